From an optimization exercise on the open Yosys and OpenROAD flow, aimed at small area; shortcuts taken in it are not production practice.
Only simulation tests tie the RTL to the original design; equivalence was not proved.
Order is by start time. A run may have started before the one above it ended, and the first run may already hold edits.
The series may have gaps, and a smaller design here may also do less where the tests do not look.
The clock input has no modelled driver; a real chip could not lean on it and would need a root buffer or a full tree.

`run.sh`:
```
#!/bin/bash
# synth_recipe.tcl (not shown) runs the flow's synth.tcl, then flattens the netlist and writes it again
# the make line also repeats each setting of config.mk as NAME=value (left out here)
make -C /OpenROAD-flow-scripts/flow DESIGN_CONFIG=/design/flow/config.mk WORK_HOME=/design/flow/orfs CLKGATE_MAP_FILE= SYNTH_SCRIPT=/design/flow/synth_recipe.tcl finish
```
`config.mk`:
```
export PLATFORM = sky130hd
export DESIGN_NAME = top_tx
export DESIGN_NICKNAME = top_tx
export VERILOG_FILES = /design/flow/design.v
export SDC_FILE = /design/flow/constraint.sdc
export NUM_CORES = 4
export LEC_CHECK = 0
export CAP_MARGIN = 20
export CORE_MARGIN = 2
export CORE_UTILIZATION = 40
export SLEW_MARGIN = 20
```
`constraint.sdc`:
```
create_clock -name core_clock -period 10.0 [get_ports {clock}]
set_input_delay 2.0000 -clock core_clock [delete_from_list [all_inputs] [get_ports {clock}]]
set_output_delay 2.0000 -clock core_clock [all_outputs]
set_load 0.01 [all_outputs]
```
`design.v`:
```
module PRBS #(parameter NB = 9, 
		      parameter SEED = 9'h1AA,
		      parameter HIGH = 9,
		      parameter LOW = 5)(
	output o_data,
	input i_reset, i_valid, clock, i_enable);
reg [NB-1:0] shift_reg;
always @(posedge clock) begin
	if (i_reset) begin
		shift_reg <= SEED;
	end
	else if (i_enable && i_valid) begin
		shift_reg <= {shift_reg[NB-2-:NB-1],shift_reg[LOW-1]^shift_reg[HIGH-9]};  
	end
	else 
		shift_reg <= shift_reg;
end
assign o_data = shift_reg[NB-1];
endmodule
module fir_filter #(parameter NB_COEFF = 10, NBF_COEFF = 8, OVER_SAMP = 8, N_BAUDS = 7, NB_COUNT = 3, NB_OUTPUT = 13)(
	input clk, i_enable, i_valid, i_prbs, i_rst,
	output [NB_OUTPUT-1:0]o_data
);
wire signed [NB_COEFF-1:0] coeffs [(OVER_SAMP*N_BAUDS)-1:0];  
wire signed [NB_OUTPUT-1:0] sample_add_w [OVER_SAMP - 1:0];
reg [N_BAUDS-1:0] shift_reg;
reg [ NB_COUNT-1:0]counter;
reg signed [NB_OUTPUT-1:0] sample_add;
assign coeffs[0] = 10'd0;
assign coeffs[1] = 10'd0;
assign coeffs[2] = 10'd1;
assign coeffs[3] = 10'd3;
assign coeffs[4] = 10'd4;
assign coeffs[5] = 10'd6;
assign coeffs[6] = 10'd6;
assign coeffs[7] = 10'd4;
assign coeffs[8] = 10'd0;
assign coeffs[9] = 10'd1018;
assign coeffs[10] = 10'd1009;
assign coeffs[11] = 10'd1001;
assign coeffs[12] = 10'd993;
assign coeffs[13] = 10'd990;
assign coeffs[14] = 10'd993;
assign coeffs[15] = 10'd1004;
assign coeffs[16] = 10'd0;
assign coeffs[17] = 10'd30;
assign coeffs[18] = 10'd67;
assign coeffs[19] = 10'd110;
assign coeffs[20] = 10'd154;
assign coeffs[21] = 10'd194;
assign coeffs[22] = 10'd227;
assign coeffs[23] = 10'd249;
assign coeffs[24] = 10'd256;
assign coeffs[25] = 10'd249;
assign coeffs[26] = 10'd227;
assign coeffs[27] = 10'd194;
assign coeffs[28] = 10'd154;
assign coeffs[29] = 10'd110;
assign coeffs[30] = 10'd67;
assign coeffs[31] = 10'd30;
assign coeffs[32] = 10'd0;
assign coeffs[33] = 10'd1004;
assign coeffs[34] = 10'd993;
assign coeffs[35] = 10'd990;
assign coeffs[36] = 10'd993;
assign coeffs[37] = 10'd1001;
assign coeffs[38] = 10'd1009;
assign coeffs[39] = 10'd1018;
assign coeffs[40] = 10'd0;
assign coeffs[41] = 10'd4;
assign coeffs[42] = 10'd6;
assign coeffs[43] = 10'd6;
assign coeffs[44] = 10'd4;
assign coeffs[45] = 10'd3;
assign coeffs[46] = 10'd1;
assign coeffs[47] = 10'd0;
assign coeffs[48] = 10'd0;
assign coeffs[49] = 10'd0;
assign coeffs[50] = 10'd1;
assign coeffs[51] = 10'd1;
assign coeffs[52] = 10'd1;
assign coeffs[53] = 10'd1;
assign coeffs[54] = 10'd1;
assign coeffs[55] = 10'd1;
assign o_data = sample_add;
always @(posedge clk) begin
	if (i_rst) begin
		shift_reg <= {N_BAUDS{1'b0}};
	end
	else if (i_enable && i_valid) begin
		shift_reg <= {shift_reg[N_BAUDS-2-:N_BAUDS-1],i_prbs};
	end else begin
		shift_reg <= shift_reg;
	end
end
 always @(posedge clk) begin
    if (i_rst) begin
      counter <= {NB_COUNT{1'b0}}; 
      sample_add <= {NB_OUTPUT{1'b0}};
    end 
    else begin
     	if (i_enable) begin
    		counter <= counter + 1'b1;
    		sample_add <= sample_add_w[counter];
    	end 
    	else begin
    		counter <= counter;
    		sample_add <= sample_add;
    	end
    end
 end        
 generate
 	genvar ptr;
 	for(ptr = 0; ptr < OVER_SAMP; ptr = ptr + 1) begin :adds  
 		assign sample_add_w[ptr] = $signed((shift_reg[0])? -coeffs[ptr + (OVER_SAMP*0)]:coeffs[ptr + (OVER_SAMP*0)]) +    
 								   $signed((shift_reg[1])? -coeffs[ptr + (OVER_SAMP*1)]:coeffs[ptr + (OVER_SAMP*1)]) + 
 								   $signed((shift_reg[2])? -coeffs[ptr + (OVER_SAMP*2)]:coeffs[ptr + (OVER_SAMP*2)]) + 
 								   $signed((shift_reg[3])? -coeffs[ptr + (OVER_SAMP*3)]:coeffs[ptr + (OVER_SAMP*3)]) + 
 								   $signed((shift_reg[4])? -coeffs[ptr + (OVER_SAMP*4)]:coeffs[ptr + (OVER_SAMP*4)]) + 
 								   $signed((shift_reg[5])? -coeffs[ptr + (OVER_SAMP*5)]:coeffs[ptr + (OVER_SAMP*5)]) + 
 								   $signed((shift_reg[6])? -coeffs[ptr + (OVER_SAMP*6)]:coeffs[ptr + (OVER_SAMP*6)]) ; 		
 	end
 endgenerate
endmodule
module top_tx #(parameter NB_COUNT = 3)( 
			input i_reset,
			input [3:0] i_enable,
			input clock,
			output [3:0] o_leds,
			output [12:0] fir_out
			);
reg [NB_COUNT-1:0] count;
wire valid;
wire data_prbs;
assign o_leds = i_enable;
always@(posedge clock) begin
		if (i_reset) 
			count <= {NB_COUNT{1'b0}};
		else 
			if (i_enable[0])
				count <= count + 1;
			else 
				count <= count;
end
assign valid = (count == {NB_COUNT{1'b1}})?1'b1:1'b0;
	PRBS
		u_prbs
		   (.o_data(data_prbs),
			.i_reset(i_reset),
			.i_valid(valid),
			.clock(clock),
			.i_enable(i_enable[1]));
	fir_filter
		u_fir( .clk(clock),
			   .i_rst(i_reset),
			   .i_valid(valid),
			   .i_enable(i_enable[2]),
			   .i_prbs(data_prbs),
			   .o_data(fir_out)
		);
endmodule
```
==> flow_summary_export.csv, run 1 <==
group,metric,value,unit
outcome,status,"complete, no violations",
floorplan,pin_count,23,
critical_path,ff2ff_setup_slack,1.94,ns
sta,skew,0.00834,ns
critical_path,endpoint_kind,"flip-flop",
placed_design,dpl.hpwl,25100,um
synth,netlist_area,11700,um^2
sta,setup_ws,1.94,ns
cts,clock_path_buffers,2,
detailed_routing,num_vias,9131,
synth,ys_seq_area_share,5.99,%
layout,area_growth,7.10,%
floorplan,initial_core_util,40.7,%
cts,hold_buffers,0,
critical_path,rr_worst_depth,26,
cts,cts_setup_buffers,0,
critical_path,slowest_delay,0.90,ns
synth,synthArstFlopShare,0,%
layout,diodes,0,
critical_path,cp.depth,26,
layout,final_common_cell,"inv_1",
floorplan,dieHeight,175,um
detailed_routing,vias_per_cell,5.30,
placed_design,place.gp.congestion,0.916,
critical_path,cp_top_family,"adder cells",
cts,cts_resized,0,
critical_path,cpMostUsedCell,"inv_1",
grt,grt_first_pass_wirelength,50100,um
synth,synth_cell_types,64,
layout,multi_input_area,9870,um^2
detailed_routing,first_pass_iters,5,
layout,fin_nets,1702,
layout,largest_reg_flops,13,
critical_path,critPathMaxFanout,15,
synth,synth-edff-count,0,
cts,clk_pin_slew,0.06,ns
cts,cts_tree,"yes",
critical_path,required,10.15,ns
layout,final_cell_mix,"268 x inv_1, 185 x fa_1, 174 x ha_1",
synth,synth_top_area_share,31.6,%
floorplan,die_w,175,um
critical_path,worstPathArrival,8.20,ns
floorplan,coreArea,28800,um^2
synth,ys_seq_elements,35,
grt,grt_util_all_layers,20.8,%
critical_path,slowest_stage,"fa_1",
layout,seqCellArea,706,um^2
synth,ys.warnings.count,3,
grt,grt_max_degree,36,
synth,syn_inst,1325,
critical_path,critPathBufInv,5,
grt,grt_pass1_vias,9179,
sta,fin_crit_sh,80.6,%
hold_path,worstHoldPathType,"flip-flop to flip-flop",
detailed_routing,drtAntennaViolNets,0,
layout,drive_gt1_share,2.99,%
grt,antenna_found_initial,0,
synth,synth_area_leaders,"fa_1 32%, ha_1 19%, inv_1 8.7%, dfxtp_1 6.0%, xnor2_1 4.9%",
hold_path,hold_depth,2,
floorplan,fp-row-count,62,
cts,cts.sinks,35,
floorplan,dieArea,30600,um^2
cts,clock-root-buffer,"clkbuf_16",
sta,maxSlewViolCount,0,
cts,h-tree-depth,2,
detailed_routing,wl_per_cell,17.8,um
detailed_routing,drc_errors,0,
critical_path,startpoint_type,"flip-flop",
sta,finalSetupTns,0,ns
synth,dominantRegCellSynth,"dfxtp_1",
critical_path,setup.worst_path.class,"flip-flop to flip-flop",
layout,nFillCells,2857,
run,cap_viol_max_count,0,
sta,fmax,0.124,GHz
sta,relSlewSlack,42.5,%
detailed_routing,route.final.wire_length,30700,um
placed_design,post-place-ws,2.03,ns
grt,grt_overflow,0,
synth,syn_area_per_cell,8.83,um^2
detailed_routing,drtIter0Drc,655,
cts,clk_latency,0.29,ns
sta,period_minus_slack,8.06,ns
synth,yosysTopAreaCell,"fa_1",
cts,cts_buffers,5,
placed_design,portBuffers,20,
sta,rsz0062_at_grt,"false",
sta,worst_slew_pin_slew,0.862,ns
sta,setup_viol,0,
sta,hold_viol_final,0,
synth,syn-num-nets,1690,
## stage by stage
step	area, um^2	hold WS [ns]	std cells	utilization (%)
4_1_cts	12500	0.457	1722	43.6
3_5_place_dp	12400	0.449	1714	43.0
2_1_floorplan	11700	0.427	1325	-
3_3_place_gp	12400	0.435	1714	43.0
6_report	12500	0.455	1722	43.6
5_1_grt	12500	0.472	1722	43.6
## per-layer routing
| layer | share of wire [%] | global-route usage, % | up-vias |
|---|---|---|---|
| met1 | 47 | 29.5 | 4508 |
| met4 | 1.6 | 3.85 | 0 |
| met5 | 0 | 0 | - |
| met2 | 47 | 34.9 | 207 |
| met3 | 4.6 | 1.70 | 31 |
| li1 | - | - | 4385 |
## cell type report
type	instances	area share (%)
Timing Repair Buffer	33	2.38
Sequential cell	35	5.63
Clock buffer	5	0.998
Inverter	270	8.08
Multi-Input combinational cell	992	78.7
Tap cell	384	3.83
Clock inverter	3	0.349
## final timing paths
| path | from | to |
|---|---|---|
| worst max-delay path | u_fir.shift_reg[0]$_SDFFE_PP0P_ | u_fir.sample_add[12]$_SDFFE_PP0P_ |
| worst min-delay path | u_prbs.shift_reg[6]$_SDFFE_PP0P_ | u_prbs.shift_reg[6]$_SDFFE_PP0P_ |
| worst max register to register | u_fir.shift_reg[0]$_SDFFE_PP0P_ | u_fir.sample_add[12]$_SDFFE_PP0P_ |
| worst min register to register | u_prbs.shift_reg[6]$_SDFFE_PP0P_ | u_prbs.shift_reg[6]$_SDFFE_PP0P_ |
## logic make-up after synthesis
group	Yosys count	synth area share (%)
adder cells (fa/ha/maj)	360	50.3
buffers and inverters	298	9.69
AO/OA/AOI/OAI	271	15.3
AND/OR/NAND/NOR	248	10.1
XOR/XNOR	105	7.86
flip-flops	35	5.99
multiplexers	8	0.684
## tightest hold or removal path, stage by stage (launching register included)
cell,delay (ns)
dfxtp_1,0.30
nand2_1,0.05
a21oi_1,0.05
## cells in the mapped netlist, types with 22 or more instances
cell type / number
nand3_1: 30
ha_1: 174
dfxtp_1: 35
xor2_1: 39
fa_1: 185
clkbuf_1: 22
nor2_1: 58
o21ai_0: 39
xnor2_1: 66
nand2_1: 77
a21oi_1: 83
inv_1: 270
Power of run 1 is not shown: the default activity estimate is doubtful for this run.
==> run 2, diff against run 1 <==
==> design.v (replaced) <==
module PRBS #(parameter NB = 9, parameter SEED = 9'h1AA)(
	output o_data,
	input i_reset, i_valid, clock, i_enable);
reg [NB-1:0] shift_reg;
always @(posedge clock) begin
	if (i_reset)
		shift_reg <= SEED;
	else if (i_enable && i_valid)
		shift_reg <= {shift_reg[NB-2:0], shift_reg[4] ^ shift_reg[0]};
end
assign o_data = shift_reg[NB-1];
endmodule
module fir_filter (
	input clk, i_enable, i_valid, i_prbs, i_rst,
	output [12:0] o_data
);
reg [6:0] so;
reg pend, b, z;
reg [2:0] k;
reg [8:0] x0;
always @(*) begin
	case ({so[3], so[2], k})
		5'd0: x0 = 9'd119;
		5'd1: x0 = 9'd118;
		5'd2: x0 = 9'd118;
		5'd3: x0 = 9'd118;
		5'd4: x0 = 9'd118;
		5'd5: x0 = 9'd117;
		5'd6: x0 = 9'd118;
		5'd7: x0 = 9'd118;
		5'd8: x0 = 9'd382;
		5'd9: x0 = 9'd118;
		5'd10: x0 = 9'd88;
		5'd11: x0 = 9'd51;
		5'd12: x0 = 9'd8;
		5'd13: x0 = 9'd475;
		5'd14: x0 = 9'd436;
		5'd15: x0 = 9'd403;
		5'd16: x0 = 9'd89;
		5'd17: x0 = 9'd374;
		5'd18: x0 = 9'd381;
		5'd19: x0 = 9'd403;
		5'd20: x0 = 9'd436;
		5'd21: x0 = 9'd475;
		5'd22: x0 = 9'd8;
		5'd23: x0 = 9'd51;
		5'd24: x0 = 9'd352;
		5'd25: x0 = 9'd374;
		5'd26: x0 = 9'd351;
		5'd27: x0 = 9'd336;
		5'd28: x0 = 9'd326;
		5'd29: x0 = 9'd321;
		5'd30: x0 = 9'd326;
		5'd31: x0 = 9'd336;
	endcase
end
reg [5:0] x1;
always @(*) begin
	case ({so[4], so[1], k})
		5'd0: x1 = 6'd0;
		5'd1: x1 = 6'd0;
		5'd2: x1 = 6'd0;
		5'd3: x1 = 6'd0;
		5'd4: x1 = 6'd0;
		5'd5: x1 = 6'd0;
		5'd6: x1 = 6'd0;
		5'd7: x1 = 6'd0;
		5'd8: x1 = 6'd20;
		5'd9: x1 = 6'd0;
		5'd10: x1 = 6'd6;
		5'd11: x1 = 6'd15;
		5'd12: x1 = 6'd23;
		5'd13: x1 = 6'd31;
		5'd14: x1 = 6'd34;
		5'd15: x1 = 6'd31;
		5'd16: x1 = 6'd6;
		5'd17: x1 = 6'd0;
		5'd18: x1 = 6'd20;
		5'd19: x1 = 6'd31;
		5'd20: x1 = 6'd34;
		5'd21: x1 = 6'd31;
		5'd22: x1 = 6'd23;
		5'd23: x1 = 6'd15;
		5'd24: x1 = 6'd26;
		5'd25: x1 = 6'd0;
		5'd26: x1 = 6'd26;
		5'd27: x1 = 6'd46;
		5'd28: x1 = 6'd57;
		5'd29: x1 = 6'd62;
		5'd30: x1 = 6'd57;
		5'd31: x1 = 6'd46;
	endcase
end
reg [3:0] x2;
always @(*) begin
	case ({so[6], so[5], so[0], k})
		6'd0: x2 = 4'd10;
		6'd1: x2 = 4'd10;
		6'd2: x2 = 4'd10;
		6'd3: x2 = 4'd10;
		6'd4: x2 = 4'd10;
		6'd5: x2 = 4'd10;
		6'd6: x2 = 4'd10;
		6'd7: x2 = 4'd10;
		6'd8: x2 = 4'd6;
		6'd9: x2 = 4'd10;
		6'd10: x2 = 4'd10;
		6'd11: x2 = 4'd9;
		6'd12: x2 = 4'd7;
		6'd13: x2 = 4'd6;
		6'd14: x2 = 4'd4;
		6'd15: x2 = 4'd4;
		6'd16: x2 = 4'd10;
		6'd17: x2 = 4'd10;
		6'd18: x2 = 4'd6;
		6'd19: x2 = 4'd4;
		6'd20: x2 = 4'd4;
		6'd21: x2 = 4'd6;
		6'd22: x2 = 4'd7;
		6'd23: x2 = 4'd9;
		6'd24: x2 = 4'd6;
		6'd25: x2 = 4'd10;
		6'd26: x2 = 4'd6;
		6'd27: x2 = 4'd3;
		6'd28: x2 = 4'd1;
		6'd29: x2 = 4'd2;
		6'd30: x2 = 4'd1;
		6'd31: x2 = 4'd3;
		6'd32: x2 = 4'd9;
		6'd33: x2 = 4'd10;
		6'd34: x2 = 4'd10;
		6'd35: x2 = 4'd9;
		6'd36: x2 = 4'd9;
		6'd37: x2 = 4'd9;
		6'd38: x2 = 4'd9;
		6'd39: x2 = 4'd9;
		6'd40: x2 = 4'd5;
		6'd41: x2 = 4'd10;
		6'd42: x2 = 4'd10;
		6'd43: x2 = 4'd8;
		6'd44: x2 = 4'd6;
		6'd45: x2 = 4'd5;
		6'd46: x2 = 4'd3;
		6'd47: x2 = 4'd3;
		6'd48: x2 = 4'd9;
		6'd49: x2 = 4'd10;
		6'd50: x2 = 4'd6;
		6'd51: x2 = 4'd3;
		6'd52: x2 = 4'd3;
		6'd53: x2 = 4'd5;
		6'd54: x2 = 4'd6;
		6'd55: x2 = 4'd8;
		6'd56: x2 = 4'd5;
		6'd57: x2 = 4'd10;
		6'd58: x2 = 4'd6;
		6'd59: x2 = 4'd2;
		6'd60: x2 = 4'd0;
		6'd61: x2 = 4'd1;
		6'd62: x2 = 4'd0;
		6'd63: x2 = 4'd2;
	endcase
end
reg p0;
always @(*) begin
	case (k)
		3'd0: p0 = 1'b0;
		3'd1: p0 = 1'b0;
		3'd2: p0 = 1'b1;
		3'd3: p0 = 1'b0;
		3'd4: p0 = 1'b1;
		3'd5: p0 = 1'b1;
		3'd6: p0 = 1'b1;
		3'd7: p0 = 1'b0;
	endcase
end
wire [8:0] fh = x0 + x1 + x2;
wire [9:0] f = {fh, p0};
always @(posedge clk) begin
	if (i_rst)
		so <= 7'd0;
	else if (i_enable && pend)
		so <= {so[5:0], b};
end
always @(posedge clk) begin
	if (i_rst) begin
		pend <= 1'b0;
		z <= 1'b1;
		k <= 3'd0;
	end else if (i_enable) begin
		pend <= i_valid;
		z <= 1'b0;
		k <= k + 1'b1;
	end
end
always @(posedge clk)
	if (i_enable)
		b <= i_prbs;
wire [9:0] fz = z ? 10'd0 : f;
assign o_data = {{3{fz[9]}}, fz};
endmodule
module top_tx #(parameter NB_COUNT = 3)(
			input i_reset,
			input [3:0] i_enable,
			input clock,
			output [3:0] o_leds,
			output [12:0] fir_out
			);
reg [NB_COUNT-1:0] count;
wire valid;
wire data_prbs;
assign o_leds = i_enable;
always @(posedge clock) begin
	if (i_reset)
		count <= {NB_COUNT{1'b0}};
	else if (i_enable[0])
		count <= count + 1'b1;
end
assign valid = &count;
PRBS u_prbs (.o_data(data_prbs), .i_reset(i_reset), .i_valid(valid), .clock(clock), .i_enable(i_enable[1]));
fir_filter u_fir (.clk(clock), .i_rst(i_reset), .i_valid(valid), .i_enable(i_enable[2]), .i_prbs(data_prbs), .o_data(fir_out));
endmodule
--- a/config.mk
+++ b/config.mk
@@ -5,6 +5,7 @@
 export SDC_FILE = /design/flow/constraint.sdc
 export NUM_CORES = 4
 export LEC_CHECK = 0
+export ABC_AREA = 1
 export CAP_MARGIN = 20
 export CORE_MARGIN = 2
 export CORE_UTILIZATION = 40
==> run 2 against run 1 <==
Effect of this change:
- still clean on timing, DRC and antenna
- non-clock buffer count shrank 13
- clock skew is 0.0042 ns lower
- final area is 81% lower
- sequential share of layout area up 16 points
- maximum frequency rose by 28%
- flip-flop and latch count is 9 lower
- critical path type is now flip-flop to primary output
- largest cell class unchanged
==> flow_summary_export.csv, run 2 <==
group,metric,value,unit
synth,synth_cell_types,37,
sta,rsz0062_at_grt,"false",
cts,hold_buffers,0,
sta,fmax,0.159,GHz
floorplan,fp-row-count,26,
critical_path,path_cells,"clkinv_1 -> ha_1 -> inv_1 -> nor2_1 -> inv_1 -> o21ai_0 -> o21ai_0 -> fa_1 -> ha_1 -> fa_1 -> nand4_1 -> o211ai_1 -> nand2_1 -> nand2_1 -> nor2_1 -> clkdlybuf4s50_1",
placed_design,place.gp.congestion,0.969,
cts,cts_setup_buffers,0,
layout,final_common_cell,"nand2_1",
critical_path,critPathBufInv,4,
synth,ys.warnings.count,3,
hold_path,worstHoldPathType,"flip-flop to flip-flop",
cts,clk_latency,0.26,ns
synth,syn_area_per_cell,6.64,um^2
floorplan,die_w,78.1,um
placed_design,portBuffers,20,
critical_path,setup.worst_path.class,"flip-flop to primary output",
cts,cts.sinks,26,
sta,worst_slew_pin_slew,0.591,ns
detailed_routing,first_pass_iters,6,
critical_path,critPathMaxFanout,10,
grt,antenna_found_initial,0,
detailed_routing,drc_errors,0,
cts,clock-root-buffer,"clkbuf_8",
cts,cts_tree,"yes",
synth,yosysTopAreaCell,"dfxtp_1",
layout,fin_nets,368,
critical_path,slowest_stage,"clkdlybuf4s50_1",
synth,synth_common_cells,"62 x nand2_1, 40 x inv_1, 40 x nor2_1, 34 x o21ai_0",
detailed_routing,drtAntennaViolNets,0,
synth,yosysMostFrequentCell,"nand2_1",
layout,nFillCells,564,
detailed_routing,drtIter0Drc,343,
critical_path,ff2ff_setup_slack,8.25,ns
sta,period_minus_slack,6.29,ns
cts,h-tree-depth,1,
sta,hold_viol_final,0,
synth,synth-edff-count,1,
floorplan,coreArea,5200,um^2
cts,clk_pin_slew,0.08,ns
detailed_routing,num_vias,2256,
layout,diodes,0,
run,cap_viol_max_count,0,
detailed_routing,wl_per_cell,14.3,um
critical_path,worstPathArrival,4.29,ns
outcome,status,"complete, no violations",
floorplan,dieArea,6100,um^2
grt,grt_max_degree,23,
critical_path,slowest_delay,0.54,ns
floorplan,pin_count,23,
synth,ys_seq_area_share,24.1,%
critical_path,worst_r2r_endpoint,"u_fir.p0$_DFF_P_",
synth,netlist_area,2200,um^2
sta,setup_viol,0,
layout,area_growth,9.91,%
hold_path,hold_depth,2,
grt,grt_pass1_vias,2115,
critical_path,rr_worst_depth,6,
cts,cts_resized,0,
sta,finalSetupTns,0,ns
critical_path,reg2reg_from,"u_fir.k[2]$_SDFFE_PP0P_",
synth,synth_area_leaders,"dfxtp_1 23%, nand2_1 11%, ha_1 10%, o21ai_0 7.7%, inv_1 6.8%",
floorplan,dieHeight,78.1,um
synth,dominantRegCellSynth,"dfxtp_1",
critical_path,cp_top_family,"adder cells",
synth,synthArstFlopShare,0,%
hold_path,hold-path-endpoint,"u_prbs.shift_reg[7]$_SDFFE_PP1P_",
synth,ys_seq_elements,26,
layout,drive_gt1_share,3.55,%
cts,cts_buffers,3,
synth,syn-num-nets,360,
critical_path,required,8.00,ns
sta,skew,0.00414,ns
placed_design,dpl.hpwl,4620,um
critical_path,startpoint_type,"flip-flop",
synth,syn_inst,331,
detailed_routing,route.final.wire_length,5850,um
grt,grt_util_all_layers,20.2,%
detailed_routing,vias_per_cell,5.53,
hold_path,worstHoldStart,"u_prbs.shift_reg[6]$_SDFFE_PP0P_",
sta,relSlewSlack,60.5,%
cts,clock_path_buffers,2,
grt,grt_overflow,0,
grt,grt_first_pass_wirelength,9960,um
layout,largest_reg_flops,9,
sta,fin_crit_sh,62.9,%
sta,maxSlewViolCount,0,
layout,final_cell_mix,"62 x nand2_1, 40 x inv_1, 40 x nor2_1",
critical_path,endpoint_kind,"primary output",
floorplan,initial_core_util,42.2,%
synth,synth_top_area_share,22.8,%
## run 2: tightest hold or removal path: cells and delay by family (launching register included)
kind / cells / cell delay (ns)
flops: 1 / 0.34
simple gates: 2 / 0.10
## run 2: worst max path at each step
stage                                  from          end  slack (ns)  cells past startpoint
CTS                 u_fir.k[0]$_SDFFE_PP0P_   fir_out[8]        3.72                     16
floorplan           u_fir.k[0]$_SDFFE_PP0P_  fir_out[10]        4.82                     19
finish              u_fir.k[0]$_SDFFE_PP0P_   fir_out[8]        3.71                     16
detailed placement  u_fir.k[0]$_SDFFE_PP0P_   fir_out[8]        4.02                     16
global route        u_fir.k[0]$_SDFFE_PP0P_   fir_out[8]        3.25                     16
global placement    u_fir.k[0]$_SDFFE_PP0P_   fir_out[8]        4.06                     16
## run 2: kinds of logic (layout without fill, tap and decap cells)
family / Yosys count / in the layout / share of synthesized area [%]
compound gates: 80 / 80 / 21.0
xor+xnor: 1 / 1 / 0.399
flops: 26 / 26 / 24.1
simple gates: 140 / 140 / 26.9
fa+ha+maj: 23 / 23 / 14.8
buf+inv: 61 / 68 / 12.8
## run 2: metal layers
metal | share of wire (%) | wire length, um | GRT usage, %
met1 | 43 | 2510 | 25.9
met2 | 48 | 2790 | 35.8
met3 | 6.1 | 354 | 1.15
met4 | 3.3 | 195 | 7.37
met5 | 0 | 0 | 0
## run 2: area by class of cell
type | instances | area (um^2) | area share [%]
tap | 70 | 87.6 | 3.63
clock buffer | 4 | 45.0 | 1.87
sequential | 26 | 531 | 22.0
multi-input combinational | 244 | 1390 | 57.4
inverter | 44 | 165 | 6.84
timing repair buffer | 20 | 200 | 8.29
## run 2: through the flow
| stage | hold WS (ns) | worst slack, ns | cells | util, % | area (um^2) |
|---|---|---|---|---|---|
| 2_1_floorplan | 0.409 | 4.82 | 331 | - | 2200 |
| 3_3_place_gp | 0.448 | 4.06 | 404 | 45.5 | 2370 |
| 3_5_place_dp | 0.437 | 4.02 | 404 | 45.5 | 2370 |
| 4_1_cts | 0.470 | 3.72 | 408 | 46.4 | 2410 |
| 5_1_grt | 0.470 | 3.25 | 408 | 46.4 | 2410 |
| 6_report | 0.466 | 3.71 | 408 | 46.4 | 2410 |
Power of run 2 is not shown: the default activity estimate is doubtful for this run.
==> run 3, diff against run 2 <==
==> design.v (replaced) <==
module PRBS #(parameter NB = 9, parameter SEED = 9'h1AA)(
	output o_data,
	input i_reset, i_valid, clock, i_enable);
reg [NB-1:0] shift_reg;
always @(posedge clock) begin
	if (i_reset)
		shift_reg <= SEED;
	else if (i_enable && i_valid)
		shift_reg <= {shift_reg[NB-2:0], shift_reg[4] ^ shift_reg[0]};
end
assign o_data = shift_reg[NB-1];
endmodule
module fir_filter (
	input clk, i_enable, i_valid, i_prbs, i_rst,
	output [12:0] o_data
);
reg [6:0] so;
reg pend, b, z;
reg [2:0] k;
reg [2:0] k_next;
wire [9:0] f;
fir_F u_f (.s(so), .k(k), .z(z), .f(f));
always @(*) begin
	case (k)
		3'd0: k_next = 3'd1;
		3'd1: k_next = 3'd3;
		3'd3: k_next = 3'd7;
		3'd7: k_next = 3'd5;
		3'd5: k_next = 3'd2;
		3'd2: k_next = 3'd6;
		3'd6: k_next = 3'd4;
		3'd4: k_next = 3'd0;
	endcase
end
always @(posedge clk) begin
	if (i_rst)
		so <= 7'd0;
	else if (i_enable && pend)
		so <= {so[5:0], b};
end
always @(posedge clk) begin
	if (i_rst) begin
		pend <= 1'b0;
		z <= 1'b1;
		k <= 3'd0;
	end else if (i_enable) begin
		pend <= i_valid;
		z <= 1'b0;
		k <= k_next;
	end
end
always @(posedge clk)
	if (i_enable)
		b <= i_prbs;
assign o_data = {{3{f[9]}}, f};
endmodule
module fir_F (input [6:0] s, input [2:0] k, input z, output [9:0] f);
wire n22, n23, n24, n25, n26, n27, n29, n30, n31, n32;
wire n33, n34, n35, n36, n37, n38, n39, n40, n41, n42;
wire n43, n44, n45, n46, n47, n48, n49, n50, n51, n52;
wire n53, n54, n55, n56, n57, n58, n59, n60, n61, n62;
wire n63, n64, n65, n66, n67, n68, n69, n70, n71, n72;
wire n73, n74, n76, n77, n78, n79, n80, n81, n82, n83;
wire n84, n85, n86, n87, n88, n89, n90, n91, n92, n93;
wire n94, n95, n96, n97, n98, n99, n100, n101, n102, n103;
wire n104, n105, n106, n107, n108, n109, n110, n111, n112, n114;
wire n115, n116, n117, n118, n119, n120, n121, n122, n123, n124;
wire n125, n126, n127, n128, n129, n130, n131, n132, n133, n134;
wire n135, n136, n137, n138, n139, n140, n141, n143, n144, n145;
wire n146, n147, n148, n149, n150, n151, n152, n153, n154, n155;
wire n156, n157, n158, n159, n160, n161, n162, n163, n164, n165;
wire n166, n167, n168, n170, n171, n172, n173, n174, n175, n176;
wire n177, n178, n179, n180, n181, n183, n184, n185, n186, n187;
wire n188, n189, n190, n191, n192, n193, n194, n195, n197, n198;
wire n199, n200, n201, n202, n204, n205, n206, n207, n208;
assign n22 = k[0] & k[1];
assign n23 = ~k[0] & ~k[1];
assign n24 = ~n22 & ~n23;
assign n25 = k[2] & n24;
assign n26 = k[1] & ~k[2];
assign n27 = ~n25 & ~n26;
assign f[0] = ~z & ~n27;
assign n29 = ~s[1] & ~s[4];
assign n30 = s[1] & s[4];
assign n31 = ~n29 & ~n30;
assign n32 = ~k[1] & ~k[2];
assign n33 = s[2] & ~s[3];
assign n34 = ~s[2] & s[3];
assign n35 = ~n33 & ~n34;
assign n36 = ~n32 & ~n35;
assign n37 = k[0] & ~k[2];
assign n38 = ~n25 & ~n37;
assign n39 = n36 & n38;
assign n40 = ~k[0] & ~k[2];
assign n41 = ~n39 & ~n40;
assign n42 = n31 & n41;
assign n43 = ~n26 & ~n39;
assign n44 = ~n31 & ~n43;
assign n45 = ~s[2] & n32;
assign n46 = n38 & ~n45;
assign n47 = ~n44 & n46;
assign n48 = ~n42 & n47;
assign n49 = k[0] & k[2];
assign n50 = ~k[1] & n49;
assign n51 = ~n40 & ~n50;
assign n52 = ~s[4] & n23;
assign n53 = n51 & ~n52;
assign n54 = s[1] & ~n53;
assign n55 = s[1] & n49;
assign n56 = s[4] & k[1];
assign n57 = ~n55 & n56;
assign n58 = ~n54 & ~n57;
assign n59 = n25 & n58;
assign n60 = ~n48 & ~n59;
assign n61 = ~s[0] & k[0];
assign n62 = ~s[5] & ~k[0];
assign n63 = k[2] & ~n62;
assign n64 = ~n61 & n63;
assign n65 = ~s[6] & ~n64;
assign n66 = ~n37 & n65;
assign n67 = s[6] & n64;
assign n68 = s[3] & n37;
assign n69 = k[1] & n68;
assign n70 = ~n67 & ~n69;
assign n71 = ~n66 & n70;
assign n72 = ~n60 & ~n71;
assign n73 = n60 & n71;
assign n74 = ~z & ~n73;
assign f[1] = ~n72 & n74;
assign n76 = ~s[1] & ~n43;
assign n77 = ~s[4] & ~n41;
assign n78 = ~k[1] & n37;
assign n79 = ~n29 & ~n78;
assign n80 = n25 & n30;
assign n81 = n79 & ~n80;
assign n82 = ~n77 & n81;
assign n83 = ~n76 & n82;
assign n84 = s[0] & ~n22;
assign n85 = s[5] & ~n23;
assign n86 = ~n84 & ~n85;
assign n87 = n84 & n85;
assign n88 = k[2] & ~n87;
assign n89 = ~n86 & n88;
assign n90 = n83 & n89;
assign n91 = ~n83 & ~n89;
assign n92 = ~n90 & ~n91;
assign n93 = s[2] & ~n32;
assign n94 = ~s[3] & ~n93;
assign n95 = ~n26 & ~n34;
assign n96 = ~k[0] & ~n95;
assign n97 = s[2] & ~k[0];
assign n98 = ~s[3] & ~n97;
assign n99 = ~n96 & ~n98;
assign n100 = ~n38 & n99;
assign n101 = ~n94 & ~n100;
assign n102 = ~n36 & ~n96;
assign n103 = ~n101 & n102;
assign n104 = ~n39 & ~n103;
assign n105 = n92 & ~n104;
assign n106 = ~n92 & n104;
assign n107 = ~n105 & ~n106;
assign n108 = n60 & ~n67;
assign n109 = ~n65 & ~n108;
assign n110 = ~n107 & ~n109;
assign n111 = n107 & n109;
assign n112 = ~n110 & ~n111;
assign f[2] = ~z & ~n112;
assign n114 = s[0] & ~s[5];
assign n115 = ~n51 & n114;
assign n116 = ~s[0] & ~k[0];
assign n117 = n85 & n116;
assign n118 = ~k[2] & ~n24;
assign n119 = ~n86 & n118;
assign n120 = ~n117 & ~n119;
assign n121 = ~n115 & n120;
assign n122 = n101 & n121;
assign n123 = ~n101 & ~n121;
assign n124 = ~n122 & ~n123;
assign n125 = n79 & ~n118;
assign n126 = ~n25 & n125;
assign n127 = n31 & ~n59;
assign n128 = ~n78 & n127;
assign n129 = ~n126 & ~n128;
assign n130 = ~n124 & ~n129;
assign n131 = n124 & n129;
assign n132 = ~n130 & ~n131;
assign n133 = ~n43 & n47;
assign n134 = ~n90 & ~n133;
assign n135 = n132 & n134;
assign n136 = ~n132 & ~n134;
assign n137 = ~n135 & ~n136;
assign n138 = ~n106 & ~n111;
assign n139 = ~n137 & ~n138;
assign n140 = n137 & n138;
assign n141 = ~z & ~n140;
assign f[3] = ~n139 & n141;
assign n143 = ~n122 & ~n131;
assign n144 = n35 & ~n68;
assign n145 = k[1] & k[2];
assign n146 = s[3] & n145;
assign n147 = ~k[0] & n146;
assign n148 = ~n35 & ~n98;
assign n149 = ~n51 & ~n94;
assign n150 = ~n148 & n149;
assign n151 = ~n147 & ~n150;
assign n152 = k[2] & n151;
assign n153 = ~n144 & ~n152;
assign n154 = ~n30 & ~n126;
assign n155 = ~n86 & n154;
assign n156 = n86 & ~n154;
assign n157 = ~n155 & ~n156;
assign n158 = ~n153 & n157;
assign n159 = n153 & ~n157;
assign n160 = ~n78 & ~n159;
assign n161 = ~n158 & n160;
assign n162 = n143 & ~n161;
assign n163 = ~n143 & n161;
assign n164 = ~n162 & ~n163;
assign n165 = ~n136 & ~n140;
assign n166 = n164 & ~n165;
assign n167 = ~n164 & n165;
assign n168 = ~z & ~n167;
assign f[4] = ~n166 & n168;
assign n170 = n58 & ~n151;
assign n171 = ~n58 & n151;
assign n172 = ~n170 & ~n171;
assign n173 = ~n155 & ~n158;
assign n174 = ~n162 & ~n173;
assign n175 = ~n166 & n174;
assign n176 = n172 & ~n175;
assign n177 = ~n172 & n175;
assign n178 = n153 & ~n154;
assign n179 = n166 & n178;
assign n180 = ~z & ~n179;
assign n181 = ~n177 & n180;
assign f[5] = ~n176 & n181;
assign n183 = n171 & ~n179;
assign n184 = ~n176 & ~n183;
assign n185 = n125 & ~n127;
assign n186 = n93 & ~n145;
assign n187 = n34 & n40;
assign n188 = ~n146 & ~n187;
assign n189 = ~n186 & n188;
assign n190 = n185 & n189;
assign n191 = ~n185 & ~n189;
assign n192 = ~n190 & ~n191;
assign n193 = ~n184 & n192;
assign n194 = n184 & ~n192;
assign n195 = ~z & ~n194;
assign f[6] = ~n193 & n195;
assign n197 = k[2] & ~n35;
assign n198 = ~n179 & ~n190;
assign n199 = ~n193 & n198;
assign n200 = ~n197 & ~n199;
assign n201 = n197 & n199;
assign n202 = ~z & ~n201;
assign f[7] = ~n200 & n202;
assign n204 = ~n35 & ~n199;
assign n205 = n26 & ~n204;
assign n206 = n96 & ~n205;
assign n207 = ~z & ~n206;
assign n208 = ~n148 & ~n200;
assign f[8] = n207 & ~n208;
assign f[9] = ~n98 & n207;
endmodule
module top_tx #(parameter NB_COUNT = 3)(
			input i_reset,
			input [3:0] i_enable,
			input clock,
			output [3:0] o_leds,
			output [12:0] fir_out
			);
reg [NB_COUNT-1:0] count;
wire valid;
wire data_prbs;
assign o_leds = i_enable;
always @(posedge clock) begin
	if (i_reset)
		count <= {NB_COUNT{1'b0}};
	else if (i_enable[0])
		count <= count + 1'b1;
end
assign valid = &count;
PRBS u_prbs (.o_data(data_prbs), .i_reset(i_reset), .i_valid(valid), .clock(clock), .i_enable(i_enable[1]));
fir_filter u_fir (.clk(clock), .i_rst(i_reset), .i_valid(valid), .i_enable(i_enable[2]), .i_prbs(data_prbs), .o_data(fir_out));
endmodule
==> run 3 against run 2 <==
Effect of this change:
- synthesized cell count down 21%
- clock skew barely moved
- sequential share of layout area up 3.6 points
- synthesized area decreased by 20%
- still clean on timing, DRC and antenna
==> flow_summary_export.csv, run 3 <==
group,metric,value,unit
outcome,status,"complete, no violations",
detailed_routing,dr_wl_met3,80,um
run,cap_viol_max_count,0,
critical_path,endpoint_kind,"primary output",
layout,largest_reg_flops,9,
sta,skew,0.00371,ns
synth,syn-num-nets,281,
detailed_routing,wl_met2,1720,um
sta,rsz0062_at_grt,"false",
layout,drive_gt1_share,8.09,%
cts,clock-root-buffer,"clkbuf_8",
detailed_routing,num_vias,1610,
synth,syn_inst,260,
detailed_routing,wl_per_cell,11.6,um
cts,cts_setup_buffers,0,
sta,fmax,0.146,GHz
cts,cts_tree,"yes",
layout,fin_nets,294,
synth,synth-simple-area-share,26.8,%
grt,grt_pass1_vias,1429,
cts,h-tree-depth,1,
critical_path,critPathMaxFanout,9,
synth,syn_area_per_cell,6.80,um^2
hold_path,hold_depth,0,
synth,ys_seq_elements,25,
critical_path,startpoint_type,"flip-flop",
hold_path,worstHoldPathType,"flip-flop to flip-flop",
layout,area_growth,12.9,%
floorplan,fp-row-count,24,
grt,grt_util_all_layers,16.3,%
critical_path,worstPathArrival,4.87,ns
critical_path,ff2ff_setup_slack,8.45,ns
synth,synth_common_cells,"47 x nand2_1, 36 x inv_1, 33 x nor2_1, 24 x dfxtp_1, 24 x o21ai_0",
critical_path,rr_worst_depth,7,
detailed_routing,m1WireLength,1860,um
floorplan,pin_count,23,
synth,netlist_area,1770,um^2
grt,antenna_found_initial,0,
synth,synth_top_family_by_area,"simple AND/OR/NAND/NOR gates",
synth,synth_fa_ha_area_share,11.5,%
grt,grt_first_pass_wirelength,6610,um
synth,ys.warnings.count,3,
synth,dominantRegCellSynth,"dfxtp_1",
floorplan,dieHeight,70.5,um
synth,synth_cell_types,36,
synth,synth-xor-area-share,0.495,%
layout,final_common_cell,"nand2_1",
cts,cts.sinks,25,
critical_path,startpoint,"u_fir.k[0]$_SDFFE_PP0P_",
grt,grt_max_degree,22,
layout,diodes,0,
synth,synth_top_area_share,27.2,%
synth,synthMuxAreaShare,0,%
synth,yosysTopAreaCell,"dfxtp_1",
sta,period_minus_slack,6.87,ns
cts,hold_buffers,0,
detailed_routing,drtAntennaViolNets,0,
sta,fin_crit_sh,68.7,%
critical_path,reg2reg_from,"count[0]$_SDFFE_PP0P_",
synth,synth_area_leaders,"dfxtp_1 27%, nand2_1 10%, ha_1 9.2%, inv_1 7.6%, nor2_1 7.0%",
floorplan,coreArea,4290,um^2
synth,synthArstFlopShare,0,%
detailed_routing,drc_errors,0,
hold_path,worstHoldStart,"u_prbs.shift_reg[8]$_SDFFE_PP1P_",
floorplan,initial_core_util,41.2,%
grt,grt_overflow,0,
sta,maxSlewViolCount,0,
synth,synth-edff-count,1,
sta,setup_viol,0,
sta,finalSetupTns,0,ns
critical_path,cpMostUsedCell,"nand2_1",
placed_design,portBuffers,20,
layout,final_cell_mix,"47 x nand2_1, 36 x inv_1, 33 x nor2_1",
sta,hold_viol_final,0,
detailed_routing,drtIter0Drc,60,
floorplan,dieArea,4970,um^2
cts,clk_pin_slew,0.08,ns
placed_design,place.gp.congestion,0.929,
synth,yosysMostFrequentCell,"nand2_1",
critical_path,slowest_stage,"clkdlybuf4s50_1",
placed_design,dpl.hpwl,2990,um
critical_path,setup.worst_path.class,"flip-flop to primary output",
cts,clock_path_buffers,2,
detailed_routing,top_layer,"met4",
cts,clk_latency,0.26,ns
critical_path,slowest_delay,0.58,ns
hold_path,hold-path-endpoint,"u_fir.b$_DFFE_PP_",
synth,synth_compound_area_share,18.8,%
detailed_routing,route.final.wire_length,3750,um
sta,relSlewSlack,62.0,%
synth,ys_seq_area_share,28.9,%
layout,nFillCells,459,
detailed_routing,vias_per_cell,4.97,
sta,worst_slew_pin_slew,0.564,ns
detailed_routing,first_pass_iters,4,
critical_path,worst_r2r_endpoint,"u_prbs.shift_reg[0]$_SDFFE_PP0P_",
critical_path,required,8.00,ns
floorplan,die_w,70.5,um
cts,cts_buffers,3,
cts,cts_resized,0,
run 3: cell type report:
type	count	area (um^2)	area share (%)
flip-flops and latches	25	510	25.6
inverters	40	158	7.90
multi-input cells	183	1020	51.0
repair buffers	20	200	10.0
well taps	52	65.1	3.26
clock buffers	4	45.0	2.26
run 3: cells by family after synthesis:
| family | count (synthesis) |
|---|---|
| buf+inv | 52 |
| flops | 25 |
| simple gates | 108 |
| xor+xnor | 1 |
| compound gates | 59 |
| fa+ha+maj | 15 |
run 3: critical path, delay by kind of cell (launching register included):
| kind | cells | cell delay, ns |
|---|---|---|
| buffers and inverters | 5 | 0.88 |
| DFF | 1 | 0.55 |
| AOI/OAI and AO/OA | 3 | 0.45 |
| and+or+nand+nor | 18 | 2.03 |
| adders and majority gates | 2 | 0.70 |
run 3: worst max path at each step:
stage | to | slack [ns] | cells after the start
floorplan | fir_out[10] | 4.26 | 29
global route | fir_out[12] | 2.50 | 28
global placement | fir_out[9] | 3.48 | 28
detailed placement | fir_out[12] | 3.44 | 28
finish | fir_out[12] | 3.13 | 28
CTS | fir_out[12] | 3.12 | 28
run 3: layer usage:
layer  track usage (%)  up-vias
met2              26.1       28
met4              7.26        0
met1              21.8      721
met5                 0        -
li1                  -      854
met3              1.88        7
run 3: per-stage QoR:
step	cell area, um^2	instances	hold WS, ns	setup WS, ns	utilization [%]
after floorplan	1770	260	0.409	4.26	-
after global placement	1950	320	0.414	3.48	45.4
after detailed placement	1950	320	0.420	3.44	45.4
after CTS	2000	324	0.445	3.12	46.5
after global routing	2000	324	0.471	2.50	46.5
final	2000	324	0.446	3.13	46.5
Power of run 3 is not shown: the default activity estimate is doubtful for this run.
==> run 4, diff against run 3 <==
==> flow/run.sh (new file) <==
#!/bin/bash
bash standard.sh > standard.log 2>&1
==> standard.sh (new file) <==
#!/bin/bash
# synth_recipe.tcl (not shown) runs the flow's synth.tcl, then flattens the netlist and writes it again
# the make line also repeats each setting of config.mk as NAME=value (left out here)
make -C /OpenROAD-flow-scripts/flow DESIGN_CONFIG=/design/flow/config.mk WORK_HOME=/design/flow/orfs CLKGATE_MAP_FILE= SYNTH_SCRIPT=/design/flow/synth_recipe.tcl "${@:-finish}"
removed: run.sh
==> run 4 against run 3 <==
Effect of this change:
- core utilization stayed put
- cell count unchanged
- clock skew did not move
- global-route usage stayed put
- non-clock buffer count stayed put
- synthesized area unchanged
- flip-flop and latch count is the same
- hold slack is the same
- final area unchanged
- sequential share of layout area stayed put
- worst setup slack did not move
- largest cell class unchanged
==> flow_summary_export.csv, run 4 <==
group,metric,value,unit
critical_path,required,8.00,ns
synth,syn_inst,260,
sta,setup_viol,0,
synth,ys_seq_elements,25,
run,cap_viol_max_count,0,
synth,synth-xor-area-share,0.495,%
sta,period_minus_slack,6.87,ns
grt,grt_util_all_layers,16.3,%
sta,maxSlewViolCount,0,
cts,clock_path_buffers,2,
layout,diodes,0,
synth,synth-simple-area-share,26.8,%
critical_path,cpMostUsedCell,"nand2_1",
critical_path,critPathMaxFanout,9,
sta,skew,0.00371,ns
layout,multi_input_area,1020,um^2
layout,nFillCells,459,
cts,cts.sinks,25,
synth,synthMuxAreaShare,0,%
placed_design,place.gp.congestion,0.929,
floorplan,fp-row-count,24,
grt,grt_overflow,0,
placed_design,post-place-ws,3.44,ns
detailed_routing,wl_per_cell,11.6,um
synth,yosysMostFrequentCell,"nand2_1",
detailed_routing,first_pass_iters,4,
detailed_routing,route.final.wire_length,3750,um
cts,cts_setup_buffers,0,
cts,clk_latency,0.26,ns
grt,grt_first_pass_wirelength,6610,um
outcome,status,"complete, no violations",
synth,synth_top_family_by_area,"simple AND/OR/NAND/NOR gates",
synth,synth_fa_ha_area_share,11.5,%
floorplan,dieHeight,70.5,um
layout,final_common_cell,"nand2_1",
layout,final_cell_mix,"47 x nand2_1, 36 x inv_1, 33 x nor2_1",
synth,synth_common_cells,"47 x nand2_1, 36 x inv_1, 33 x nor2_1, 24 x dfxtp_1, 24 x o21ai_0",
cts,h-tree-depth,1,
floorplan,die_w,70.5,um
synth,ys_seq_area_share,28.9,%
critical_path,slowest_delay,0.58,ns
critical_path,worst_r2r_endpoint,"u_prbs.shift_reg[0]$_SDFFE_PP0P_",
synth,synth_top_area_share,27.2,%
synth,dominantRegCellSynth,"dfxtp_1",
placed_design,dpl.hpwl,2990,um
critical_path,startpoint_type,"flip-flop",
hold_path,hold-path-endpoint,"u_fir.b$_DFFE_PP_",
critical_path,ff2ff_setup_slack,8.45,ns
critical_path,endpoint_kind,"primary output",
cts,cts_tree,"yes",
detailed_routing,num_vias,1610,
layout,seqCellArea,510,um^2
critical_path,reg2reg_from,"count[0]$_SDFFE_PP0P_",
cts,clock-root-buffer,"clkbuf_8",
detailed_routing,drtIter0Drc,60,
layout,design_area,2000,um^2
layout,largest_reg_flops,9,
floorplan,coreArea,4290,um^2
hold_path,worstHoldPathType,"flip-flop to flip-flop",
placed_design,portBuffers,20,
critical_path,slowest_stage,"clkdlybuf4s50_1",
hold_path,worstHoldStart,"u_prbs.shift_reg[8]$_SDFFE_PP1P_",
grt,grt_pass1_vias,1429,
cts,cts_resized,0,
synth,syn_area_per_cell,6.80,um^2
sta,relSlewSlack,62.0,%
synth,synth-edff-count,1,
critical_path,rr_worst_depth,7,
layout,area_growth,12.9,%
detailed_routing,drtAntennaViolNets,0,
sta,finalSetupTns,0,ns
synth,synth_compound_area_share,18.8,%
synth,syn-num-nets,281,
floorplan,initial_core_util,41.2,%
sta,setup_ws,3.13,ns
cts,hold_buffers,0,
cts,cts_buffers,3,
grt,antenna_found_initial,0,
floorplan,pin_count,23,
synth,netlist_area,1770,um^2
synth,ys.warnings.count,3,
sta,fmax,0.146,GHz
synth,yosysTopAreaCell,"dfxtp_1",
floorplan,dieArea,4970,um^2
cts,clk_pin_slew,0.08,ns
sta,hold_viol_final,0,
sta,rsz0062_at_grt,"false",
synth,synth_cell_types,36,
sta,fin_crit_sh,68.7,%
critical_path,worstPathArrival,4.87,ns
detailed_routing,vias_per_cell,4.97,
layout,drive_gt1_share,8.09,%
synth,synth_area_leaders,"dfxtp_1 27%, nand2_1 10%, ha_1 9.2%, inv_1 7.6%, nor2_1 7.0%",
placed_design,placed_cell_area,1950,um^2
layout,fin_nets,294,
sta,worst_slew_pin_slew,0.564,ns
grt,grt_max_degree,22,
hold_path,hold_depth,0,
detailed_routing,drc_errors,0,
critical_path,setup.worst_path.class,"flip-flop to primary output",
synth,synthArstFlopShare,0,%
run 4: cells by family after synthesis:
logic type      Yosys count
buf+inv                  52
fa+ha+maj                15
xor+xnor                  1
flops                    25
simple gates            108
compound gates           59
run 4: layout make-up:
class                      count  area share, %
clock buffer                   4           2.26
tap                           52           3.26
inverter                      40           7.90
multi-input combinational    183           51.0
timing repair buffer          20           10.0
sequential                    25           25.6
run 4: through the flow:
stage	util, %	hold WS, ns	std cells
finish	46.5	0.446	324
global route	46.5	0.471	324
CTS	46.5	0.445	324
detailed placement	45.4	0.420	320
global placement	45.4	0.414	320
floorplan	-	0.409	260
run 4: critical path: cells and delay by family, from the launching register on:
kind | cells | cell delay, ns
flip-flops | 1 | 0.55
buffers and inverters | 5 | 0.88
adder cells (fa/ha/maj) | 2 | 0.70
AO/OA/AOI/OAI | 3 | 0.45
AND/OR/NAND/NOR | 18 | 2.03
run 4: worst max path at each step:
stage / from / endpoint / slack [ns] / cells past startpoint
5_1_grt: u_fir.k[0]$_SDFFE_PP0P_ / fir_out[12] / 2.50 / 28
2_1_floorplan: u_fir.k[0]$_SDFFE_PP0P_ / fir_out[10] / 4.26 / 29
3_3_place_gp: u_fir.k[0]$_SDFFE_PP0P_ / fir_out[9] / 3.48 / 28
4_1_cts: u_fir.k[0]$_SDFFE_PP0P_ / fir_out[12] / 3.12 / 28
6_report: u_fir.k[0]$_SDFFE_PP0P_ / fir_out[12] / 3.13 / 28
3_5_place_dp: u_fir.k[0]$_SDFFE_PP0P_ / fir_out[12] / 3.44 / 28
run 4: metal layers:
layer / share of wire [%] / wire length (um) / track usage (%)
met1: 50 / 1860 / 21.8
met2: 46 / 1720 / 26.1
met3: 2.1 / 80 / 1.88
met4: 2.1 / 79 / 7.26
met5: 0 / 0 / 0
Power of run 4 is not shown: the default activity estimate is doubtful for this run.
==> run 5, diff against run 4 <==
==> run.sh (new file) <==
#!/bin/bash
# synth_recipe.tcl (not shown) runs the flow's synth.tcl, then flattens the netlist and writes it again
# the make line also repeats each setting of config.mk as NAME=value (left out here)
make -C /OpenROAD-flow-scripts/flow DESIGN_CONFIG=/design/flow/config.mk WORK_HOME=/design/flow/orfs CLKGATE_MAP_FILE= SYNTH_SCRIPT=/design/flow/synth_recipe.tcl finish
--- a/config.mk
+++ b/config.mk
@@ -9,4 +9,7 @@
 export CAP_MARGIN = 20
 export CORE_MARGIN = 2
 export CORE_UTILIZATION = 40
+export CTS_BUF_LIST = sky130_fd_sc_hd__clkbuf_4
+export CTS_CLUSTER_DIAMETER = 200
+export CTS_CLUSTER_SIZE = 40
 export SLEW_MARGIN = 20
removed: flow/run.sh
removed: standard.sh
==> run 5 against run 4 <==
Effect of this change:
- first-iteration DRC count increased by 23%
- maximum frequency decreased by 0.80%
- critical endpoint unchanged
- highest routed layer unchanged
- worst setup slack got worse by 0.055 ns
- via count decreased by 0.19%
- still clean on timing, DRC and antenna
- final area decreased by 0.75%
==> flow_summary_export.csv, run 5 <==
group,metric,value,unit
cts,hold_buffers,0,
grt,grt_pass1_vias,1443,
critical_path,ff2ff_setup_slack,8.44,ns
synth,synth_fa_ha_area_share,11.5,%
detailed_routing,wl_met2,1760,um
cts,clk_pin_slew,0.12,ns
grt,antenna_found_initial,0,
sta,whs,0.456,ns
floorplan,die_w,70.5,um
synth,synth_cell_types,36,
synth,netlist_area,1770,um^2
cts,cts_resized,0,
cts,clk_latency,0.30,ns
detailed_routing,top_layer,"met4",
grt,grt_max_degree,22,
synth,ys.warnings.count,3,
sta,maxSlewViolCount,0,
floorplan,coreArea,4290,um^2
critical_path,slowest_delay,0.58,ns
synth,synthMuxAreaShare,0,%
critical_path,endpoint_kind,"primary output",
synth,syn_inst,260,
run,cap_viol_max_count,0,
layout,final_common_cell,"nand2_1",
synth,synthArstFlopShare,0,%
detailed_routing,route.final.wire_length,3730,um
sta,hold_viol_final,0,
sta,relSlewSlack,61.8,%
critical_path,required,8.00,ns
critical_path,critPathBufInv,5,
grt,grt_overflow,0,
synth,ys_seq_area_share,28.9,%
floorplan,pin_count,23,
sta,finalSetupTns,0,ns
critical_path,rr_worst_depth,7,
detailed_routing,first_pass_iters,4,
sta,rsz0062_at_grt,"false",
layout,area_growth,12.0,%
detailed_routing,num_vias,1607,
hold_path,hold-path-endpoint,"u_fir.b$_DFFE_PP_",
detailed_routing,drc_errors,0,
synth,synth_top_family_by_area,"simple AND/OR/NAND/NOR gates",
placed_design,place.gp.congestion,0.929,
grt,grt_first_pass_wirelength,6570,um
critical_path,critPathMaxFanout,9,
synth,synth-edff-count,1,
cts,cts_tree,"yes",
sta,period_minus_slack,6.92,ns
layout,largest_reg_flops,9,
layout,drive_gt1_share,8.46,%
outcome,status,"complete, no violations",
critical_path,reg2reg_from,"count[0]$_SDFFE_PP0P_",
critical_path,slowest_stage,"clkdlybuf4s50_1",
synth,dominantRegCellSynth,"dfxtp_1",
floorplan,dieArea,4970,um^2
synth,yosysTopAreaCell,"dfxtp_1",
detailed_routing,vias_per_cell,4.96,
hold_path,hold_depth,0,
synth,synth_top_area_share,27.2,%
detailed_routing,dr_wl_met3,96,um
critical_path,cpMostUsedCell,"nand2_1",
floorplan,fp-row-count,24,
cts,h-tree-depth,1,
sta,fin_crit_sh,69.2,%
sta,fmax,0.144,GHz
synth,synth_common_cells,"47 x nand2_1, 36 x inv_1, 33 x nor2_1, 24 x dfxtp_1, 24 x o21ai_0",
detailed_routing,wl_per_cell,11.5,um
cts,clock_path_buffers,2,
critical_path,worst_r2r_endpoint,"u_prbs.shift_reg[0]$_SDFFE_PP0P_",
sta,skew,0.00244,ns
hold_path,worstHoldPathType,"flip-flop to flip-flop",
critical_path,cp_top_family,"simple AND/OR/NAND/NOR gates",
critical_path,setup.worst_path.class,"flip-flop to primary output",
critical_path,worstPathArrival,4.92,ns
detailed_routing,m1WireLength,1830,um
synth,syn-num-nets,281,
critical_path,startpoint_type,"flip-flop",
floorplan,initial_core_util,41.2,%
sta,worst_slew_pin_slew,0.566,ns
floorplan,dieHeight,70.5,um
placed_design,dpl.hpwl,2990,um
detailed_routing,drtIter0Drc,74,
placed_design,portBuffers,20,
synth,yosysMostFrequentCell,"nand2_1",
critical_path,startpoint,"u_fir.k[0]$_SDFFE_PP0P_",
layout,fin_nets,294,
cts,cts_buffers,3,
synth,ys_seq_elements,25,
synth,syn_area_per_cell,6.80,um^2
cts,cts_setup_buffers,0,
synth,synth-xor-area-share,0.495,%
synth,synth_area_leaders,"dfxtp_1 27%, nand2_1 10%, ha_1 9.2%, inv_1 7.6%, nor2_1 7.0%",
cts,cts.sinks,25,
sta,setup_viol,0,
hold_path,worstHoldStart,"u_prbs.shift_reg[8]$_SDFFE_PP1P_",
synth,synth_compound_area_share,18.8,%
synth,synth-simple-area-share,26.8,%
grt,grt_util_all_layers,15.9,%
layout,final_cell_mix,"47 x nand2_1, 36 x inv_1, 33 x nor2_1",
detailed_routing,drtAntennaViolNets,0,
cts,clock-root-buffer,"clkbuf_4",
layout,diodes,0,
run 5: cell counts after synthesis:
No cell type changed its count.
run 5: area by class of cell:
class | count | area [um^2]
flip-flops and latches | 25 | 510
well taps | 52 | 65.1
fillers | 458 | 2310
clock buffers | 4 | 30.0
multi-input cells | 183 | 1020
repair buffers | 20 | 200
inverters | 40 | 158
run 5: metrics by stage:
stage	setup slack, ns	std cells	instance area, um^2	utilization, %
5_1_grt	2.44	324	1980	46.1
3_5_place_dp	3.44	320	1950	45.4
6_report	3.08	324	1980	46.1
3_3_place_gp	3.48	320	1950	45.4
4_1_cts	3.06	324	1980	46.1
2_1_floorplan	4.26	260	1770	-
run 5: worst reg2reg max path: stages (launching register included):
cell	delay (ns)
dfxtp_1	0.35
ha_1	0.20
ha_1	0.19
nand2_1	0.23
inv_1	0.19
nand2_1	0.13
o21ai_0	0.08
a21oi_1	0.14
run 5: worst max-delay path by stage:
stage | end | slack (ns) | cells past startpoint
after global placement | fir_out[9] | 3.48 | 28
final | fir_out[12] | 3.08 | 28
after global routing | fir_out[12] | 2.44 | 28
after CTS | fir_out[12] | 3.06 | 28
after floorplan | fir_out[10] | 4.26 | 29
after detailed placement | fir_out[12] | 3.44 | 28
run 5: cells by family after synthesis:
| family | after synthesis |
|---|---|
| AND/OR/NAND/NOR | 108 |
| AO/OA/AOI/OAI | 59 |
| buffers and inverters | 52 |
| flip-flops | 25 |
| adder cells (fa/ha/maj) | 15 |
| XOR/XNOR | 1 |
run 5: metal layers:
| metal | vias to the layer above | GRT usage (%) |
|---|---|---|
| met3 | 4 | 1.01 |
| met2 | 28 | 26.3 |
| met4 | 0 | 5.98 |
| met1 | 717 | 21.7 |
| li1 | 858 | - |
| met5 | - | 0 |
Power of run 5 is not shown: the default activity estimate is doubtful for this run.
==> run 6, diff against run 5 <==
==> flow/run.sh (new file) <==
#!/bin/bash
# Standard layout, except that the port buffers are the smallest buffer cell.
export BUFFER_PORTS_ARGS="-buffer_cell sky130_fd_sc_hd__buf_1"
bash standard.sh > standard.log 2>&1
==> standard.sh (new file) <==
#!/bin/bash
# synth_recipe.tcl (not shown) runs the flow's synth.tcl, then flattens the netlist and writes it again
# the make line also repeats each setting of config.mk as NAME=value (left out here)
make -C /OpenROAD-flow-scripts/flow DESIGN_CONFIG=/design/flow/config.mk WORK_HOME=/design/flow/orfs CLKGATE_MAP_FILE= SYNTH_SCRIPT=/design/flow/synth_recipe.tcl "${@:-finish}"
--- a/config.mk
+++ b/config.mk
@@ -9,7 +9,4 @@
 export CAP_MARGIN = 20
 export CORE_MARGIN = 2
 export CORE_UTILIZATION = 40
-export CTS_BUF_LIST = sky130_fd_sc_hd__clkbuf_4
-export CTS_CLUSTER_DIAMETER = 200
-export CTS_CLUSTER_SIZE = 40
 export SLEW_MARGIN = 20
removed: run.sh
==> run 6 against run 5 <==
Effect of this change:
- final area shrank 5.6%
- count of clock-buffer cells in the layout is the same
- synthesized cell count is the same
- global-route usage grew 0.23 points
- critical endpoint is now fir_out[9]
- largest cell class unchanged
==> flow_summary_export.csv, run 6 <==
group,metric,value,unit
critical_path,slowest_delay,0.54,ns
critical_path,startpoint,"u_fir.k[0]$_SDFFE_PP0P_",
floorplan,dieArea,4970,um^2
synth,synthArstFlopShare,0,%
cts,cts_resized,0,
synth,ys.warnings.count,3,
hold_path,hold_depth,0,
cts,hold_buffers,0,
detailed_routing,num_vias,1601,
critical_path,slowest_stage,"dfxtp_1",
sta,period_minus_slack,6.43,ns
layout,largest_reg_flops,9,
detailed_routing,vias_per_cell,4.94,
sta,maxSlewViolCount,0,
critical_path,cp_top_family,"simple AND/OR/NAND/NOR gates",
cts,clock_path_buffers,2,
placed_design,dpl.hpwl,2950,um
critical_path,rr_worst_depth,7,
critical_path,startpoint_type,"flip-flop",
cts,cts.sinks,25,
floorplan,pin_count,23,
sta,relSlewSlack,60.5,%
floorplan,coreArea,4290,um^2
detailed_routing,first_pass_iters,5,
synth,syn_area_per_cell,6.80,um^2
run,cap_viol_max_count,0,
synth,yosysTopAreaCell,"dfxtp_1",
synth,yosysMostFrequentCell,"nand2_1",
placed_design,place.gp.congestion,0.895,
critical_path,critPathBufInv,5,
cts,clock-root-buffer,"clkbuf_8",
synth,syn_inst,260,
cts,clk_pin_slew,0.08,ns
floorplan,dieHeight,70.5,um
sta,fmax,0.156,GHz
floorplan,initial_core_util,41.2,%
synth,syn-num-nets,281,
floorplan,die_w,70.5,um
synth,ys_seq_elements,25,
critical_path,worstPathArrival,4.43,ns
layout,fin_nets,294,
critical_path,worst_r2r_endpoint,"u_prbs.shift_reg[0]$_SDFFE_PP0P_",
outcome,status,"complete, no violations",
grt,grt_util_all_layers,16.2,%
synth,synth_common_cells,"47 x nand2_1, 36 x inv_1, 33 x nor2_1, 24 x dfxtp_1, 24 x o21ai_0",
critical_path,endpoint_kind,"primary output",
layout,nFillCells,460,
hold_path,hold-path-endpoint,"u_fir.b$_DFFE_PP_",
layout,final_common_cell,"nand2_1",
critical_path,setup.worst_path.class,"flip-flop to primary output",
hold_path,worstHoldPathType,"flip-flop to flip-flop",
synth,dominantRegCellSynth,"dfxtp_1",
synth,synth_top_area_share,27.2,%
critical_path,ff2ff_setup_slack,8.47,ns
synth,netlist_area,1770,um^2
sta,setup_viol,0,
critical_path,required,8.00,ns
synth,synth-edff-count,1,
cts,cts_buffers,3,
cts,clk_latency,0.26,ns
synth,synth_area_leaders,"dfxtp_1 27%, nand2_1 10%, ha_1 9.2%, inv_1 7.6%, nor2_1 7.0%",
critical_path,critPathMaxFanout,9,
critical_path,reg2reg_from,"count[0]$_SDFFE_PP0P_",
floorplan,fp-row-count,24,
placed_design,portBuffers,20,
hold_path,worstHoldStart,"u_prbs.shift_reg[8]$_SDFFE_PP1P_",
sta,hold_viol_final,0,
sta,fin_crit_sh,64.3,%
layout,area_growth,5.80,%
layout,final_cell_mix,"47 x nand2_1, 36 x inv_1, 33 x nor2_1",
detailed_routing,drc_errors,0,
grt,grt_first_pass_wirelength,6640,um
layout,drive_gt1_share,8.09,%
detailed_routing,drtIter0Drc,76,
cts,cts_setup_buffers,0,
critical_path,cpMostUsedCell,"nand2_1",
grt,grt_max_degree,22,
sta,skew,0.00332,ns
cts,h-tree-depth,1,
detailed_routing,wl_per_cell,11.3,um
grt,grt_pass1_vias,1479,
synth,ys_seq_area_share,28.9,%
detailed_routing,route.final.wire_length,3670,um
grt,grt_overflow,0,
cts,cts_tree,"yes",
detailed_routing,drtAntennaViolNets,0,
sta,rsz0062_at_grt,"false",
grt,antenna_found_initial,0,
sta,worst_slew_pin_slew,0.585,ns
sta,finalSetupTns,0,ns
synth,synth_cell_types,36,
layout,diodes,0,
==> run 6: cell count changes in the layout (fill, tap and decap cells not counted), sizes merged <==
cell           previous run  this run
buf                       0        20
clkdlybuf4s50            20         0
==> run 6: metrics by stage <==
stage / setup WS [ns] / hold slack [ns] / std cells / cell area (um^2) / utilization (%)
global placement: 3.94 / 0.414 / 320 / 1830 / 42.5
finish: 3.57 / 0.435 / 324 / 1870 / 43.6
detailed placement: 3.87 / 0.418 / 320 / 1830 / 42.5
global route: 2.98 / 0.454 / 324 / 1870 / 43.6
CTS: 3.54 / 0.439 / 324 / 1870 / 43.6
floorplan: 4.26 / 0.409 / 260 / 1770 / -
==> run 6: area by class of cell <==
type / count / area, um^2 / area share [%]
flip-flops and latches: 25 / 510 / 27.3
repair buffers: 20 / 75.1 / 4.01
inverters: 40 / 158 / 8.43
well taps: 52 / 65.1 / 3.48
multi-input cells: 183 / 1020 / 54.4
clock buffers: 4 / 45.0 / 2.41
==> run 6: metal layers <==
| layer | routed length [um] | vias up | GRT usage [%] |
|---|---|---|---|
| li1 | - | 862 | - |
| met1 | 1770 | 694 | 22.0 |
| met2 | 1720 | 39 | 26.6 |
| met3 | 116 | 6 | 1.30 |
| met4 | 63 | 0 | 5.77 |
| met5 | 0 | - | 0 |
==> run 6: cell families after synthesis <==
| logic type | Yosys count | share of synthesized area [%] |
|---|---|---|
| AO/OA/AOI/OAI | 59 | 18.8 |
| XOR/XNOR | 1 | 0.495 |
| AND/OR/NAND/NOR | 108 | 26.8 |
| buffers and inverters | 52 | 13.6 |
| flip-flops | 25 | 28.9 |
| adder cells (fa/ha/maj) | 15 | 11.5 |
==> run 6: worst max-delay path by stage <==
stage	cells after the start	slack [ns]	endpoint
after global routing	28	2.98	fir_out[11]
final	28	3.57	fir_out[9]
after detailed placement	28	3.87	fir_out[9]
after global placement	28	3.94	fir_out[10]
after floorplan	29	4.26	fir_out[10]
after CTS	28	3.54	fir_out[9]
Power of run 6 is not shown: the default activity estimate is doubtful for this run.
==> run 7, diff against run 6 <==
==> flow/run.sh (replaced) <==
#!/bin/bash
# Own layout flow: the standard layout (standard.sh), with three changes:
#  - Yosys's ABC step maps the combinational logic with an area-oriented script
#    (flow/abc_area_map.script: amap instead of delay-oriented map plus buffering/upsizing),
#  - no full/half-adder cell extraction before ABC (ADDER_MAP_FILE empty),
#  - port buffers are the smallest buffer cell (buf_1).
# Registers, their names and cell types are those of the standard synthesis.
set -euo pipefail
W=$(pwd)
{
  echo "proc abc {args} { set i [lsearch \$args -script]; if {\$i >= 0} { lset args [expr {\$i+1}] $W/flow/abc_area_map.script }; yosys abc {*}\$args }"
  cat synth_recipe.tcl
} > flow_synth.tcl
sed -e "s#SYNTH_SCRIPT=[^ ]*#SYNTH_SCRIPT=$W/flow_synth.tcl ADDER_MAP_FILE=#" standard.sh > flow_standard.sh
grep -q "flow_synth.tcl ADDER_MAP_FILE=" flow_standard.sh
export BUFFER_PORTS_ARGS="-buffer_cell sky130_fd_sc_hd__buf_1"
bash flow_standard.sh > flow_standard.log 2>&1
==> flow/abc_area_map.script (new file) <==
strash
dch
amap
strash
dch
amap
==> run 7 against run 6 <==
Effect of this change:
- worst setup slack worse by 0.70 ns
- critical path depth down 1
- largest cell class unchanged
- hold slack better by 0.015 ns
- sequential share of layout area up 3.8 points
- count of clock-buffer cells in the layout unchanged
- flip-flop and latch count unchanged
- maximum frequency down 9.8%
- die area down 14%
- highest routed layer unchanged
- critical path type unchanged
- synthesized area down 14%
- clock skew about the same
==> flow_summary_export.csv, run 7 <==
group,metric,value,unit
synth,synth_common_cells,"56 x nor2_1, 24 x dfxtp_1, 23 x clkinv_1, 16 x nand2_1, 16 x o21ai_0",
floorplan,dieHeight,65.5,um
critical_path,endpoint_kind,"primary output",
placed_design,portBuffers,20,
run,cap_viol_max_count,0,
sta,setup_viol,0,
detailed_routing,drc_errors,0,
layout,final_common_cell,"nor2_1",
layout,largest_reg_flops,9,
layout,area_growth,8.42,%
layout,multi_input_area,866,um^2
layout,diodes,0,
synth,dominantRegCellSynth,"dfxtp_1",
detailed_routing,wl_per_cell,12.4,um
layout,fin_nets,240,
cts,clock-root-buffer,"clkbuf_8",
cts,clock_path_buffers,2,
layout,drive_gt1_share,1.29,%
floorplan,initial_core_util,41.4,%
sta,maxSlewViolCount,0,
floorplan,pin_count,23,
synth,ys.warnings.count,3,
cts,cts_resized,0,
layout,seqCellArea,510,um^2
sta,fmax,0.140,GHz
floorplan,fp-row-count,22,
layout,nFillCells,399,
critical_path,worst_r2r_endpoint,"u_prbs.shift_reg[7]$_SDFFE_PP1P_",
synth,synth_top_area_share,31.7,%
hold_path,hold_depth,0,
sta,period_minus_slack,7.12,ns
grt,grt_pass1_vias,1307,
cts,h-tree-depth,1,
synth,synthArstFlopShare,0,%
detailed_routing,drtIter0Drc,111,
critical_path,startpoint_type,"flip-flop",
sta,finalSetupTns,0,ns
grt,grt_util_all_layers,17.3,%
cts,clk_latency,0.27,ns
detailed_routing,drtAntennaViolNets,0,
critical_path,required,8.00,ns
sta,rsz0062_at_grt,"false",
critical_path,rr_worst_depth,4,
cts,cts_buffers,3,
detailed_routing,route.final.wire_length,3480,um
grt,grt_first_pass_wirelength,5840,um
floorplan,coreArea,3660,um^2
floorplan,dieArea,4300,um^2
cts,cts_tree,"yes",
sta,worst_slew_pin_slew,1.01,ns
hold_path,worstHoldPathType,"flip-flop to flip-flop",
hold_path,hold-path-endpoint,"u_fir.b$_DFFE_PP_",
placed_design,place.gp.congestion,0.870,
synth,ys_seq_elements,25,
synth,synth_cell_types,34,
sta,relSlewSlack,33.0,%
layout,final_cell_mix,"56 x nor2_1, 24 x dfxtp_1, 23 x clkinv_1",
grt,grt_overflow,0,
cts,cts_setup_buffers,0,
detailed_routing,vias_per_cell,5.49,
synth,yosysMostFrequentCell,"nor2_1",
cts,hold_buffers,0,
sta,skew,0.00350,ns
sta,fin_crit_sh,71.2,%
critical_path,setup.worst_path.class,"flip-flop to primary output",
synth,netlist_area,1520,um^2
sta,hold_viol_final,0,
outcome,status,"complete, no violations",
detailed_routing,num_vias,1543,
synth,yosysTopAreaCell,"dfxtp_1",
placed_design,dpl.hpwl,2650,um
critical_path,slowest_delay,0.47,ns
hold_path,worstHoldStart,"u_prbs.shift_reg[8]$_SDFFE_PP1P_",
grt,antenna_found_initial,0,
synth,ys_seq_area_share,33.7,%
critical_path,critPathMaxFanout,7,
detailed_routing,first_pass_iters,4,
critical_path,worstPathArrival,5.12,ns
grt,grt_max_degree,25,
synth,syn_inst,216,
synth,synth-edff-count,1,
cts,cts.sinks,25,
critical_path,reg2reg_from,"count[2]$_SDFFE_PP0P_",
cts,clk_pin_slew,0.08,ns
synth,syn-num-nets,222,
critical_path,ff2ff_setup_slack,8.47,ns
critical_path,slowest_stage,"dfxtp_1",
synth,synth_area_leaders,"dfxtp_1 32%, nor2_1 14%, clkinv_1 5.7%, o21ai_0 5.3%, a221oi_1 4.0%",
floorplan,die_w,65.5,um
synth,syn_area_per_cell,7.01,um^2
critical_path,cpMostUsedCell,"nor2_1",
run 7: cell count changes after synthesis, moves of 8 or more:
cell | previous run | this run
a211oi_1 | 0 | 8
ha_1 | 13 | 0
inv_1 | 36 | 0
nand2_2 | 9 | 0
o21ai_0 | 24 | 16
nand2_1 | 47 | 16
nor2_1 | 33 | 56
clkinv_1 | 0 | 23
run 7: cell families (layout without fill, tap and decap cells):
| logic type | count (synthesis) | in the layout | synth area share (%) |
|---|---|---|---|
| buf+inv | 30 | 47 | 9.17 |
| simple gates | 88 | 88 | 23.9 |
| flops | 25 | 25 | 33.7 |
| compound gates | 73 | 73 | 33.2 |
run 7: per-stage QoR:
stage / area (um^2) / worst slack (ns) / hold WS (ns) / utilization, % / instances
after floorplan: 1520 / 3.86 / 0.409 / - / 216
after global placement: 1600 / 3.35 / 0.426 / 43.6 / 277
after detailed placement: 1600 / 3.29 / 0.418 / 43.6 / 277
after CTS: 1640 / 2.97 / 0.452 / 44.9 / 281
after global routing: 1640 / 2.24 / 0.465 / 44.9 / 281
final: 1640 / 2.88 / 0.450 / 44.9 / 281
run 7: area by class of cell:
class                           instances  share of cell area, %
Clock buffer                            4                   2.74
Sequential cell                        25                   31.1
Inverter                               23                   5.26
Timing Repair Buffer                   20                   4.57
Tap cell                               48                   3.66
Multi-Input combinational cell        161                   52.7
run 7: worst max-delay path by stage:
stage,cells past startpoint,to,from
finish,27,fir_out[12],u_fir.k[0]$_SDFFE_PP0P_
global route,27,fir_out[9],u_fir.k[0]$_SDFFE_PP0P_
CTS,27,fir_out[12],u_fir.k[0]$_SDFFE_PP0P_
detailed placement,27,fir_out[12],u_fir.k[0]$_SDFFE_PP0P_
global placement,27,fir_out[10],u_fir.k[0]$_SDFFE_PP0P_
floorplan,27,fir_out[10],u_fir.k[0]$_SDFFE_PP0P_
run 7: routing by layer:
| metal | GRT usage (%) | share of wire, % |
|---|---|---|
| met5 | 0 | 0 |
| met4 | 4.95 | 1.1 |
| met3 | 3.77 | 6.8 |
| met2 | 25.9 | 41 |
| met1 | 24.8 | 51 |
run 7: worst max-delay path: cells and delay by family, from the launching register on:
kind                   cells  cell delay [ns]
flip-flops                 1             0.47
AND/OR/NAND/NOR           16             2.61
buffers and inverters      4             0.68
AO/OA/AOI/OAI              7             1.11
Power of run 7 is not shown: the default activity estimate is doubtful for this run.
==> run 8, diff against run 7 <==
==> design.v (replaced) <==
module PRBS #(parameter NB = 9, parameter SEED = 9'h1AA)(
	output o_data,
	input i_reset, i_valid, clock, i_enable);
reg [NB-1:0] shift_reg;
always @(posedge clock) begin
	if (i_reset)
		shift_reg <= SEED;
	else if (i_enable && i_valid)
		shift_reg <= {shift_reg[NB-2:0], shift_reg[4] ^ shift_reg[0]};
end
assign o_data = shift_reg[NB-1];
endmodule
module fir_filter (
	input clk, i_enable, i_valid, i_prbs, i_rst,
	output [12:0] o_data
);
reg [6:0] so;
reg u, v;
reg [2:0] k;
wire [6:0] so_d;
wire u_d, v_d;
wire [2:0] k_d;
wire [9:0] f;
fir_logic u_logic (.so(so), .u(u), .v(v), .k(k), .en(i_enable), .valid(i_valid), .prbs(i_prbs), .rst(i_rst),
	.so_d(so_d), .u_d(u_d), .v_d(v_d), .k_d(k_d), .fo(f));
always @(posedge clk) begin
	so <= so_d;
	u <= u_d;
	v <= v_d;
	k <= k_d;
end
assign o_data = {{3{f[9]}}, f};
endmodule
module fir_logic(input [6:0] so, input u, input v, input [2:0] k, input en, input valid, input prbs, input rst,
  output [6:0] so_d, output u_d, output v_d, output [2:0] k_d, output [9:0] fo);
wire n39, n40, n41, n42, n43, n45, n46, n48, n49, n51;
wire n52, n54, n55, n57, n58, n60, n61, n63, n64, n66;
wire n67, n68, n70, n71, n72, n73, n74, n76, n77, n78;
wire n79, n81, n83, n84, n85, n86, n87, n88, n90, n91;
wire n92, n93, n94, n95, n96, n97, n98, n99, n100, n101;
wire n102, n103, n104, n105, n106, n107, n108, n109, n110, n111;
wire n112, n113, n114, n115, n116, n117, n118, n119, n120, n121;
wire n122, n123, n124, n125, n126, n127, n128, n129, n130, n131;
wire n132, n133, n134, n135, n137, n138, n139, n140, n141, n142;
wire n143, n144, n145, n146, n147, n148, n149, n150, n151, n152;
wire n153, n154, n155, n156, n157, n158, n159, n160, n161, n162;
wire n163, n164, n165, n166, n167, n168, n169, n170, n171, n173;
wire n174, n175, n176, n177, n178, n179, n180, n181, n182, n183;
wire n184, n185, n186, n187, n188, n189, n190, n191, n192, n193;
wire n194, n195, n197, n198, n199, n200, n201, n202, n203, n204;
wire n205, n206, n207, n208, n209, n210, n211, n212, n213, n214;
wire n215, n216, n217, n218, n219, n220, n222, n223, n224, n225;
wire n226, n227, n228, n229, n230, n231, n232, n233, n234, n235;
wire n236, n237, n238, n239, n241, n242, n243, n244, n245, n246;
wire n247, n248, n249, n250, n251, n252, n254, n255, n256, n257;
wire n258, n259, n261, n262, n263, n264, n265, n266, n267, n268;
wire n269, n271;
assign n39 = en & ~rst;
assign n40 = u & n39;
assign n41 = ~rst & ~n40;
assign n42 = so[0] & n41;
assign n43 = v & n40;
assign so_d[0] = n42 | n43;
assign n45 = so[0] & n40;
assign n46 = so[1] & n41;
assign so_d[1] = n45 | n46;
assign n48 = so[1] & n40;
assign n49 = so[2] & n41;
assign so_d[2] = n48 | n49;
assign n51 = so[2] & n40;
assign n52 = so[3] & n41;
assign so_d[3] = n51 | n52;
assign n54 = so[3] & n40;
assign n55 = so[4] & n41;
assign so_d[4] = n54 | n55;
assign n57 = so[4] & n40;
assign n58 = so[5] & n41;
assign so_d[5] = n57 | n58;
assign n60 = so[5] & n40;
assign n61 = so[6] & n41;
assign so_d[6] = n60 | n61;
assign n63 = valid & n39;
assign n64 = u & n41;
assign u_d = n63 | n64;
assign n66 = prbs & n63;
assign n67 = v & ~en;
assign n68 = ~rst & ~n67;
assign v_d = n66 | ~n68;
assign n70 = ~k[1] & ~k[2];
assign n71 = n39 & n70;
assign n72 = ~k[1] & en;
assign n73 = ~rst & ~n72;
assign n74 = k[0] & n73;
assign k_d[0] = n71 | n74;
assign n76 = k[2] & en;
assign n77 = k[1] & ~n76;
assign n78 = k[0] & n72;
assign n79 = ~n77 & ~n78;
assign k_d[1] = ~rst & ~n79;
assign n81 = ~k[2] & ~en;
assign k_d[2] = n73 & ~n81;
assign n83 = k[0] & k[1];
assign n84 = ~k[0] & ~k[1];
assign n85 = ~n83 & ~n84;
assign n86 = k[2] & ~n85;
assign n87 = ~u & v;
assign n88 = ~n70 & ~n87;
assign fo[0] = ~n86 & n88;
assign n90 = ~so[1] & ~so[4];
assign n91 = so[1] & so[4];
assign n92 = ~n90 & ~n91;
assign n93 = k[1] & ~k[2];
assign n94 = ~k[0] & n93;
assign n95 = ~n86 & ~n94;
assign n96 = so[2] & so[3];
assign n97 = ~so[2] & ~so[3];
assign n98 = ~n96 & ~n97;
assign n99 = ~n70 & n98;
assign n100 = ~n94 & ~n99;
assign n101 = ~n95 & ~n100;
assign n102 = n92 & n101;
assign n103 = so[1] & ~n95;
assign n104 = so[4] & k[1];
assign n105 = k[1] & k[2];
assign n106 = k[0] & ~k[2];
assign n107 = so[1] & ~n106;
assign n108 = ~n105 & n107;
assign n109 = ~n104 & ~n108;
assign n110 = n85 & n109;
assign n111 = n92 & ~n110;
assign n112 = ~n103 & ~n111;
assign n113 = k[2] & ~n90;
assign n114 = n112 & n113;
assign n115 = k[2] & ~n92;
assign n116 = ~n114 & n115;
assign n117 = so[2] & ~k[0];
assign n118 = ~k[2] & n117;
assign n119 = ~n110 & ~n118;
assign n120 = ~n116 & n119;
assign n121 = ~n101 & ~n120;
assign n122 = ~n102 & ~n121;
assign n123 = so[6] & ~n106;
assign n124 = ~so[0] & k[0];
assign n125 = ~so[5] & ~k[0];
assign n126 = k[2] & ~n125;
assign n127 = ~n124 & n126;
assign n128 = ~n123 & ~n127;
assign n129 = so[6] & n127;
assign n130 = ~n128 & ~n129;
assign n131 = n122 & n130;
assign n132 = ~n122 & ~n130;
assign n133 = ~so[3] & n106;
assign n134 = ~n87 & ~n133;
assign n135 = ~n132 & n134;
assign fo[1] = ~n131 & n135;
assign n137 = n102 & n128;
assign n138 = ~n102 & ~n128;
assign n139 = ~n137 & ~n138;
assign n140 = ~n131 & ~n139;
assign n141 = n105 & n117;
assign n142 = k[0] & ~k[1];
assign n143 = so[3] & ~n106;
assign n144 = ~n142 & n143;
assign n145 = so[2] & n99;
assign n146 = ~n144 & ~n145;
assign n147 = ~n141 & ~n146;
assign n148 = n100 & ~n147;
assign n149 = ~n95 & n99;
assign n150 = ~n148 & ~n149;
assign n151 = so[1] & ~n70;
assign n152 = so[4] & ~n106;
assign n153 = ~n151 & ~n152;
assign n154 = n151 & n152;
assign n155 = n95 & n154;
assign n156 = ~n153 & ~n155;
assign n157 = so[5] & ~n84;
assign n158 = so[0] & ~n83;
assign n159 = ~n157 & ~n158;
assign n160 = n157 & n158;
assign n161 = k[2] & ~n160;
assign n162 = ~n159 & n161;
assign n163 = n156 & n162;
assign n164 = ~n156 & ~n162;
assign n165 = ~n163 & ~n164;
assign n166 = n150 & ~n165;
assign n167 = ~n150 & n165;
assign n168 = ~n166 & ~n167;
assign n169 = ~n140 & n168;
assign n170 = n140 & ~n168;
assign n171 = ~n87 & ~n170;
assign fo[2] = ~n169 & n171;
assign n173 = ~n137 & ~n169;
assign n174 = k[2] & ~n142;
assign n175 = so[0] & ~n106;
assign n176 = ~n157 & n175;
assign n177 = ~n174 & n176;
assign n178 = k[0] & k[2];
assign n179 = so[5] & k[1];
assign n180 = ~n178 & n179;
assign n181 = ~n158 & n180;
assign n182 = ~n177 & ~n181;
assign n183 = n147 & n182;
assign n184 = ~n147 & ~n182;
assign n185 = ~n183 & ~n184;
assign n186 = n112 & ~n185;
assign n187 = ~n112 & n185;
assign n188 = ~n186 & ~n187;
assign n189 = ~n163 & ~n167;
assign n190 = n188 & ~n189;
assign n191 = ~n188 & n189;
assign n192 = ~n190 & ~n191;
assign n193 = ~n173 & n192;
assign n194 = n173 & ~n192;
assign n195 = ~n87 & ~n194;
assign fo[3] = ~n193 & n195;
assign n197 = so[3] & ~n178;
assign n198 = ~n86 & n197;
assign n199 = ~so[2] & n198;
assign n200 = so[2] & ~n143;
assign n201 = ~n174 & n200;
assign n202 = ~n199 & ~n201;
assign n203 = n159 & ~n202;
assign n204 = ~n159 & n202;
assign n205 = ~n203 & ~n204;
assign n206 = ~n90 & ~n95;
assign n207 = ~n91 & ~n206;
assign n208 = ~n205 & n207;
assign n209 = n205 & ~n207;
assign n210 = ~n208 & ~n209;
assign n211 = ~n184 & ~n187;
assign n212 = n210 & ~n211;
assign n213 = ~k[1] & n106;
assign n214 = ~n210 & ~n213;
assign n215 = n211 & n214;
assign n216 = ~n212 & ~n215;
assign n217 = ~n190 & ~n193;
assign n218 = ~n216 & n217;
assign n219 = n216 & ~n217;
assign n220 = ~n87 & ~n219;
assign fo[4] = ~n218 & n220;
assign n222 = ~n212 & ~n219;
assign n223 = ~n203 & ~n209;
assign n224 = n222 & n223;
assign n225 = ~n109 & ~n116;
assign n226 = ~k[2] & ~n117;
assign n227 = n198 & ~n226;
assign n228 = so[2] & ~n70;
assign n229 = ~n105 & n228;
assign n230 = n178 & n229;
assign n231 = ~n227 & ~n230;
assign n232 = n225 & n231;
assign n233 = ~n225 & ~n231;
assign n234 = ~n232 & ~n233;
assign n235 = ~n224 & n234;
assign n236 = n224 & ~n234;
assign n237 = ~n222 & ~n223;
assign n238 = ~n87 & ~n237;
assign n239 = ~n236 & n238;
assign fo[5] = ~n235 & n239;
assign n241 = n232 & ~n237;
assign n242 = ~n235 & ~n241;
assign n243 = ~n105 & n202;
assign n244 = n143 & ~n243;
assign n245 = ~n229 & ~n244;
assign n246 = ~n114 & ~n154;
assign n247 = n245 & ~n246;
assign n248 = ~n245 & n246;
assign n249 = ~n247 & ~n248;
assign n250 = ~n242 & n249;
assign n251 = n242 & ~n249;
assign n252 = ~n87 & ~n251;
assign fo[6] = ~n250 & n252;
assign n254 = k[2] & n98;
assign n255 = ~n237 & ~n247;
assign n256 = ~n250 & n255;
assign n257 = ~n254 & ~n256;
assign n258 = n254 & n256;
assign n259 = ~n87 & ~n258;
assign fo[7] = ~n257 & n259;
assign n261 = ~so[3] & ~n117;
assign n262 = n93 & fo[7];
assign n263 = so[2] & ~n93;
assign n264 = ~k[0] & ~n263;
assign n265 = ~n262 & n264;
assign n266 = ~n261 & ~n265;
assign n267 = n99 & ~n266;
assign n268 = ~n99 & n256;
assign n269 = ~n87 & ~n268;
assign fo[8] = ~n267 & n269;
assign n271 = ~n96 & ~n266;
assign fo[9] = ~n87 & ~n271;
endmodule
module top_tx #(parameter NB_COUNT = 3)(
			input i_reset,
			input [3:0] i_enable,
			input clock,
			output [3:0] o_leds,
			output [12:0] fir_out
			);
reg [NB_COUNT-1:0] count;
wire valid;
wire data_prbs;
assign o_leds = i_enable;
always @(posedge clock) begin
	if (i_reset)
		count <= {NB_COUNT{1'b0}};
	else if (i_enable[0])
		count <= count + 1'b1;
end
assign valid = &count;
PRBS u_prbs (.o_data(data_prbs), .i_reset(i_reset), .i_valid(valid), .clock(clock), .i_enable(i_enable[1]));
fir_filter u_fir (.clk(clock), .i_rst(i_reset), .i_valid(valid), .i_enable(i_enable[2]), .i_prbs(data_prbs), .o_data(fir_out));
endmodule
==> run 8 against run 7 <==
Effect of this change:
- non-clock buffer count unchanged
- flip-flop and latch count is 1 lower
- register-to-register slack improved by 0.11 ns
- clock skew decreased by 0.0020 ns
- worst setup slack lost 0.61 ns
- hold slack better by 0.023 ns
- synthesized cell count decreased by 0.93%
- final area is 1.1% lower
- critical path type unchanged
==> flow_summary_export.csv, run 8 <==
group,metric,value,unit
cts,cts_setup_buffers,0,
synth,synth_top_area_share,32.7,%
synth,yosysTopAreaCell,"dfxtp_1",
cts,cts.sinks,24,
critical_path,slowest_delay,0.49,ns
grt,grt_overflow,0,
grt,grt_first_pass_wirelength,5620,um
critical_path,endpoint_kind,"primary output",
floorplan,coreArea,3610,um^2
critical_path,reg2reg_from,"count[0]$_SDFFE_PP0P_",
synth,syn_area_per_cell,6.88,um^2
hold_path,worstHoldPathType,"flip-flop to flip-flop",
cts,clk_pin_slew,0.08,ns
grt,grt_util_all_layers,17.1,%
cts,h-tree-depth,1,
cts,cts_buffers,3,
critical_path,cpMostUsedCell,"nor2_1",
detailed_routing,route.final.wire_length,3420,um
sta,period_minus_slack,7.73,ns
cts,clock_path_buffers,2,
detailed_routing,wl_per_cell,12.3,um
synth,synth-edff-count,0,
detailed_routing,drtIter0Drc,113,
critical_path,critPathMaxFanout,9,
grt,grt_pass1_vias,1296,
synth,synthArstFlopShare,0,%
synth,ys_seq_elements,24,
sta,fin_crit_sh,77.3,%
synth,syn_inst,214,
cts,cts_resized,0,
cts,cts_tree,"yes",
layout,final_cell_mix,"46 x nor2_1, 24 x dfxtp_1, 22 x clkinv_1",
layout,drive_gt1_share,1.73,%
placed_design,dpl.hpwl,2630,um
sta,finalSetupTns,0,ns
layout,fin_nets,238,
hold_path,worstHoldStart,"u_prbs.shift_reg[8]$_SDFFE_PP1P_",
placed_design,place.gp.congestion,0.889,
floorplan,pin_count,23,
placed_design,place_inst,275,
cts,hold_buffers,0,
layout,final_common_cell,"nor2_1",
critical_path,rr_worst_depth,3,
outcome,status,"complete, no violations",
grt,antenna_found_initial,0,
floorplan,die_w,64.7,um
synth,synth_area_leaders,"dfxtp_1 33%, nor2_1 12%, o22ai_1 6.4%, nor3_1 5.8%, clkinv_1 5.6%",
sta,worst_slew_pin_slew,0.761,ns
synth,ys.warnings.count,3,
synth,ys_seq_area_share,32.7,%
cts,clk_latency,0.26,ns
floorplan,dieArea,4180,um^2
sta,relSlewSlack,49.1,%
floorplan,fp-row-count,22,
sta,fmax,0.129,GHz
run,cap_viol_max_count,0,
layout,design_area,1630,um^2
synth,yosysMostFrequentCell,"nor2_1",
synth,dominantRegCellSynth,"dfxtp_1",
floorplan,dieHeight,64.7,um
placed_design,portBuffers,20,
critical_path,worstPathArrival,5.73,ns
placed_design,placed_cell_area,1550,um^2
detailed_routing,first_pass_iters,4,
layout,area_growth,10.5,%
layout,largest_reg_flops,9,
sta,hold_viol_final,0,
sta,rsz0062_at_grt,"false",
detailed_routing,num_vias,1522,
detailed_routing,drtAntennaViolNets,0,
synth,syn-num-nets,220,
detailed_routing,drc_errors,0,
hold_path,hold_depth,2,
layout,nFillCells,384,
synth,netlist_area,1470,um^2
synth,synth_common_cells,"46 x nor2_1, 24 x dfxtp_1, 22 x clkinv_1, 17 x nor3_1",
critical_path,setup.worst_path.class,"flip-flop to primary output",
critical_path,slowest_stage,"dfxtp_1",
cts,clock-root-buffer,"clkbuf_8",
layout,layout.cells.non_filler,279,
layout,diodes,0,
critical_path,required,8.00,ns
sta,setup_viol,0,
critical_path,startpoint,"u_fir.k[1]$_DFF_P_",
floorplan,initial_core_util,40.8,%
layout,utilization,45.1,%
critical_path,startpoint_type,"flip-flop",
detailed_routing,vias_per_cell,5.46,
grt,grt_max_degree,15,
sta,maxSlewViolCount,0,
sta,skew,0.00145,ns
synth,synth_cell_types,31,
## run 8: final cells by class
cell class | instances | area (um^2) | area share, %
clock inverters | 1 | 30.0 | 1.85
repair buffers | 20 | 75.1 | 4.62
multi-input cells | 161 | 856 | 52.7
well taps | 48 | 60.1 | 3.70
flip-flops and latches | 24 | 480 | 29.6
inverters | 22 | 82.6 | 5.08
clock buffers | 3 | 41.3 | 2.54
## run 8: worst paths after layout
kind,endpoint,slack [ns]
hold / removal,u_prbs.shift_reg[8]$_SDFFE_PP1P_,0.47
setup reg to reg,u_prbs.shift_reg[7]$_SDFFE_PP1P_,8.58
setup / recovery,fir_out[8],2.27
hold reg to reg,u_prbs.shift_reg[8]$_SDFFE_PP1P_,0.47
## run 8: worst max-delay path: cells and delay by family (launching register included)
family                 cells  cell delay [ns]
AND/OR/NAND/NOR           14             2.16
buffers and inverters      4             0.79
flip-flops                 1             0.49
AO/OA/AOI/OAI             10             2.02
## run 8: kinds of logic (layout without fill, tap and decap cells)
logic type | count (synthesis) | count (layout) | share of synthesized area (%)
buf+inv | 29 | 46 | 9.18
compound gates | 70 | 70 | 30.8
flops | 24 | 24 | 32.7
simple gates | 91 | 91 | 27.4
## run 8: per-layer routing
| metal | track usage (%) | wire length, um | vias to the layer above |
|---|---|---|---|
| li1 | - | - | 810 |
| met1 | 20.9 | 1630 | 676 |
| met2 | 29.8 | 1610 | 32 |
| met3 | 3.65 | 139 | 4 |
| met4 | 5.85 | 31 | 0 |
| met5 | 0 | 0 | - |
## run 8: through the flow
stage / worst slack [ns] / hold WS, ns
after floorplan: 3.21 / 0.432
after global placement: 2.64 / 0.453
after detailed placement: 2.65 / 0.459
after CTS: 2.31 / 0.480
after global routing: 1.76 / 0.495
final: 2.27 / 0.474
Power of run 8 is not shown: the default activity estimate is doubtful for this run.
==> run 9, diff against run 8 <==
==> flow/run.sh (replaced) <==
#!/bin/bash
# Own layout flow: the standard layout (standard.sh), with these changes:
#  - Yosys's ABC step maps the combinational logic with an area-oriented script
#    (flow/abc_area_map.script: amap instead of delay-oriented map plus buffering/upsizing),
#  - no full/half-adder cell extraction before ABC (ADDER_MAP_FILE empty),
#  - port buffers are the smallest buffer cell (buf_1),
#  - clock tree: no dummy load cells, and after CTS (flow/post_cts.tcl) one clock buffer
#    from the clock port drives all registers.
# Registers, their names and cell types are those of the standard synthesis.
set -euo pipefail
W=$(pwd)
{
  echo "proc abc {args} { set i [lsearch \$args -script]; if {\$i >= 0} { lset args [expr {\$i+1}] $W/flow/abc_area_map.script }; yosys abc {*}\$args }"
  cat synth_recipe.tcl
} > flow_synth.tcl
sed -e "s#SYNTH_SCRIPT=[^ ]*#SYNTH_SCRIPT=$W/flow_synth.tcl ADDER_MAP_FILE=#" standard.sh > flow_standard.sh
grep -q "flow_synth.tcl ADDER_MAP_FILE=" flow_standard.sh
export BUFFER_PORTS_ARGS="-buffer_cell sky130_fd_sc_hd__buf_1"
export CTS_ARGS="$(cat flow/cts_args.txt)"
export POST_CTS_TCL=$W/flow/post_cts.tcl
export CLOCK_ROOT_CELL=sky130_fd_sc_hd__clkbuf_16
bash flow_standard.sh > flow_standard.log 2>&1
==> flow/cts_args.txt (new file) <==
-sink_clustering_enable -repair_clock_nets -dont_use_dummy_load
==> flow/post_cts.tcl (new file) <==
# After clock tree synthesis: the design is small, so the clock root buffer drives every
# register directly. The tree's other buffers are removed and their loads moved to the
# root buffer's net; the root buffer is the cell named in CLOCK_ROOT_CELL (set in run.sh), placed at the centre of the registers. Clock port -> one buffer -> registers.
set block [ord::get_db_block]
set clk_port_net [$block findNet clock]
set root ""
foreach it [$clk_port_net getITerms] {
  set inst [$it getInst]
  if {[string match "*clkbuf*" [[$inst getMaster] getName]]} { set root $inst }
}
if {$root eq ""} { error "post_cts: no clock root buffer found" }
set rootnet [[$root findITerm X] getNet]
set removed 1
while {$removed} {
  set removed 0
  foreach it [$rootnet getITerms] {
    set inst [$it getInst]
    if {$inst == $root} { continue }
    if {![string match "*clkbuf*" [[$inst getMaster] getName]]} { continue }
    set outnet [[$inst findITerm X] getNet]
    foreach sit [$outnet getITerms] {
      if {[$sit getInst] != $inst} { $sit disconnect; $sit connect $rootnet }
    }
    puts "post_cts: removing [$inst getName]"
    odb::dbInst_destroy $inst
    odb::dbNet_destroy $outnet
    set removed 1
    break
  }
}
replace_cell [$root getName] $::env(CLOCK_ROOT_CELL)
# place the root buffer at the centre of its loads (detailed_placement legalizes it)
set sx 0; set sy 0; set n 0
foreach it [$rootnet getITerms] {
  set inst [$it getInst]
  if {$inst == $root} { continue }
  set loc [$inst getLocation]
  incr sx [lindex $loc 0]; incr sy [lindex $loc 1]; incr n
}
if {$n > 0} {
  $root setPlacementStatus PLACED
  $root setLocation [expr {$sx / $n}] [expr {$sy / $n}]
}
puts "post_cts: root [$root getName] drives [llength [$rootnet getITerms]] pins"
estimate_parasitics -placement
detailed_placement
check_placement -verbose
report_clock_min_period
==> run 9 against run 8 <==
Effect of this change:
- global-route usage is 0.95 points higher
- cell count decreased by 1.1%
- wire length is 0.76% lower
- clock skew is 0.00051 ns lower
- sequential share of layout area is 0.87 points higher
- hold slack gained 0.0070 ns
- synthesized area unchanged
- flip-flop and latch count stayed put
- final area fell by 2.8%
- critical endpoint unchanged
==> flow_summary_export.csv, run 9 <==
group,metric,value,unit
layout,final_cell_mix,"46 x nor2_1, 24 x dfxtp_1, 22 x clkinv_1",
placed_design,portBuffers,20,
synth,syn-num-nets,220,
layout,utilization,43.8,%
synth,synth_area_leaders,"dfxtp_1 33%, nor2_1 12%, o22ai_1 6.4%, nor3_1 5.8%, clkinv_1 5.6%",
critical_path,slowest_stage,"dfxtp_1",
critical_path,cp_top_family,"simple AND/OR/NAND/NOR gates",
sta,maxSlewViolCount,0,
detailed_routing,route.final.wire_length,3390,um
critical_path,worstPathArrival,5.60,ns
sta,period_minus_slack,7.60,ns
layout,drive_gt1_share,0.439,%
floorplan,dieHeight,64.7,um
sta,hold_viol_final,0,
grt,grt_pass1_vias,1275,
critical_path,endpoint_kind,"primary output",
layout,design_area,1580,um^2
placed_design,dpl.hpwl,2630,um
synth,dominantRegCellSynth,"dfxtp_1",
detailed_routing,drtAntennaViolNets,0,
cts,cts.sinks,24,
detailed_routing,wl_per_cell,12.3,um
synth,ys.warnings.count,3,
detailed_routing,num_vias,1530,
layout,largest_reg_flops,9,
layout,area_growth,7.31,%
floorplan,die_w,64.7,um
hold_path,hold_depth,2,
floorplan,coreArea,3610,um^2
synth,yosysMostFrequentCell,"nor2_1",
critical_path,rr_worst_depth,3,
detailed_routing,drtIter0Drc,149,
synth,syn_area_per_cell,6.88,um^2
floorplan,pin_count,23,
sta,fin_crit_sh,76.0,%
layout,nFillCells,390,
layout,diodes,0,
layout,fin_nets,236,
critical_path,setup.worst_path.class,"flip-flop to primary output",
cts,clk_latency,0.15,ns
critical_path,critPathMaxFanout,9,
sta,skew,0.000945,ns
grt,grt_first_pass_wirelength,5540,um
detailed_routing,vias_per_cell,5.54,
hold_path,worstHoldPathType,"flip-flop to flip-flop",
grt,grt_util_all_layers,18.1,%
detailed_routing,drc_errors,0,
placed_design,placed_cell_area,1550,um^2
sta,finalSetupTns,0,ns
sta,rsz0062_at_grt,"false",
synth,synth_cell_types,31,
synth,ys_seq_area_share,32.7,%
synth,synth_common_cells,"46 x nor2_1, 24 x dfxtp_1, 22 x clkinv_1, 17 x nor3_1",
sta,fmax,0.132,GHz
sta,worst_slew_pin_slew,0.767,ns
layout,final_common_cell,"nor2_1",
critical_path,cpMostUsedCell,"nor2_1",
synth,synthArstFlopShare,0,%
synth,synth-edff-count,0,
grt,grt_max_degree,25,
floorplan,dieArea,4180,um^2
placed_design,place.gp.congestion,0.889,
run,cap_viol_max_count,0,
sta,whs,0.481,ns
detailed_routing,first_pass_iters,6,
synth,yosysTopAreaCell,"dfxtp_1",
grt,grt_overflow,0,
grt,antenna_found_initial,0,
critical_path,critPathBufInv,4,
synth,synth_top_area_share,32.7,%
sta,relSlewSlack,48.7,%
critical_path,startpoint_type,"flip-flop",
critical_path,slowest_delay,0.50,ns
critical_path,required,8.00,ns
cts,clk_pin_slew,0.09,ns
floorplan,fp-row-count,22,
synth,ys_seq_elements,24,
synth,syn_inst,214,
layout,seqCellArea,480,um^2
outcome,status,"complete, no violations",
synth,netlist_area,1470,um^2
floorplan,initial_core_util,40.8,%
critical_path,cp.depth,28,
layout,multi_input_area,856,um^2
sta,setup_viol,0,
-- run 9: cell counts after synthesis --
Identical to the previous run, type by type.
-- run 9: kinds of logic (layout without fill, tap and decap cells) --
kind of cell,after synthesis,count (layout),synth area share [%]
compound gates,70,70,30.8
buf+inv,29,43,9.18
flops,24,24,32.7
simple gates,91,91,27.4
-- run 9: worst min-delay path: stages (launching register included) --
cell and delay (ns):
dfxtp_1 0.33, a21oi_1 0.06, nand2_1 0.06
-- run 9: cell type report --
cell class / instances / share of cell area [%]
clock buffer: 1 / 1.58
inverter: 22 / 5.23
multi-input combinational: 161 / 54.2
sequential: 24 / 30.4
tap: 48 / 3.80
timing repair buffer: 20 / 4.75
-- run 9: final timing paths --
path | startpoint | end | slack, ns
worst max-delay path | u_fir.k[1]$_DFF_P_ | fir_out[8] | 2.40
worst min-delay path | u_prbs.shift_reg[5]$_SDFFE_PP1P_ | u_prbs.shift_reg[5]$_SDFFE_PP1P_ | 0.48
worst max register to register | count[0]$_SDFFE_PP0P_ | u_prbs.shift_reg[7]$_SDFFE_PP1P_ | 8.58
worst min register to register | u_prbs.shift_reg[5]$_SDFFE_PP1P_ | u_prbs.shift_reg[5]$_SDFFE_PP1P_ | 0.48
-- run 9: per-stage QoR --
stage	cells	setup slack [ns]
floorplan	214	3.21
global placement	275	2.64
detailed placement	275	2.65
global route	276	1.88
finish	276	2.40
-- run 9: routing by layer --
layer	vias up	track usage, %	wire, um
li1	804	-	-
met1	675	23.6	1530
met2	49	32.3	1640
met3	2	1.56	194
met4	0	4.26	24
met5	-	0	0
Power of run 9 is not shown: the default activity estimate is doubtful for this run.
==> run 10, diff against run 9 <==
--- a/flow/run.sh
+++ b/flow/run.sh
@@ -18,5 +18,5 @@
 export BUFFER_PORTS_ARGS="-buffer_cell sky130_fd_sc_hd__buf_1"
 export CTS_ARGS="$(cat flow/cts_args.txt)"
 export POST_CTS_TCL=$W/flow/post_cts.tcl
-export CLOCK_ROOT_CELL=sky130_fd_sc_hd__clkbuf_16
+export CLOCK_ROOT_CELL=sky130_fd_sc_hd__buf_8
 bash flow_standard.sh > flow_standard.log 2>&1
==> run 10 against run 9 <==
Effect of this change:
- count of clock-buffer cells in the layout unchanged
- sequential share of layout area increased by 0.19 points
- maximum frequency about the same
- clock skew about the same
- global-route usage decreased by 0.11 points
- critical path type unchanged
- hold slack improved by 0.0049 ns
- wire length decreased by 1.0%
==> flow_summary_export.csv, run 10 <==
group,metric,value,unit
outcome,status,"complete, no violations",
layout,fin_nets,236,
synth,synth-edff-count,0,
synth,synth_cell_types,31,
cts,clk_latency,0.14,ns
sta,finalSetupTns,0,ns
detailed_routing,drtIter0Drc,146,
detailed_routing,route.final.wire_length,3360,um
critical_path,critPathMaxFanout,9,
synth,netlist_area,1470,um^2
hold_path,worstHoldStart,"u_prbs.shift_reg[0]$_SDFFE_PP0P_",
synth,synth-simple-area-share,27.4,%
critical_path,startpoint_type,"flip-flop",
layout,largest_reg_flops,9,
critical_path,reg2reg_from,"count[0]$_SDFFE_PP0P_",
synth,syn-num-nets,220,
sta,fmax,0.132,GHz
synth,synth_top_area_share,32.7,%
critical_path,cpMostUsedCell,"nor2_1",
floorplan,fp-row-count,22,
critical_path,slowest_stage,"dfxtp_1",
critical_path,endpoint_kind,"primary output",
placed_design,dpl.hpwl,2630,um
critical_path,cp_top_family,"simple AND/OR/NAND/NOR gates",
run,cap_viol_max_count,0,
sta,period_minus_slack,7.59,ns
synth,yosysTopAreaCell,"dfxtp_1",
detailed_routing,wl_per_cell,12.2,um
cts,cts.sinks,24,
sta,worst_slew_pin_slew,0.771,ns
grt,grt_first_pass_wirelength,5530,um
sta,setup_viol,0,
synth,synth_compound_area_share,30.8,%
sta,relSlewSlack,48.4,%
layout,area_growth,6.63,%
layout,final_cell_mix,"46 x nor2_1, 24 x dfxtp_1, 22 x clkinv_1",
critical_path,setup.worst_path.class,"flip-flop to primary output",
synth,dominantRegCellSynth,"dfxtp_1",
critical_path,worstPathArrival,5.59,ns
floorplan,coreArea,3610,um^2
synth,ys.warnings.count,3,
layout,drive_gt1_share,0.439,%
layout,final_common_cell,"nor2_1",
grt,antenna_found_initial,0,
sta,fin_crit_sh,75.9,%
hold_path,worstHoldPathType,"flip-flop to flip-flop",
synth,synthMuxAreaShare,0,%
critical_path,slowest_delay,0.51,ns
sta,maxSlewViolCount,0,
detailed_routing,vias_per_cell,5.52,
synth,yosysMostFrequentCell,"nor2_1",
floorplan,initial_core_util,40.8,%
cts,clk_pin_slew,0.12,ns
synth,ys_seq_area_share,32.7,%
detailed_routing,drtAntennaViolNets,0,
critical_path,required,8.00,ns
placed_design,place.gp.congestion,0.889,
grt,grt_pass1_vias,1278,
floorplan,dieHeight,64.7,um
floorplan,pin_count,23,
synth,synth-xor-area-share,0,%
synth,synth_common_cells,"46 x nor2_1, 24 x dfxtp_1, 22 x clkinv_1, 17 x nor3_1",
grt,grt_util_all_layers,18.0,%
layout,diodes,0,
floorplan,dieArea,4180,um^2
sta,hold_viol_final,0,
detailed_routing,first_pass_iters,8,
synth,synth_top_family_by_area,"compound AO/OA/AOI/OAI gates",
layout,utilization,43.5,%
synth,syn_inst,214,
synth,syn_area_per_cell,6.88,um^2
layout,nFillCells,389,
synth,synthArstFlopShare,0,%
synth,ys_seq_elements,24,
grt,grt_overflow,0,
synth,synth_area_leaders,"dfxtp_1 33%, nor2_1 12%, o22ai_1 6.4%, nor3_1 5.8%, clkinv_1 5.6%",
critical_path,startpoint,"u_fir.k[1]$_DFF_P_",
detailed_routing,num_vias,1524,
synth,synth_fa_ha_area_share,0,%
floorplan,die_w,64.7,um
grt,grt_max_degree,25,
detailed_routing,drc_errors,0,
critical_path,critPathBufInv,4,
sta,rsz0062_at_grt,"false",
sta,skew,0.000844,ns
placed_design,portBuffers,20,
[run 10: cell count changes in the layout (fill, tap and decap cells not counted), sizes merged]
cell	change
buf	+1
clkbuf	-1
[run 10: worst register-to-register path, delay by kind of cell, from the launching register on]
family	cells	cell delay, ns
DFF	1	0.36
buffers and inverters	1	0.29
AOI/OAI and AO/OA	1	0.38
and+or+nand+nor	1	0.30
[run 10: per-stage QoR]
step / hold WS [ns] / cell area [um^2] / setup slack (ns) / instances
6_report: 0.485 / 1570 / 2.41 / 276
5_1_grt: 0.501 / 1570 / 1.87 / 276
3_5_place_dp: 0.459 / 1550 / 2.65 / 275
3_3_place_gp: 0.453 / 1550 / 2.64 / 275
2_1_floorplan: 0.432 / 1470 / 3.21 / 214
[run 10: area by class of cell]
cell class                 instances  area [um^2]  area share (%)
tap                               48         60.1            3.83
multi-input combinational        161          856            54.5
timing repair buffer              20         75.1            4.78
inverter                          22         82.6            5.26
clock buffer                       1         15.0           0.957
sequential                        24          480            30.6
[run 10: path summary, 6_finish.rpt]
kind | end | slack, ns | cells past startpoint
worst max-delay path | fir_out[8] | 2.41 | 28
worst min-delay path | u_prbs.shift_reg[0]$_SDFFE_PP0P_ | 0.49 | 1
worst max register to register | u_prbs.shift_reg[7]$_SDFFE_PP1P_ | 8.57 | 3
worst min register to register | u_prbs.shift_reg[0]$_SDFFE_PP0P_ | 0.49 | 1
[run 10: kinds of logic after synthesis]
group,Yosys count
AOI/OAI and AO/OA,70
DFF,24
buffers and inverters,29
and+or+nand+nor,91
[run 10: routing by layer]
metal  vias up  track usage, %  wire length (um)
li1        804               -                 -
met1       670            23.9              1570
met2        42            31.9              1580
met3         8            1.56               177
met4         0            3.46                34
met5         -               0                 0
Power of run 10 is not shown: the default activity estimate is doubtful for this run.
==> run 11, diff against run 10 <==
==> design.v (replaced) <==
module PRBS #(parameter NB = 9, parameter SEED = 9'h1AA)(
	output o_data,
	input i_reset, i_valid, clock, i_enable);
reg [NB-1:0] shift_reg;
always @(posedge clock) begin
	if (i_reset)
		shift_reg <= SEED;
	else if (i_enable && i_valid)
		shift_reg <= {shift_reg[NB-2:0], shift_reg[4] ^ shift_reg[0]};
end
assign o_data = shift_reg[NB-1];
endmodule
module fir_filter (
	input clk, i_enable, i_valid, i_prbs, i_rst,
	output [12:0] o_data
);
reg [6:0] so;
reg u, v;
reg [2:0] k;
wire [6:0] so_d;
wire u_d, v_d;
wire [2:0] k_d;
wire [9:0] f;
fir_logic u_logic (.so(so), .u(u), .v(v), .k(k), .en(i_enable), .valid(i_valid), .prbs(i_prbs), .rst(i_rst),
	.so_d(so_d), .u_d(u_d), .v_d(v_d), .k_d(k_d), .fo(f));
always @(posedge clk) begin
	so <= so_d;
	u <= u_d;
	v <= v_d;
	k <= k_d;
end
assign o_data = {{3{f[9]}}, f};
endmodule
module fir_logic(input [6:0] so, input u, input v, input [2:0] k, input en, input valid, input prbs, input rst,
  output [6:0] so_d, output u_d, output v_d, output [2:0] k_d, output [9:0] fo);
wire n39, n40, n41, n42, n43, n45, n46, n48, n49, n51;
wire n52, n54, n55, n57, n58, n60, n61, n63, n64, n65;
wire n67, n68, n69, n71, n72, n73, n74, n75, n77, n78;
wire n79, n80, n81, n83, n85, n86, n87, n88, n89, n90;
wire n92, n93, n94, n95, n96, n97, n98, n99, n100, n101;
wire n102, n103, n104, n105, n106, n107, n108, n109, n110, n111;
wire n112, n113, n114, n115, n116, n117, n118, n119, n120, n121;
wire n122, n123, n124, n125, n126, n127, n128, n129, n130, n131;
wire n133, n134, n135, n136, n137, n138, n139, n140, n141, n142;
wire n143, n144, n145, n146, n147, n148, n149, n150, n151, n152;
wire n153, n154, n155, n156, n157, n158, n159, n160, n161, n162;
wire n163, n164, n165, n166, n168, n169, n170, n171, n172, n173;
wire n174, n175, n176, n177, n178, n179, n180, n181, n182, n183;
wire n184, n185, n186, n187, n188, n189, n190, n191, n192, n193;
wire n194, n196, n197, n198, n199, n200, n201, n202, n203, n204;
wire n205, n206, n207, n208, n209, n210, n211, n212, n213, n214;
wire n215, n216, n217, n218, n220, n221, n222, n223, n224, n225;
wire n226, n227, n228, n229, n230, n231, n232, n233, n234, n235;
wire n236, n237, n239, n240, n241, n242, n243, n244, n245, n246;
wire n247, n248, n249, n250, n252, n253, n254, n255, n256, n257;
wire n259, n260, n261, n262, n263, n264, n265, n266, n268;
assign n39 = en & ~rst;
assign n40 = u & n39;
assign n41 = ~rst & ~n40;
assign n42 = so[0] & n41;
assign n43 = v & n40;
assign so_d[0] = n42 | n43;
assign n45 = so[1] & n41;
assign n46 = so[0] & n40;
assign so_d[1] = n45 | n46;
assign n48 = so[2] & n41;
assign n49 = so[1] & n40;
assign so_d[2] = n48 | n49;
assign n51 = so[3] & n41;
assign n52 = so[2] & n40;
assign so_d[3] = n51 | n52;
assign n54 = so[4] & n41;
assign n55 = so[3] & n40;
assign so_d[4] = n54 | n55;
assign n57 = so[5] & n41;
assign n58 = so[4] & n40;
assign so_d[5] = n57 | n58;
assign n60 = so[6] & n41;
assign n61 = so[5] & n40;
assign so_d[6] = n60 | n61;
assign n63 = en & valid;
assign n64 = u & ~en;
assign n65 = ~n63 & ~n64;
assign u_d = ~rst & ~n65;
assign n67 = prbs & n63;
assign n68 = v & ~en;
assign n69 = ~rst & ~n68;
assign v_d = n67 | ~n69;
assign n71 = ~k[1] & ~k[2];
assign n72 = n39 & n71;
assign n73 = ~k[1] & en;
assign n74 = ~rst & ~n73;
assign n75 = k[0] & n74;
assign k_d[0] = n72 | n75;
assign n77 = k[2] & en;
assign n78 = k[1] & ~n77;
assign n79 = k[0] & ~k[1];
assign n80 = en & n79;
assign n81 = ~n78 & ~n80;
assign k_d[1] = ~rst & ~n81;
assign n83 = ~k[2] & ~en;
assign k_d[2] = n74 & ~n83;
assign n85 = k[0] & k[1];
assign n86 = ~k[0] & ~k[1];
assign n87 = ~n85 & ~n86;
assign n88 = k[2] & ~n87;
assign n89 = ~u & v;
assign n90 = ~n71 & ~n89;
assign fo[0] = ~n88 & n90;
assign n92 = ~so[1] & ~so[4];
assign n93 = so[1] & so[4];
assign n94 = ~n92 & ~n93;
assign n95 = k[1] & ~k[2];
assign n96 = ~k[0] & n95;
assign n97 = ~n88 & ~n96;
assign n98 = so[2] & so[3];
assign n99 = ~so[2] & ~so[3];
assign n100 = ~n98 & ~n99;
assign n101 = ~n71 & n100;
assign n102 = ~n96 & ~n101;
assign n103 = ~n97 & ~n102;
assign n104 = n94 & n103;
assign n105 = so[4] & k[1];
assign n106 = k[1] & k[2];
assign n107 = k[0] & ~k[2];
assign n108 = so[1] & ~n107;
assign n109 = ~n106 & n108;
assign n110 = ~n105 & ~n109;
assign n111 = n87 & n110;
assign n112 = so[2] & ~k[0];
assign n113 = ~k[2] & n112;
assign n114 = n88 & ~n94;
assign n115 = ~n113 & ~n114;
assign n116 = ~n111 & n115;
assign n117 = ~n103 & ~n116;
assign n118 = ~n104 & ~n117;
assign n119 = so[6] & ~n107;
assign n120 = ~so[0] & k[0];
assign n121 = ~so[5] & ~k[0];
assign n122 = k[2] & ~n121;
assign n123 = ~n120 & n122;
assign n124 = ~n119 & ~n123;
assign n125 = so[6] & n123;
assign n126 = ~n124 & ~n125;
assign n127 = n118 & n126;
assign n128 = ~n118 & ~n126;
assign n129 = ~so[3] & n107;
assign n130 = ~n89 & ~n129;
assign n131 = ~n128 & n130;
assign fo[1] = ~n127 & n131;
assign n133 = n104 & n124;
assign n134 = ~n104 & ~n124;
assign n135 = ~n133 & ~n134;
assign n136 = ~n127 & ~n135;
assign n137 = ~n97 & n101;
assign n138 = n106 & n112;
assign n139 = so[3] & ~n107;
assign n140 = ~n79 & n139;
assign n141 = so[2] & n101;
assign n142 = ~n140 & ~n141;
assign n143 = ~n138 & ~n142;
assign n144 = n102 & ~n143;
assign n145 = ~n137 & ~n144;
assign n146 = so[1] & ~n71;
assign n147 = so[4] & ~n107;
assign n148 = ~n146 & ~n147;
assign n149 = n146 & n147;
assign n150 = n97 & n149;
assign n151 = ~n148 & ~n150;
assign n152 = so[5] & ~n86;
assign n153 = so[0] & ~n85;
assign n154 = ~n152 & ~n153;
assign n155 = n152 & n153;
assign n156 = k[2] & ~n155;
assign n157 = ~n154 & n156;
assign n158 = n151 & n157;
assign n159 = ~n151 & ~n157;
assign n160 = ~n158 & ~n159;
assign n161 = n145 & ~n160;
assign n162 = ~n145 & n160;
assign n163 = ~n161 & ~n162;
assign n164 = ~n136 & n163;
assign n165 = n136 & ~n163;
assign n166 = ~n89 & ~n165;
assign fo[2] = ~n164 & n166;
assign n168 = ~n133 & ~n164;
assign n169 = k[2] & ~n79;
assign n170 = so[0] & ~n107;
assign n171 = ~n152 & n170;
assign n172 = ~n169 & n171;
assign n173 = k[0] & k[2];
assign n174 = so[5] & k[1];
assign n175 = ~n173 & n174;
assign n176 = ~n153 & n175;
assign n177 = ~n172 & ~n176;
assign n178 = n143 & n177;
assign n179 = ~n143 & ~n177;
assign n180 = ~n178 & ~n179;
assign n181 = ~n92 & ~n97;
assign n182 = ~n111 & ~n149;
assign n183 = n94 & n182;
assign n184 = ~n181 & ~n183;
assign n185 = ~n180 & n184;
assign n186 = n180 & ~n184;
assign n187 = ~n185 & ~n186;
assign n188 = ~n158 & ~n162;
assign n189 = n187 & ~n188;
assign n190 = ~n187 & n188;
assign n191 = ~n189 & ~n190;
assign n192 = ~n168 & n191;
assign n193 = n168 & ~n191;
assign n194 = ~n89 & ~n193;
assign fo[3] = ~n192 & n194;
assign n196 = ~n93 & ~n181;
assign n197 = so[3] & ~n173;
assign n198 = ~n88 & n197;
assign n199 = ~so[2] & n198;
assign n200 = so[2] & ~n139;
assign n201 = ~n169 & n200;
assign n202 = ~n199 & ~n201;
assign n203 = n154 & ~n202;
assign n204 = ~n154 & n202;
assign n205 = ~n203 & ~n204;
assign n206 = n196 & ~n205;
assign n207 = ~n196 & n205;
assign n208 = ~n206 & ~n207;
assign n209 = ~n179 & ~n186;
assign n210 = n208 & ~n209;
assign n211 = ~k[1] & n107;
assign n212 = ~n208 & ~n211;
assign n213 = n209 & n212;
assign n214 = ~n210 & ~n213;
assign n215 = ~n189 & ~n192;
assign n216 = n214 & ~n215;
assign n217 = ~n214 & n215;
assign n218 = ~n89 & ~n217;
assign fo[4] = ~n216 & n218;
assign n220 = ~n210 & ~n216;
assign n221 = ~n203 & ~n207;
assign n222 = n220 & n221;
assign n223 = ~n110 & ~n114;
assign n224 = ~k[2] & ~n112;
assign n225 = n198 & ~n224;
assign n226 = so[2] & ~n71;
assign n227 = ~n106 & n226;
assign n228 = n173 & n227;
assign n229 = ~n225 & ~n228;
assign n230 = n223 & n229;
assign n231 = ~n223 & ~n229;
assign n232 = ~n230 & ~n231;
assign n233 = ~n222 & n232;
assign n234 = n222 & ~n232;
assign n235 = ~n220 & ~n221;
assign n236 = ~n89 & ~n235;
assign n237 = ~n234 & n236;
assign fo[5] = ~n233 & n237;
assign n239 = n230 & ~n235;
assign n240 = ~n233 & ~n239;
assign n241 = ~n106 & n202;
assign n242 = n139 & ~n241;
assign n243 = ~n227 & ~n242;
assign n244 = ~n148 & ~n182;
assign n245 = n243 & n244;
assign n246 = ~n243 & ~n244;
assign n247 = ~n245 & ~n246;
assign n248 = ~n240 & n247;
assign n249 = n240 & ~n247;
assign n250 = ~n89 & ~n249;
assign fo[6] = ~n248 & n250;
assign n252 = k[2] & n100;
assign n253 = ~n235 & ~n245;
assign n254 = ~n248 & n253;
assign n255 = ~n252 & ~n254;
assign n256 = n252 & n254;
assign n257 = ~n89 & ~n256;
assign fo[7] = ~n255 & n257;
assign n259 = ~k[0] & ~n95;
assign n260 = so[3] & ~n259;
assign n261 = ~n112 & ~n260;
assign n262 = n96 & ~fo[7];
assign n263 = ~n261 & ~n262;
assign n264 = n101 & ~n263;
assign n265 = ~n101 & n254;
assign n266 = ~n89 & ~n265;
assign fo[8] = ~n264 & n266;
assign n268 = ~n98 & ~n263;
assign fo[9] = ~n89 & ~n268;
endmodule
module top_tx #(parameter NB_COUNT = 3)(
			input i_reset,
			input [3:0] i_enable,
			input clock,
			output [3:0] o_leds,
			output [12:0] fir_out
			);
reg [NB_COUNT-1:0] count;
wire valid;
wire data_prbs;
assign o_leds = i_enable;
always @(posedge clock) begin
	if (i_reset)
		count <= {NB_COUNT{1'b0}};
	else if (i_enable[0])
		count <= count + 1'b1;
end
assign valid = &count;
PRBS u_prbs (.o_data(data_prbs), .i_reset(i_reset), .i_valid(valid), .clock(clock), .i_enable(i_enable[1]));
fir_filter u_fir (.clk(clock), .i_rst(i_reset), .i_valid(valid), .i_enable(i_enable[2]), .i_prbs(data_prbs), .o_data(fir_out));
endmodule
==> run 11 against run 10 <==
Effect of this change:
- critical path depth shrank 3
- die area shrank 1.5%
- synthesized area shrank 1.6%
- highest routed layer unchanged
- first-iteration DRC count shrank 53%
- cell count shrank 3.3%
- sequential share of layout area grew 0.52 points
==> flow_summary_export.csv, run 11 <==
group,metric,value,unit
outcome,status,"complete, no violations",
layout,final_common_cell,"nor2_1",
synth,syn-num-nets,213,
grt,grt_util_all_layers,18.7,%
sta,setup_viol,0,
grt,grt_overflow,0,
placed_design,portBuffers,20,
run,cap_viol_max_count,0,
layout,drive_gt1_share,0.452,%
placed_design,place.gp.congestion,0.925,
synth,yosysMostFrequentCell,"nor2_1",
synth,dominantRegCellSynth,"dfxtp_1",
critical_path,rr_worst_depth,4,
critical_path,worst_r2r_endpoint,"u_prbs.shift_reg[8]$_SDFFE_PP1P_",
synth,synth_cell_types,31,
synth,yosysTopAreaCell,"dfxtp_1",
sta,fmax,0.149,GHz
sta,relSlewSlack,46.3,%
sta,worst_slew_pin_slew,0.803,ns
floorplan,die_w,64.2,um
critical_path,critPathMaxFanout,6,
detailed_routing,vias_per_cell,5.55,
synth,synth_area_leaders,"dfxtp_1 33%, nor2_1 11%, o22ai_1 6.5%, clkinv_1 5.4%, a21oi_1 5.2%",
synth,synthArstFlopShare,0,%
synth,synth_common_cells,"42 x nor2_1, 24 x dfxtp_1, 21 x clkinv_1",
critical_path,endpoint_kind,"primary output",
layout,final_cell_mix,"42 x nor2_1, 24 x dfxtp_1, 21 x clkinv_1",
grt,grt_max_degree,25,
layout,nFillCells,389,
sta,maxSlewViolCount,0,
detailed_routing,wl_per_cell,12.8,um
synth,ys.warnings.count,3,
grt,grt_pass1_vias,1328,
detailed_routing,first_pass_iters,4,
synth,ys_seq_area_share,33.2,%
placed_design,dpl.hpwl,2680,um
critical_path,worstPathArrival,4.70,ns
floorplan,coreArea,3420,um^2
sta,fin_crit_sh,67.0,%
grt,grt_first_pass_wirelength,5800,um
synth,ys_seq_elements,24,
sta,skew,0.00282,ns
grt,antenna_found_initial,0,
synth,syn_area_per_cell,6.99,um^2
floorplan,dieArea,4120,um^2
cts,clk_latency,0.14,ns
detailed_routing,num_vias,1483,
critical_path,startpoint,"u_fir.so[3]$_DFF_P_",
floorplan,initial_core_util,42.4,%
sta,finalSetupTns,0,ns
synth,synth-edff-count,0,
sta,rsz0062_at_grt,"false",
cts,cts.sinks,24,
layout,design_area,1540,um^2
synth,netlist_area,1450,um^2
floorplan,pin_count,23,
critical_path,reg2reg_from,"count[0]$_SDFFE_PP0P_",
layout,diodes,0,
layout,fin_nets,229,
layout,largest_reg_flops,9,
layout,area_growth,6.57,%
floorplan,fp-row-count,21,
sta,period_minus_slack,6.70,ns
critical_path,required,8.00,ns
hold_path,worstHoldPathType,"flip-flop to flip-flop",
floorplan,dieHeight,64.2,um
synth,syn_inst,207,
placed_design,placed_cell_area,1530,um^2
critical_path,startpoint_type,"flip-flop",
sta,hold_viol_final,0,
critical_path,endpoint,"fir_out[8]",
critical_path,ff2ff_setup_slack,8.43,ns
detailed_routing,drtIter0Drc,68,
detailed_routing,route.final.wire_length,3410,um
detailed_routing,drc_errors,0,
synth,synth_top_area_share,33.2,%
cts,clk_pin_slew,0.11,ns
critical_path,setup.worst_path.class,"flip-flop to primary output",
detailed_routing,drtAntennaViolNets,0,
## run 11: kinds of logic after synthesis
| kind of cell | Yosys count | share of synthesized area (%) |
|---|---|---|
| AND/OR/NAND/NOR | 78 | 22.8 |
| flip-flops | 24 | 33.2 |
| AO/OA/AOI/OAI | 77 | 34.9 |
| buffers and inverters | 28 | 9.08 |
## run 11: layer usage
metal	track usage [%]	vias to the layer above	wire, um
met5	0	-	0
met4	3.99	0	63
met3	2.11	9	148
met2	31.1	38	1460
met1	26.0	653	1730
li1	-	783	-
## run 11: worst min-delay path by stage
stage	start	endpoint	slack [ns]	depth (start not counted)
floorplan	count[1]$_SDFFE_PP0P_	count[1]$_SDFFE_PP0P_	0.43	2
global placement	u_prbs.shift_reg[0]$_SDFFE_PP0P_	u_prbs.shift_reg[0]$_SDFFE_PP0P_	0.45	1
global route	count[1]$_SDFFE_PP0P_	count[1]$_SDFFE_PP0P_	0.50	2
finish	count[1]$_SDFFE_PP0P_	count[1]$_SDFFE_PP0P_	0.48	2
detailed placement	u_prbs.shift_reg[0]$_SDFFE_PP0P_	u_prbs.shift_reg[0]$_SDFFE_PP0P_	0.46	1
## run 11: final cells by class
type	instances	area (um^2)	area share [%]
timing repair buffer	20	75.1	4.87
tap	46	57.6	3.73
sequential	24	480	31.1
multi-input combinational	155	836	54.2
inverter	21	78.8	5.11
clock buffer	1	15.0	0.973
## run 11: through the flow
step	cells	util (%)	setup slack, ns	hold WS (ns)
3_5_place_dp	266	44.7	3.52	0.459
5_1_grt	267	45.2	2.69	0.499
2_1_floorplan	207	-	3.88	0.432
3_3_place_gp	266	44.7	3.52	0.455
6_report	267	45.2	3.30	0.476
## run 11: worst max-delay path: stages, from the launching register on
cell      delay [ns]
dfxtp_1         0.38
clkinv_1        0.16
o22ai_1         0.13
nor2_1          0.28
clkinv_1        0.19
o32ai_1         0.13
a21boi_0        0.38
nor2_1          0.12
a21o_1          0.18
a21o_1          0.18
nor2_1          0.17
a21oi_1         0.08
o21a_1          0.14
o21a_1          0.19
nor2_1          0.12
nand2_1         0.08
nand3_1         0.10
o21ai_0         0.10
and2_0          0.18
nor3_1          0.28
nor2_1          0.07
a211oi_1        0.30
o32a_1          0.21
nor2_1          0.05
a211oi_1        0.19
buf_1           0.17
Power of run 11 is not shown: the default activity estimate is doubtful for this run.
==> run 12, diff against run 11 <==
==> design.v (replaced) <==
module PRBS #(parameter NB = 9, parameter SEED = 9'h1AA)(
	output o_data,
	input i_reset, i_valid, clock, i_enable);
reg [NB-1:0] shift_reg;
always @(posedge clock) begin
	if (i_reset)
		shift_reg <= SEED;
	else if (i_enable && i_valid)
		shift_reg <= {shift_reg[NB-2:0], shift_reg[4] ^ shift_reg[0]};
end
assign o_data = shift_reg[NB-1];
endmodule
module fir_filter (
	input clk, i_enable, i_valid, i_prbs, i_rst,
	output [12:0] o_data
);
reg [6:0] s;
reg [2:0] k;
reg [9:0] acc;
wire [6:0] s_d;
wire [2:0] k_d;
wire [9:0] acc_d;
fir_logic u_logic (.s(s), .k(k), .acc(acc), .en(i_enable), .valid(i_valid), .prbs(i_prbs), .rst(i_rst),
	.s_d(s_d), .k_d(k_d), .acc_d(acc_d));
always @(posedge clk) begin
	s <= s_d;
	k <= k_d;
	acc <= acc_d;
end
assign o_data = {{3{acc[9]}}, acc};
endmodule
module fir_logic(input [6:0] s, input [2:0] k, input [9:0] acc, input en, input valid, input prbs, input rst,
  output [6:0] s_d, output [2:0] k_d, output [9:0] acc_d);
wire n45, n46, n47, n48, n49, n51, n52, n54, n55, n57;
wire n58, n60, n61, n63, n64, n66, n67, n69, n70, n71;
wire n72, n73, n74, n75, n76, n77, n79, n80, n81, n83;
wire n84, n85, n87, n88, n89, n90, n92, n93, n94, n95;
wire n96, n97, n98, n99, n100, n101, n102, n103, n104, n105;
wire n106, n107, n108, n109, n110, n111, n112, n113, n114, n115;
wire n116, n117, n118, n119, n120, n121, n122, n123, n124, n125;
wire n126, n127, n128, n129, n130, n131, n132, n133, n134, n135;
wire n136, n137, n138, n139, n140, n141, n142, n143, n144, n145;
wire n146, n147, n148, n150, n151, n152, n153, n154, n155, n156;
wire n157, n158, n159, n160, n161, n162, n163, n164, n165, n166;
wire n167, n168, n169, n170, n171, n172, n173, n174, n175, n176;
wire n177, n179, n180, n181, n182, n183, n184, n185, n186, n187;
wire n188, n189, n190, n191, n192, n193, n194, n195, n196, n197;
wire n198, n199, n200, n201, n202, n203, n204, n205, n206, n208;
wire n209, n210, n211, n212, n213, n214, n215, n216, n217, n218;
wire n219, n220, n221, n222, n223, n224, n225, n226, n227, n228;
wire n229, n230, n231, n232, n234, n235, n236, n237, n238, n239;
wire n240, n241, n242, n243, n244, n245, n246, n247, n248, n249;
wire n250, n251, n252, n253, n254, n255, n256, n257, n258, n260;
wire n261, n262, n263, n264, n265, n266, n267, n268, n269, n270;
wire n271, n272, n273, n274, n275, n276, n277, n279, n280, n281;
wire n282, n283, n284, n285, n287, n288, n289, n290, n291, n292;
wire n293, n294, n295, n297, n298;
assign n45 = en & valid;
assign n46 = ~rst & ~n45;
assign n47 = s[0] & n46;
assign n48 = ~rst & n45;
assign n49 = prbs & n48;
assign s_d[0] = n47 | n49;
assign n51 = s[1] & n46;
assign n52 = s[0] & n48;
assign s_d[1] = n51 | n52;
assign n54 = s[2] & n46;
assign n55 = s[1] & n48;
assign s_d[2] = n54 | n55;
assign n57 = s[3] & n46;
assign n58 = s[2] & n48;
assign s_d[3] = n57 | n58;
assign n60 = s[4] & n46;
assign n61 = s[3] & n48;
assign s_d[4] = n60 | n61;
assign n63 = s[5] & n46;
assign n64 = s[4] & n48;
assign s_d[5] = n63 | n64;
assign n66 = s[6] & n46;
assign n67 = s[5] & n48;
assign s_d[6] = n66 | n67;
assign n69 = en & ~rst;
assign n70 = ~k[0] & ~k[1];
assign n71 = n69 & n70;
assign n72 = ~k[0] & ~k[2];
assign n73 = k[0] & k[2];
assign n74 = ~n72 & ~n73;
assign n75 = en & ~n74;
assign n76 = k[0] & ~rst;
assign n77 = ~n75 & n76;
assign k_d[0] = n71 | n77;
assign n79 = k[1] & n75;
assign n80 = ~k[1] & ~n75;
assign n81 = ~rst & ~n80;
assign k_d[1] = ~n79 & n81;
assign n83 = ~en & ~rst;
assign n84 = k[2] & n83;
assign n85 = k[0] & n69;
assign k_d[2] = n84 | n85;
assign n87 = acc[0] & n83;
assign n88 = k[1] & k[2];
assign n89 = n69 & ~n72;
assign n90 = ~n88 & n89;
assign acc_d[0] = n87 | n90;
assign n92 = k[0] & k[1];
assign n93 = ~n70 & ~n92;
assign n94 = ~s[5] & n93;
assign n95 = ~s[0] & ~n93;
assign n96 = k[2] & ~n95;
assign n97 = ~n94 & n96;
assign n98 = s[6] & n97;
assign n99 = ~k[2] & ~n93;
assign n100 = s[6] & ~n99;
assign n101 = ~n97 & ~n100;
assign n102 = ~n98 & ~n101;
assign n103 = k[0] & ~k[2];
assign n104 = s[2] & ~s[3];
assign n105 = ~s[2] & s[3];
assign n106 = ~n104 & ~n105;
assign n107 = k[2] & ~n106;
assign n108 = n103 & n106;
assign n109 = ~n107 & ~n108;
assign n110 = k[1] & ~n109;
assign n111 = ~n103 & ~n110;
assign n112 = k[1] & ~k[2];
assign n113 = s[1] & s[4];
assign n114 = ~k[1] & ~k[2];
assign n115 = k[0] & ~n114;
assign n116 = s[1] & ~n115;
assign n117 = s[4] & k[0];
assign n118 = ~n116 & ~n117;
assign n119 = ~k[1] & k[2];
assign n120 = ~s[1] & ~s[4];
assign n121 = ~n119 & ~n120;
assign n122 = n118 & ~n121;
assign n123 = ~n113 & ~n122;
assign n124 = ~n112 & ~n123;
assign n125 = ~n111 & n124;
assign n126 = n88 & ~n113;
assign n127 = n114 & ~n117;
assign n128 = s[1] & ~n72;
assign n129 = s[4] & ~n103;
assign n130 = ~n128 & ~n129;
assign n131 = ~n127 & ~n130;
assign n132 = ~n106 & n126;
assign n133 = n131 & ~n132;
assign n134 = n126 & n133;
assign n135 = ~n118 & n119;
assign n136 = ~s[2] & k[1];
assign n137 = n72 & n136;
assign n138 = s[3] & ~n70;
assign n139 = n99 & n138;
assign n140 = ~n137 & ~n139;
assign n141 = ~n135 & n140;
assign n142 = ~n134 & n141;
assign n143 = ~n125 & n142;
assign n144 = n102 & n143;
assign n145 = ~n102 & ~n143;
assign n146 = ~n144 & ~n145;
assign n147 = n69 & ~n146;
assign n148 = acc[1] & n83;
assign acc_d[1] = n147 | n148;
assign n150 = ~n98 & ~n144;
assign n151 = n113 & n119;
assign n152 = n133 & ~n151;
assign n153 = n150 & n152;
assign n154 = ~n150 & ~n152;
assign n155 = ~n153 & ~n154;
assign n156 = ~n72 & n104;
assign n157 = ~n138 & ~n156;
assign n158 = k[1] & ~n157;
assign n159 = n109 & ~n158;
assign n160 = ~n110 & ~n159;
assign n161 = s[0] & ~k[0];
assign n162 = s[5] & k[0];
assign n163 = ~n161 & ~n162;
assign n164 = n88 & ~n163;
assign n165 = ~s[0] & ~s[5];
assign n166 = s[0] & s[5];
assign n167 = ~n165 & ~n166;
assign n168 = n119 & n167;
assign n169 = ~n164 & ~n168;
assign n170 = n160 & n169;
assign n171 = ~n160 & ~n169;
assign n172 = ~n170 & ~n171;
assign n173 = n155 & ~n172;
assign n174 = ~n155 & n172;
assign n175 = ~n173 & ~n174;
assign n176 = n69 & ~n175;
assign n177 = acc[2] & n83;
assign acc_d[2] = n176 | n177;
assign n179 = ~n112 & n121;
assign n180 = ~n152 & n179;
assign n181 = ~n153 & ~n180;
assign n182 = n112 & ~n163;
assign n183 = ~n97 & ~n103;
assign n184 = ~k[1] & n167;
assign n185 = ~n183 & n184;
assign n186 = ~n182 & ~n185;
assign n187 = ~n123 & ~n179;
assign n188 = n186 & n187;
assign n189 = ~n186 & ~n187;
assign n190 = ~n188 & ~n189;
assign n191 = s[2] & n93;
assign n192 = n73 & n191;
assign n193 = ~n139 & ~n157;
assign n194 = ~n192 & n193;
assign n195 = n190 & n194;
assign n196 = ~n190 & ~n194;
assign n197 = ~n195 & ~n196;
assign n198 = n181 & n197;
assign n199 = ~n181 & ~n197;
assign n200 = ~n198 & ~n199;
assign n201 = ~n170 & ~n174;
assign n202 = ~n200 & n201;
assign n203 = n200 & ~n201;
assign n204 = ~n202 & ~n203;
assign n205 = n69 & ~n204;
assign n206 = acc[3] & n83;
assign acc_d[3] = n205 | n206;
assign n208 = acc[4] & n83;
assign n209 = ~n198 & ~n203;
assign n210 = n163 & ~n184;
assign n211 = ~n188 & ~n195;
assign n212 = n210 & n211;
assign n213 = ~n210 & ~n211;
assign n214 = ~n212 & ~n213;
assign n215 = ~n73 & n104;
assign n216 = ~n70 & n105;
assign n217 = ~n215 & ~n216;
assign n218 = ~n88 & ~n217;
assign n219 = ~n139 & ~n218;
assign n220 = ~n113 & ~n179;
assign n221 = ~n219 & ~n220;
assign n222 = n219 & n220;
assign n223 = ~n221 & ~n222;
assign n224 = ~n214 & ~n223;
assign n225 = n214 & n223;
assign n226 = ~n224 & ~n225;
assign n227 = n209 & n226;
assign n228 = ~k[1] & n72;
assign n229 = n69 & ~n228;
assign n230 = ~n209 & ~n226;
assign n231 = n229 & ~n230;
assign n232 = ~n227 & n231;
assign acc_d[4] = n208 | n232;
assign n234 = acc[5] & n83;
assign n235 = n73 & n105;
assign n236 = ~s[3] & ~n191;
assign n237 = ~n106 & ~n236;
assign n238 = s[2] & ~n92;
assign n239 = ~n237 & n238;
assign n240 = ~n235 & ~n239;
assign n241 = ~n88 & ~n240;
assign n242 = n118 & n241;
assign n243 = ~n118 & ~n241;
assign n244 = ~n242 & ~n243;
assign n245 = n213 & n222;
assign n246 = ~n212 & ~n221;
assign n247 = ~n225 & n246;
assign n248 = ~n209 & n247;
assign n249 = ~n245 & ~n248;
assign n250 = n244 & n249;
assign n251 = ~n244 & ~n249;
assign n252 = n214 & n221;
assign n253 = n209 & n252;
assign n254 = n88 & n113;
assign n255 = n229 & ~n254;
assign n256 = ~n253 & n255;
assign n257 = ~n251 & n256;
assign n258 = ~n250 & n257;
assign acc_d[5] = n234 | n258;
assign n260 = acc[6] & n83;
assign n261 = s[2] & n74;
assign n262 = k[0] & ~n139;
assign n263 = ~n137 & ~n262;
assign n264 = s[3] & ~n263;
assign n265 = ~n261 & ~n264;
assign n266 = n124 & n131;
assign n267 = n265 & n266;
assign n268 = ~n265 & ~n266;
assign n269 = ~n267 & ~n268;
assign n270 = ~n243 & ~n249;
assign n271 = ~n242 & ~n253;
assign n272 = ~n270 & n271;
assign n273 = ~n228 & ~n272;
assign n274 = n269 & ~n273;
assign n275 = ~n269 & n273;
assign n276 = n69 & ~n275;
assign n277 = ~n274 & n276;
assign acc_d[6] = n260 | n277;
assign n279 = acc[7] & n83;
assign n280 = ~n253 & ~n267;
assign n281 = ~n274 & n280;
assign n282 = n107 & n281;
assign n283 = ~n107 & ~n281;
assign n284 = n69 & ~n283;
assign n285 = ~n282 & n284;
assign acc_d[7] = n279 | n285;
assign n287 = acc[8] & n83;
assign n288 = ~n237 & ~n283;
assign n289 = n218 & n262;
assign n290 = ~n281 & n289;
assign n291 = n105 & ~n114;
assign n292 = n93 & n291;
assign n293 = n69 & ~n292;
assign n294 = ~n290 & n293;
assign n295 = ~n288 & n294;
assign acc_d[8] = n287 | n295;
assign n297 = ~n236 & n294;
assign n298 = acc[9] & n83;
assign acc_d[9] = n297 | n298;
endmodule
module top_tx #(parameter NB_COUNT = 3)(
			input i_reset,
			input [3:0] i_enable,
			input clock,
			output [3:0] o_leds,
			output [12:0] fir_out
			);
reg [NB_COUNT-1:0] count;
wire valid;
wire data_prbs;
assign o_leds = i_enable;
always @(posedge clock) begin
	if (i_reset)
		count <= {NB_COUNT{1'b0}};
	else if (i_enable[0])
		count <= count + 1'b1;
end
assign valid = &count;
PRBS u_prbs (.o_data(data_prbs), .i_reset(i_reset), .i_valid(valid), .clock(clock), .i_enable(i_enable[1]));
fir_filter u_fir (.clk(clock), .i_rst(i_reset), .i_valid(valid), .i_enable(i_enable[2]), .i_prbs(data_prbs), .o_data(fir_out));
endmodule
--- a/flow/run.sh
+++ b/flow/run.sh
@@ -18,5 +18,5 @@
 export BUFFER_PORTS_ARGS="-buffer_cell sky130_fd_sc_hd__buf_1"
 export CTS_ARGS="$(cat flow/cts_args.txt)"
 export POST_CTS_TCL=$W/flow/post_cts.tcl
-export CLOCK_ROOT_CELL=sky130_fd_sc_hd__buf_8
+export CLOCK_ROOT_CELL=sky130_fd_sc_hd__clkbuf_16
 bash flow_standard.sh > flow_standard.log 2>&1
==> run 12 against run 11 <==
Effect of this change:
- critical path type is now flip-flop to flip-flop
- flip-flop and latch count up 8
- synthesized cell count up 21%
- hold slack worse by 0.022 ns
- critical path depth unchanged
- non-clock buffer count unchanged
- die area up 19%
- highest routed layer unchanged
- maximum frequency up 33%
- largest cell class unchanged
- final area up 20%
==> flow_summary_export.csv, run 12 <==
group,metric,value,unit
detailed_routing,first_pass_iters,6,
hold_path,hold_depth,2,
detailed_routing,drtIter0Drc,158,
hold_path,worstHoldPathType,"flip-flop to flip-flop",
synth,syn_area_per_cell,6.97,um^2
synth,netlist_area,1740,um^2
synth,synth_area_leaders,"dfxtp_1 37%, nor2_1 12%, clkinv_1 8.4%, o22ai_1 7.2%, a21oi_1 4.3%",
sta,worst_slew_pin_slew,0.692,ns
sta,hold_viol_final,0,
synth,syn-num-nets,256,
critical_path,setup.worst_path.class,"flip-flop to flip-flop",
critical_path,startpoint_type,"flip-flop",
floorplan,initial_core_util,40.9,%
sta,finalSetupTns,0,ns
placed_design,dpl.hpwl,3090,um
synth,synth_cell_types,28,
layout,largest_reg_flops,10,
detailed_routing,route.final.wire_length,4090,um
layout,drive_gt1_share,0.379,%
sta,skew,0.00344,ns
floorplan,die_w,70.0,um
layout,final_cell_mix,"55 x nor2_1, 39 x clkinv_1, 32 x dfxtp_1",
grt,grt_util_all_layers,19.3,%
cts,cts.sinks,32,
synth,yosysTopAreaCell,"dfxtp_1",
cts,clk_pin_slew,0.12,ns
synth,yosysMostFrequentCell,"nor2_1",
synth,ys_seq_area_share,36.8,%
grt,grt_pass1_vias,1521,
run,cap_viol_max_count,0,
detailed_routing,num_vias,1762,
layout,multi_input_area,903,um^2
floorplan,dieHeight,70.0,um
synth,ys_seq_elements,32,
sta,relSlewSlack,53.9,%
synth,syn_inst,250,
synth,synthArstFlopShare,0,%
layout,fin_nets,272,
critical_path,cp_top_family,"simple AND/OR/NAND/NOR gates",
floorplan,dieArea,4900,um^2
critical_path,required,10.11,ns
critical_path,cpMostUsedCell,"nor2_1",
sta,rsz0062_at_grt,"false",
layout,final_common_cell,"nor2_1",
sta,maxSlewViolCount,0,
sta,setup_viol,0,
layout,area_growth,6.46,%
critical_path,endpoint_kind,"flip-flop",
detailed_routing,vias_per_cell,5.58,
critical_path,critPathMaxFanout,10,
sta,fmax,0.199,GHz
synth,ys.warnings.count,3,
floorplan,coreArea,4260,um^2
placed_design,place.gp.congestion,0.923,
critical_path,worstPathArrival,5.14,ns
critical_path,rr_worst_depth,25,
critical_path,slowest_stage,"dfxtp_1",
floorplan,fp-row-count,24,
outcome,status,"complete, no violations",
synth,synth_common_cells,"55 x nor2_1, 39 x clkinv_1, 32 x dfxtp_1, 20 x o22ai_1",
floorplan,pin_count,23,
grt,antenna_found_initial,0,
detailed_routing,drtAntennaViolNets,0,
cts,clk_latency,0.18,ns
sta,fin_crit_sh,50.4,%
synth,dominantRegCellSynth,"dfxtp_1",
grt,grt_max_degree,33,
detailed_routing,drc_errors,0,
critical_path,slowest_delay,0.48,ns
detailed_routing,wl_per_cell,13.0,um
synth,synth-edff-count,0,
critical_path,critPathBufInv,3,
grt,grt_first_pass_wirelength,7000,um
critical_path,cp.depth,25,
grt,grt_overflow,0,
layout,nFillCells,445,
placed_design,portBuffers,20,
synth,synth_top_area_share,36.8,%
layout,seqCellArea,641,um^2
layout,diodes,0,
sta,period_minus_slack,5.04,ns
## run 12: changes by cell type after synthesis, sizes merged, moves of 3 or more
cell,change
clkinv,+18
nand3,+3
or2,+3
o22ai,+5
o32ai,+3
nor2,+13
dfxtp,+8
nor3,-5
## run 12: worst min-delay path, stage by stage (launching register included)
cell and delay, ns:
dfxtp_1 0.32, clkinv_1 0.05, a211oi_1 0.05
## run 12: per-stage QoR
step	utilization, %	setup slack [ns]	area [um^2]	hold WS (ns)	instances
after floorplan	-	5.80	1740	0.417	250
after global placement	42.9	5.08	1830	0.429	315
after detailed placement	42.9	5.07	1830	0.439	315
after global routing	43.5	4.30	1860	0.468	316
final	43.5	4.96	1860	0.454	316
## run 12: path summary, 6_finish.rpt
path,start,endpoint,slack [ns]
worst min-delay path,u_prbs.shift_reg[5]$_SDFFE_PP1P_,u_prbs.shift_reg[6]$_SDFFE_PP0P_,0.45
worst max-delay path,u_fir.k[1]$_DFF_P_,u_fir.acc[8]$_DFF_P_,4.96
worst max register to register,u_fir.k[1]$_DFF_P_,u_fir.acc[8]$_DFF_P_,4.96
worst min register to register,u_prbs.shift_reg[5]$_SDFFE_PP1P_,u_prbs.shift_reg[6]$_SDFFE_PP0P_,0.45
## run 12: routing by layer
layer	up-vias	track usage (%)	wire [um]
met5	-	0	0
met4	0	4.06	42
met3	4	1.30	332
met2	85	30.7	1860
met1	770	28.9	1860
li1	903	-	-
## run 12: cells by family (layout without fill, tap and decap cells)
kind of cell / Yosys count / in the layout / synth area share, %
flops: 32 / 32 / 36.8
buf+inv: 46 / 60 / 11.4
simple gates: 97 / 97 / 24.3
compound gates: 75 / 75 / 27.5
## run 12: final cells by class
type / count / share of cell area, %
Timing Repair Buffer: 20 / 4.05
Inverter: 39 / 7.89
Clock buffer: 1 / 1.35
Multi-Input combinational cell: 172 / 48.7
Sequential cell: 32 / 34.5
Tap cell: 52 / 3.51
Power of run 12 is not shown: the default activity estimate is doubtful for this run.

-- afterwards: timing with drivers on the ports --
How much do the figures lean on ideal ports? The routed layouts below were timed once more, with nothing changed but the port constraints.
Step 1, drivers: a clkbuf_16 drives clock and a buf_2 each remaining input, both assumed.
Step 2, shift: input delay + t, output delay - t, t = (earliest + latest rising clock arrival at the registers) / 2. This alone moves slack from input paths to output paths.
a / b / c = no drivers / after step 1 / after step 2; a / b = the first two.
run	t (ns)	setup WS [ns]	cell pins on the clock port's net
run 1	0.323	1.944 / 1.944 / 1.944	1
run 2	0.277	3.706 / 3.685 / 3.962	1
run 3	0.287	3.134 / 3.109 / 3.396	1
run 4	0.287	3.134 / 3.109 / 3.396	1
run 5	0.322	3.078 / 3.056 / 3.378	1
run 6	0.286	3.572 / 3.548 / 3.834	1
run 7	0.289	2.876 / 2.852 / 3.141	1
run 8	0.286	2.270 / 2.246 / 2.532	1
run 9	0.177	2.401 / 2.372 / 2.550	1
run 10	0.167	2.406 / 2.379 / 2.546	1
run 11	0.163	3.298 / 3.272 / 3.434	1
run 12	0.207	4.965 / 4.965 / 4.965	1
After both steps setup and hold are still met in every run listed.
